What follows belongs to an exercise in optimizing a design on an open flow for small area; a production flow would make more cautious choices.
Where RTL was checked, it was by simulation tests only, not by an equivalence proof against the original.
Order is by start time. A run may have started before the one above it ended, and the first run may already hold edits.
Some runs may be left out. An edit can pass the tests and still lose a function that they never use.
No functional check of the RTL was part of runs 3 to 8.
The clock cells of runs 21 to 31 come from the design's own scripts or RTL, not from TritonCTS.
The clock input has no modelled driver; a real chip could not lean on it and would need a root buffer or a full tree.
Power and IR drop assume default switching activity.

===== flow/run.sh =====
#!/bin/bash
# synth_recipe.tcl (not shown) runs the flow's synth.tcl, then flattens the netlist and writes it again
# the make line also repeats each setting of config.mk as NAME=value (left out here)
make -C /OpenROAD-flow-scripts/flow DESIGN_CONFIG=/design/flow/config.mk WORK_HOME=/design/flow/orfs CLKGATE_MAP_FILE= SYNTH_SCRIPT=/design/flow/synth_recipe.tcl finish

===== flow/config.mk =====
export PLATFORM = sky130hd
export DESIGN_NAME = top
export DESIGN_NICKNAME = top
export VERILOG_FILES = /design/flow/design.v
export SDC_FILE = /design/flow/constraint.sdc
export NUM_CORES = 4
export LEC_CHECK = 0
export CAP_MARGIN = 20
export CORE_MARGIN = 2
export CORE_UTILIZATION = 40
export SLEW_MARGIN = 20

===== flow/constraint.sdc =====
create_clock -name core_clock -period 10.0 [get_ports {clk}]
set_input_delay 2.0000 -clock core_clock [delete_from_list [all_inputs] [get_ports {clk}]]
set_output_delay 2.0000 -clock core_clock [all_outputs]
set_load 0.01 [all_outputs]

===== flow/design.v =====
module debounc_1 (
	clk,
	n_rst,
	din,
	dout
);
parameter T_20MS = 15'd20_000;  
input clk;
input n_rst;
input din;
output dout;
reg [14:0] cnt;
wire cnt_restart;
reg din_d1;
always @(posedge clk or negedge n_rst)
	if(!n_rst) begin
		din_d1 <= 1'b0;
	end
	else begin
		din_d1 <= din;
	end
assign cnt_restart = (din != din_d1)? 1'b1 : 1'b0;
always @(posedge clk or negedge n_rst)
	if(!n_rst) begin
		cnt <= 15'h0000;
	end
	else begin
		cnt <= (cnt_restart == 1'b1)? T_20MS :
			   (cnt > 15'h0000)? cnt - 15'h0001 : cnt;
	end
reg dout_rdy;
always @(posedge clk or negedge n_rst)
	if(!n_rst) begin
		dout_rdy <= 1'b0;
	end
	else begin
		dout_rdy <= ((cnt == 15'h0000) && (cnt_restart == 1'b0))? din : dout_rdy;
	end	
assign dout = dout_rdy;
endmodule
module debounc_2 (
	clk,
	n_rst,
	din,
	dout
);
parameter T_20MS = 15'd20_000;  
input clk;
input n_rst;
input din;
output dout;
reg [14:0] cnt;
wire cnt_restart;
reg din_d1;
always @(posedge clk or negedge n_rst)
	if(!n_rst) begin
		din_d1 <= 1'b0;
	end
	else begin
		din_d1 <= din;
	end
assign cnt_restart = (din != din_d1)? 1'b1 : 1'b0;
always @(posedge clk or negedge n_rst)
	if(!n_rst) begin
		cnt <= 15'h0000;
	end
	else begin
		 cnt <= ((cnt_restart == 1'b1) && (cnt == 15'h0000))? T_20MS :
            (cnt > 15'h0000)? cnt - 15'h0001 : cnt;
	end
reg dout_rdy;
always @(posedge clk or negedge n_rst)
   if(!n_rst) begin
      dout_rdy <= 1'b0;
   end
   else begin
      dout_rdy <= (cnt == T_20MS)? din_d1 : dout_rdy;
   end   assign dout = dout_rdy;
endmodule
module debounc_3 (
	clk,
	n_rst,
	din,
	dout
);
parameter T_20MS = 15'd20_000;  
input clk;
input n_rst;
input din;
output dout;
reg [14:0] cnt;
wire cnt_restart;
reg din_d1;
always @(posedge clk or negedge n_rst)
	if(!n_rst) begin
		din_d1 <= 1'b0;
	end
	else begin
		din_d1 <= din;
	end
assign cnt_restart = (din != din_d1)? 1'b1 : 1'b0;
always @(posedge clk or negedge n_rst)
	if(!n_rst) begin
		cnt <= 15'h0000;
	end
	else begin
		 cnt <= ((cnt_restart == 1'b1) && (cnt == 15'h0000))? T_20MS :
            (cnt > 15'h0000)? cnt - 15'h0001 : cnt;
	end
reg dout_rdy;
always @(posedge clk or negedge n_rst)
	if(!n_rst) begin
		dout_rdy <= 1'b0;
	end
	else begin
		dout_rdy <= ((cnt == 15'h0000) && (cnt_restart == 1'b0))? din : dout_rdy;
	end	
assign dout = dout_rdy;
endmodule
module edge_det_p(
    clk,
    n_rst,
    b0,
    b0_on
);
input clk;
input n_rst;
input b0;
output b0_on;
reg b0_d1;
reg b0_d2;
wire b0_on;
always @(posedge clk or negedge n_rst)  
if(!n_rst) begin
    b0_d1 <= 1'b0;
    b0_d2 <= 1'b0;
end
else begin
    b0_d1 <= b0;
    b0_d2 <= b0_d1;
end
assign b0_on = (b0_d1 && !b0_d2) ? 1'b1 : 1'b0;  
endmodule
module led(
  clk,
  n_rst,
  din,
  dout
  );
input clk;
input n_rst;
input din;
output reg dout;
parameter T_1S = 20'd1_000_000; 
reg [19:0] counter; 
reg din_prev; 
always @(posedge clk or negedge n_rst) begin
  if (!n_rst) begin
    counter <= 0;
    dout <= 0;
    din_prev <= 0;
  end 
  else begin
    if (din != din_prev) begin
      counter <= 0;  
      dout <= 1;  
    end 
    else if (counter >= T_1S) begin
      dout <= 0;
      counter <= counter;  
    end 
    else begin
      counter <= counter + 1;  
    end
    din_prev <= din;  
  end
end
endmodule
module doorlock_hdl(
  clk,
  n_rst,
  bt,
  btstar,
  led
);
input clk;
input n_rst;
input [9:0] bt;
input btstar;
output led;
parameter S_IDLE = 3'h0;
parameter S_FIRST = 3'h1;
parameter S_SEC = 3'h2;
parameter S_LAST = 3'h3;
parameter S_OPEN = 3'h4;
parameter S_FAKE = 3'h5;
wire bt_any;
reg [2:0] c_state, n_state;
always @(posedge clk or negedge n_rst)
  if(!n_rst) begin
    c_state <= S_IDLE;
  end
  else begin
    c_state <= n_state;
  end
assign bt_any = (bt == 10'h000)? 1'b0 : 1'b1;
always @(c_state or bt or btstar or bt_any)
  case (c_state)
    S_IDLE : begin
      n_state = (bt[1] == 1'b1)? S_FIRST : c_state;
    end
    S_FIRST : begin
      n_state = (bt[2] == 1'b1)? S_SEC : ((btstar == 1'b1) || (bt_any == 1'b1))? S_IDLE : c_state;
    end
    S_SEC : begin
      n_state = (bt[7] == 1'b1)? S_LAST : (btstar == 1'b1) ? S_IDLE : (bt_any == 1'b1) ? S_FAKE : c_state;
    end
    S_LAST : begin
      n_state = (btstar == 1'b1)? S_OPEN : (bt[7] == 1'b1) ? c_state : (bt_any == 1'b1)? S_FAKE : c_state;
    end
    S_OPEN : begin
      n_state = S_IDLE;
    end
    S_FAKE : begin
      n_state = (bt[7] == 1'b1) ? S_LAST : (btstar == 1'b1) ? S_IDLE : c_state;
    end
    default : begin
      n_state = S_IDLE;
    end
  endcase
assign led = (c_state == S_OPEN)? 1'b1 : 1'b0;
endmodule
module bd_if(
  clk,
  n_rst,
  bt_i,
  btstar_i,
  led_i,
  bt_o,
  btstar_o,
  led_o
  );
parameter T_1S = 20'd1_000_000;
parameter T_20MS = 15'd20_000;
input clk;
input n_rst;
input [9:0] bt_i;
input btstar_i;
input led_i;
output [9:0] bt_o;
output btstar_o;
output led_o;
wire [9:0] dwire;
debounc_1 #(.T_20MS(T_20MS)) u_debounc0(
  .clk(clk),
  .n_rst(n_rst),
  .din(bt_i[0]),
  .dout(dwire[0])
);
edge_det_p u_edgedet_p0 (
  .clk(clk),
  .n_rst(n_rst),
  .b0(dwire[0]),
  .b0_on(bt_o[0])
  );
debounc_1 #(.T_20MS(T_20MS)) u_debounc1(
  .clk(clk),
  .n_rst(n_rst),
  .din(bt_i[1]),
  .dout(dwire[1])
);
edge_det_p u_edgedet_p1 (
  .clk(clk),
  .n_rst(n_rst),
  .b0(dwire[1]),
  .b0_on(bt_o[1])
  );
debounc_2 #(.T_20MS(T_20MS)) u_debounc2(
  .clk(clk),
  .n_rst(n_rst),
  .din(bt_i[2]),
  .dout(dwire[2])
);
edge_det_p u_edgedet_p2 (
  .clk(clk),
  .n_rst(n_rst),
  .b0(dwire[2]),
  .b0_on(bt_o[2])
  );
debounc_2 #(.T_20MS(T_20MS)) u_debounc3(
  .clk(clk),
  .n_rst(n_rst),
  .din(bt_i[3]),
  .dout(dwire[3])
);
edge_det_p u_edgedet_p3 (
  .clk(clk),
  .n_rst(n_rst),
  .b0(dwire[3]),
  .b0_on(bt_o[3])
  );
debounc_2 #(.T_20MS(T_20MS)) u_debounc4(
  .clk(clk),
  .n_rst(n_rst),
  .din(bt_i[4]),
  .dout(dwire[4])
);
edge_det_p u_edgedet_p4 (
  .clk(clk),
  .n_rst(n_rst),
  .b0(dwire[4]),
  .b0_on(bt_o[4])
  );
debounc_2 #(.T_20MS(T_20MS)) u_debounc5(
  .clk(clk),
  .n_rst(n_rst),
  .din(bt_i[5]),
  .dout(dwire[5])
);
edge_det_p u_edgedet_p5 (
  .clk(clk),
  .n_rst(n_rst),
  .b0(dwire[5]),
  .b0_on(bt_o[5])
  );
debounc_3 #(.T_20MS(T_20MS)) u_debounc6(
  .clk(clk),
  .n_rst(n_rst),
  .din(bt_i[6]),
  .dout(dwire[6])
);
edge_det_p u_edgedet_p6 (
  .clk(clk),
  .n_rst(n_rst),
  .b0(dwire[6]),
  .b0_on(bt_o[6])
  );
debounc_3 #(.T_20MS(T_20MS)) u_debounc7(
  .clk(clk),
  .n_rst(n_rst),
  .din(bt_i[7]),
  .dout(dwire[7])
);
edge_det_p u_edgedet_p7(
  .clk(clk),
  .n_rst(n_rst),
  .b0(dwire[7]),
  .b0_on(bt_o[7])
  );
debounc_3 #(.T_20MS(T_20MS)) u_debounc8(
  .clk(clk),
  .n_rst(n_rst),
  .din(bt_i[8]),
  .dout(dwire[8])
);
edge_det_p u_edgedet_p8 (
  .clk(clk),
  .n_rst(n_rst),
  .b0(dwire[8]),
  .b0_on(bt_o[8])
  );
debounc_3 #(.T_20MS(T_20MS)) u_debounc9(
  .clk(clk),
  .n_rst(n_rst),
  .din(bt_i[9]),
  .dout(dwire[9])
);
edge_det_p u_edgedet_p9 (
  .clk(clk),
  .n_rst(n_rst),
  .b0(dwire[9]),
  .b0_on(bt_o[9])
  );
edge_det_p u_edgedet_pstar (
  .clk(clk),
  .n_rst(n_rst),
  .b0(~btstar_i),
  .b0_on(btstar_o)
  );
led #(.T_1S(T_1S)) u_led(
  .clk(clk),
  .n_rst(n_rst),
  .din(led_i),
  .dout(led_o)
);
endmodule
module top(
	clk,
	n_rst,
	bt,
	btstar,
	led
);
parameter T_1S = 20'd1_000_000;  
parameter T_20MS = 15'd20_000;  
input clk;
input n_rst;
input [9:0] bt;
input btstar;
output led;
wire [9:0] bt_w;
wire btstar_w;
wire led_w;
bd_if #(
	.T_1S(T_1S),
	.T_20MS(T_20MS)
) u_bd_if(
    .clk(clk),
    .n_rst(n_rst),
    .bt_i(bt),
    .btstar_i(btstar),
    .led_i(led_w),
    .bt_o(bt_w),
    .btstar_o(btstar_w),
    .led_o(led)
);
doorlock_hdl u_doorlock(
    .clk(clk),
    .n_rst(n_rst),
    .bt(bt_w),
    .btstar(btstar_w),
    .led(led_w)
);
endmodule

==> impl_results.md, run 1 <==
- CP max FO: 85
- Clock Skews: 0.00815 ns
- # rows: 59
- # diodes: 0
- Fin cells: 1395
- Synth Flop Type: dfrtp_1
- Area Overhead vs Synth: 12.9%
- Post-synthesis adder-cell area fraction: 2.65%
- TritonCTS sink count: 217
- Crit path required time: 10.52 ns
- Total die area: 27300 um2
- Ys Warns: 6
- Avg Inst Size Synth: 10.2 um2
- Multiplexer share of the synthesized area: 2.00%
- Simple-gate share of the synthesized area: 23.8%
- Synth Instances: 1015
- GP Congestion: 0.809
- Final HPWL DP: 12.7 mm
- PwrDens: 195 nW/um2
- Seq/Total Area, Yosys: 52.2%
- Setup violators final: 0
- Compound-Gate Fraction of Synth Area: 9.08%
- CP delay by family, top: buffers and inverters
- Number of DRC markers in iteration 0: 358
- Vias per inst: 5.30
- Status: finished clean
- DR pass1 iterations: 4
- DR vias: 7397
- CP startpoint kind: primary input
- Final hold viol count: 0
- WP data arrival: 4.10 ns
- Slew Limit Fails: 0
- Post-CTS sizing: 0
- Slew @ Worst Pin: 0.990 ns
- Initial antenna violation count: 0
- Combinational family with the most area after synthesis: simple AND/OR/NAND/NOR gates
- Cell taking the most area after synthesis: dfrtp_1
- Initial Util: 40.4%
- Clock buffer count from CTS: 25
- Final wirelength: 19.1 mm
- I/O Buffers: 13
- Rel. slew slack: 33.5%
- Remaining DRCs: 0
- CP Capture Type: async pin
- Largest net degree at the start of global routing: 86
- CTS max path bufs: 3
- Achievable Freq: 279 MHz
- Slowest stage cell, crit path: buf_4
- First-pass GRT wire length: 34.2 mm
- CTS tree: yes
- Worst-Skew Late Latency: 0.52 ns
- Static Leak: 4.73 nW
- Crit path time final: 3.58 ns
- CP max stage delay: 0.82 ns
- IO Count: 14
- Cell area after synthesis: 10400 um2
- Max capacitance violation total: 0
- Root buf cell: clkbuf_16
- Total GRT Usage: 14.8%
- Post-synth top area share: 52.2%
- Die width: 165 um
- Die Y: 165 um
- Synth async-reset ratio: 100%
- VDD IR max: 121 uV
- Post-layout util: 45.6%
- Synthesized Nets: 1050
- Post-synthesis xor/xnor area fraction: 8.17%
- Place WS: 5.69 ns
- CP dominant cell by count: buf_4
- Grt total ovfl: 0
- Core area: 25800 um2
- H-tree Lvls: 1
- Routed len/inst: 13.7 um
- Routed Antenna Nets: 0
- Placed Instances: 1351
- Synth top area cells: dfrtp_1 52%, xor2_1 4.3%, xnor2_1 3.9%
- CP bufs+invs: 3
- Nets: 1078
- Synth unique cells: 65
- Cell Chain, Critical Path: buf_8 -> buf_4 -> buf_4
- Vias in the first global route: 7183
- Cts-stage hold buffer count: 0
- Fin crit share: 35.8%
- Layout cells sized above 1: 6.89%
- Final TNS setup: 0 ns
- Hold Crit Class: flip-flop to flip-flop
- Worst setup margin: 6.42 ns
- Seq cells post-synth: 217
- Setup Buffers After CTS: 0
- Design Power: 2.28 mW
- Clk slew on worst S/H paths: 0.06 ns
- Number of flops mapped to enable cells by yosys: 0
- WS Path Type: primary input to async pin
- RSZ-0062 raised after global routing: false
[metal layers]
metal | share of wire, % | GRT usage [%] | vias to the layer above | wire, um
li1 | - | - | 3741 | -
met1 | 50 | 21.1 | 3548 | 9550
met2 | 45 | 23.6 | 73 | 8640
met3 | 2.6 | 2.27 | 35 | 505
met4 | 2.2 | 3.95 | 0 | 422
met5 | 0 | 0 | - | 0
[where the power goes]
part | switching, mW | leakage, nW | internal, mW | total (mW)
Sequential | 0.112 | 2.59 | 0.975 | 1.09
Clock | 0.366 | 0.403 | 0.541 | 0.907
Combinational | 0.156 | 1.73 | 0.134 | 0.290
[state kept, by name, indices dropped and copies added (netlist names), 3 cells and up]
register,count
u_bd_if.u_led.counter,20
u_bd_if.u_debounc0.cnt,15
u_bd_if.u_debounc1.cnt,15
u_bd_if.u_debounc2.cnt,15
u_bd_if.u_debounc3.cnt,15
u_bd_if.u_debounc4.cnt,15
u_bd_if.u_debounc5.cnt,15
u_bd_if.u_debounc6.cnt,15
u_bd_if.u_debounc7.cnt,15
u_bd_if.u_debounc8.cnt,15
u_bd_if.u_debounc9.cnt,15
u_doorlock.c_state,3
[layout make-up]
type / count / area [um2]
flip-flops and latches: 217 / 5430
fillers: 2380 / 14000
inverters: 38 / 143
repair buffers: 18 / 173
clock buffers: 31 / 688
multi-input cells: 743 / 4750
well taps: 335 / 419
clock inverters: 13 / 138
[logic make-up (layout without fill, tap and decap cells)]
logic type                 after synthesis  in the layout
and+or+nand+nor                        452            452
DFF                                    217            217
AOI/OAI and AO/OA                      152            152
xor gates and xnor gates                97             97
buffers and inverters                   55            100
adders and majority gates               22             22
muxes                                   20             20
[stage by stage]
stage / instance area (um2) / hold WS (ns)
finish: 11700 / 0.366
global route: 11700 / 0.389
CTS: 11700 / 0.367
detailed placement: 10900 / 0.359
global placement: 10900 / 0.353
floorplan: 10400 / 0.347
[worst paths after layout]
path / start / to / slack (ns) / depth (start not counted)
worst max-delay path: n_rst / u_bd_if.u_debounc5.cnt[6] / 6.42 / 3
max in group core_clock: u_bd_if.u_led.dout / led / 6.61 / 1
worst min-delay path: u_bd_if.u_edgedet_p6.b0_d1 / u_bd_if.u_edgedet_p6.b0_d2 / 0.37 / 0
min in group asynchronous: n_rst / u_bd_if.u_debounc8.cnt[10] / 1.47 / 1
worst min register to register: u_bd_if.u_edgedet_p6.b0_d1 / u_bd_if.u_edgedet_p6.b0_d2 / 0.37 / 0
worst max register to register: u_doorlock.c_state[0] / u_bd_if.u_led.counter[10] / 7.70 / 7
[cell usage after synthesis (all sizes together), types with 9 or more instances]
| master | instances |
|---|---|
| nand2 | 71 |
| a31oi | 10 |
| nand2b | 13 |
| nor3 | 48 |
| or4 | 19 |
| a21oi | 41 |
| inv | 38 |
| nand4 | 19 |
| nor2 | 101 |
| xnor2 | 46 |
| mux2i | 14 |
| a211oi | 14 |
| clkbuf | 11 |
| ha | 22 |
| dfrtp | 217 |
| or3 | 22 |
| xor2 | 51 |
| nand3 | 38 |
| o31ai | 11 |
| nand3b | 9 |
| and3 | 11 |
| nor3b | 10 |
| nor4 | 50 |
| o21ai | 44 |
[layout by cell type, fill, tap and decap left out, drive strengths merged, types with 5 or more instances in the layout]
cell	netlist	final
and3	11	11
xnor2	46	46
nand2b	13	13
nand3	38	38
clkdlybuf4s50	0	12
nor4b	7	7
buf	6	6
clkinv	0	7
and2	7	7
inv	38	39
a21o	5	5
a211oi	14	14
or4	19	19
nor4	50	50
nor3b	10	10
dfrtp	217	217
mux2	6	6
nand2	71	71
nand4b	7	7
nor2	101	101
or3	22	22
a21oi	41	41
nor2b	7	7
nand3b	9	9
o31ai	11	11
a31oi	10	10
ha	22	22
o21ai	44	44
xor2	51	51
clkbuf	11	31
mux2i	14	14
nand4	19	19
nor3	48	48
and4	7	7
==> run 2: changes to the inputs <==
==> flow/design.v (replaced) <==
module debounc_1 (
	clk,
	n_rst,
	din,
	rise
);
input clk;
input n_rst;
input din;
output reg rise;
localparam [14:0] LOAD = 15'h2908;
reg [14:0] cnt;
reg din_d1;
reg dout_rdy;
wire restart = din ^ din_d1;
wire idle = ~|cnt;
wire [14:0] cnt_step = {cnt[13:0], ~(cnt[14] ^ cnt[7]) & ~idle};
wire take = idle & ~restart;
always @(posedge clk or negedge n_rst)
	if(!n_rst) begin
		din_d1 <= 1'b0;
		cnt <= 15'h0;
		dout_rdy <= 1'b0;
		rise <= 1'b0;
	end
	else begin
		din_d1 <= din;
		cnt <= restart ? LOAD : cnt_step;
		if (take) dout_rdy <= din;
		rise <= take & din & ~dout_rdy;
	end
endmodule
module debounc_2 (
	clk,
	n_rst,
	din,
	rise
);
input clk;
input n_rst;
input din;
output reg rise;
localparam [14:0] LOAD = 15'h2908;
reg [14:0] cnt;
reg din_d1;
reg dnext;
reg up;
wire restart = din ^ din_d1;
wire idle = ~|cnt;
wire [14:0] cnt_step = {cnt[13:0], ~(cnt[14] ^ cnt[7]) & ~idle};
wire start = idle & restart;
always @(posedge clk or negedge n_rst)
	if(!n_rst) begin
		din_d1 <= 1'b0;
		cnt <= 15'h0;
		dnext <= 1'b0;
		up <= 1'b0;
		rise <= 1'b0;
	end
	else begin
		din_d1 <= din;
		cnt <= cnt_step | ({15{start}} & LOAD);
		if (start) dnext <= din;
		up <= start & din & ~dnext;
		rise <= up;
	end
endmodule
module debounc_3 (
	clk,
	n_rst,
	din,
	rise
);
input clk;
input n_rst;
input din;
output reg rise;
localparam [14:0] LOAD = 15'h2908;
reg [14:0] cnt;
reg din_d1;
reg dout_rdy;
wire restart = din ^ din_d1;
wire idle = ~|cnt;
wire [14:0] cnt_step = {cnt[13:0], ~(cnt[14] ^ cnt[7]) & ~idle};
wire take = idle & ~restart;
wire start = idle & restart;
always @(posedge clk or negedge n_rst)
	if(!n_rst) begin
		din_d1 <= 1'b0;
		cnt <= 15'h0;
		dout_rdy <= 1'b0;
		rise <= 1'b0;
	end
	else begin
		din_d1 <= din;
		cnt <= cnt_step | ({15{start}} & LOAD);
		if (take) dout_rdy <= din;
		rise <= take & din & ~dout_rdy;
	end
endmodule
module edge_det_p(
    clk,
    n_rst,
    b0,
    b0_on
);
input clk;
input n_rst;
input b0;
output b0_on;
reg b0_d1;
always @(posedge clk or negedge n_rst)
if(!n_rst) begin
    b0_d1 <= 1'b0;
end
else begin
    b0_d1 <= b0;
end
assign b0_on = b0 & ~b0_d1;
endmodule
module led(
  clk,
  n_rst,
  din,
  dout
  );
input clk;
input n_rst;
input din;
output dout;
localparam [19:0] LOAD = 20'haccb;
reg [19:0] counter;
wire idle = ~|counter;
wire [19:0] step = {counter[18:0], ~(counter[19] ^ counter[16]) & ~idle};
always @(posedge clk or negedge n_rst)
  if (!n_rst) counter <= 20'h0;
  else counter <= din ? LOAD : step;
assign dout = ~idle;
endmodule
module doorlock_hdl(
  clk,
  n_rst,
  bt,
  btstar,
  opened
);
input clk;
input n_rst;
input [9:0] bt;
input btstar;
output opened;
parameter S_IDLE = 3'h0;
parameter S_FIRST = 3'h1;
parameter S_SEC = 3'h2;
parameter S_LAST = 3'h3;
parameter S_OPEN = 3'h4;
parameter S_FAKE = 3'h5;
parameter S_IDLE_O = 3'h6;
reg [2:0] c_state, n_state;
wire bt_any = |bt;
always @(posedge clk or negedge n_rst)
  if(!n_rst) c_state <= S_IDLE;
  else c_state <= n_state;
always @(*)
  case (c_state)
    S_IDLE, S_IDLE_O : n_state = bt[1] ? S_FIRST : S_IDLE;
    S_FIRST : n_state = bt[2] ? S_SEC : (btstar | bt_any) ? S_IDLE : S_FIRST;
    S_SEC : n_state = bt[7] ? S_LAST : btstar ? S_IDLE : bt_any ? S_FAKE : S_SEC;
    S_LAST : n_state = btstar ? S_OPEN : bt[7] ? S_LAST : bt_any ? S_FAKE : S_LAST;
    S_OPEN : n_state = S_IDLE_O;
    S_FAKE : n_state = bt[7] ? S_LAST : btstar ? S_IDLE : S_FAKE;
    default : n_state = S_IDLE;
  endcase
assign opened = (c_state == S_IDLE_O);
endmodule
module bd_if(
  clk,
  n_rst,
  bt_i,
  btstar_i,
  led_i,
  bt_o,
  btstar_o,
  led_o
  );
input clk;
input n_rst;
input [9:0] bt_i;
input btstar_i;
input led_i;
output [9:0] bt_o;
output btstar_o;
output led_o;
debounc_1 u_debounc0(.clk(clk), .n_rst(n_rst), .din(bt_i[0]), .rise(bt_o[0]));
debounc_1 u_debounc1(.clk(clk), .n_rst(n_rst), .din(bt_i[1]), .rise(bt_o[1]));
debounc_2 u_debounc2(.clk(clk), .n_rst(n_rst), .din(bt_i[2]), .rise(bt_o[2]));
debounc_2 u_debounc3(.clk(clk), .n_rst(n_rst), .din(bt_i[3]), .rise(bt_o[3]));
debounc_2 u_debounc4(.clk(clk), .n_rst(n_rst), .din(bt_i[4]), .rise(bt_o[4]));
debounc_2 u_debounc5(.clk(clk), .n_rst(n_rst), .din(bt_i[5]), .rise(bt_o[5]));
debounc_3 u_debounc6(.clk(clk), .n_rst(n_rst), .din(bt_i[6]), .rise(bt_o[6]));
debounc_3 u_debounc7(.clk(clk), .n_rst(n_rst), .din(bt_i[7]), .rise(bt_o[7]));
debounc_3 u_debounc8(.clk(clk), .n_rst(n_rst), .din(bt_i[8]), .rise(bt_o[8]));
debounc_3 u_debounc9(.clk(clk), .n_rst(n_rst), .din(bt_i[9]), .rise(bt_o[9]));
edge_det_p u_edgedet_pstar(.clk(clk), .n_rst(n_rst), .b0(~btstar_i), .b0_on(btstar_o));
led u_led(.clk(clk), .n_rst(n_rst), .din(led_i), .dout(led_o));
endmodule
module top(
	clk,
	n_rst,
	bt,
	btstar,
	led
);
input clk;
input n_rst;
input [9:0] bt;
input btstar;
output led;
wire [9:0] bt_w;
wire btstar_w;
wire open_w;
bd_if u_bd_if(
    .clk(clk),
    .n_rst(n_rst),
    .bt_i(bt),
    .btstar_i(btstar),
    .led_i(open_w),
    .bt_o(bt_w),
    .btstar_o(btstar_w),
    .led_o(led)
);
doorlock_hdl u_doorlock(
    .clk(clk),
    .n_rst(n_rst),
    .bt(bt_w),
    .btstar(btstar_w),
    .opened(open_w)
);
endmodule
==> impl_results.md, run 2 <==
- Total die area: 18100 um2 (-34%)
- Synth Flop Type: dfrtp_1
- Nets: 515 (-52%)
- CTS tree: yes
- DR vias: 3544 (-52%)
- CP max stage delay: 0.50 ns (-0.32 ns)
- Slew Limit Fails: 0 (unchanged)
- WS Path Type: flip-flop to output port
- Clock Skews: 0.00938 ns (+0.00123 ns)
- GP Congestion: 0.739 (-8.7%)
- Synth unique cells: 31 (-52%)
- Root buf cell: clkbuf_16
- Setup violators final: 0 (unchanged)
- Largest net degree at the start of global routing: 131 (+52%)
- Hold Crit Class: flip-flop to flip-flop
- Crit path time final: 3.93 ns (+0.350 ns)
- Number of flops mapped to enable cells by yosys: 0 (unchanged)
- TritonCTS sink count: 208 (-4.1%)
- Remaining DRCs: 0 (unchanged)
- Max reg flops: 20 (unchanged)
- Total GRT Usage: 11.9% (-2.9 points)
- Vias in the first global route: 3763 (-48%)
- First-pass GRT wire length: 17.9 mm (-48%)
- Avg Inst Size Synth: 14.6 um2 (+42%)
- Slowest stage cell, crit path: clkdlybuf4s50_1
- Cell Chain, Critical Path: nor4_1 -> and3_1 -> nand3_1 -> clkdlybuf4s50_1
- Synth cell count leaders: 208 x dfrtp_1, 39 x and2_1, 39 x nor4_1
- PwrDens: 275 nW/um2 (+41%)
- Rel. slew slack: 37.6% (+4.1 points)
- RSZ-0062 raised after global routing: false
- H-tree Lvls: 1 (unchanged)
- Vias per inst: 4.82 (-9.2%)
- I/O Buffers: 13 (unchanged)
- Ys Warns: 6 (unchanged)
- Reg2Reg Setup Slack: 8.26 ns (+0.56 ns)
- Synthesized Nets: 481 (-54%)
- Most common cell in the netlist: dfrtp_1
- Most frequent cells in the layout: 208 x dfrtp_1, 39 x and2_1, 39 x nor4_1, 32 x or2_2, 23 x clkbuf_16
- Core area: 16600 um2 (-35%)
- Die Y: 135 um (-19%)
- Crit path required time: 8.00 ns (-2.52 ns)
- VDD IR max: 132 uV (+9.3%)
- Critical R2R Capture: u_doorlock.c_state[0]
- # diodes: 0 (unchanged)
- Seq cells post-synth: 208 (-4.1%)
- Synth top area cells: dfrtp_1 76%, and2_1 3.6%, nor4_1 3.6%
- Post-synth top area share: 76.4% (+24 points)
- Fin crit share: 39.3% (+3.5 points)
- Final TNS setup: 0 ns (unchanged)
- Routed Antenna Nets: 0 (unchanged)
- Grt total ovfl: 0 (unchanged)
- CP max FO: 2 (-98%)
- Achievable Freq: 254 MHz (-8.9%)
- CP delay by family, top: simple AND/OR/NAND/NOR gates
- Cts-stage hold buffer count: 0 (unchanged)
- Commonest non-fill, non-tap cell in the layout: dfrtp_1
- Design Power: 2.18 mW (-4.6%)
- Clock buffer count from CTS: 22 (-12%)
- CP startpoint kind: flip-flop
- Clk slew on worst S/H paths: 0.06 ns (about the same)
- Placed Instances: 697 (-48%)
- Static Leak: 3.45 nW (-27%)
- Fin cells: 736 (-47%)
- CP Capture Type: output port
- IO Count: 14 (unchanged)
- Slew @ Worst Pin: 0.936 ns (-0.0543 ns)
- CP bufs+invs: 1 (-2)
- Cell area after synthesis: 6810 um2 (-35%)
- Design area: 7930 um2 (-32%)
- Status: finished clean
- WP data arrival: 1.93 ns (-2.17 ns)
- Final HPWL DP: 6.20 mm (-51%)
- Routed len/inst: 13.7 um (+0.22%)
- Hold_sp: u_bd_if.u_debounc2.up
- Seq/Total Area, Yosys: 76.4% (+24 points)
- Synth async-reset ratio: 100% (unchanged)
- Area Overhead vs Synth: 16.4%
- DP Area: 7210 um2 (-34%)
- FF-to-FF path depth: 4 (-3)
- Worst hold path depth: 0 (unchanged)
- Max capacitance violation total: 0 (unchanged)
- Initial Util: 40.9% (+0.56 points)
- Cell taking the most area after synthesis: dfrtp_1
- Final hold viol count: 0 (unchanged)
- Post-CTS sizing: 0 (unchanged)
- Synth Instances: 468 (-54%)
- # rows: 47 (-20%)
- Final wirelength: 10.1 mm (-47%)
- Setup Buffers After CTS: 0 (unchanged)
- WHS Endpoint: u_bd_if.u_debounc2.rise
- Number of DRC markers in iteration 0: 169 (-53%)
- Most flop-heavy register: u_bd_if.u_led.counter
- CTS max path bufs: 3 (unchanged)
- Worst r2r src: u_bd_if.u_debounc7.rise
- Die width: 135 um (-19%)
- Worst-Skew Late Latency: 0.49 ns (-0.03 ns)
- Initial antenna violation count: 0 (unchanged)
- DR pass1 iterations: 4 (unchanged)
- Layout cells sized above 1: 13.8% (+6.9 points)
==> run 2: area by class of cell <==
cell class	count	area [um2]
fillers	1430	8710
flip-flops and latches	208	5200
multi-input cells	249	1570
repair buffers	15	169
well taps	220	275
inverters	6	22.5
clock buffers	34	667
clock inverters	4	22.5
==> run 2: through the flow <==
step | worst slack (ns) | utilization, % | hold WS [ns]
2_1_floorplan | 7.13 | - | 0.331
3_5_place_dp | 6.18 | 43.3 | 0.340
5_1_grt | 5.91 | 47.6 | 0.367
4_1_cts | 6.04 | 47.5 | 0.355
3_3_place_gp | 6.23 | 43.3 | 0.334
6_report | 6.07 | 47.6 | 0.353
==> run 2: routing by layer <==
layer  wire length [um]  global-route usage, %  vias to the layer above
met5                  0                      0                        -
met3                353                   2.85                       25
met4                251                   3.98                        0
met1               5120                   17.8                     1810
li1                   -                      -                     1672
met2               4380                   17.3                       37
==> run 2: how the worst max path moves through the flow <==
stage / cells past startpoint / from / end / slack (ns)
2_1_floorplan: 3 / u_bd_if.u_led.counter[2] / led / 7.13
6_report: 4 / u_bd_if.u_led.counter[6] / led / 6.07
5_1_grt: 4 / u_bd_if.u_led.counter[6] / led / 5.91
4_1_cts: 4 / u_bd_if.u_led.counter[6] / led / 6.04
3_5_place_dp: 2 / n_rst / u_bd_if.u_debounc1.cnt[13] / 6.18
3_3_place_gp: 2 / n_rst / u_bd_if.u_debounc1.cnt[13] / 6.23
==> run 2: kinds of logic after synthesis <==
kind of cell	share of synthesized area, %
AND/OR/NAND/NOR	17.0
AO/OA/AOI/OAI	3.14
flip-flops	76.4
buffers and inverters	0.606
multiplexers	0.147
XOR/XNOR	2.70
==> run 2: report_power, final <==
group	internal, mW	leakage [nW]	total [mW]	switching [mW]
clock network	0.456	0.338	0.758	0.301
logic	0.119	0.630	0.204	0.0846
registers	1.08	2.48	1.22	0.140
==> run 3: changes to the inputs <==
--- a/flow/design.v
+++ b/flow/design.v
@@ -41,3 +41,3 @@
 input din;
-output reg rise;
+output rise;
 localparam [14:0] LOAD = 15'h2908;
@@ -48,3 +48,5 @@
 wire restart = din ^ din_d1;
-wire idle = ~|cnt;
+wire low0 = ~|{cnt[13], cnt[11], cnt[10], cnt[8], cnt[7], cnt[6], cnt[5], cnt[3], cnt[2], cnt[1]};
+wire idle = low0 & ~|{cnt[14], cnt[12], cnt[9], cnt[4], cnt[0]};
+assign rise = up & low0 & (&{cnt[14], cnt[12], cnt[9], cnt[4], cnt[0]});
 wire [14:0] cnt_step = {cnt[13:0], ~(cnt[14] ^ cnt[7]) & ~idle};
@@ -57,3 +59,2 @@
 		up <= 1'b0;
-		rise <= 1'b0;
 	end
@@ -62,5 +63,6 @@
 		cnt <= cnt_step | ({15{start}} & LOAD);
-		if (start) dnext <= din;
-		up <= start & din & ~dnext;
-		rise <= up;
+		if (start) begin
+			dnext <= din;
+			up <= din & ~dnext;
+		end
 	end
--- a/flow/config.mk
+++ b/flow/config.mk
@@ -10,2 +10,5 @@
 export CORE_UTILIZATION = 40
+export CTS_BUF_LIST = sky130_fd_sc_hd__clkbuf_16
+export CTS_CLUSTER_DIAMETER = 60
+export CTS_CLUSTER_SIZE = 30
 export SLEW_MARGIN = 20
==> impl_results.md, run 3 <==
- Area Overhead vs Synth: 13.4%
- Root buf cell: clkbuf_16
- Cell Chain, Critical Path: nor4_1 -> nand3_1 -> nand3b_1 -> clkdlybuf4s50_1
- Number of flops mapped to enable cells by yosys: 0 (unchanged)
- Seq cells post-synth: 204 (-1.9%)
- Synth Flop Type: dfrtp_1
- Total GRT Usage: 12.6% (+0.69 points)
- Setup violators final: 0 (unchanged)
- Total die area: 18400 um2 (+1.5%)
- Most flop-heavy register: u_bd_if.u_led.counter
- Hold_sp: u_bd_if.u_debounc4.cnt[6]
- Vias per inst: 4.92 (+2.1%)
- Remaining DRCs: 0 (unchanged)
- # rows: 48 (+2.1%)
- IO Count: 14 (unchanged)
- Worst r2r src: u_bd_if.u_debounc7.rise
- VDD IR max: 137 uV (+4.3%)
- CP startpoint kind: flip-flop
- Int Pwr: 1.51 mW (-8.9%)
- Vias in the first global route: 3918 (+4.1%)
- Rel. slew slack: 39.3% (+1.7 points)
- Fin cells: 766 (+4.1%)
- TritonCTS sink count: 204 (-1.9%)
- Slowest stage cell, crit path: clkdlybuf4s50_1
- Synth cell count leaders: 204 x dfrtp_1, 36 x nor4_1, 35 x and2_1
- Die width: 136 um (+0.75%)
- Synth unique cells: 37 (+19%)
- RSZ-0062 raised after global routing: false
- CTS tree: yes
- CP max FO: 2 (unchanged)
- Cell area after synthesis: 6920 um2 (+1.5%)
- DR vias: 3765 (+6.2%)
- Die Y: 136 um (+0.75%)
- Initial antenna violation count: 0 (unchanged)
- First-pass GRT wire length: 18.9 mm (+5.7%)
- Hold Crit Class: flip-flop to flip-flop
- H-tree Lvls: 1 (unchanged)
- WP data arrival: 2.00 ns (+0.07 ns)
- Most common cell in the netlist: dfrtp_1
- Worst-Skew Late Latency: 0.48 ns (about the same)
- Synth async-reset ratio: 100% (unchanged)
- Crit path required time: 8.00 ns (about the same)
- Post-synth top area share: 73.8% (-2.6 points)
- Achievable Freq: 250 MHz (-1.5%)
- Setup Buffers After CTS: 0 (unchanged)
- Number of DRC markers in iteration 0: 197 (+17%)
- Commonest non-fill, non-tap cell in the layout: dfrtp_1
- Placed Instances: 742 (+6.5%)
- PwrDens: 267 nW/um2 (-2.9%)
- Largest net degree at the start of global routing: 120 (-8.4%)
- Sw Share: 28.0% (+3.9 points)
- WS Path Type: flip-flop to output port
- I/O Buffers: 13 (unchanged)
- Clock buffer count from CTS: 14 (-36%)
- Max reg flops: 20 (unchanged)
- Origin of the worst setup path: u_bd_if.u_led.counter[2]
- Max capacitance violation total: 0 (unchanged)
- Slew Limit Fails: 0 (unchanged)
- Post-CTS sizing: 0 (unchanged)
- CP Capture Type: output port
- Cell taking the most area after synthesis: dfrtp_1
- Static Leak: 3.37 nW (-2.2%)
- Gate power share: 10.0% (+0.7 points)
- Crit path time final: 4.00 ns (+0.0607 ns)
- Synthesized Nets: 521 (+8.3%)
- Layout cells sized above 1: 7.95% (-5.8 points)
- Avg Inst Size Synth: 13.6 um2 (-6.5%)
- Routed len/inst: 14.1 um (+2.4%)
- Fin crit share: 40.0% (+0.61 points)
- Final hold viol count: 0 (unchanged)
- GP Congestion: 0.788 (+6.7%)
- Grt total ovfl: 0 (unchanged)
- Final wirelength: 10.8 mm (+6.5%)
- Clk pwr share: 30.2% (-4.6 points)
- Status: finished clean
- Synth Instances: 508 (+8.5%)
- Synth top area cells: dfrtp_1 74%, nor4_1 3.3%, and2_1 3.2%
- P_sw: 0.587 mW (+12%)
- Clock Skews: 0.0177 ns (+0.00827 ns)
- CTS max path bufs: 3 (unchanged)
- Nets: 546 (+6.0%)
- CP max stage delay: 0.51 ns (about the same)
- Reg2Reg Setup Slack: 7.89 ns (-0.37 ns)
- Core area: 17100 um2 (+2.8%)
- Routed Antenna Nets: 0 (unchanged)
- Initial Util: 40.4% (-0.52 points)
- Cts-stage hold buffer count: 0 (unchanged)
- Final TNS setup: 0 ns (unchanged)
- Most frequent cells in the layout: 204 x dfrtp_1, 36 x nor4_1, 35 x and2_1, 34 x nand2b_1, 25 x nor2_1
- Clk slew on worst S/H paths: 0.10 ns (+0.04 ns)
- Reg power frac: 59.8% (+3.9 points)
- Final HPWL DP: 7.00 mm (+13%)
- Ys Warns: 6 (unchanged)
- Seq/Total Area, Yosys: 73.8% (-2.6 points)
- DR pass1 iterations: 4 (unchanged)
- Slew @ Worst Pin: 0.911 ns (-0.0250 ns)
- # diodes: 0 (unchanged)
[run 3: changes by cell type in the layout (fill, tap and decap cells not counted), moves of 8 or more]
cell,previous run,this run
or2_2,32,16
nand2b_1,18,34
nand2_1,13,23
nor2_1,15,25
xor2_1,0,8
xnor2_1,21,13
clkbuf_16,23,15
[run 3: cells by family after synthesis]
| group | synth area share, % |
|---|---|
| AOI/OAI and AO/OA | 3.69 |
| and+or+nand+nor | 18.9 |
| buffers and inverters | 0.922 |
| DFF | 73.8 |
| xor gates and xnor gates | 2.66 |
[run 3: layout make-up]
cell class | count | area (um2)
fill | 1539 | 9270
sequential | 204 | 5100
multi-input combinational | 287 | 1750
clock buffer | 15 | 375
tap | 225 | 282
timing repair buffer | 14 | 145
clock inverter | 9 | 141
inverter | 12 | 45.0
[run 3: through the flow]
step / power [mW] / util, % / cell area [um2] / setup WS [ns] / hold slack, ns
after global routing: 2.22 / 45.8 / 7840 / 5.87 / 0.393
after CTS: 2.12 / 45.8 / 7840 / 5.99 / 0.378
final: 2.09 / 45.8 / 7840 / 6.00 / 0.381
after global placement: 1.46 / 42.8 / 7320 / 6.23 / 0.359
after detailed placement: 1.48 / 42.8 / 7320 / 6.16 / 0.363
after floorplan: 1.37 / - / 6920 / 7.09 / 0.354
[run 3: final timing paths]
path	to	depth (start not counted)
worst min register to register	u_bd_if.u_debounc4.cnt[7]	0
max in group asynchronous	u_bd_if.u_debounc7.cnt[10]	2
worst min-delay path	u_bd_if.u_debounc4.cnt[7]	0
min in group asynchronous	u_bd_if.u_debounc1.cnt[13]	1
worst max register to register	u_doorlock.c_state[2]	5
worst max-delay path	led	4
[run 3: worst max-delay path: cells and delay by family, from the launching register on]
| family | cells | cell delay (ns) |
|---|---|---|
| DFF | 1 | 0.39 |
| buffers and inverters | 1 | 0.51 |
| and+or+nand+nor | 3 | 0.61 |
[run 3: power groups by stage]
stage	Sequential, mW	Clock (mW)	Combinational (mW)
after floorplan	1.20	0	0.169
after global placement	1.26	0	0.206
after detailed placement	1.27	0	0.212
after CTS	1.25	0.654	0.214
after global routing	1.29	0.692	0.241
final	1.25	0.633	0.209
[run 3: per-layer routing]
metal  global-route usage [%]  vias up  part of all wire [%]
met5                        0        -                     0
met4                     3.53        0                   2.2
met3                     2.69       20                   2.5
met2                     19.0       25                    45
met1                     18.7     1924                    50
li1                         -     1796                     -
==> run 4: changes to the inputs <==
--- a/flow/config.mk
+++ b/flow/config.mk
@@ -10,5 +10,5 @@
 export CORE_UTILIZATION = 40
-export CTS_BUF_LIST = sky130_fd_sc_hd__clkbuf_16
-export CTS_CLUSTER_DIAMETER = 60
-export CTS_CLUSTER_SIZE = 30
+export CTS_BUF_LIST = sky130_fd_sc_hd__clkbuf_8
+export CTS_CLUSTER_DIAMETER = 50
+export CTS_CLUSTER_SIZE = 16
 export SLEW_MARGIN = 20
==> impl_results.md, run 4 <==
- Max capacitance violation total: 0 (unchanged)
- WS Path Type: flip-flop to output port
- Crit. path cell count: 4 (unchanged)
- Final hold viol count: 0 (unchanged)
- Sw Share: 27.6% (-0.41 points)
- Clock buffer count from CTS: 19 (+5)
- Die Y: 136 um (unchanged)
- Simple-gate share of the synthesized area: 18.9% (unchanged)
- Crit path required time: 8.00 ns (about the same)
- Reg power frac: 64.2% (+4.4 points)
- Layout fillers: 1561 (+1.4%)
- CP Capture Type: output port
- Synth cell count leaders: 204 x dfrtp_1, 36 x nor4_1, 35 x and2_1
- Remaining DRCs: 0 (unchanged)
- Nets: 551 (+0.92%)
- DP Area: 7320 um2 (unchanged)
- CP bufs+invs: 1 (unchanged)
- RSZ-0062 raised after global routing: false
- FF-to-FF path depth: 5 (unchanged)
- P_sw: 0.539 mW (-8.3%)
- Number of flops mapped to enable cells by yosys: 0 (unchanged)
- Avg Inst Size Synth: 13.6 um2 (unchanged)
- Seq cells post-synth: 204 (unchanged)
- Synth Flop Type: dfrtp_1
- First-pass GRT wire length: 18.9 mm (about the same)
- Gate power share: 10.8% (+0.8 points)
- Area Overhead vs Synth: 11.3%
- Max reg flops: 20 (unchanged)
- VDD IR max: 122 uV (-11%)
- Setup violators final: 0 (unchanged)
- Clk pwr share: 25.0% (-5.2 points)
- CP max stage delay: 0.51 ns (about the same)
- Largest net degree at the start of global routing: 120 (unchanged)
- Initial antenna violation count: 0 (unchanged)
- Number of DRC markers in iteration 0: 195 (-1.0%)
- Slew Limit Fails: 0 (unchanged)
- Crit path time final: 4.01 ns (+0.0169 ns)
- Hold Crit Class: flip-flop to flip-flop
- Root buf cell: clkbuf_8
- Setup Buffers After CTS: 0 (unchanged)
- Routed len/inst: 14.0 um (-0.48%)
- Routed Antenna Nets: 0 (unchanged)
- I/O Buffers: 13 (unchanged)
- Compound-Gate Fraction of Synth Area: 3.69% (unchanged)
- Post-CTS sizing: 0 (unchanged)
- Synth async-reset ratio: 100% (unchanged)
- Synth top area cells: dfrtp_1 74%, nor4_1 3.3%, and2_1 3.2%
- Combinational family with the most area after synthesis: simple AND/OR/NAND/NOR gates
- Fin crit share: 40.1% (+0.17 points)
- PwrDens: 253 nW/um2 (-5.2%)
- Cts-stage hold buffer count: 0 (unchanged)
- GP Congestion: 0.788 (unchanged)
- Cell Chain, Critical Path: nor4_1 -> nand3_1 -> nand3b_1 -> clkdlybuf4s50_1
- # diodes: 0 (unchanged)
- Multiplexer share of the synthesized area: 0% (unchanged)
- Reg2Reg Setup Slack: 7.90 ns (about the same)
- Core area: 17100 um2 (unchanged)
- Origin of the worst setup path: u_bd_if.u_led.counter[2]
- Post-synthesis adder-cell area fraction: 0% (unchanged)
- Initial Util: 40.4% (unchanged)
- CP Capture Point: led
- Synth Instances: 508 (unchanged)
- Final HPWL DP: 7.00 mm (unchanged)
- IO Count: 14 (unchanged)
- Status: finished clean
- DR vias: 3812 (+1.2%)
- Rel. slew slack: 38.8% (-0.45 points)
- Die width: 136 um (unchanged)
- CP startpoint kind: flip-flop
- Vias in the first global route: 3975 (+1.5%)
- Layout cells sized above 1: 8.96% (+1.0 points)
- CTS tree: yes
- CTS max path bufs: 3 (unchanged)
- Final TNS setup: 0 ns (unchanged)
- Commonest non-fill, non-tap cell in the layout: dfrtp_1
- Ys Warns: 6 (unchanged)
- Static Leak: 3.32 nW (-1.7%)
- Most frequent cells in the layout: 204 x dfrtp_1, 36 x nor4_1, 35 x and2_1, 34 x nand2b_1, 25 x nor2_1
- Clk slew on worst S/H paths: 0.09 ns (about the same)
- Achievable Freq: 249 MHz (-0.42%)
- Most flop-heavy register: u_bd_if.u_led.counter
- # rows: 48 (unchanged)
- DR pass1 iterations: 4 (unchanged)
- Cell taking the most area after synthesis: dfrtp_1
- Post-synth top area share: 73.8% (unchanged)
- Total die area: 18400 um2 (unchanged)
- Slowest stage cell, crit path: clkdlybuf4s50_1
- Seq/Total Area, Yosys: 73.8% (unchanged)
- Slew @ Worst Pin: 0.917 ns (+0.00681 ns)
- Most common cell in the netlist: dfrtp_1
- CP max FO: 2 (unchanged)
- WP data arrival: 2.01 ns (about the same)
- Worst-Skew Late Latency: 0.51 ns (+0.03 ns)
- Vias per inst: 4.94 (+0.46%)
- Int Pwr: 1.41 mW (-6.4%)
- Grt total ovfl: 0 (unchanged)
- H-tree Lvls: 1 (unchanged)
- Multi-input logic area: 1750 um2 (unchanged)
- TritonCTS sink count: 204 (unchanged)
- Synthesized Nets: 521 (unchanged)
- FF/Latch Area: 5100 um2 (unchanged)
- Synth unique cells: 37 (unchanged)
- Post-synthesis xor/xnor area fraction: 2.66% (unchanged)
- CP delay by family, top: simple AND/OR/NAND/NOR gates
- Cell area after synthesis: 6920 um2 (unchanged)
- Worst r2r src: u_bd_if.u_debounc7.rise
- Critical R2R Capture: u_doorlock.c_state[0]
- Clock Skews: 0.0147 ns (-0.00295 ns)
- Total GRT Usage: 12.6% (+0.014 points)
- Final wirelength: 10.8 mm (+0.30%)
- Design area: 7700 um2 (-1.8%)
## run 4: cell types whose count changed in the layout (fill, tap and decap cells not counted)
cell       change
clkbuf_8      +22
inv_12         -4
inv_8          +2
clkbuf_16     -15
clkinv_4       +3
inv_16         -3
clkinv_2       +1
## run 4: kinds of logic after synthesis
| logic type | after synthesis |
|---|---|
| compound gates | 40 |
| xor+xnor | 21 |
| buf+inv | 17 |
| flops | 204 |
| simple gates | 226 |
## run 4: worst min path at each step
stage	from	endpoint	slack, ns	cells past startpoint
floorplan	u_bd_if.u_debounc5.cnt[13]	u_bd_if.u_debounc5.cnt[14]	0.35	0
global placement	u_bd_if.u_debounc9.cnt[13]	u_bd_if.u_debounc9.cnt[14]	0.36	0
detailed placement	u_bd_if.u_debounc8.cnt[5]	u_bd_if.u_debounc8.cnt[6]	0.36	0
CTS	u_bd_if.u_debounc4.cnt[5]	u_bd_if.u_debounc4.cnt[6]	0.37	0
global route	u_bd_if.u_debounc4.cnt[5]	u_bd_if.u_debounc4.cnt[6]	0.37	0
finish	u_bd_if.u_debounc4.cnt[5]	u_bd_if.u_debounc4.cnt[6]	0.37	0
## run 4: routing by layer
metal  track usage (%)  part of all wire [%]
met5                 0                     0
met4              4.57                   2.7
met3              2.62                   3.0
met2              18.9                    45
met1              18.4                    49
## run 4: power groups by stage
stage	Combinational (mW)	Sequential, mW	Clock (mW)
6_report	0.210	1.25	0.488
4_1_cts	0.214	1.25	0.509
5_1_grt	0.240	1.29	0.547
3_5_place_dp	0.212	1.27	0
2_1_floorplan	0.169	1.20	0
3_3_place_gp	0.206	1.26	0
## run 4: worst register-to-register path, delay by kind of cell (launching register included)
| family | cells | cell delay [ns] |
|---|---|---|
| compound gates | 2 | 0.42 |
| flops | 1 | 0.48 |
| simple gates | 3 | 1.08 |
## run 4: final cells by class
cell class                      instances  area share, %
Clock buffer                           22           3.93
Timing Repair Buffer                   14           1.89
Tap cell                              225           3.66
Multi-Input combinational cell        287           22.7
Sequential cell                       204           66.3
Clock inverter                          8          0.910
Inverter                               12          0.585
## run 4: metrics by stage
stage | worst slack, ns | util (%) | hold WS (ns) | instances | power [mW]
finish | 5.99 | 45.0 | 0.370 | 772 | 1.95
floorplan | 7.09 | - | 0.354 | 508 | 1.37
CTS | 5.96 | 45.0 | 0.374 | 772 | 1.98
global route | 5.83 | 45.0 | 0.372 | 772 | 2.07
detailed placement | 6.16 | 42.8 | 0.363 | 742 | 1.48
global placement | 6.23 | 42.8 | 0.359 | 742 | 1.46
==> run 5: changes to the inputs <==
==> flow/flow/run.sh (new file) <==
#!/bin/bash
# The standard layout (standard.sh), with two changes made through the ORFS
# variables it reads: the port buffers are the smallest buffer, and clock tree
# synthesis inserts no dummy loads and uses clkbuf_8 in small clusters.
set -euo pipefail
export BUFFER_PORTS_ARGS="-buffer_cell sky130_fd_sc_hd__buf_1"
export CTS_ARGS="-sink_clustering_enable -repair_clock_nets -dont_use_dummy_load -buf_list sky130_fd_sc_hd__clkbuf_8 -sink_clustering_size 16 -sink_clustering_max_diameter 50"
bash standard.sh > standard.log 2>&1
==> flow/standard.sh (new file) <==
#!/bin/bash
# synth_recipe.tcl (not shown) runs the flow's synth.tcl, then flattens the netlist and writes it again
# the make line also repeats each setting of config.mk as NAME=value (left out here)
make -C /OpenROAD-flow-scripts/flow DESIGN_CONFIG=/design/flow/config.mk WORK_HOME=/design/flow/orfs CLKGATE_MAP_FILE= SYNTH_SCRIPT=/design/flow/synth_recipe.tcl "${@:-finish}"
--- a/flow/config.mk
+++ b/flow/config.mk
@@ -10,5 +10,2 @@
 export CORE_UTILIZATION = 40
-export CTS_BUF_LIST = sky130_fd_sc_hd__clkbuf_8
-export CTS_CLUSTER_DIAMETER = 50
-export CTS_CLUSTER_SIZE = 16
 export SLEW_MARGIN = 20
removed: flow/run.sh
==> impl_results.md, run 5 <==
- Status: finished clean
- Layout cells sized above 1: 7.09% (-1.9 points)
- Crit path required time: 10.49 ns (+2.49 ns)
- Clk slew on worst S/H paths: 0.09 ns (about the same)
- Area Overhead vs Synth: 8.36%
- Synth unique cells: 37 (unchanged)
- CTS max path bufs: 3 (unchanged)
- Most flop-heavy register: u_bd_if.u_led.counter
- Routed Antenna Nets: 0 (unchanged)
- Hold Crit Class: flip-flop to flip-flop
- Initial Util: 40.4% (unchanged)
- Clock buffer count from CTS: 18 (-1)
- CTS tree: yes
- PwrDens: 248 nW/um2 (-2.1%)
- Remaining DRCs: 0 (unchanged)
- # rows: 48 (unchanged)
- WS Path Type: primary input to async pin
- CP max FO: 72 (+70)
- Max reg flops: 20 (unchanged)
- Most frequent cells in the layout: 204 x dfrtp_1, 36 x nor4_1, 35 x and2_1, 34 x nand2b_1, 25 x nor2_1
- Synth top area cells: dfrtp_1 74%, nor4_1 3.3%, and2_1 3.2%
- Vias in the first global route: 4016 (+1.0%)
- CP dominant cell by count: buf_4
- WHS Endpoint: u_bd_if.u_debounc5.cnt[6]
- Slew Limit Fails: 0 (unchanged)
- Setup Buffers After CTS: 0 (unchanged)
- Design area: 7500 um2 (-2.6%)
- FF-to-FF path depth: 5 (unchanged)
- Achievable Freq: 260 MHz (+4.3%)
- VDD IR max: 105 uV (-14%)
- Rel. slew slack: 38.9% (about the same)
- Max capacitance violation total: 0 (unchanged)
- Synth Instances: 508 (unchanged)
- Final HPWL DP: 7.29 mm (+4.2%)
- Synth cell count leaders: 204 x dfrtp_1, 36 x nor4_1, 35 x and2_1
- CP Capture Type: async pin
- Most common cell in the netlist: dfrtp_1
- Hold_sp: u_bd_if.u_debounc5.cnt[5]
- DR vias: 3744 (-1.8%)
- IO Count: 14 (unchanged)
- # diodes: 0 (unchanged)
- Nets: 551 (unchanged)
- Die width: 136 um (unchanged)
- Synth async-reset ratio: 100% (unchanged)
- Fin crit share: 38.5% (-1.7 points)
- Design Power: 1.86 mW (-4.6%)
- Setup violators final: 0 (unchanged)
- CP max stage delay: 0.77 ns (+0.26 ns)
- Post-synth top area share: 73.8% (unchanged)
- Reg2Reg Setup Slack: 7.95 ns (+0.05 ns)
- Synth Flop Type: dfrtp_1
- DR pass1 iterations: 4 (unchanged)
- Grt total ovfl: 0 (unchanged)
- Seq/Total Area, Yosys: 73.8% (unchanged)
- I/O Buffers: 13 (unchanged)
- Die Y: 136 um (unchanged)
- DP Area: 7250 um2 (-1.0%)
- Slowest stage cell, crit path: buf_4
- Cell Chain, Critical Path: clkbuf_4 -> buf_4 -> buf_4
- Static Leak: 3.22 nW (-2.8%)
- Routed len/inst: 14.5 um (+3.5%)
- Cell taking the most area after synthesis: dfrtp_1
- First-pass GRT wire length: 19.7 mm (+4.0%)
- Avg Inst Size Synth: 13.6 um2 (unchanged)
- CP bufs+invs: 3 (+2)
- Commonest non-fill, non-tap cell in the layout: dfrtp_1
- TritonCTS sink count: 204 (unchanged)
- Total GRT Usage: 13.2% (+0.59 points)
- Cell area after synthesis: 6920 um2 (unchanged)
- Clock Skews: 0.0312 ns (+0.0165 ns)
- Critical R2R Capture: u_doorlock.c_state[2]
- Layout fillers: 1563 (+0.13%)
- Largest net degree at the start of global routing: 73 (-39%)
- WP data arrival: 4.34 ns (+2.33 ns)
- Synthesized Nets: 521 (unchanged)
- CP delay by family, top: buffers and inverters
- Initial antenna violation count: 0 (unchanged)
- Final TNS setup: 0 ns (unchanged)
- GP Congestion: 0.757 (-3.9%)
- Worst-Skew Late Latency: 0.49 ns (-0.02 ns)
- H-tree Lvls: 1 (unchanged)
- Total die area: 18400 um2 (unchanged)
- Worst r2r src: u_bd_if.u_debounc7.rise
- Post-CTS sizing: 0 (unchanged)
- Core area: 17100 um2 (unchanged)
- RSZ-0062 raised after global routing: false
- Slew @ Worst Pin: 0.917 ns (-0.000288 ns)
- Number of DRC markers in iteration 0: 148 (-24%)
- Number of flops mapped to enable cells by yosys: 0 (unchanged)
- Worst hold path depth: 0 (unchanged)
- Final hold viol count: 0 (unchanged)
- Seq cells post-synth: 204 (unchanged)
- Final wirelength: 11.0 mm (+2.0%)
- Ys Warns: 6 (unchanged)
- Root buf cell: clkbuf_8
- CP startpoint kind: primary input
- Crit path time final: 3.85 ns (-0.167 ns)
- Vias per inst: 4.92 (-0.36%)
- Cts-stage hold buffer count: 0 (unchanged)
-- run 5: how the worst max path moves through the flow --
stage	end	depth (start not counted)	start	slack [ns]
final	u_bd_if.u_led.counter[8]	3	n_rst	6.15
after global routing	u_bd_if.u_led.counter[6]	3	n_rst	5.66
after CTS	u_bd_if.u_debounc7.cnt[9]	3	n_rst	5.99
after detailed placement	u_bd_if.u_debounc7.dout_rdy	3	n_rst	5.53
after global placement	u_bd_if.u_debounc5.up	3	n_rst	5.61
after floorplan	led	3	u_bd_if.u_led.counter[2]	7.09
-- run 5: cells by family after synthesis --
logic type             share of synthesized area [%]
AO/OA/AOI/OAI                                   3.69
XOR/XNOR                                        2.66
buffers and inverters                          0.922
flip-flops                                      73.8
AND/OR/NAND/NOR                                 18.9
-- run 5: where the power goes --
group          switching, mW  total, mW  internal (mW)
clock                  0.238      0.399          0.162
combinational         0.0939      0.207          0.113
sequential             0.168       1.25           1.08
total                  0.500       1.86           1.36
-- run 5: final cells by class --
class	instances	area, um2	area share, %
clock buffers	18	248	3.30
inverters	12	45.0	0.601
multi-input cells	287	1750	23.3
flip-flops and latches	204	5100	68.1
well taps	225	282	3.76
repair buffers	15	67.6	0.901
-- run 5: routing by layer --
metal | wire length (um) | GRT usage, % | up-vias
met4 | 346 | 4.69 | 0
met1 | 5360 | 18.4 | 1880
met5 | 0 | 0 | -
met3 | 332 | 2.43 | 22
met2 | 4980 | 21.1 | 42
li1 | - | - | 1800
-- run 5: metrics by stage --
stage / worst slack (ns) / util, % / hold slack (ns) / cells
after floorplan: 7.09 / - / 0.354 / 508
after global placement: 5.61 / 42.3 / 0.357 / 743
after detailed placement: 5.53 / 42.3 / 0.361 / 743
after CTS: 5.99 / 43.8 / 0.351 / 761
after global routing: 5.66 / 43.8 / 0.353 / 761
final: 6.15 / 43.8 / 0.359 / 761
==> run 6: changes to the inputs <==
==> flow/run.sh (new file) <==
#!/bin/bash
# synth_recipe.tcl (not shown) runs the flow's synth.tcl, then flattens the netlist and writes it again
# the make line also repeats each setting of config.mk as NAME=value (left out here)
make -C /OpenROAD-flow-scripts/flow DESIGN_CONFIG=/design/flow/config.mk WORK_HOME=/design/flow/orfs CLKGATE_MAP_FILE= SYNTH_SCRIPT=/design/flow/synth_recipe.tcl finish
--- a/flow/config.mk
+++ b/flow/config.mk
@@ -10,2 +10,5 @@
 export CORE_UTILIZATION = 40
+export CTS_BUF_LIST = sky130_fd_sc_hd__clkbuf_8
+export CTS_CLUSTER_DIAMETER = 40
+export CTS_CLUSTER_SIZE = 12
 export SLEW_MARGIN = 20
removed: flow/flow/run.sh
removed: flow/standard.sh
==> impl_results.md, run 6 <==
- Status: finished clean
- Slowest stage cell, crit path: clkdlybuf4s50_1
- Remaining DRCs: 0 (unchanged)
- Clk pwr share: 27.4% (+5.9 points)
- Core area: 17100 um2 (unchanged)
- Crit path time final: 4.06 ns (+0.217 ns)
- Synth top area cells: dfrtp_1 74%, nor4_1 3.3%, and2_1 3.2%
- Final HPWL DP: 7.00 mm (-4.1%)
- DR vias: 3835 (+2.4%)
- CTS tree: yes
- Sw Share: 27.4% (+0.50 points)
- IO Count: 14 (unchanged)
- Most flop-heavy register: u_bd_if.u_led.counter
- Seq cells post-synth: 204 (unchanged)
- CP max stage delay: 0.51 ns (-0.26 ns)
- Post-CTS sizing: 0 (unchanged)
- Die width: 136 um (unchanged)
- Origin of the worst setup path: u_bd_if.u_led.counter[2]
- CP max FO: 2 (-97%)
- CP startpoint kind: flip-flop
- Setup Buffers After CTS: 0 (unchanged)
- Cell Chain, Critical Path: nor4_1 -> nand3_1 -> nand3b_1 -> clkdlybuf4s50_1
- Avg Inst Size Synth: 13.6 um2 (unchanged)
- Int Pwr: 1.46 mW (+7.7%)
- Routed len/inst: 14.0 um (-3.0%)
- Total GRT Usage: 12.8% (-0.43 points)
- RSZ-0062 raised after global routing: false
- Synth async-reset ratio: 100% (unchanged)
- Synth Flop Type: dfrtp_1
- Max capacitance violation total: 0 (unchanged)
- Cell area after synthesis: 6920 um2 (unchanged)
- DR pass1 iterations: 4 (unchanged)
- Reg2Reg Setup Slack: 7.90 ns (-0.05 ns)
- Cell taking the most area after synthesis: dfrtp_1
- Grt total ovfl: 0 (unchanged)
- Total die area: 18400 um2 (unchanged)
- Initial Util: 40.4% (unchanged)
- Crit path required time: 8.00 ns (-2.49 ns)
- WP data arrival: 2.06 ns (-2.28 ns)
- CP delay by family, top: simple AND/OR/NAND/NOR gates
- Final wirelength: 11.0 mm (-0.19%)
- CP bufs+invs: 1 (-2)
- Setup violators final: 0 (unchanged)
- Synthesized Nets: 521 (unchanged)
- Crit. path cell count: 4 (+1)
- Clock Skews: 0.0171 ns (-0.0141 ns)
- Synth Instances: 508 (unchanged)
- Slew Limit Fails: 0 (unchanged)
- Achievable Freq: 246 MHz (-5.3%)
- Cts-stage hold buffer count: 0 (unchanged)
- Layout cells sized above 1: 10.6% (+3.5 points)
- Worst hold slack: 0.372 ns (+0.0126 ns)
- Worst r2r src: u_bd_if.u_debounc7.rise
- Largest net degree at the start of global routing: 120 (+64%)
- CP Capture Type: output port
- Routed Antenna Nets: 0 (unchanged)
- Gate power share: 10.4% (-0.7 points)
- Static Leak: 3.37 nW (+4.7%)
- Synth cell count leaders: 204 x dfrtp_1, 36 x nor4_1, 35 x and2_1
- Max reg flops: 20 (unchanged)
- TritonCTS sink count: 204 (unchanged)
- Slew @ Worst Pin: 0.926 ns (+0.00897 ns)
- Layout fillers: 1555 (-0.51%)
- FF-to-FF path depth: 5 (unchanged)
- Die Y: 136 um (unchanged)
- Design area: 7790 um2 (+3.9%)
- DP Area: 7320 um2 (+1.0%)
- Critical R2R Capture: u_doorlock.c_state[0]
- Vias in the first global route: 4002 (-0.35%)
- Most common cell in the netlist: dfrtp_1
- Clock buffer count from CTS: 25 (+7)
- WS Path Type: flip-flop to output port
- # rows: 48 (unchanged)
- Initial antenna violation count: 0 (unchanged)
- CP Capture Point: led
- Commonest non-fill, non-tap cell in the layout: dfrtp_1
- Ys Warns: 6 (unchanged)
- Seq/Total Area, Yosys: 73.8% (unchanged)
- Final TNS setup: 0 ns (unchanged)
- Vias per inst: 4.90 (-0.45%)
- Area Overhead vs Synth: 12.6%
- PwrDens: 259 nW/um2 (+4.3%)
- H-tree Lvls: 1 (unchanged)
- Reg power frac: 62.2% (-5.2 points)
- Fin crit share: 40.6% (+2.2 points)
- VDD IR max: 117 uV (+11%)
- I/O Buffers: 13 (unchanged)
- # diodes: 0 (unchanged)
- Worst-Skew Late Latency: 0.52 ns (+0.03 ns)
- Nets: 557 (+1.1%)
- First-pass GRT wire length: 19.2 mm (-2.5%)
- Number of flops mapped to enable cells by yosys: 0 (unchanged)
- P_sw: 0.552 mW (+10%)
- Number of DRC markers in iteration 0: 198 (+34%)
- Rel. slew slack: 38.3% (-0.60 points)
- Most frequent cells in the layout: 204 x dfrtp_1, 36 x nor4_1, 35 x and2_1, 34 x nand2b_1, 29 x clkbuf_8
- GP Congestion: 0.788 (+4.1%)
- Root buf cell: clkbuf_8
- Hold Crit Class: flip-flop to flip-flop
- Synth unique cells: 37 (unchanged)
- Clk slew on worst S/H paths: 0.07 ns (-0.02 ns)
- Final hold viol count: 0 (unchanged)
- CTS max path bufs: 3 (unchanged)
- Post-synth top area share: 73.8% (unchanged)
## run 6: kinds of logic (layout without fill, tap and decap cells)
kind of cell	Yosys count	in the layout	synth area share, %
simple gates	226	226	18.9
flops	204	204	73.8
compound gates	40	40	3.69
xor+xnor	21	21	2.66
buf+inv	17	67	0.922
## run 6: layout make-up
cell class / count / area, um2 / area share, %
Sequential cell: 204 / 5100 / 65.5
Multi-Input combinational cell: 287 / 1750 / 22.5
Clock buffer: 28 / 385 / 4.95
Tap cell: 225 / 282 / 3.61
Timing Repair Buffer: 14 / 145 / 1.86
Clock inverter: 13 / 80.1 / 1.03
Inverter: 12 / 45.0 / 0.578
## run 6: metrics by stage
step	power, mW	std cells	setup WS, ns	utilization (%)
2_1_floorplan	1.37	508	7.09	-
3_3_place_gp	1.46	742	6.23	42.8
3_5_place_dp	1.48	742	6.16	42.8
4_1_cts	2.05	783	5.87	45.5
5_1_grt	2.15	783	5.77	45.5
6_report	2.02	783	5.94	45.5
## run 6: worst reg2reg max path, delay by kind of cell, from the launching register on
kind / cells / cell delay, ns
simple gates: 3 / 1.08
flops: 1 / 0.48
compound gates: 2 / 0.42
## run 6: worst min path at each step
stage          cells past startpoint                        from                          to
6_report                           0   u_bd_if.u_debounc8.cnt[8]   u_bd_if.u_debounc8.cnt[9]
5_1_grt                            0   u_bd_if.u_debounc4.cnt[8]   u_bd_if.u_debounc4.cnt[9]
4_1_cts                            0   u_bd_if.u_debounc6.cnt[0]   u_bd_if.u_debounc6.cnt[1]
3_5_place_dp                       0   u_bd_if.u_debounc8.cnt[5]   u_bd_if.u_debounc8.cnt[6]
3_3_place_gp                       0  u_bd_if.u_debounc9.cnt[13]  u_bd_if.u_debounc9.cnt[14]
2_1_floorplan                      0  u_bd_if.u_debounc5.cnt[13]  u_bd_if.u_debounc5.cnt[14]
## run 6: per-layer routing
layer  track usage (%)  wire length, um
met1              18.8             5460
met2              18.8             4880
met3              3.14              370
met4              4.34              282
met5                 0                0
## run 6: power by group through the flow
stage                     logic, mW  registers, mW  clock network [mW]
after floorplan               0.169           1.20                   0
after global placement        0.206           1.26                   0
after detailed placement      0.212           1.27                   0
after CTS                     0.214           1.25               0.579
after global routing          0.240           1.29               0.617
final                         0.210           1.25               0.553
==> run 7: changes to the inputs <==
--- a/flow/design.v
+++ b/flow/design.v
@@ -41,3 +41,3 @@
 input din;
-output rise;
+output reg rise;
 localparam [14:0] LOAD = 15'h2908;
@@ -48,5 +48,3 @@
 wire restart = din ^ din_d1;
-wire low0 = ~|{cnt[13], cnt[11], cnt[10], cnt[8], cnt[7], cnt[6], cnt[5], cnt[3], cnt[2], cnt[1]};
-wire idle = low0 & ~|{cnt[14], cnt[12], cnt[9], cnt[4], cnt[0]};
-assign rise = up & low0 & (&{cnt[14], cnt[12], cnt[9], cnt[4], cnt[0]});
+wire idle = ~|cnt;
 wire [14:0] cnt_step = {cnt[13:0], ~(cnt[14] ^ cnt[7]) & ~idle};
@@ -59,2 +57,3 @@
 		up <= 1'b0;
+		rise <= 1'b0;
 	end
@@ -63,6 +62,5 @@
 		cnt <= cnt_step | ({15{start}} & LOAD);
-		if (start) begin
-			dnext <= din;
-			up <= din & ~dnext;
-		end
+		if (start) dnext <= din;
+		up <= start & din & ~dnext;
+		rise <= up;
 	end
@@ -155,7 +153,7 @@
 parameter S_FIRST = 3'h1;
-parameter S_SEC = 3'h2;
-parameter S_LAST = 3'h3;
+parameter S_SEC = 3'h3;
+parameter S_LAST = 3'h6;
 parameter S_OPEN = 3'h4;
-parameter S_FAKE = 3'h5;
-parameter S_IDLE_O = 3'h6;
+parameter S_FAKE = 3'h2;
+parameter S_IDLE_O = 3'h5;
 reg [2:0] c_state, n_state;
==> flow/flow/run.sh (new file) <==
#!/bin/bash
# The standard layout (standard.sh), with two changes made through the ORFS
# variables it reads: the port buffers are the smallest buffer, and clock tree
# synthesis inserts no dummy loads and uses small clusters.
set -euo pipefail
export BUFFER_PORTS_ARGS="-buffer_cell sky130_fd_sc_hd__buf_1"
export CTS_ARGS="-sink_clustering_enable -repair_clock_nets -dont_use_dummy_load -buf_list {sky130_fd_sc_hd__clkbuf_8} -sink_clustering_size 16 -sink_clustering_max_diameter 50"
bash standard.sh > standard.log 2>&1
==> flow/standard.sh (new file) <==
#!/bin/bash
# synth_recipe.tcl (not shown) runs the flow's synth.tcl, then flattens the netlist and writes it again
# the make line also repeats each setting of config.mk as NAME=value (left out here)
make -C /OpenROAD-flow-scripts/flow DESIGN_CONFIG=/design/flow/config.mk WORK_HOME=/design/flow/orfs CLKGATE_MAP_FILE= SYNTH_SCRIPT=/design/flow/synth_recipe.tcl "${@:-finish}"
--- a/flow/config.mk
+++ b/flow/config.mk
@@ -10,5 +10,2 @@
 export CORE_UTILIZATION = 40
-export CTS_BUF_LIST = sky130_fd_sc_hd__clkbuf_8
-export CTS_CLUSTER_DIAMETER = 40
-export CTS_CLUSTER_SIZE = 12
 export SLEW_MARGIN = 20
removed: flow/run.sh
==> impl_results.md, run 7 <==
- Grt total ovfl: 0 (unchanged)
- Seq cells post-synth: 208 (+2.0%)
- FF-to-FF path depth: 2 (-3)
- Final wirelength: 9.76 mm (-11%)
- CP bufs+invs: 1 (unchanged)
- Fin crit share: 36.4% (-4.2 points)
- # rows: 47 (-2.1%)
- RSZ-0062 raised after global routing: false
- Initial antenna violation count: 0 (unchanged)
- PwrDens: 229 nW/um2 (-11%)
- DP Area: 7060 um2 (-3.6%)
- Cts-stage hold buffer count: 0 (unchanged)
- Setup violators final: 0 (unchanged)
- IO Count: 14 (unchanged)
- H-tree Lvls: 1 (unchanged)
- Seq/Total Area, Yosys: 77.3% (+3.5 points)
- Slew Limit Fails: 0 (unchanged)
- WS Path Type: flip-flop to output port
- Largest net degree at the start of global routing: 74 (-38%)
- VDD IR max: 123 uV (+5.1%)
- Worst r2r src: u_bd_if.u_debounc0.din_d1
- Final TNS setup: 0 ns (unchanged)
- Area Overhead vs Synth: 8.55%
- WP data arrival: 1.64 ns (-0.42 ns)
- DR vias: 3366 (-12%)
- Ys Warns: 6 (unchanged)
- Reg2Reg Setup Slack: 8.51 ns (+0.61 ns)
- Most frequent cells in the layout: 208 x dfrtp_1, 41 x nor4_1, 36 x and2_1, 21 x xnor2_1, 18 x clkbuf_8
- Gate power share: 8.1% (-2.3 points)
- Clk pwr share: 23.7% (-3.7 points)
- Max reg flops: 20 (unchanged)
- Clock buffer count from CTS: 18 (-28%)
- FF/Latch Area: 5200 um2 (+2.0%)
- CP Capture Type: output port
- Initial Util: 40.7% (+0.33 points)
- Setup Buffers After CTS: 0 (unchanged)
- Number of DRC markers in iteration 0: 193 (-2.5%)
- Most flop-heavy register: u_bd_if.u_led.counter
- Reg power frac: 68.2% (+6.0 points)
- Max capacitance violation total: 0 (unchanged)
- Synth Flop Type: dfrtp_1
- Routed len/inst: 13.8 um (-1.8%)
- Cell taking the most area after synthesis: dfrtp_1
- Cell area after synthesis: 6730 um2 (-2.7%)
- Nets: 503 (-9.7%)
- Number of flops mapped to enable cells by yosys: 0 (unchanged)
- First-pass GRT wire length: 17.3 mm (-9.7%)
- Final HPWL DP: 6.30 mm (-10%)
- Layout fillers: 1440 (-7.4%)
- Post-layout util: 44.2% (-1.3 points)
- Die width: 134 um (-1.3%)
- GP Congestion: 0.779 (-1.1%)
- DR pass1 iterations: 4 (unchanged)
- CTS max path bufs: 3 (unchanged)
- CP Capture Point: led
- Achievable Freq: 275 MHz (+12%)
- CP delay by family, top: simple AND/OR/NAND/NOR gates
- Clock Skews: 0.0355 ns (+0.0184 ns)
- Most common cell in the netlist: dfrtp_1
- Core area: 16500 um2 (-3.5%)
- # diodes: 0 (unchanged)
- Synth Instances: 459 (-9.6%)
- Crit path required time: 8.00 ns (about the same)
- Critical R2R Capture: u_bd_if.u_debounc0.cnt[0]
- Post-CTS sizing: 0 (unchanged)
- Worst-Skew Late Latency: 0.48 ns (-0.04 ns)
- CP startpoint kind: flip-flop
- Origin of the worst setup path: u_bd_if.u_led.counter[6]
- Cell Chain, Critical Path: nor4_1 -> and3_1 -> nand3_1 -> buf_1
- Vias in the first global route: 3584 (-10%)
- Crit path time final: 3.64 ns (-0.421 ns)
- Synth async-reset ratio: 100% (unchanged)
- CTS tree: yes
- TritonCTS sink count: 208 (+2.0%)
- Sw Share: 24.3% (-3.1 points)
- I/O Buffers: 13 (unchanged)
- Routed Antenna Nets: 0 (unchanged)
- Avg Inst Size Synth: 14.7 um2 (+7.7%)
- CP max FO: 2 (unchanged)
- Synthesized Nets: 472 (-9.4%)
- Root buf cell: clkbuf_8
- Synth unique cells: 29 (-22%)
- Die Y: 134 um (-1.3%)
- Design area: 7310 um2 (-6.2%)
- Multi-input logic area: 1490 um2 (-15%)
- Status: finished clean
- CP max stage delay: 0.39 ns (-0.12 ns)
- Total GRT Usage: 11.8% (-1.0 points)
- Int Pwr: 1.27 mW (-13%)
- Total die area: 17900 um2 (-2.6%)
- Worst hold path depth: 0 (unchanged)
- Static Leak: 3.26 nW (-3.3%)
- Synth top area cells: dfrtp_1 77%, nor4_1 3.8%, and2_1 3.3%
- Rel. slew slack: 37.6% (-0.69 points)
- Vias per inst: 4.75 (-2.9%)
- Slowest stage cell, crit path: dfrtp_1
- Final hold viol count: 0 (unchanged)
- Hold Crit Class: flip-flop to flip-flop
- Post-synth top area share: 77.3% (+3.5 points)
- Layout cells sized above 1: 8.20% (-2.4 points)
- Clk slew on worst S/H paths: 0.09 ns (+0.02 ns)
- Slew @ Worst Pin: 0.930 ns (+0.00364 ns)
- Commonest non-fill, non-tap cell in the layout: dfrtp_1
- P_sw: 0.408 mW (-26%)
- Remaining DRCs: 0 (unchanged)
- Crit. path cell count: 4 (unchanged)
- Synth cell count leaders: 208 x dfrtp_1, 41 x nor4_1, 36 x and2_1
[run 7: per-layer routing]
layer	global-route usage, %	wire [um]	up-vias
met5	0	0	-
met4	3.43	189	0
met3	2.85	349	15
met2	17.9	4400	40
met1	17.0	4830	1699
li1	-	-	1612
[run 7: worst min-delay path by stage]
stage,endpoint,start,slack (ns)
floorplan,u_bd_if.u_debounc2.rise,u_bd_if.u_debounc2.up,0.33
global placement,u_bd_if.u_debounc5.rise,u_bd_if.u_debounc5.up,0.34
detailed placement,u_bd_if.u_debounc4.rise,u_bd_if.u_debounc4.up,0.33
CTS,u_bd_if.u_debounc4.cnt[10],u_bd_if.u_debounc4.cnt[9],0.34
global route,u_bd_if.u_debounc9.cnt[10],u_bd_if.u_debounc9.cnt[9],0.35
finish,u_bd_if.u_debounc4.cnt[10],u_bd_if.u_debounc4.cnt[9],0.34
[run 7: power by group through the flow]
| stage | Sequential (mW) | Clock, mW | Combinational, mW |
|---|---|---|---|
| 6_report | 1.14 | 0.397 | 0.136 |
| 5_1_grt | 1.17 | 0.457 | 0.155 |
| 4_1_cts | 1.15 | 0.420 | 0.139 |
| 3_5_place_dp | 1.16 | 0 | 0.138 |
| 3_3_place_gp | 1.16 | 0 | 0.133 |
| 2_1_floorplan | 1.12 | 0 | 0.102 |
[run 7: area by class of cell]
| class | instances | area share (%) |
|---|---|---|
| sequential | 208 | 71.2 |
| inverter | 5 | 0.257 |
| timing repair buffer | 15 | 0.924 |
| multi-input combinational | 242 | 20.4 |
| clock buffer | 18 | 3.39 |
| tap | 220 | 3.77 |
[run 7: stage by stage]
| step | power [mW] | hold slack (ns) | std cells | setup slack [ns] |
|---|---|---|---|---|
| after CTS | 1.71 | 0.344 | 708 | 6.31 |
| final | 1.68 | 0.337 | 708 | 6.36 |
| after detailed placement | 1.30 | 0.335 | 690 | 6.30 |
| after global placement | 1.29 | 0.335 | 690 | 6.36 |
| after floorplan | 1.22 | 0.331 | 459 | 7.13 |
| after global routing | 1.79 | 0.350 | 708 | 6.22 |
[run 7: kinds of logic (layout without fill, tap and decap cells)]
kind of cell	after synthesis	after routing	synth area share, %
DFF	208	208	77.3
and+or+nand+nor	193	193	16.6
AOI/OAI and AO/OA	27	27	2.71
xor gates and xnor gates	22	22	2.86
buffers and inverters	9	38	0.502
[run 7: worst register-to-register path: cells and delay by family (launching register included)]
family	cells	cell delay, ns
simple gates	1	0.28
xor+xnor	1	0.75
flops	1	0.41
==> run 8: changes to the inputs <==
--- a/flow/flow/run.sh
+++ b/flow/flow/run.sh
@@ -6,3 +6,3 @@
 export BUFFER_PORTS_ARGS="-buffer_cell sky130_fd_sc_hd__buf_1"
-export CTS_ARGS="-sink_clustering_enable -repair_clock_nets -dont_use_dummy_load -buf_list {sky130_fd_sc_hd__clkbuf_8} -sink_clustering_size 16 -sink_clustering_max_diameter 50"
+export CTS_ARGS="-sink_clustering_enable -repair_clock_nets -dont_use_dummy_load -buf_list {sky130_fd_sc_hd__clkbuf_4} -sink_clustering_size 10 -sink_clustering_max_diameter 40"
 bash standard.sh > standard.log 2>&1
==> impl_results.md, run 8 <==
- WP data arrival: 1.77 ns (+0.13 ns)
- GP Congestion: 0.779 (unchanged)
- Grt total ovfl: 0 (unchanged)
- Final HPWL DP: 6.30 mm (unchanged)
- DP Area: 7060 um2 (unchanged)
- Synth top area cells: dfrtp_1 77%, nor4_1 3.8%, and2_1 3.3%
- Seq cells post-synth: 208 (unchanged)
- Setup Buffers After CTS: 0 (unchanged)
- Slew Limit Fails: 0 (unchanged)
- Final hold viol count: 0 (unchanged)
- Post-CTS sizing: 0 (unchanged)
- Final TNS setup: 0 ns (unchanged)
- Layout fillers: 1448 (+0.56%)
- Setup violators final: 0 (unchanged)
- Total GRT Usage: 12.0% (+0.18 points)
- Clock Skews: 0.0476 ns (+0.0121 ns)
- Worst-Skew Late Latency: 0.62 ns (+0.14 ns)
- Design Power: 1.65 mW (-1.4%)
- Most frequent cells in the layout: 208 x dfrtp_1, 41 x nor4_1, 36 x and2_1, 29 x clkbuf_4, 21 x xnor2_1
- DR vias: 3433 (+2.0%)
- Routed len/inst: 13.8 um (-0.12%)
- CP Capture Type: output port
- Root buf cell: clkbuf_4
- Number of flops mapped to enable cells by yosys: 0 (unchanged)
- Remaining DRCs: 0 (unchanged)
- VDD IR max: 108 uV (-12%)
- Nets: 513 (+2.0%)
- Avg Inst Size Synth: 14.7 um2 (unchanged)
- Place WS: 6.30 ns (unchanged)
- Final wirelength: 9.90 mm (+1.4%)
- CTS max path bufs: 3 (unchanged)
- Reg2Reg Setup Slack: 8.50 ns (about the same)
- Crit path required time: 8.00 ns (about the same)
- Max capacitance violation total: 0 (unchanged)
- PwrDens: 227 nW/um2 (-0.90%)
- Area Overhead vs Synth: 8.03%
- Cell taking the most area after synthesis: dfrtp_1
- Total die area: 17900 um2 (unchanged)
- CP max stage delay: 0.39 ns (about the same)
- Vias per inst: 4.77 (+0.43%)
- Status: finished clean
- Static Leak: 3.26 nW (about the same)
- Synth Instances: 459 (unchanged)
- FF-to-FF path depth: 2 (unchanged)
- CP max FO: 2 (unchanged)
- Synth cell count leaders: 208 x dfrtp_1, 41 x nor4_1, 36 x and2_1
- Die width: 134 um (unchanged)
- Largest net degree at the start of global routing: 74 (unchanged)
- Clock buffer count from CTS: 28 (+10)
- Cell Chain, Critical Path: nor4_1 -> and3_1 -> nand3_1 -> buf_1
- Hold Crit Class: flip-flop to flip-flop
- Ys Warns: 6 (unchanged)
- Slew @ Worst Pin: 0.929 ns (-0.000951 ns)
- Origin of the worst setup path: u_bd_if.u_led.counter[6]
- Layout cells sized above 1: 10.0% (+1.8 points)
- Slowest stage cell, crit path: dfrtp_1
- WS Path Type: flip-flop to output port
- Routed Antenna Nets: 0 (unchanged)
- Seq/Total Area, Yosys: 77.3% (unchanged)
- Synth Flop Type: dfrtp_1
- Rel. slew slack: 37.6% (+0.064 points)
- Initial Util: 40.7% (unchanged)
- I/O Buffers: 13 (unchanged)
- Number of DRC markers in iteration 0: 178 (-7.8%)
- Initial antenna violation count: 1 (+1)
- Worst setup margin: 6.23 ns (-0.127 ns)
- H-tree Lvls: 1 (unchanged)
- Max reg flops: 20 (unchanged)
- # rows: 47 (unchanged)
- First-pass GRT wire length: 17.6 mm (+1.4%)
- CP Capture Point: led
- Critical R2R Capture: u_bd_if.u_debounc0.cnt[0]
- Crit path time final: 3.77 ns (+0.127 ns)
- Post-synth top area share: 77.3% (unchanged)
- Core area: 16500 um2 (unchanged)
- Worst r2r src: u_bd_if.u_debounc0.din_d1
- Cell area after synthesis: 6730 um2 (unchanged)
- Fin crit share: 37.7% (+1.3 points)
- Design area: 7270 um2 (-0.48%)
- TritonCTS sink count: 208 (unchanged)
- Clk slew on worst S/H paths: 0.10 ns (about the same)
- Synth unique cells: 29 (unchanged)
- Commonest non-fill, non-tap cell in the layout: dfrtp_1
- Most common cell in the netlist: dfrtp_1
- CP startpoint kind: flip-flop
- Synth async-reset ratio: 100% (unchanged)
- CTS tree: yes
- Cts-stage hold buffer count: 0 (unchanged)
- Achievable Freq: 265 MHz (-3.4%)
- RSZ-0062 raised after global routing: false
- DR pass1 iterations: 4 (unchanged)
- Vias in the first global route: 3668 (+2.3%)
- IO Count: 14 (unchanged)
- Most flop-heavy register: u_bd_if.u_led.counter
- Synthesized Nets: 472 (unchanged)
- Die Y: 134 um (unchanged)
-- run 8: changes by cell type in the layout (fill, tap and decap cells not counted), sizes merged --
cell	delta
diode	+1
clkbuf	+10
-- run 8: final cells by class --
class	count	area [um2]	share of cell area [%]
sequential	208	5200	71.6
multi-input combinational	242	1490	20.5
tap	220	275	3.78
clock buffer	28	210	2.89
timing repair buffer	15	67.6	0.929
inverter	5	18.8	0.258
antenna	1	2.50	0.0344
-- run 8: cell families (layout without fill, tap and decap cells) --
family          Yosys count  in the layout  share of synthesized area, %
buf+inv                   9             48                         0.502
xor+xnor                 22             22                          2.86
other cells               0              1                             0
compound gates           27             27                          2.71
flops                   208            208                          77.3
simple gates            193            193                          16.6
-- run 8: metal layers --
| metal | wire length (um) | global-route usage [%] | vias to the layer above | share of wire, % |
|---|---|---|---|---|
| li1 | - | - | 1635 | - |
| met1 | 4810 | 16.9 | 1722 | 49 |
| met2 | 4460 | 18.1 | 52 | 45 |
| met3 | 379 | 3.20 | 24 | 3.8 |
| met4 | 251 | 4.20 | 0 | 2.5 |
| met5 | 0 | 0 | - | 0 |
-- run 8: where the power goes --
group / internal [mW] / switching (mW)
clock network: 0.128 / 0.246
logic: 0.0761 / 0.0598
registers: 1.03 / 0.113
total: 1.24 / 0.418
-- run 8: worst min path at each step --
stage | startpoint | to | slack (ns) | cells after the start
after floorplan | u_bd_if.u_debounc2.up | u_bd_if.u_debounc2.rise | 0.33 | 0
after CTS | u_bd_if.u_debounc3.cnt[13] | u_bd_if.u_debounc3.cnt[14] | 0.35 | 0
final | u_bd_if.u_debounc3.cnt[13] | u_bd_if.u_debounc3.cnt[14] | 0.35 | 0
after detailed placement | u_bd_if.u_debounc4.up | u_bd_if.u_debounc4.rise | 0.33 | 0
after global placement | u_bd_if.u_debounc5.up | u_bd_if.u_debounc5.rise | 0.34 | 0
after global routing | u_bd_if.u_debounc3.cnt[13] | u_bd_if.u_debounc3.cnt[14] | 0.34 | 0
-- run 8: stage by stage --
step	util, %	cells	hold WS [ns]
after detailed placement	42.7	690	0.335
final	44.0	719	0.346
after CTS	44.0	718	0.347
after global placement	42.7	690	0.335
after floorplan	-	459	0.331
after global routing	44.0	719	0.345
-- run 8: worst max-delay path: cells and delay by family, from the launching register on --
| family | cells | cell delay, ns |
|---|---|---|
| and+or+nand+nor | 3 | 0.62 |
| DFF | 1 | 0.39 |
| buffers and inverters | 1 | 0.15 |
==> run 9: changes to the inputs <==
--- a/flow/design.v
+++ b/flow/design.v
@@ -9,11 +9,12 @@
 input din;
-output reg rise;
-localparam [14:0] LOAD = 15'h2908;
+output rise;
+localparam [14:0] LOAD = 15'h1484;
 reg [14:0] cnt;
 reg din_d1;
-reg dout_rdy;
+reg dout_d1;
 wire restart = din ^ din_d1;
-wire idle = ~|cnt;
+wire idle = ~|cnt[13:0];
+wire zero = idle & ~cnt[14];
 wire [14:0] cnt_step = {cnt[13:0], ~(cnt[14] ^ cnt[7]) & ~idle};
-wire take = idle & ~restart;
+assign rise = zero & din_d1 & ~dout_d1;
 always @(posedge clk or negedge n_rst)
@@ -22,4 +23,3 @@
 		cnt <= 15'h0;
-		dout_rdy <= 1'b0;
-		rise <= 1'b0;
+		dout_d1 <= 1'b0;
 	end
@@ -28,4 +28,3 @@
 		cnt <= restart ? LOAD : cnt_step;
-		if (take) dout_rdy <= din;
-		rise <= take & din & ~dout_rdy;
+		if (zero) dout_d1 <= din_d1;
 	end
@@ -76,12 +75,12 @@
 input din;
-output reg rise;
-localparam [14:0] LOAD = 15'h2908;
+output rise;
+localparam [14:0] LOAD = 15'h1484;
 reg [14:0] cnt;
 reg din_d1;
-reg dout_rdy;
+reg dout_d1;
 wire restart = din ^ din_d1;
-wire idle = ~|cnt;
+wire idle = ~|cnt[13:0];
+wire zero = idle & ~cnt[14];
 wire [14:0] cnt_step = {cnt[13:0], ~(cnt[14] ^ cnt[7]) & ~idle};
-wire take = idle & ~restart;
-wire start = idle & restart;
+assign rise = zero & din_d1 & ~dout_d1;
 always @(posedge clk or negedge n_rst)
@@ -90,4 +89,3 @@
 		cnt <= 15'h0;
-		dout_rdy <= 1'b0;
-		rise <= 1'b0;
+		dout_d1 <= 1'b0;
 	end
@@ -95,5 +93,4 @@
 		din_d1 <= din;
-		cnt <= cnt_step | ({15{start}} & LOAD);
-		if (take) dout_rdy <= din;
-		rise <= take & din & ~dout_rdy;
+		cnt <= cnt_step | ({15{idle & restart}} & LOAD);
+		if (zero) dout_d1 <= din_d1;
 	end
==> impl_results.md, run 9 <==
- # rows: 47 (unchanged)
- Number of DRC markers in iteration 0: 168 (-5.6%)
- Initial antenna violation count: 1 (unchanged)
- VDD IR max: 73.5 uV (-32%)
- Worst hold path depth: 0 (unchanged)
- Post-CTS sizing: 0 (unchanged)
- Clock Skews: 0.0454 ns (-0.00221 ns)
- Cts-stage hold buffer count: 0 (unchanged)
- Ys Warns: 6 (unchanged)
- Achievable Freq: 266 MHz (+0.38%)
- Setup violators final: 0 (unchanged)
- PwrDens: 232 nW/um2 (+1.9%)
- DR vias: 3374 (-1.7%)
- WS Path Type: flip-flop to output port
- Final hold viol count: 0 (unchanged)
- CP max FO: 2 (unchanged)
- Seq/Total Area, Yosys: 76.4% (-0.87 points)
- Final TNS setup: 0 ns (unchanged)
- CP Capture Type: output port
- Commonest non-fill, non-tap cell in the layout: dfrtp_1
- Rel. slew slack: 40.4% (+2.8 points)
- Die Y: 133 um (-0.87%)
- Worst-Skew Late Latency: 0.60 ns (-0.02 ns)
- Synth top area cells: dfrtp_1 76%, and2_1 3.2%, nor4_1 3.1%
- Crit path time final: 3.75 ns (-0.0141 ns)
- CTS max path bufs: 3 (unchanged)
- CTS tree: yes
- Synth async-reset ratio: 100% (unchanged)
- TritonCTS sink count: 202 (-2.9%)
- Slew Limit Fails: 0 (unchanged)
- Nets: 498 (-2.9%)
- IO Count: 14 (unchanged)
- Most common cell in the netlist: dfrtp_1
- Core area: 16300 um2 (-1.1%)
- Seq cells post-synth: 202 (-2.9%)
- Hold Crit Class: flip-flop to flip-flop
- Routed len/inst: 13.8 um (about the same)
- FF-to-FF path depth: 6 (+4)
- Fin crit share: 37.5% (-0.14 points)
- Vias in the first global route: 3676 (+0.22%)
- Max capacitance violation total: 0 (unchanged)
- Cell area after synthesis: 6610 um2 (-1.8%)
- Worst r2r src: u_bd_if.u_debounc7.cnt[2]
- Vias per inst: 4.79 (+0.38%)
- Root buf cell: clkbuf_4
- Final wirelength: 9.70 mm (-2.1%)
- Clk slew on worst S/H paths: 0.10 ns (about the same)
- DR pass1 iterations: 4 (unchanged)
- Initial Util: 40.4% (-0.30 points)
- Critical R2R Capture: u_doorlock.c_state[0]
- Post-synth top area share: 76.4% (-0.87 points)
- Grt total ovfl: 0 (unchanged)
- Die width: 133 um (-0.87%)
- Reg2Reg Setup Slack: 8.15 ns (-0.35 ns)
- Synthesized Nets: 459 (-2.8%)
- Synth Instances: 446 (-2.8%)
- Crit path required time: 8.00 ns (about the same)
- Layout cells sized above 1: 15.7% (+5.7 points)
- GP Congestion: 0.708 (-9.1%)
- Clock buffer count from CTS: 27 (-3.6%)
- Synth Flop Type: dfrtp_1
- CP startpoint kind: flip-flop
- Synth unique cells: 33 (+14%)
- RSZ-0062 raised after global routing: false
- Status: finished clean
- Remaining DRCs: 0 (unchanged)
- Max reg flops: 20 (unchanged)
- Most flop-heavy register: u_bd_if.u_led.counter
- WHS Endpoint: u_bd_if.u_debounc4.rise
- Slew @ Worst Pin: 0.894 ns (-0.0351 ns)
- I/O Buffers: 13 (unchanged)
- Hold_sp: u_bd_if.u_debounc4.up
- First-pass GRT wire length: 17.2 mm (-2.4%)
- Most frequent cells in the layout: 202 x dfrtp_1, 34 x and2_1, 33 x nor4_1, 32 x or2_2, 28 x clkbuf_4
- Setup Buffers After CTS: 0 (unchanged)
- Largest net degree at the start of global routing: 93 (+26%)
- WP data arrival: 1.75 ns (-0.02 ns)
- Static Leak: 3.15 nW (-3.4%)
- Design Power: 1.66 mW (+0.11%)
- Avg Inst Size Synth: 14.8 um2 (+1.1%)
- Synth cell count leaders: 202 x dfrtp_1, 34 x and2_1, 33 x nor4_1
- Total die area: 17600 um2 (-1.7%)
- Routed Antenna Nets: 0 (unchanged)
- Number of flops mapped to enable cells by yosys: 0 (unchanged)
- Cell taking the most area after synthesis: dfrtp_1
- Final HPWL DP: 6.35 mm (+0.72%)
- Total GRT Usage: 11.7% (-0.25 points)
- H-tree Lvls: 1 (unchanged)
- Area Overhead vs Synth: 8.06% (about the same)
- Layout fillers: 1517 (+4.8%)
run 9: cell count changes after synthesis, sizes merged, moves of 5 or more:
cell    before  now
o211ai       6    0
nor2        16   26
mux2         0    6
dfrtp      208  202
nor4b        0    6
nand2       13    6
nor4        41   36
nor3        17   10
run 9: layout make-up:
cell class / instances / area [um2] / share of cell area [%]
Sequential cell: 202 / 5050 / 70.7
Multi-Input combinational cell: 233 / 1520 / 21.2
Tap cell: 220 / 275 / 3.85
Clock buffer: 27 / 203 / 2.84
Timing Repair Buffer: 15 / 71.3 / 0.998
Inverter: 6 / 22.5 / 0.315
Antenna cell: 1 / 2.50 / 0.0350
run 9: kinds of logic after synthesis:
kind of cell / after synthesis / synth area share, %
DFF: 202 / 76.4
AOI/OAI and AO/OA: 18 / 1.74
xor gates and xnor gates: 22 / 2.91
buffers and inverters: 11 / 0.624
muxes: 6 / 1.02
and+or+nand+nor: 187 / 17.3
run 9: power by group:
group	switching, mW	internal (mW)	total, mW
logic	0.0605	0.0800	0.140
clock network	0.232	0.124	0.356
registers	0.131	1.03	1.16
run 9: worst max path at each step:
stage                             startpoint                         end  cells past startpoint
floorplan           u_bd_if.u_led.counter[2]                         led                      3
global placement                       n_rst  u_bd_if.u_debounc5.cnt[11]                      2
detailed placement                     n_rst    u_bd_if.u_led.counter[0]                      2
CTS                 u_bd_if.u_led.counter[6]                         led                      4
global route        u_bd_if.u_led.counter[6]                         led                      4
finish              u_bd_if.u_led.counter[6]                         led                      4
run 9: worst max-delay path: stages (launching register included):
cell	delay, ns
dfrtp_1	0.39
nor4_1	0.34
nand3_1	0.11
nand3b_1	0.18
buf_1	0.15
run 9: stage by stage:
step	setup WS (ns)	hold slack (ns)	std cells	util, %	cell area, um2
floorplan	7.09	0.331	446	-	6610
global placement	6.49	0.335	676	42.4	6940
detailed placement	6.41	0.340	676	42.4	6940
CTS	6.18	0.354	703	43.7	7140
global route	6.08	0.357	704	43.7	7150
finish	6.25	0.355	704	43.7	7150
run 9: layer usage:
metal  global-route usage (%)  share of wire (%)
met1                     15.9                 46
met2                     19.0                 48
met3                     2.68                3.8
met4                     3.58                1.4
met5                        0                  0
==> run 10: changes to the inputs <==
--- a/flow/flow/run.sh
+++ b/flow/flow/run.sh
@@ -6,3 +6,3 @@
 export BUFFER_PORTS_ARGS="-buffer_cell sky130_fd_sc_hd__buf_1"
-export CTS_ARGS="-sink_clustering_enable -repair_clock_nets -dont_use_dummy_load -buf_list {sky130_fd_sc_hd__clkbuf_4} -sink_clustering_size 10 -sink_clustering_max_diameter 40"
+export CTS_ARGS="-sink_clustering_enable -repair_clock_nets -dont_use_dummy_load -buf_list {sky130_fd_sc_hd__clkbuf_2} -sink_clustering_size 5 -sink_clustering_max_diameter 25"
 bash standard.sh > standard.log 2>&1
--- a/flow/config.mk
+++ b/flow/config.mk
@@ -9,3 +9,3 @@
 export CORE_MARGIN = 2
-export CORE_UTILIZATION = 40
+export CORE_UTILIZATION = 70
 export SLEW_MARGIN = 20
==> impl_results.md, run 10 <==
- # rows: 35 (-26%)
- VDD IR max: 151 uV (+110%)
- Seq cells post-synth: 202 (unchanged)
- Final HPWL DP: 6.46 mm (+1.9%)
- Seq/Total Area, Yosys: 76.4% (unchanged)
- Static Leak: 3.23 nW (+2.5%)
- Max reg flops: 20 (unchanged)
- Hold_sp: u_bd_if.u_debounc6.cnt[4]
- Post-CTS sizing: 0 (unchanged)
- Synth top area cells: dfrtp_1 76%, and2_1 3.2%, nor4_1 3.1%
- Critical R2R Capture: u_doorlock.c_state[0]
- IO Count: 14 (unchanged)
- Die width: 101 um (-24%)
- CP bufs+invs: 1 (unchanged)
- Root buf cell: clkbuf_2
- Clk slew on worst S/H paths: 0.09 ns (about the same)
- Grt total ovfl: 0 (unchanged)
- Routed len/inst: 16.4 um (+19%)
- WP data arrival: 1.76 ns (about the same)
- CTS max path bufs: 3 (unchanged)
- Most flop-heavy register: u_bd_if.u_led.counter
- Routed Antenna Nets: 0 (unchanged)
- Number of flops mapped to enable cells by yosys: 0 (unchanged)
- Reg power frac: 68.8% (-1.2 points)
- Synthesized Nets: 459 (unchanged)
- Slew Limit Fails: 0 (unchanged)
- Largest net degree at the start of global routing: 76 (-18%)
- I/O Buffers: 13 (unchanged)
- Cell area after synthesis: 6610 um2 (unchanged)
- Setup violators final: 0 (unchanged)
- WHS Endpoint: u_bd_if.u_debounc6.cnt[5]
- Final TNS setup: 0 ns (unchanged)
- Core area: 9200 um2 (-44%)
- Worst r2r src: u_bd_if.u_debounc1.cnt[7]
- Vias per inst: 5.57 (+16%)
- Die Y: 101 um (-24%)
- CP max FO: 2 (unchanged)
- WS Path Type: flip-flop to output port
- Sw Share: 27.1% (+1.5 points)
- Clock Skews: 0.0519 ns (+0.00646 ns)
- Vias in the first global route: 3752 (+2.1%)
- Ys Warns: 6 (unchanged)
- Nets: 520 (+4.4%)
- DR vias: 3431 (+1.7%)
- Status: finished clean
- Post-synth top area share: 76.4% (unchanged)
- CP delay by family, top: simple AND/OR/NAND/NOR gates
- Final hold viol count: 0 (unchanged)
- # diodes: 0 (-1)
- Crit. path cell count: 4 (unchanged)
- Synth Flop Type: dfrtp_1
- Remaining DRCs: 0 (unchanged)
- Slew @ Worst Pin: 0.893 ns (-0.000413 ns)
- Worst hold path depth: 0 (unchanged)
- Initial antenna violation count: 0 (-1)
- Most common cell in the netlist: dfrtp_1
- Synth Instances: 446 (unchanged)
- Synth unique cells: 33 (unchanged)
- Initial Util: 71.9% (+31 points)
- H-tree Lvls: 2 (+1)
- RSZ-0062 raised after global routing: false
- Avg Inst Size Synth: 14.8 um2 (unchanged)
- Worst-Skew Late Latency: 0.65 ns (+0.05 ns)
- Layout fillers: 574 (-62%)
- Slowest stage cell, crit path: dfrtp_1
- CTS tree: yes
- Achievable Freq: 266 MHz (-0.21%)
- Clk pwr share: 22.8% (+1.3 points)
- Design area: 7050 um2 (-1.4%)
- TritonCTS sink count: 202 (unchanged)
- Crit path required time: 8.00 ns (about the same)
- Number of DRC markers in iteration 0: 135 (-20%)
- Hold Crit Class: flip-flop to flip-flop
- Area Overhead vs Synth: 6.55%
- Int Pwr: 1.24 mW (+0.30%)
- Fin crit share: 37.6% (+0.078 points)
- PwrDens: 241 nW/um2 (+3.9%)
- Gate power share: 8.5% (about the same)
- Layout cells sized above 1: 19.4% (+3.7 points)
- CP Capture Type: output port
- DP Area: 6800 um2 (-2.0%)
- First-pass GRT wire length: 17.5 mm (+1.7%)
- Clock buffer count from CTS: 49 (+81%)
- FF-to-FF path depth: 6 (unchanged)
- Rel. slew slack: 40.0% (-0.40 points)
- Max capacitance violation total: 0 (unchanged)
- Reg2Reg Setup Slack: 8.01 ns (-0.14 ns)
- GP Congestion: 0.745 (+5.2%)
- P_sw: 0.460 mW (+8.5%)
- Cts-stage hold buffer count: 0 (unchanged)
- Synth async-reset ratio: 100% (unchanged)
- CP max stage delay: 0.39 ns (about the same)
- Crit path time final: 3.76 ns (+0.00781 ns)
- DR pass1 iterations: 4 (unchanged)
- Cell taking the most area after synthesis: dfrtp_1
- Cell Chain, Critical Path: nor4_1 -> nand3_1 -> nand3b_1 -> buf_1
- Total GRT Usage: 21.9% (+10 points)
- Synth cell count leaders: 202 x dfrtp_1, 34 x and2_1, 33 x nor4_1
- Commonest non-fill, non-tap cell in the layout: dfrtp_1
- Setup Buffers After CTS: 0 (unchanged)
- Total die area: 10200 um2 (-42%)
- Most frequent cells in the layout: 202 x dfrtp_1, 49 x clkbuf_2, 34 x and2_1, 33 x nor4_1, 32 x or2_2
- CP startpoint kind: flip-flop
- Final wirelength: 10.1 mm (+4.0%)
-- run 10: cell counts after synthesis --
No cell type changed its count.
-- run 10: final cells by class --
| cell class | instances | area [um2] | share of cell area [%] |
|---|---|---|---|
| sequential | 202 | 5050 | 71.7 |
| multi-input combinational | 233 | 1520 | 21.5 |
| clock buffer | 49 | 245 | 3.48 |
| tap | 111 | 139 | 1.97 |
| timing repair buffer | 15 | 67.6 | 0.959 |
| inverter | 6 | 22.5 | 0.320 |
-- run 10: cells by family after synthesis --
kind of cell	after synthesis	synth area share (%)
buffers and inverters	11	0.624
DFF	202	76.4
muxes	6	1.02
AOI/OAI and AO/OA	18	1.74
and+or+nand+nor	187	17.3
xor gates and xnor gates	22	2.91
-- run 10: stage by stage --
| stage | instances | hold WS, ns | utilization [%] | power, mW | worst slack [ns] |
|---|---|---|---|---|---|
| 6_report | 616 | 0.354 | 76.6 | 1.70 | 6.24 |
| 3_3_place_gp | 567 | 0.332 | 73.9 | 1.31 | 6.47 |
| 4_1_cts | 616 | 0.357 | 76.6 | 1.72 | 6.17 |
| 3_5_place_dp | 567 | 0.338 | 73.9 | 1.32 | 6.44 |
| 2_1_floorplan | 446 | 0.331 | - | 1.24 | 7.09 |
| 5_1_grt | 616 | 0.349 | 76.6 | 1.80 | 6.03 |
-- run 10: worst max path at each step --
stage	end	startpoint	slack (ns)
finish	led	u_bd_if.u_led.counter[2]	6.24
global route	led	u_bd_if.u_led.counter[6]	6.03
CTS	led	u_bd_if.u_led.counter[2]	6.17
detailed placement	u_bd_if.u_debounc2.cnt[8]	n_rst	6.44
global placement	u_bd_if.u_debounc2.cnt[12]	n_rst	6.47
floorplan	led	u_bd_if.u_led.counter[2]	7.09
-- run 10: worst reg2reg max path, cell delays in order, from the launching register on --
cell and delay [ns]:
dfrtp_1 0.41, nor4_1 0.28, nand4_1 0.18, nor4b_1 0.61
nor4_1 0.12, nand2_1 0.16, o32ai_1 0.12
-- run 10: routing by layer --
| metal | vias up | wire, um | GRT usage, % |
|---|---|---|---|
| li1 | 1634 | - | - |
| met1 | 1722 | 4890 | 31.8 |
| met2 | 58 | 4640 | 32.6 |
| met3 | 17 | 375 | 5.66 |
| met4 | 0 | 173 | 8.63 |
| met5 | - | 0 | 0 |
-- run 10: power by group through the flow --
stage | combinational, mW | sequential (mW) | clock [mW]
final | 0.143 | 1.17 | 0.386
after global routing | 0.161 | 1.19 | 0.445
after CTS | 0.145 | 1.17 | 0.405
after detailed placement | 0.144 | 1.18 | 0
after global placement | 0.137 | 1.17 | 0
after floorplan | 0.107 | 1.13 | 0
==> run 11: changes to the inputs <==
--- a/flow/flow/run.sh
+++ b/flow/flow/run.sh
@@ -6,3 +6,3 @@
 export BUFFER_PORTS_ARGS="-buffer_cell sky130_fd_sc_hd__buf_1"
-export CTS_ARGS="-sink_clustering_enable -repair_clock_nets -dont_use_dummy_load -buf_list {sky130_fd_sc_hd__clkbuf_2} -sink_clustering_size 5 -sink_clustering_max_diameter 25"
+export CTS_ARGS="-sink_clustering_enable -repair_clock_nets -dont_use_dummy_load -buf_list {sky130_fd_sc_hd__clkbuf_4} -sink_clustering_size 10 -sink_clustering_max_diameter 40"
 bash standard.sh > standard.log 2>&1
==> impl_results.md, run 11 <==
- Status: finished clean
- CTS tree: yes
- GP Congestion: 0.745 (unchanged)
- Reg power frac: 70.5% (+1.7 points)
- Initial Util: 71.9% (unchanged)
- Worst setup margin: 6.29 ns (+0.0492 ns)
- H-tree Lvls: 1 (-1)
- CP Capture Type: output port
- Largest net degree at the start of global routing: 76 (unchanged)
- Hold Crit Class: flip-flop to flip-flop
- DP Area: 6800 um2 (unchanged)
- Worst-Skew Late Latency: 0.58 ns (-0.07 ns)
- Post-CTS sizing: 0 (unchanged)
- IO Count: 14 (unchanged)
- DR vias: 3350 (-2.4%)
- Slew Limit Fails: 0 (unchanged)
- Synth async-reset ratio: 100% (unchanged)
- Commonest non-fill, non-tap cell in the layout: dfrtp_1
- Sw Share: 26.0% (-1.1 points)
- Gate power share: 8.6% (about the same)
- VDD IR max: 153 uV (+1.6%)
- Seq/Total Area, Yosys: 76.4% (unchanged)
- CP max FO: 2 (unchanged)
- Fin crit share: 37.1% (-0.49 points)
- Most frequent cells in the layout: 202 x dfrtp_1, 34 x and2_1, 33 x nor4_1, 32 x or2_2
- Final wirelength: 9.85 mm (-2.3%)
- Layout cells sized above 1: 15.4% (-4.0 points)
- Max reg flops: 20 (unchanged)
- Synth unique cells: 33 (unchanged)
- I/O Buffers: 13 (unchanged)
- Avg Inst Size Synth: 14.8 um2 (unchanged)
- Total GRT Usage: 21.2% (-0.68 points)
- Setup Buffers After CTS: 0 (unchanged)
- Most flop-heavy register: u_bd_if.u_led.counter
- # diodes: 0 (unchanged)
- P_sw: 0.431 mW (-6.3%)
- CTS max path bufs: 3 (unchanged)
- Setup violators final: 0 (unchanged)
- Clk slew on worst S/H paths: 0.10 ns (about the same)
- # rows: 35 (unchanged)
- Place WS: 6.44 ns (unchanged)
- Vias in the first global route: 3589 (-4.3%)
- Remaining DRCs: 0 (unchanged)
- Root buf cell: clkbuf_4
- Nets: 496 (-4.6%)
- Clk pwr share: 20.9% (-1.9 points)
- Grt total ovfl: 0 (unchanged)
- Clock buffer count from CTS: 25 (-49%)
- Cell taking the most area after synthesis: dfrtp_1
- Post-synth top area share: 76.4% (unchanged)
- Seq cells post-synth: 202 (unchanged)
- Vias per inst: 5.66 (+1.6%)
- CP startpoint kind: flip-flop
- Routed len/inst: 16.6 um (+1.6%)
- Die Y: 101 um (unchanged)
- Max capacitance violation total: 0 (unchanged)
- RSZ-0062 raised after global routing: false
- Final TNS setup: 0 ns (unchanged)
- Final HPWL DP: 6.46 mm (unchanged)
- Final hold viol count: 0 (unchanged)
- Rel. slew slack: 40.1% (+0.059 points)
- WS Path Type: flip-flop to output port
- Number of flops mapped to enable cells by yosys: 0 (unchanged)
- Core area: 9200 um2 (unchanged)
- Die width: 101 um (unchanged)
- Most common cell in the netlist: dfrtp_1
- Synthesized Nets: 459 (unchanged)
- First-pass GRT wire length: 17.1 mm (-2.0%)
- Synth top area cells: dfrtp_1 76%, and2_1 3.2%, nor4_1 3.1%
- WP data arrival: 1.71 ns (-0.05 ns)
- Total die area: 10200 um2 (unchanged)
- Static Leak: 3.14 nW (-2.7%)
- Crit path required time: 8.00 ns (about the same)
- Synth cell count leaders: 202 x dfrtp_1, 34 x and2_1, 33 x nor4_1
- Worst hold slack: 0.331 ns (-0.0234 ns)
- TritonCTS sink count: 202 (unchanged)
- Initial antenna violation count: 0 (unchanged)
- Int Pwr: 1.22 mW (-1.0%)
- Area Overhead vs Synth: 5.68%
- Routed Antenna Nets: 0 (unchanged)
- Slew @ Worst Pin: 0.892 ns (-0.000882 ns)
- Synth Flop Type: dfrtp_1
- Design Power: 1.65 mW (-2.5%)
- PwrDens: 237 nW/um2 (-1.7%)
- DR pass1 iterations: 4 (unchanged)
- Clock Skews: 0.0485 ns (-0.00333 ns)
- Ys Warns: 6 (unchanged)
- Cell area after synthesis: 6610 um2 (unchanged)
- Achievable Freq: 269 MHz (+1.3%)
- Design area: 6990 um2 (-0.82%)
- Synth Instances: 446 (unchanged)
- Number of DRC markers in iteration 0: 180 (+33%)
- Crit path time final: 3.71 ns (-0.0492 ns)
- Cts-stage hold buffer count: 0 (unchanged)
[run 11: cell counts after synthesis]
Identical to the previous run, type by type.
[run 11: kinds of logic (layout without fill, tap and decap cells)]
kind of cell / after synthesis / count (layout) / share of synthesized area, %
multiplexers: 6 / 6 / 1.02
AO/OA/AOI/OAI: 18 / 18 / 1.74
buffers and inverters: 11 / 46 / 0.624
AND/OR/NAND/NOR: 187 / 187 / 17.3
XOR/XNOR: 22 / 22 / 2.91
flip-flops: 202 / 202 / 76.4
[run 11: layer usage]
layer	GRT usage, %	part of all wire (%)	routed length (um)	up-vias
met5	0	0	0	-
met4	6.44	1.8	182	0
met3	4.14	3.4	338	16
met2	32.0	46	4540	41
met1	32.3	49	4790	1700
li1	-	-	-	1593
[run 11: path summary, 6_finish.rpt]
kind,startpoint,endpoint,slack (ns),depth (start not counted)
max,u_bd_if.u_led.counter[2],led,6.29,4
min,u_bd_if.u_debounc3.cnt[8],u_bd_if.u_debounc3.cnt[9],0.33,0
max reg2reg,u_bd_if.u_debounc1.cnt[9],u_doorlock.c_state[0],8.01,6
min reg2reg,u_bd_if.u_debounc3.cnt[8],u_bd_if.u_debounc3.cnt[9],0.33,0
max in group asynchronous,n_rst,u_bd_if.u_debounc3.cnt[7],7.11,2
min in group asynchronous,n_rst,u_bd_if.u_debounc0.cnt[11],1.49,1
[run 11: final cells by class]
type                            count  area (um2)
Inverter                            6        22.5
Multi-Input combinational cell    233        1520
Sequential cell                   202        5050
Timing Repair Buffer               15        67.6
Fill cell                         574        2210
Tap cell                          111         139
Clock buffer                       25         188
[run 11: power groups by stage]
stage          clock network [mW]  registers (mW)  logic [mW]
5_1_grt                     0.396            1.19       0.161
3_3_place_gp                    0            1.17       0.137
4_1_cts                     0.358            1.17       0.145
3_5_place_dp                    0            1.18       0.144
2_1_floorplan                   0            1.13       0.107
6_report                    0.345            1.17       0.143
[run 11: stage by stage]
step,util (%),std cells
floorplan,-,446
global placement,73.9,567
detailed placement,73.9,567
CTS,76.0,592
global route,76.0,592
finish,76.0,592
[run 11: critical path, stage by stage, from the launching register on]
cell	delay, ns
dfrtp_1	0.39
nor4_1	0.29
nand3_1	0.10
nand3b_1	0.19
buf_1	0.15
==> run 12: changes to the inputs <==
--- a/flow/design.v
+++ b/flow/design.v
@@ -41,3 +41,3 @@
 output reg rise;
-localparam [14:0] LOAD = 15'h2908;
+localparam [14:0] LOAD = 15'h1484;
 reg [14:0] cnt;
@@ -47,3 +47,3 @@
 wire restart = din ^ din_d1;
-wire idle = ~|cnt;
+wire idle = ~|cnt[13:0];    
 wire [14:0] cnt_step = {cnt[13:0], ~(cnt[14] ^ cnt[7]) & ~idle};
@@ -127,5 +127,5 @@
 output dout;
-localparam [19:0] LOAD = 20'haccb;
+localparam [19:0] LOAD = 20'h5665;
 reg [19:0] counter;
-wire idle = ~|counter;
+wire idle = ~|counter[18:0];    
 wire [19:0] step = {counter[18:0], ~(counter[19] ^ counter[16]) & ~idle};
==> flow/flow/run.sh (replaced) <==
#!/bin/bash
# The standard layout (standard.sh) with three changes:
# - after the standard synthesis, its combinational logic is re-mapped by
#   flow/reopt.ys (registers untouched), and the layout continues from that;
# - the port buffers are the smallest buffer (BUFFER_PORTS_ARGS);
# - clock tree synthesis inserts no dummy loads and uses small clusters
#   of small buffers (CTS_ARGS).
# Each tool's output goes to a log file in this folder.
set -euo pipefail
export BUFFER_PORTS_ARGS="-buffer_cell sky130_fd_sc_hd__buf_1"
export CTS_ARGS="-sink_clustering_enable -repair_clock_nets -dont_use_dummy_load -buf_list {sky130_fd_sc_hd__clkbuf_8} -sink_clustering_size 20 -sink_clustering_max_diameter 50"
R=$PWD/orfs/results/$FLOW_PLATFORM/top/base
LIB=$FLOW_HOME/platforms/$FLOW_PLATFORM/lib/sky130_fd_sc_hd__tt_025C_1v80.lib
YOSYS=$(command -v yosys || echo $FLOW_HOME/../tools/install/yosys/bin/yosys)
bash standard.sh $R/1_2_yosys.v > synth.log 2>&1
cp $R/1_2_yosys.v standard_1_2_yosys.v
sed -e "s#LIBFILE#$LIB#g; s#IN_NETLIST#$PWD/standard_1_2_yosys.v#; s#OUT_NETLIST#$PWD/reopt_1_2_yosys.v#" flow/reopt.ys > reopt_run.ys
"$YOSYS" -s reopt_run.ys > reopt.log 2>&1
cp reopt_1_2_yosys.v $R/1_2_yosys.v
bash standard.sh > standard.log 2>&1
==> flow/flow/reopt.ys (new file) <==
# Re-map the combinational logic of the standard synthesis netlist with a
# stronger area-oriented ABC script. Flip-flops (and tie cells) are kept as
# black boxes, so every register keeps its name and cell type.
read_liberty -ignore_miss_func LIBFILE
read_verilog IN_NETLIST
hierarchy -top top
setattr -mod -set blackbox 1 sky130_fd_sc_hd__df* sky130_fd_sc_hd__sdf* sky130_fd_sc_hd__edf* sky130_fd_sc_hd__sedf* sky130_fd_sc_hd__dl* sky130_fd_sc_hd__conb_1
flatten -noscopeinfo
opt_clean
abc -liberty LIBFILE -dont_use sky130_fd_sc_hd__probe_p_8 -dont_use sky130_fd_sc_hd__probec_p_8 -dont_use sky130_fd_sc_hd__lpflow_* -script +strash;&get,-n;&dch,-f;&nf,-a,-R,1000;&put
opt_clean -purge
hierarchy -top top
rename -enumerate
hilomap -singleton -hicell sky130_fd_sc_hd__conb_1 HI -locell sky130_fd_sc_hd__conb_1 LO
insbuf -buf sky130_fd_sc_hd__buf_4 A X
opt_clean -purge
tee -o reopt_stat.txt stat -liberty LIBFILE
write_verilog -noattr -noexpr -nohex -nodec OUT_NETLIST
==> impl_results.md, run 12 <==
- Nets: 492 (-0.81%)
- DR vias: 3299 (-1.5%)
- Cts-stage hold buffer count: 0 (unchanged)
- WP data arrival: 1.73 ns (+0.02 ns)
- Layout cells sized above 1: 3.77% (-12 points)
- Worst setup margin: 6.27 ns (-0.0202 ns)
- Initial Util: 71.3% (-0.65 points)
- Area Overhead vs Synth: 6.39%
- Largest net degree at the start of global routing: 90 (+18%)
- Number of DRC markers in iteration 0: 169 (-6.1%)
- CP dominant cell by count: nor4_1
- RSZ-0062 raised after global routing: false
- CP max stage delay: 0.39 ns (about the same)
- Static Leak: 2.92 nW (-6.9%)
- Cell area after synthesis: 6520 um2 (-1.4%)
- CP delay by family, top: simple AND/OR/NAND/NOR gates
- CTS tree: yes
- DR pass1 iterations: 4 (unchanged)
- Slowest stage cell, crit path: dfrtp_1
- Vias in the first global route: 3467 (-3.4%)
- TritonCTS sink count: 202 (unchanged)
- Root buf cell: clkbuf_8
- Core area: 9150 um2 (-0.48%)
- CP startpoint kind: flip-flop
- Status: finished clean
- GP Congestion: 0.886 (+19%)
- Cell Chain, Critical Path: nor4_1 -> nand2_1 -> nor4_1 -> nand3_1 -> buf_1
- Fin crit share: 37.3% (+0.20 points)
- Initial antenna violation count: 0 (unchanged)
- Final wirelength: 9.30 mm (-5.5%)
- Avg Inst Size Synth: 14.6 um2 (-1.6%)
- First-pass GRT wire length: 16.2 mm (-5.4%)
- Total GRT Usage: 20.3% (-0.91 points)
- Rel. slew slack: 36.3% (-3.8 points)
- WS Path Type: flip-flop to output port
- H-tree Lvls: 1 (unchanged)
- Die Y: 101 um (-0.67%)
- Max reg flops: 20 (unchanged)
- CP max FO: 2 (unchanged)
- CP bufs+invs: 1 (unchanged)
- Most frequent cells in the layout: 202 x dfrtp_1, 36 x and2_0, 32 x or2_0, 31 x nor4_1, 24 x nor2_1
- Slew Limit Fails: 0 (unchanged)
- Final hold viol count: 0 (unchanged)
- Remaining DRCs: 0 (unchanged)
- I/O Buffers: 13 (unchanged)
- Final HPWL DP: 6.11 mm (-5.5%)
- Routed Antenna Nets: 0 (unchanged)
- Synthesized Nets: 460 (+0.22%)
- Clock buffer count from CTS: 15 (-40%)
- Final TNS setup: 0 ns (unchanged)
- Setup Buffers After CTS: 0 (unchanged)
- # rows: 35 (unchanged)
- Vias per inst: 5.61 (-0.85%)
- Routed len/inst: 15.8 um (-4.9%)
- Place WS: 6.28 ns (-0.156 ns)
- VDD IR max: 184 uV (+20%)
- Hold Crit Class: flip-flop to flip-flop
- Post-CTS sizing: 0 (unchanged)
- CTS max path bufs: 3 (unchanged)
- Slew @ Worst Pin: 0.948 ns (+0.0561 ns)
- IO Count: 14 (unchanged)
- Clock Skews: 0.0343 ns (-0.0142 ns)
- DP Area: 6730 um2 (-1.1%)
- PwrDens: 247 nW/um2 (+4.4%)
- Total die area: 10100 um2 (-1.3%)
- Clk slew on worst S/H paths: 0.11 ns (about the same)
- Crit path time final: 3.73 ns (+0.0202 ns)
- Ys Warns: 6 (unchanged)
- Synth Instances: 447 (+0.22%)
- Commonest non-fill, non-tap cell in the layout: dfrtp_1
- Max capacitance violation total: 0 (unchanged)
- Achievable Freq: 268 MHz (-0.54%)
- Die width: 101 um (-0.67%)
- Crit path required time: 8.00 ns (about the same)
- Layout fillers: 583 (+1.6%)
- Worst-Skew Late Latency: 0.49 ns (-0.09 ns)
- # diodes: 0 (unchanged)
- Grt total ovfl: 0 (unchanged)
- CP Capture Type: output port
- Most flop-heavy register: u_bd_if.u_led.counter
- Setup violators final: 0 (unchanged)
- Design area: 6940 um2 (-0.72%)
==> run 12: power by group <==
group	total, mW	switching, mW	internal [mW]
clock	0.361	0.225	0.136
sequential	1.21	0.141	1.07
combinational	0.147	0.0695	0.0773
==> run 12: final cells by class <==
cell class	instances	area (um2)	share of cell area, %
Sequential cell	202	5050	72.9
Multi-Input combinational cell	241	1450	20.9
Clock buffer	15	206	2.98
Tap cell	111	139	2.00
Timing Repair Buffer	15	71.3	1.03
Inverter	4	15.0	0.216
==> run 12: final timing paths <==
path / startpoint / endpoint / slack [ns] / cells past startpoint
max in group asynchronous: n_rst / u_bd_if.u_debounc3.cnt[12] / 7.20 / 2
max reg2reg: u_bd_if.u_debounc1.cnt[7] / u_doorlock.c_state[2] / 7.57 / 8
min reg2reg: u_bd_if.u_debounc3.up / u_bd_if.u_debounc3.rise / 0.34 / 0
max: u_bd_if.u_led.counter[12] / led / 6.27 / 5
min: u_bd_if.u_debounc3.up / u_bd_if.u_debounc3.rise / 0.34 / 0
min in group asynchronous: n_rst / u_bd_if.u_debounc7.cnt[10] / 1.59 / 1
==> run 12: routing by layer <==
metal  track usage (%)  up-vias  wire length (um)
li1                  -     1570                 -
met1              31.5     1674              4610
met2              30.8       39              4260
met3              3.12       16               232
met4              6.11        0               203
met5                 0        -                 0
==> run 12: per-stage QoR <==
stage	total power, mW	hold WS, ns	cells	util [%]
3_3_place_gp	1.36	0.335	573	73.5
4_1_cts	1.74	0.338	588	75.8
2_1_floorplan	1.28	0.331	447	-
3_5_place_dp	1.37	0.341	573	73.5
6_report	1.71	0.344	588	75.8
5_1_grt	1.81	0.353	588	75.8
==> run 13: changes to the inputs <==
--- a/flow/flow/run.sh
+++ b/flow/flow/run.sh
@@ -10,3 +10,3 @@
 export BUFFER_PORTS_ARGS="-buffer_cell sky130_fd_sc_hd__buf_1"
-export CTS_ARGS="-sink_clustering_enable -repair_clock_nets -dont_use_dummy_load -buf_list {sky130_fd_sc_hd__clkbuf_8} -sink_clustering_size 20 -sink_clustering_max_diameter 50"
+export CTS_ARGS="-sink_clustering_enable -repair_clock_nets -dont_use_dummy_load -buf_list {sky130_fd_sc_hd__clkbuf_4} -sink_clustering_size 10 -sink_clustering_max_diameter 40"
 R=$PWD/orfs/results/$FLOW_PLATFORM/top/base
==> impl_results.md, run 13 <==
- Grt total ovfl: 0 (unchanged)
- DR vias: 3361 (+1.9%)
- Core area: 9150 um2 (unchanged)
- Commonest non-fill, non-tap cell in the layout: dfrtp_1
- Met3 usage: 3.88% (+0.76 points)
- Routed Antenna Nets: 0 (unchanged)
- Max capacitance violation total: 0 (unchanged)
- Post-CTS sizing: 0 (unchanged)
- Layout fillers: 575 (-1.4%)
- Synth Instances: 447 (unchanged)
- IO Count: 14 (unchanged)
- FF/Latch Area: 5050 um2 (unchanged)
- Total die area: 10100 um2 (unchanged)
- CTS tree: yes
- Number of DRC markers in iteration 0: 129 (-24%)
- # rows: 35 (unchanged)
- Vias per inst: 5.63 (+0.34%)
- Multi-input logic area: 1450 um2 (unchanged)
- PwrDens: 245 nW/um2 (-0.73%)
- Nets: 501 (+1.8%)
- Worst setup margin: 6.17 ns (-0.0940 ns)
- Clk pwr share: 20.2% (-0.8 points)
- Hold Crit Class: flip-flop to flip-flop
- Gate power share: 8.6% (about the same)
- Layout cells sized above 1: 5.56% (+1.8 points)
- Reg2Reg Setup Slack: 7.59 ns (+0.02 ns)
- DP Area: 6730 um2 (unchanged)
- Routed len/inst: 15.7 um (-0.64%)
- Clock buffer count from CTS: 24 (+9)
- Worst-Skew Late Latency: 0.58 ns (+0.09 ns)
- CP max FO: 2 (unchanged)
- Hold_sp: u_bd_if.u_debounc5.cnt[10]
- Final TNS setup: 0 ns (unchanged)
- Crit path time final: 3.83 ns (+0.0940 ns)
- Global Route met2 Usage: 30.4% (-0.41 points)
- Most used routing layer: met1
- Remaining DRCs: 0 (unchanged)
- Cts-stage hold buffer count: 0 (unchanged)
- RSZ-0062 raised after global routing: false
- Total GRT Usage: 20.5% (+0.26 points)
- Root buf cell: clkbuf_4
- Cell area after synthesis: 6520 um2 (unchanged)
- Setup Buffers After CTS: 0 (unchanged)
- Area Overhead vs Synth: 5.99%
- Place WS: 6.28 ns (unchanged)
- CTS max path bufs: 3 (unchanged)
- # diodes: 0 (unchanged)
- Most flop-heavy register: u_bd_if.u_led.counter
- Largest net degree at the start of global routing: 90 (unchanged)
- Status: finished clean
- Achievable Freq: 261 MHz (-2.5%)
- WP data arrival: 1.83 ns (+0.10 ns)
- Final HPWL DP: 6.11 mm (unchanged)
- Initial antenna violation count: 0 (unchanged)
- Static Leak: 2.92 nW (about the same)
- Initial Util: 71.3% (unchanged)
- WHS Endpoint: u_bd_if.u_debounc5.cnt[11]
- Worst r2r src: u_bd_if.u_debounc1.cnt[7]
- Rel. slew slack: 37.4% (+1.1 points)
- Setup violators final: 0 (unchanged)
- Final hold viol count: 0 (unchanged)
- Clk slew on worst S/H paths: 0.10 ns (about the same)
- Reg power frac: 71.2% (+0.8 points)
- Design area: 6910 um2 (-0.38%)
- Most frequent cells in the layout: 202 x dfrtp_1, 36 x and2_0, 32 x or2_0, 31 x nor4_1, 25 x clkbuf_4
- Crit path required time: 8.00 ns (about the same)
- Vias in the first global route: 3524 (+1.6%)
- Met1 Use GR: 32.4% (+0.83 points)
- First-pass GRT wire length: 16.3 mm (+1.1%)
- Die Y: 101 um (unchanged)
- Fin crit share: 38.3% (+0.94 points)
- Critical R2R Capture: u_doorlock.c_state[2]
- I/O Buffers: 13 (unchanged)
- TritonCTS sink count: 202 (unchanged)
- Int Pwr: 1.25 mW (-2.0%)
- Final wirelength: 9.38 mm (+0.88%)
- Die width: 101 um (unchanged)
- FF-to-FF path depth: 8 (unchanged)
- Ys Warns: 6 (unchanged)
- Slew Limit Fails: 0 (unchanged)
- DR pass1 iterations: 4 (unchanged)
- CP startpoint kind: flip-flop
- WS Path Type: flip-flop to output port
- Worst hold path depth: 0 (unchanged)
- Synthesized Nets: 460 (unchanged)
- CP Capture Type: output port
- Slew @ Worst Pin: 0.932 ns (-0.0165 ns)
- Clock Skews: 0.0298 ns (-0.00451 ns)
- VDD IR max: 145 uV (-21%)
- Sw Share: 26.0% (+0.65 points)
- Max reg flops: 20 (unchanged)
- H-tree Lvls: 1 (unchanged)
- P_sw: 0.441 mW (+1.4%)
- GP Congestion: 0.886 (unchanged)
- Avg Inst Size Synth: 14.6 um2 (unchanged)
==> run 13: layout make-up <==
class / count / share of cell area (%)
clock buffer: 24 / 2.61
inverter: 4 / 0.217
multi-input combinational: 241 / 21.0
sequential: 202 / 73.1
tap: 111 / 2.01
timing repair buffer: 15 / 1.03
==> run 13: power by group through the flow <==
| stage | clock [mW] | sequential [mW] | combinational (mW) |
|---|---|---|---|
| 2_1_floorplan | 0 | 1.17 | 0.109 |
| 3_3_place_gp | 0 | 1.22 | 0.142 |
| 3_5_place_dp | 0 | 1.22 | 0.148 |
| 4_1_cts | 0.354 | 1.21 | 0.149 |
| 5_1_grt | 0.391 | 1.24 | 0.168 |
| 6_report | 0.343 | 1.21 | 0.146 |
==> run 13: worst max path at each step <==
stage | slack, ns | depth (start not counted) | to | startpoint
final | 6.17 | 5 | led | u_bd_if.u_led.counter[12]
after global routing | 6.00 | 5 | led | u_bd_if.u_led.counter[12]
after CTS | 6.13 | 5 | led | u_bd_if.u_led.counter[12]
after detailed placement | 6.28 | 2 | u_bd_if.u_debounc3.cnt[11] | n_rst
after global placement | 6.33 | 2 | u_bd_if.u_debounc3.cnt[12] | n_rst
after floorplan | 7.00 | 4 | led | u_bd_if.u_led.counter[12]
==> run 13: critical path: stages (launching register included) <==
cell and delay, ns:
dfrtp_1 0.39, nor4_1 0.29, nand2_1 0.08, nor4_1 0.20
nand3_1 0.14, buf_1 0.15
==> run 13: stage by stage <==
| stage | hold slack [ns] | std cells | utilization, % | power (mW) |
|---|---|---|---|---|
| 3_5_place_dp | 0.341 | 573 | 73.5 | 1.37 |
| 3_3_place_gp | 0.335 | 573 | 73.5 | 1.36 |
| 2_1_floorplan | 0.331 | 447 | - | 1.28 |
| 4_1_cts | 0.365 | 597 | 75.5 | 1.71 |
| 5_1_grt | 0.368 | 597 | 75.5 | 1.80 |
| 6_report | 0.359 | 597 | 75.5 | 1.70 |
==> run 13: routing by layer <==
| metal | share of wire [%] | wire length (um) | vias up |
|---|---|---|---|
| met5 | 0 | 0 | - |
| met4 | 2.4 | 229 | 0 |
| met3 | 2.8 | 260 | 24 |
| met2 | 45 | 4230 | 45 |
| met1 | 50 | 4660 | 1688 |
| li1 | - | - | 1604 |
==> run 14: changes to the inputs <==
--- a/flow/flow/run.sh
+++ b/flow/flow/run.sh
@@ -10,3 +10,3 @@
 export BUFFER_PORTS_ARGS="-buffer_cell sky130_fd_sc_hd__buf_1"
-export CTS_ARGS="-sink_clustering_enable -repair_clock_nets -dont_use_dummy_load -buf_list {sky130_fd_sc_hd__clkbuf_4} -sink_clustering_size 10 -sink_clustering_max_diameter 40"
+export CTS_ARGS="-sink_clustering_enable -repair_clock_nets -dont_use_dummy_load -buf_list {sky130_fd_sc_hd__clkbuf_16} -sink_clustering_size 40 -sink_clustering_max_diameter 60"
 R=$PWD/orfs/results/$FLOW_PLATFORM/top/base
==> impl_results.md, run 14 <==
- Status: finished clean
- Final TNS setup: 0 ns (unchanged)
- CP Capture Point: led
- Synth Instances: 447 (unchanged)
- Fin crit share: 37.1% (-1.2 points)
- Vias in the first global route: 3455 (-2.0%)
- CTS tree: yes
- Largest net degree at the start of global routing: 90 (unchanged)
- Slew Limit Fails: 0 (unchanged)
- Final wirelength: 9.35 mm (-0.37%)
- Area Overhead vs Synth: 7.44%
- Initial Util: 71.3% (unchanged)
- Hold Crit Class: flip-flop to flip-flop
- Root buf cell: clkbuf_16
- Post-CTS sizing: 0 (unchanged)
- CP dominant cell by count: nor4_1
- Cell area after synthesis: 6520 um2 (unchanged)
- CP max FO: 2 (unchanged)
- Crit path time final: 3.71 ns (-0.119 ns)
- Final hold viol count: 0 (unchanged)
- Rel. slew slack: 37.7% (+0.28 points)
- Routed Antenna Nets: 0 (unchanged)
- Fin cells: 584 (-2.2%)
- Max reg flops: 20 (unchanged)
- RSZ-0062 raised after global routing: false
- Layout cells sized above 1: 2.96% (-2.6 points)
- Critical R2R Capture: u_doorlock.c_state[2]
- Avg Inst Size Synth: 14.6 um2 (unchanged)
- # diodes: 0 (unchanged)
- Origin of the worst setup path: u_bd_if.u_led.counter[12]
- WS Path Type: flip-flop to output port
- IO Count: 14 (unchanged)
- Clock buffer count from CTS: 11 (-54%)
- Placed Instances: 573 (unchanged)
- Slowest stage cell, crit path: dfrtp_1
- Clock Skews: 0.0303 ns (+0.000462 ns)
- Number of DRC markers in iteration 0: 135 (+4.7%)
- CP startpoint kind: flip-flop
- Grt total ovfl: 0 (unchanged)
- Achievable Freq: 270 MHz (+3.2%)
- Die width: 101 um (unchanged)
- Reg2Reg Setup Slack: 7.53 ns (-0.06 ns)
- Setup violators final: 0 (unchanged)
- Most frequent cells in the layout: 202 x dfrtp_1, 36 x and2_0, 32 x or2_0, 31 x nor4_1, 24 x nor2_1
- GP Congestion: 0.886 (unchanged)
- CTS max path bufs: 3 (unchanged)
- Static Leak: 2.95 nW (+0.86%)
- Final HPWL DP: 6.11 mm (unchanged)
- Synthesized Nets: 460 (unchanged)
- Cell Chain, Critical Path: nor4_1 -> nand2_1 -> nor4_1 -> nand3_1 -> buf_1
- Layout fillers: 560 (-2.6%)
- Routed len/inst: 16.0 um (+1.8%)
- PwrDens: 254 nW/um2 (+3.7%)
- Ys Warns: 6 (unchanged)
- Total die area: 10100 um2 (unchanged)
- Max capacitance violation total: 0 (unchanged)
- Crit path required time: 8.00 ns (about the same)
- Worst r2r src: u_bd_if.u_debounc1.cnt[7]
- Worst-Skew Late Latency: 0.45 ns (-0.13 ns)
- # rows: 35 (unchanged)
- Vias per inst: 5.61 (-0.42%)
- Cts-stage hold buffer count: 0 (unchanged)
- Nets: 488 (-2.6%)
- CP Capture Type: output port
- Clk slew on worst S/H paths: 0.11 ns (about the same)
- Remaining DRCs: 0 (unchanged)
- First-pass GRT wire length: 16.3 mm (-0.46%)
- VDD IR max: 192 uV (+33%)
- DR pass1 iterations: 4 (unchanged)
- Core area: 9150 um2 (unchanged)
- Setup Buffers After CTS: 0 (unchanged)
- I/O Buffers: 13 (unchanged)
- Die Y: 101 um (unchanged)
- FF-to-FF path depth: 8 (unchanged)
- DR vias: 3274 (-2.6%)
- TritonCTS sink count: 202 (unchanged)
- Slew @ Worst Pin: 0.928 ns (-0.00424 ns)
- Most flop-heavy register: u_bd_if.u_led.counter
- Commonest non-fill, non-tap cell in the layout: dfrtp_1
- Initial antenna violation count: 0 (unchanged)
- WP data arrival: 1.71 ns (-0.12 ns)
- Design area: 7010 um2 (+1.4%)
- Total GRT Usage: 20.4% (-0.16 points)
- CP max stage delay: 0.39 ns (about the same)
- DP Area: 6730 um2 (unchanged)
- H-tree Lvls: 1 (unchanged)
run 14: worst min path at each step:
stage / start / to / slack [ns] / cells after the start
after detailed placement: u_bd_if.u_debounc5.up / u_bd_if.u_debounc5.rise / 0.34 / 0
after global routing: u_bd_if.u_debounc5.up / u_bd_if.u_debounc5.rise / 0.38 / 0
after CTS: u_bd_if.u_debounc5.up / u_bd_if.u_debounc5.rise / 0.37 / 0
after global placement: u_bd_if.u_debounc5.up / u_bd_if.u_debounc5.rise / 0.34 / 0
final: u_bd_if.u_debounc5.up / u_bd_if.u_debounc5.rise / 0.36 / 0
after floorplan: u_bd_if.u_debounc2.up / u_bd_if.u_debounc2.rise / 0.33 / 0
run 14: layout make-up:
type / instances / area, um2 / share of cell area (%)
flip-flops and latches: 202 / 5050 / 72.1
multi-input cells: 241 / 1450 / 20.7
clock buffers: 11 / 275 / 3.93
well taps: 111 / 139 / 1.98
repair buffers: 15 / 71.3 / 1.02
inverters: 4 / 15.0 / 0.214
run 14: per-stage QoR:
stage	setup slack, ns	total power, mW	utilization (%)	hold slack (ns)
after floorplan	7.00	1.28	-	0.331
after global placement	6.33	1.36	73.5	0.335
after detailed placement	6.28	1.37	73.5	0.341
after CTS	6.26	1.80	76.5	0.367
after global routing	6.14	1.88	76.6	0.381
final	6.29	1.78	76.6	0.363
run 14: critical path: cells and delay by family, from the launching register on:
| kind | cells | cell delay [ns] |
|---|---|---|
| flops | 1 | 0.39 |
| buf+inv | 1 | 0.15 |
| simple gates | 4 | 0.71 |
run 14: per-layer routing:
metal / wire (um) / track usage [%]
met1: 4590 / 31.8
met2: 4380 / 31.7
met3: 217 / 2.91
met4: 161 / 4.74
met5: 0 / 0
run 14: where the power goes:
part	total (mW)	leakage [nW]	switching, mW	internal, mW
registers	1.21	2.37	0.144	1.07
clock network	0.425	0.136	0.227	0.198
logic	0.148	0.444	0.0702	0.0773
total	1.78	2.95	0.441	1.34
==> run 15: changes to the inputs <==
--- a/flow/flow/run.sh
+++ b/flow/flow/run.sh
@@ -10,3 +10,3 @@
 export BUFFER_PORTS_ARGS="-buffer_cell sky130_fd_sc_hd__buf_1"
-export CTS_ARGS="-sink_clustering_enable -repair_clock_nets -dont_use_dummy_load -buf_list {sky130_fd_sc_hd__clkbuf_16} -sink_clustering_size 40 -sink_clustering_max_diameter 60"
+export CTS_ARGS="-sink_clustering_enable -repair_clock_nets -dont_use_dummy_load -buf_list {sky130_fd_sc_hd__clkbuf_4} -sink_clustering_size 12 -sink_clustering_max_diameter 35"
 R=$PWD/orfs/results/$FLOW_PLATFORM/top/base
==> impl_results.md, run 15 <==
- # diodes: 0 (unchanged)
- I/O Buffers: 13 (unchanged)
- CP dominant cell by count: nor4_1
- Cell Chain, Critical Path: nor4_1 -> nand2_1 -> nor4_1 -> nand3_1 -> buf_1
- Core area: 9150 um2 (unchanged)
- Crit path required time: 8.00 ns (about the same)
- CP delay by family, top: simple AND/OR/NAND/NOR gates
- FF-to-FF path depth: 8 (unchanged)
- Final TNS setup: 0 ns (unchanged)
- WHS Endpoint: u_bd_if.u_debounc3.cnt[1]
- Initial antenna violation count: 0 (unchanged)
- Initial Util: 71.3% (unchanged)
- Area Overhead vs Synth: 6.33%
- WP data arrival: 1.83 ns (+0.12 ns)
- CP startpoint kind: flip-flop
- Remaining DRCs: 0 (unchanged)
- Setup violators final: 0 (unchanged)
- Static Leak: 2.94 nW (-0.38%)
- Root buf cell: clkbuf_4
- Hold_sp: u_bd_if.u_debounc3.cnt[0]
- DR pass1 iterations: 4 (unchanged)
- Routed len/inst: 15.8 um (-1.5%)
- CP Capture Type: output port
- Synth Instances: 447 (unchanged)
- Slew Limit Fails: 0 (unchanged)
- Max capacitance violation total: 0 (unchanged)
- Design area: 6930 um2 (-1.0%)
- Die width: 101 um (unchanged)
- Slew @ Worst Pin: 0.921 ns (-0.00660 ns)
- CP bufs+invs: 1 (unchanged)
- Worst r2r src: u_bd_if.u_debounc1.cnt[7]
- WS Path Type: flip-flop to output port
- Synthesized Nets: 460 (unchanged)
- Grt total ovfl: 0 (unchanged)
- Final HPWL DP: 6.11 mm (unchanged)
- Most flop-heavy register: u_bd_if.u_led.counter
- Die Y: 101 um (unchanged)
- Status: finished clean
- TritonCTS sink count: 202 (unchanged)
- Vias per inst: 5.61 (about the same)
- Max reg flops: 20 (unchanged)
- DR vias: 3365 (+2.8%)
- Setup Buffers After CTS: 0 (unchanged)
- Clk slew on worst S/H paths: 0.12 ns (about the same)
- Crit path time final: 3.83 ns (+0.118 ns)
- DP Area: 6730 um2 (unchanged)
- Vias in the first global route: 3588 (+3.8%)
- Commonest non-fill, non-tap cell in the layout: dfrtp_1
- Most frequent cells in the layout: 202 x dfrtp_1, 36 x and2_0, 32 x or2_0, 31 x nor4_1, 28 x clkbuf_4
- Final wirelength: 9.46 mm (+1.2%)
- IO Count: 14 (unchanged)
- Layout fillers: 577 (+3.0%)
- Ys Warns: 6 (unchanged)
- Reg2Reg Setup Slack: 7.58 ns (+0.05 ns)
- Routed Antenna Nets: 0 (unchanged)
- Cell area after synthesis: 6520 um2 (unchanged)
- Avg Inst Size Synth: 14.6 um2 (unchanged)
- # rows: 35 (unchanged)
- Fin crit share: 38.3% (+1.2 points)
- CTS max path bufs: 3 (unchanged)
- PwrDens: 247 nW/um2 (-2.8%)
- Cts-stage hold buffer count: 0 (unchanged)
- Post-layout util: 75.8% (-0.79 points)
- Post-CTS sizing: 0 (unchanged)
- Nets: 504 (+3.3%)
- CP max FO: 2 (unchanged)
- Total die area: 10100 um2 (unchanged)
- VDD IR max: 139 uV (-28%)
- H-tree Lvls: 1 (unchanged)
- Clock Skews: 0.0429 ns (+0.0126 ns)
- Clock buffer count from CTS: 27 (+16)
- Achievable Freq: 261 MHz (-3.1%)
- Final hold viol count: 0 (unchanged)
- Layout cells sized above 1: 6.13% (+3.2 points)
- Hold Crit Class: flip-flop to flip-flop
- RSZ-0062 raised after global routing: false
- Worst-Skew Late Latency: 0.59 ns (+0.14 ns)
- Slowest stage cell, crit path: dfrtp_1
- Number of DRC markers in iteration 0: 150 (+11%)
- CTS tree: yes
- Critical R2R Capture: u_doorlock.c_state[2]
- CP max stage delay: 0.39 ns (about the same)
- Largest net degree at the start of global routing: 90 (unchanged)
- GP Congestion: 0.886 (unchanged)
- First-pass GRT wire length: 16.6 mm (+2.3%)
- Total GRT Usage: 20.8% (+0.45 points)
- Worst hold path depth: 0 (unchanged)
- Rel. slew slack: 38.2% (+0.44 points)
## run 15: worst max path at each step
| stage | slack (ns) | depth (start not counted) | startpoint | to |
|---|---|---|---|---|
| 2_1_floorplan | 7.00 | 4 | u_bd_if.u_led.counter[12] | led |
| 3_3_place_gp | 6.33 | 2 | n_rst | u_bd_if.u_debounc3.cnt[12] |
| 3_5_place_dp | 6.28 | 2 | n_rst | u_bd_if.u_debounc3.cnt[11] |
| 4_1_cts | 6.14 | 5 | u_bd_if.u_led.counter[12] | led |
| 5_1_grt | 5.99 | 5 | u_bd_if.u_led.counter[0] | led |
| 6_report | 6.17 | 5 | u_bd_if.u_led.counter[0] | led |
## run 15: final cells by class
class | count | area, um2 | share of cell area, %
timing repair buffer | 15 | 71.3 | 1.03
multi-input combinational | 241 | 1450 | 20.9
sequential | 202 | 5050 | 72.9
clock buffer | 27 | 203 | 2.92
tap | 111 | 139 | 2.00
inverter | 4 | 15.0 | 0.217
## run 15: stage by stage
step           worst slack, ns  hold slack [ns]  total power, mW  std cells
3_5_place_dp              6.28            0.341             1.37        573
4_1_cts                   6.14            0.346             1.73        600
5_1_grt                   5.99            0.351             1.82        600
6_report                  6.17            0.344             1.71        600
2_1_floorplan             7.00            0.331             1.28        447
3_3_place_gp              6.33            0.335             1.36        573
## run 15: where the power goes
part           switching [mW]  internal, mW  total [mW]
registers               0.141          1.07        1.21
logic                  0.0693        0.0773       0.147
clock network           0.237         0.124       0.361
## run 15: metal layers
layer  share of wire, %  wire length (um)  GRT usage (%)
met1                 49              4650           32.7
met2                 46              4310           30.7
met3                3.4               326           4.23
met4                1.8               170           6.11
met5                  0                 0              0
==> run 16: changes to the inputs <==
--- a/flow/flow/run.sh
+++ b/flow/flow/run.sh
@@ -10,3 +10,3 @@
 export BUFFER_PORTS_ARGS="-buffer_cell sky130_fd_sc_hd__buf_1"
-export CTS_ARGS="-sink_clustering_enable -repair_clock_nets -dont_use_dummy_load -buf_list {sky130_fd_sc_hd__clkbuf_4} -sink_clustering_size 12 -sink_clustering_max_diameter 35"
+export CTS_ARGS="-sink_clustering_enable -repair_clock_nets -dont_use_dummy_load -buf_list {sky130_fd_sc_hd__clkbuf_4} -sink_clustering_size 8 -sink_clustering_max_diameter 30"
 R=$PWD/orfs/results/$FLOW_PLATFORM/top/base
==> impl_results.md, run 16 <==
- Remaining DRCs: 0 (unchanged)
- WP data arrival: 1.78 ns (-0.05 ns)
- Total GRT Usage: 21.1% (+0.27 points)
- H-tree Lvls: 2 (+1)
- Max reg flops: 20 (unchanged)
- Core area: 9150 um2 (unchanged)
- Root buf cell: clkbuf_4
- Nets: 513 (+1.8%)
- CTS tree: yes
- Status: finished clean
- Number of DRC markers in iteration 0: 108 (-28%)
- Rel. slew slack: 38.0% (-0.18 points)
- Cell area after synthesis: 6520 um2 (unchanged)
- GP Congestion: 0.886 (unchanged)
- Layout cells sized above 1: 7.83% (+1.7 points)
- PwrDens: 252 nW/um2 (+2.1%)
- Grt total ovfl: 0 (unchanged)
- Final TNS setup: 0 ns (unchanged)
- # rows: 35 (unchanged)
- Cts-stage hold buffer count: 0 (unchanged)
- Crit path time final: 3.78 ns (-0.0423 ns)
- Avg Inst Size Synth: 14.6 um2 (unchanged)
- VDD IR max: 151 uV (+8.8%)
- Routed Antenna Nets: 0 (unchanged)
- Ys Warns: 6 (unchanged)
- Largest net degree at the start of global routing: 90 (unchanged)
- CTS max path bufs: 3 (unchanged)
- CP startpoint kind: flip-flop
- Vias in the first global route: 3688 (+2.8%)
- Initial Util: 71.3% (unchanged)
- DR pass1 iterations: 4 (unchanged)
- Clock Skews: 0.0344 ns (-0.00847 ns)
- Clock buffer count from CTS: 36 (+33%)
- Max capacitance violation total: 0 (unchanged)
- Routed len/inst: 15.8 um (about the same)
- RSZ-0062 raised after global routing: false
- FF-to-FF path depth: 8 (unchanged)
- Final hold viol count: 0 (unchanged)
- Vias per inst: 5.60 (-0.19%)
- Die width: 101 um (unchanged)
- Synthesized Nets: 460 (unchanged)
- Final HPWL DP: 6.11 mm (unchanged)
- Area Overhead vs Synth: 7.37%
- Hold Crit Class: flip-flop to flip-flop
- WS Path Type: flip-flop to output port
- Static Leak: 2.98 nW (+1.4%)
- Achievable Freq: 264 MHz (+1.1%)
- Most frequent cells in the layout: 202 x dfrtp_1, 37 x clkbuf_4, 36 x and2_0, 32 x or2_0, 31 x nor4_1
- CP max FO: 2 (unchanged)
- DR vias: 3409 (+1.3%)
- Worst hold path depth: 0 (unchanged)
- # diodes: 0 (unchanged)
- I/O Buffers: 13 (unchanged)
- Die Y: 101 um (unchanged)
- Post-CTS sizing: 0 (unchanged)
- Total die area: 10100 um2 (unchanged)
- Synth Instances: 447 (unchanged)
- Fin crit share: 37.8% (-0.42 points)
- Commonest non-fill, non-tap cell in the layout: dfrtp_1
- Final wirelength: 9.61 mm (+1.6%)
- Most flop-heavy register: u_bd_if.u_led.counter
- Worst hold slack: 0.354 ns (+0.00984 ns)
- Slew @ Worst Pin: 0.924 ns (+0.00270 ns)
- IO Count: 14 (unchanged)
- Slew Limit Fails: 0 (unchanged)
- Initial antenna violation count: 0 (unchanged)
- Clk slew on worst S/H paths: 0.08 ns (-0.04 ns)
- Worst-Skew Late Latency: 0.55 ns (-0.04 ns)
- Crit path required time: 8.00 ns (about the same)
- Setup violators final: 0 (unchanged)
- TritonCTS sink count: 202 (unchanged)
- First-pass GRT wire length: 16.7 mm (+0.33%)
- Setup Buffers After CTS: 0 (unchanged)
- CP Capture Type: output port
-- run 16: area by class of cell --
type / count / area (um2)
fill: 585 / 2150
timing repair buffer: 15 / 71.3
inverter: 4 / 15.0
clock buffer: 36 / 270
tap: 111 / 139
sequential: 202 / 5050
multi-input combinational: 241 / 1450
-- run 16: metal layers --
metal,track usage [%],wire (um)
met2,31.4,4520
met3,5.20,329
met1,31.6,4630
met5,0,0
met4,7.17,122
-- run 16: metrics by stage --
step	power (mW)	worst slack [ns]	cells	area, um2	util (%)
5_1_grt	1.88	6.05	609	7000	76.5
3_3_place_gp	1.36	6.33	573	6730	73.5
2_1_floorplan	1.28	7.00	447	6520	-
4_1_cts	1.79	6.16	609	7000	76.5
3_5_place_dp	1.37	6.28	573	6730	73.5
6_report	1.77	6.22	609	7000	76.5
-- run 16: report_power, final --
group	internal, mW	switching (mW)
logic	0.0773	0.0697
registers	1.07	0.142
clock network	0.166	0.245
-- run 16: worst paths after layout --
| path | from | end | slack (ns) |
|---|---|---|---|
| max in group asynchronous | n_rst | u_bd_if.u_debounc2.cnt[5] | 7.25 |
| setup / recovery | u_bd_if.u_led.counter[12] | led | 6.22 |
| setup reg to reg | u_bd_if.u_debounc1.cnt[7] | u_doorlock.c_state[2] | 7.59 |
| hold reg to reg | u_bd_if.u_debounc5.up | u_bd_if.u_debounc5.rise | 0.35 |
| hold / removal | u_bd_if.u_debounc5.up | u_bd_if.u_debounc5.rise | 0.35 |
| min in group asynchronous | n_rst | u_bd_if.u_debounc7.cnt[4] | 1.54 |
-- run 16: critical path: stages, from the launching register on --
cell     delay [ns]
dfrtp_1        0.38
nor4_1         0.29
nand2_1        0.09
nor4_1         0.20
nand3_1        0.14
buf_1          0.15
==> run 17: changes to the inputs <==
--- a/flow/flow/run.sh
+++ b/flow/flow/run.sh
@@ -10,3 +10,3 @@
 export BUFFER_PORTS_ARGS="-buffer_cell sky130_fd_sc_hd__buf_1"
-export CTS_ARGS="-sink_clustering_enable -repair_clock_nets -dont_use_dummy_load -buf_list {sky130_fd_sc_hd__clkbuf_4} -sink_clustering_size 8 -sink_clustering_max_diameter 30"
+export CTS_ARGS="-sink_clustering_enable -repair_clock_nets -dont_use_dummy_load -buf_list {sky130_fd_sc_hd__clkbuf_4} -sink_clustering_size 10 -sink_clustering_max_diameter 40"
 R=$PWD/orfs/results/$FLOW_PLATFORM/top/base
--- a/flow/config.mk
+++ b/flow/config.mk
@@ -9,3 +9,3 @@
 export CORE_MARGIN = 2
-export CORE_UTILIZATION = 70
+export CORE_UTILIZATION = 85
 export SLEW_MARGIN = 20
==> impl_results.md, run 17 <==
- I/O Buffers: 13 (unchanged)
- Last stage the flow got to: detailed placement (3_5_place_dp)
- # rows: 31 (-11%)
- Die Y: 91.6 um (-8.9%)
- Error: [ERROR DPL-0033] detailed placement checks failed during check placement.
- Avg Inst Size Synth: 14.6 um2 (unchanged)
- Synth Instances: 447 (unchanged)
- Initial Util: 89.0% (+18 points)
- Final HPWL DP: 9.81 mm (+61%)
- GP Congestion: 0.811 (-8.5%)
- Ys Warns: 6 (unchanged)
- Status: aborted with a tool error
- Synthesized Nets: 460 (unchanged)
- IO Count: 14 (unchanged)
- Cell area after synthesis: 6520 um2 (unchanged)
- Die width: 91.6 um (-8.9%)
[run 17: worst max-delay path by stage]
stage	start	endpoint	cells after the start
global placement	n_rst	u_bd_if.u_debounc3.cnt[0]	3
floorplan	u_bd_if.u_led.counter[12]	led	4
[run 17: power groups by stage]
stage / sequential (mW) / clock [mW] / combinational [mW]
3_3_place_gp: 1.21 / 0 / 0.142
2_1_floorplan: 1.17 / 0 / 0.109
[run 17: per-stage QoR]
stage / hold slack, ns / cells / power [mW]
after floorplan: 0.331 / 447 / 1.28
after global placement: 0.337 / 561 / 1.36
==> run 18: changes to the inputs <==
--- a/flow/flow/reopt.ys
+++ b/flow/flow/reopt.ys
@@ -9,3 +9,3 @@
 opt_clean
-abc -liberty LIBFILE -dont_use sky130_fd_sc_hd__probe_p_8 -dont_use sky130_fd_sc_hd__probec_p_8 -dont_use sky130_fd_sc_hd__lpflow_* -script +strash;&get,-n;&dch,-f;&nf,-a,-R,1000;&put
+abc -liberty LIBFILE -dont_use sky130_fd_sc_hd__probe_p_8 -dont_use sky130_fd_sc_hd__probec_p_8 -dont_use sky130_fd_sc_hd__lpflow_* -script +strash;dc2;dc2;&get,-n;&dch,-f;&nf,-a,-R,1000;&dch,-f;&nf,-a,-R,1000;&put;mfs3,-a
 opt_clean -purge
--- a/flow/config.mk
+++ b/flow/config.mk
@@ -9,3 +9,3 @@
 export CORE_MARGIN = 2
-export CORE_UTILIZATION = 85
+export CORE_UTILIZATION = 70
 export SLEW_MARGIN = 20
==> impl_results.md, run 18 <==
- Int Pwr: 1.24 mW
- CP dominant cell by count: nor4_1
- Design Power: 1.68 mW
- CTS tree: yes
- Number of DRC markers in iteration 0: 103
- Area Overhead vs Synth: 6.09%
- Fin crit share: 38.1%
- Root buf cell: clkbuf_4
- Initial Util: 71.1% (-18 points)
- Most frequent cells in the layout: 202 x dfrtp_1, 36 x nor4_1, 34 x nor2_1, 28 x and2_0, 25 x clkbuf_4
- Gate power share: 9.0%
- CP max stage delay: 0.39 ns
- Achievable Freq: 263 MHz
- Final hold viol count: 0
- PwrDens: 245 nW/um2
- Design area: 6870 um2
- Status: finished clean
- Origin of the worst setup path: u_bd_if.u_led.counter[0]
- H-tree Lvls: 1
- CP bufs+invs: 1
- Hold_sp: u_bd_if.u_debounc5.cnt[0]
- Synthesized Nets: 455 (-1.1%)
- Routed len/inst: 15.7 um
- First-pass GRT wire length: 16.3 mm
- Commonest non-fill, non-tap cell in the layout: dfrtp_1
- Clock Skews: 0.0787 ns
- Core area: 9110 um2
- Rel. slew slack: 34.4%
- Die Y: 100 um (+9.4%)
- DR vias: 3273
- # rows: 35 (+13%)
- CP delay by family, top: simple AND/OR/NAND/NOR gates
- Final wirelength: 9.32 mm
- Clk pwr share: 20.6%
- GP Congestion: 0.771 (-4.9%)
- Static Leak: 3.11 nW
- Final HPWL DP: 5.92 mm (-40%)
- Crit path time final: 3.81 ns
- # diodes: 0
- Crit path required time: 8.00 ns
- Reg power frac: 70.4%
- Most flop-heavy register: u_bd_if.u_led.counter
- Clock buffer count from CTS: 25
- Largest net degree at the start of global routing: 78
- Clk slew on worst S/H paths: 0.10 ns
- Hold Crit Class: flip-flop to flip-flop
- Layout cells sized above 1: 5.81%
- Sw Share: 26.0%
- Post-CTS sizing: 0
- Vias per inst: 5.52
- Avg Inst Size Synth: 14.6 um2 (+0.41%)
- VDD IR max: 165 uV
- Total die area: 10000 um2
- Cts-stage hold buffer count: 0
- CP startpoint kind: flip-flop
- I/O Buffers: 13 (unchanged)
- Worst hold slack: 0.353 ns
- Post-layout util: 75.4%
- DR pass1 iterations: 4
- CTS max path bufs: 3
- Die width: 100 um (+9.4%)
- WP data arrival: 1.81 ns
- Max capacitance violation total: 0
- Cell Chain, Critical Path: nor4_1 -> nand2_1 -> nor4_1 -> nand3_1 -> buf_1
- Final TNS setup: 0 ns
- Worst-Skew Late Latency: 0.60 ns
- IO Count: 14 (unchanged)
- Remaining DRCs: 0
- Synth Instances: 442 (-1.1%)
- P_sw: 0.437 mW
- Total GRT Usage: 20.4%
- Slew Limit Fails: 0
- Nets: 497
- Slowest stage cell, crit path: dfrtp_1
- WS Path Type: flip-flop to output port
- Routed Antenna Nets: 0
- TritonCTS sink count: 202
- Worst r2r src: u_bd_if.u_debounc7.cnt[13]
- Initial antenna violation count: 0
- Grt total ovfl: 0
- RSZ-0062 raised after global routing: false
- CP max FO: 2
- DP Area: 6680 um2
- Max reg flops: 20
- Slew @ Worst Pin: 0.976 ns
- Setup Buffers After CTS: 0
- Vias in the first global route: 3441
- Setup violators final: 0
- CP Capture Type: output port
- Ys Warns: 6 (unchanged)
- Cell area after synthesis: 6470 um2 (-0.71%)
run 18: path summary, 6_finish.rpt:
| kind | endpoint | slack [ns] | cells after the start |
|---|---|---|---|
| worst max-delay path | led | 6.19 | 5 |
| worst min-delay path | u_bd_if.u_debounc5.cnt[1] | 0.35 | 0 |
| worst max register to register | u_doorlock.c_state[2] | 7.92 | 10 |
| worst min register to register | u_bd_if.u_debounc5.cnt[1] | 0.35 | 0 |
| max in group asynchronous | u_bd_if.u_debounc1.cnt[14] | 7.11 | 2 |
| min in group asynchronous | u_doorlock.c_state[1] | 1.55 | 1 |
run 18: stage by stage:
step	setup slack, ns	instances
after global routing	5.98	593
final	6.19	593
after detailed placement	6.37	568
after global placement	6.43	568
after CTS	6.16	593
after floorplan	7.00	442
run 18: layout make-up:
| class | count | area, um2 |
|---|---|---|
| well taps | 111 | 139 |
| multi-input cells | 237 | 1410 |
| inverters | 3 | 11.3 |
| fillers | 601 | 2240 |
| repair buffers | 15 | 67.6 |
| flip-flops and latches | 202 | 5050 |
| clock buffers | 25 | 188 |
run 18: worst reg2reg max path, cell delays in order (launching register included):
cell and delay [ns]:
dfrtp_1 0.39, nor4_1 0.30, nand4_1 0.22, nor2_1 0.13
nand2_1 0.07, nor2_1 0.24, nor3_1 0.11, nand2_1 0.10
nand2_1 0.06, nor3_1 0.21, o22ai_1 0.09
run 18: power groups by stage:
stage,registers [mW],logic [mW],clock network [mW]
3_3_place_gp,1.19,0.148,0
3_5_place_dp,1.20,0.152,0
4_1_cts,1.19,0.155,0.361
5_1_grt,1.22,0.174,0.393
6_report,1.18,0.152,0.346
2_1_floorplan,1.15,0.110,0
run 18: per-layer routing:
| layer | wire, um | up-vias | track usage, % | share of wire [%] |
|---|---|---|---|---|
| li1 | - | 1578 | - | - |
| met1 | 4640 | 1637 | 32.8 | 50 |
| met2 | 4160 | 42 | 29.5 | 45 |
| met3 | 325 | 16 | 4.18 | 3.5 |
| met4 | 193 | 0 | 5.48 | 2.1 |
| met5 | 0 | - | 0 | 0 |
==> run 19: changes to the inputs <==
--- a/flow/design.v
+++ b/flow/design.v
@@ -40,4 +40,5 @@
 input din;
-output reg rise;
+output rise;
 localparam [14:0] LOAD = 15'h1484;
+localparam [14:0] LOAD_NEXT = 15'h2908;
 reg [14:0] cnt;
@@ -50,2 +51,3 @@
 wire start = idle & restart;
+assign rise = up & (cnt == LOAD_NEXT);
 always @(posedge clk or negedge n_rst)
@@ -56,3 +58,2 @@
 		up <= 1'b0;
-		rise <= 1'b0;
 	end
@@ -61,5 +62,6 @@
 		cnt <= cnt_step | ({15{start}} & LOAD);
-		if (start) dnext <= din;
-		up <= start & din & ~dnext;
-		rise <= up;
+		if (start) begin
+			dnext <= din;
+			up <= din & ~dnext;
+		end
 	end
--- a/flow/flow/run.sh
+++ b/flow/flow/run.sh
@@ -10,3 +10,3 @@
 export BUFFER_PORTS_ARGS="-buffer_cell sky130_fd_sc_hd__buf_1"
-export CTS_ARGS="-sink_clustering_enable -repair_clock_nets -dont_use_dummy_load -buf_list {sky130_fd_sc_hd__clkbuf_4} -sink_clustering_size 10 -sink_clustering_max_diameter 40"
+export CTS_ARGS="-sink_clustering_enable -repair_clock_nets -dont_use_dummy_load -buf_list {sky130_fd_sc_hd__clkbuf_8} -sink_clustering_size 20 -sink_clustering_max_diameter 50"
 R=$PWD/orfs/results/$FLOW_PLATFORM/top/base
==> impl_results.md, run 19 <==
- Die Y: 100 um (-0.15%)
- Total die area: 10000 um2 (-0.31%)
- Routed Antenna Nets: 0 (unchanged)
- # diodes: 0 (unchanged)
- PwrDens: 243 nW/um2 (-0.72%)
- Nets: 509 (+2.4%)
- WHS Endpoint: u_bd_if.u_debounc9.cnt[9]
- Crit. path cell count: 4 (-1)
- Synthesized Nets: 475 (+4.4%)
- CP max stage delay: 0.51 ns (+0.12 ns)
- Largest net degree at the start of global routing: 78 (unchanged)
- Cts-stage hold buffer count: 0 (unchanged)
- DR pass1 iterations: 4 (unchanged)
- FF-to-FF path depth: 8 (-2)
- Final HPWL DP: 6.55 mm (+11%)
- TritonCTS sink count: 198 (-2.0%)
- Routed len/inst: 16.0 um (+1.5%)
- # rows: 35 (unchanged)
- GP Congestion: 0.779 (+1.0%)
- Rel. slew slack: 39.7% (+5.3 points)
- Hold Crit Class: flip-flop to flip-flop
- Setup Buffers After CTS: 0 (unchanged)
- Crit path required time: 8.00 ns (about the same)
- Slowest stage cell, crit path: or4_1
- Setup violators final: 0 (unchanged)
- Slew Limit Fails: 0 (unchanged)
- Worst hold path depth: 0 (unchanged)
- Cell Chain, Critical Path: or4_1 -> nor4_1 -> nand4_1 -> buf_1
- Slew @ Worst Pin: 0.898 ns (-0.0787 ns)
- Max capacitance violation total: 0 (unchanged)
- Clk slew on worst S/H paths: 0.09 ns (about the same)
- Static Leak: 3.08 nW (-0.89%)
- Max reg flops: 20 (unchanged)
- Worst hold slack: 0.357 ns (+0.00397 ns)
- Final hold viol count: 0 (unchanged)
- H-tree Lvls: 4 (+3)
- DP Area: 6660 um2 (-0.32%)
- Origin of the worst setup path: u_bd_if.u_led.counter[0]
- RSZ-0062 raised after global routing: false
- WS Path Type: flip-flop to output port
- Design area: 6890 um2 (+0.36%)
- Status: finished clean
- First-pass GRT wire length: 17.1 mm (+5.0%)
- Clock buffer count from CTS: 17 (-32%)
- CP Capture Type: output port
- Root buf cell: clkbuf_8
- Avg Inst Size Synth: 14.0 um2 (-4.6%)
- Clock Skews: 0.0287 ns (-0.0499 ns)
- Area Overhead vs Synth: 6.82%
- Hold_sp: u_bd_if.u_debounc9.cnt[8]
- IO Count: 14 (unchanged)
- Final wirelength: 9.66 mm (+3.6%)
- Worst-Skew Late Latency: 0.44 ns (-0.16 ns)
- Core area: 9110 um2 (unchanged)
- Crit path time final: 3.83 ns (+0.0276 ns)
- Vias in the first global route: 3527 (+2.5%)
- CP max FO: 2 (unchanged)
- Die width: 100 um (-0.15%)
- Cell area after synthesis: 6450 um2 (-0.33%)
- Initial antenna violation count: 0 (unchanged)
- DR vias: 3454 (+5.5%)
- CTS max path bufs: 2 (-1)
- CP delay by family, top: simple AND/OR/NAND/NOR gates
- Post-CTS sizing: 0 (unchanged)
- Most flop-heavy register: u_bd_if.u_led.counter
- Remaining DRCs: 0 (unchanged)
- Fin crit share: 38.3% (+0.28 points)
- Grt total ovfl: 0 (unchanged)
- Achievable Freq: 261 MHz (-0.72%)
- Reg2Reg Setup Slack: 7.64 ns (-0.28 ns)
- WP data arrival: 1.83 ns (+0.02 ns)
- Layout cells sized above 1: 4.05% (-1.8 points)
- CP startpoint kind: flip-flop
- Layout fillers: 593 (-1.3%)
- CP bufs+invs: 1 (unchanged)
- Final TNS setup: 0 ns (unchanged)
- Initial Util: 70.9% (-0.23 points)
- CTS tree: yes
- Ys Warns: 6 (unchanged)
- Number of DRC markers in iteration 0: 137 (+33%)
- VDD IR max: 151 uV (-8.4%)
- Critical R2R Capture: u_doorlock.c_state[2]
- I/O Buffers: 13 (unchanged)
- Worst r2r src: u_bd_if.u_debounc2.cnt[5]
- Commonest non-fill, non-tap cell in the layout: dfrtp_1
- Synth Instances: 462 (+4.5%)
- Vias per inst: 5.71 (+3.4%)
- Total GRT Usage: 22.7% (+2.3 points)
- Most frequent cells in the layout: 198 x dfrtp_1, 52 x nor2_1, 36 x and2_0, 31 x nor4_1, 26 x nand2_1
## run 19: cell count changes in the layout (fill, tap and decap cells not counted), moves of 5 or more
cell / change
clkbuf_4: -24
nor2_1: +18
nor2b_1: -18
clkbuf_8: +17
nand2_1: +10
nor3b_1: -9
and2_0: +8
nand2b_1: +8
or2_0: -7
nor4_1: -5
or4_1: +5
## run 19: power breakdown
part	internal (mW)	leakage, nW	switching (mW)	total [mW]
Sequential	1.03	2.42	0.141	1.17
Combinational	0.0669	0.538	0.0616	0.129
Clock	0.151	0.122	0.224	0.375
## run 19: area by class of cell
type / count / area, um2 / area share (%)
flip-flops and latches: 198 / 4950 / 71.9
repair buffers: 15 / 67.6 / 0.980
well taps: 111 / 139 / 2.01
inverters: 3 / 11.3 / 0.163
clock buffers: 17 / 234 / 3.39
multi-input cells: 261 / 1490 / 21.6
## run 19: worst max path at each step
stage	slack [ns]	end
5_1_grt	5.94	led
4_1_cts	6.16	led
2_1_floorplan	6.80	led
6_report	6.17	led
3_3_place_gp	6.31	u_bd_if.u_debounc2.dnext
3_5_place_dp	6.26	u_bd_if.u_debounc2.cnt[1]
## run 19: routing by layer
layer | GRT usage [%] | share of wire [%] | up-vias
met4 | 7.69 | 1.4 | 0
met3 | 5.50 | 2.6 | 15
met5 | 0 | 0 | -
met1 | 35.2 | 51 | 1761
met2 | 32.6 | 45 | 40
li1 | - | - | 1638
## run 19: stage by stage
step	power [mW]	util (%)	setup WS (ns)	std cells
after detailed placement	1.32	73.1	6.26	588
after CTS	1.69	75.7	6.16	605
after floorplan	1.23	-	6.80	462
after global routing	1.76	75.7	5.94	605
final	1.67	75.7	6.17	605
after global placement	1.30	73.1	6.31	588
==> run 20: changes to the inputs <==
--- a/flow/flow/run.sh
+++ b/flow/flow/run.sh
@@ -10,3 +10,3 @@
 export BUFFER_PORTS_ARGS="-buffer_cell sky130_fd_sc_hd__buf_1"
-export CTS_ARGS="-sink_clustering_enable -repair_clock_nets -dont_use_dummy_load -buf_list {sky130_fd_sc_hd__clkbuf_8} -sink_clustering_size 20 -sink_clustering_max_diameter 50"
+export CTS_ARGS="-sink_clustering_enable -repair_clock_nets -dont_use_dummy_load -buf_list {sky130_fd_sc_hd__clkbuf_4 sky130_fd_sc_hd__clkbuf_8} -sink_clustering_size 10 -sink_clustering_max_diameter 40"
 R=$PWD/orfs/results/$FLOW_PLATFORM/top/base
==> impl_results.md, run 20 <==
- PwrDens: 243 nW/um2 (unchanged)
- FF/Latch Area: 4950 um2 (unchanged)
- CP startpoint kind: flip-flop
- Max reg flops: 20 (unchanged)
- Multi-input logic area: 1490 um2 (unchanged)
- CTS max path bufs: 2 (unchanged)
- DR pass1 iterations: 4 (unchanged)
- Die width: 100 um (unchanged)
- Root buf cell: clkbuf_8
- IO Count: 14 (unchanged)
- Vias per inst: 5.71 (unchanged)
- Total GRT Usage: 22.7% (unchanged)
- Crit path required time: 8.00 ns (about the same)
- Achievable Freq: 261 MHz (unchanged)
- H-tree Lvls: 4 (unchanged)
- Number of DRC markers in iteration 0: 137 (unchanged)
- DR vias: 3454 (unchanged)
- Die Y: 100 um (unchanged)
- Initial antenna violation count: 0 (unchanged)
- Final hold viol count: 0 (unchanged)
- CTS tree: yes
- Slowest stage cell, crit path: or4_1
- CP max FO: 2 (unchanged)
- Initial Util: 70.9% (unchanged)
- Vias in the first global route: 3527 (unchanged)
- Area Overhead vs Synth: 6.82% (unchanged)
- GP Congestion: 0.779 (unchanged)
- # rows: 35 (unchanged)
- CP max stage delay: 0.51 ns (about the same)
- Synth Instances: 462 (unchanged)
- Final HPWL DP: 6.55 mm (unchanged)
- Setup violators final: 0 (unchanged)
- RSZ-0062 raised after global routing: false
- Rel. slew slack: 39.7% (unchanged)
- Status: finished clean
- WP data arrival: 1.83 ns (about the same)
- CP Capture Type: output port
- Slew @ Worst Pin: 0.898 ns (unchanged)
- Core area: 9110 um2 (unchanged)
- I/O Buffers: 13 (unchanged)
- Remaining DRCs: 0 (unchanged)
- Static Leak: 3.08 nW (unchanged)
- Total die area: 10000 um2 (unchanged)
- Hold Crit Class: flip-flop to flip-flop
- Routed len/inst: 16.0 um (unchanged)
- Final wirelength: 9.66 mm (unchanged)
- VDD IR max: 151 uV (unchanged)
- Nets: 509 (unchanged)
- Clock buffer count from CTS: 17 (unchanged)
- Design Power: 1.67 mW (unchanged)
- Ys Warns: 6 (unchanged)
- Post-CTS sizing: 0 (unchanged)
- First-pass GRT wire length: 17.1 mm (unchanged)
- Clk slew on worst S/H paths: 0.09 ns (about the same)
- Cell Chain, Critical Path: or4_1 -> nor4_1 -> nand4_1 -> buf_1
- Synthesized Nets: 475 (unchanged)
- Commonest non-fill, non-tap cell in the layout: dfrtp_1
- TritonCTS sink count: 198 (unchanged)
- Cts-stage hold buffer count: 0 (unchanged)
- Layout fillers: 593 (unchanged)
- Fin crit share: 38.3% (unchanged)
- WS Path Type: flip-flop to output port
- Routed Antenna Nets: 0 (unchanged)
- Slew Limit Fails: 0 (unchanged)
- Crit path time final: 3.83 ns (unchanged)
- Largest net degree at the start of global routing: 78 (unchanged)
- CP delay by family, top: simple AND/OR/NAND/NOR gates
- Clock Skews: 0.0287 ns (unchanged)
- Avg Inst Size Synth: 14.0 um2 (unchanged)
- Grt total ovfl: 0 (unchanged)
- Layout cells sized above 1: 4.05% (unchanged)
- CP bufs+invs: 1 (unchanged)
- Final TNS setup: 0 ns (unchanged)
- # diodes: 0 (unchanged)
- Worst-Skew Late Latency: 0.44 ns (about the same)
- Most flop-heavy register: u_bd_if.u_led.counter
- Most frequent cells in the layout: 198 x dfrtp_1, 52 x nor2_1, 36 x and2_0, 31 x nor4_1, 26 x nand2_1
- Max capacitance violation total: 0 (unchanged)
- Setup Buffers After CTS: 0 (unchanged)
- Cell area after synthesis: 6450 um2 (unchanged)
run 20: path summary, 6_finish.rpt:
path	slack [ns]	startpoint	endpoint	depth (start not counted)
max in group asynchronous	6.81	n_rst	u_bd_if.u_debounc4.cnt[1]	2
worst min-delay path	0.36	u_bd_if.u_debounc9.cnt[8]	u_bd_if.u_debounc9.cnt[9]	0
worst max-delay path	6.17	u_bd_if.u_led.counter[0]	led	4
worst min register to register	0.36	u_bd_if.u_debounc9.cnt[8]	u_bd_if.u_debounc9.cnt[9]	0
worst max register to register	7.64	u_bd_if.u_debounc2.cnt[5]	u_doorlock.c_state[2]	8
min in group asynchronous	1.71	n_rst	u_bd_if.u_debounc0.cnt[10]	1
run 20: routing by layer:
metal / wire length, um / share of wire (%) / GRT usage, %
met1: 4940 / 51 / 35.2
met2: 4330 / 45 / 32.6
met3: 253 / 2.6 / 5.50
met4: 140 / 1.4 / 7.69
met5: 0 / 0 / 0
run 20: worst reg2reg max path, delay by kind of cell (launching register included):
| kind | cells | cell delay (ns) |
|---|---|---|
| compound gates | 3 | 0.36 |
| flops | 1 | 0.39 |
| simple gates | 5 | 1.47 |
run 20: cell type report:
cell class	instances	share of cell area, %
multi-input combinational	261	21.6
inverter	3	0.163
clock buffer	17	3.39
sequential	198	71.9
tap	111	2.01
timing repair buffer	15	0.980
run 20: where the power goes:
part           switching, mW  internal [mW]
Combinational         0.0616         0.0669
Clock                  0.224          0.151
Sequential             0.141           1.03
Total                  0.427           1.25
run 20: metrics by stage:
step           utilization (%)  instances  hold WS [ns]  area, um2  setup slack [ns]
2_1_floorplan                -        462         0.354       6450              6.80
3_3_place_gp              73.1        588         0.359       6660              6.31
3_5_place_dp              73.1        588         0.360       6660              6.26
4_1_cts                   75.7        605         0.358       6890              6.16
5_1_grt                   75.7        605         0.361       6890              5.94
6_report                  75.7        605         0.357       6890              6.17
==> run 21: changes to the inputs <==
--- a/flow/flow/run.sh
+++ b/flow/flow/run.sh
@@ -5,4 +5,4 @@
 # - the port buffers are the smallest buffer (BUFFER_PORTS_ARGS);
-# - clock tree synthesis inserts no dummy loads and uses small clusters
-#   of small buffers (CTS_ARGS).
+# - the clock tree is built by flow/cts_hook.tcl (a root buffer and one leaf
+#   buffer per cluster of flip-flops) in place of TritonCTS.
 # Each tool's output goes to a log file in this folder.
@@ -10,3 +10,7 @@
 export BUFFER_PORTS_ARGS="-buffer_cell sky130_fd_sc_hd__buf_1"
-export CTS_ARGS="-sink_clustering_enable -repair_clock_nets -dont_use_dummy_load -buf_list {sky130_fd_sc_hd__clkbuf_4 sky130_fd_sc_hd__clkbuf_8} -sink_clustering_size 10 -sink_clustering_max_diameter 40"
+export PRE_CTS_TCL=$PWD/flow/cts_hook.tcl
+export CTS_CLOCK_PORT=clk
+export CTS_LEAF_BUF=sky130_fd_sc_hd__clkbuf_4
+export CTS_LEAF_SIZE=12
+export CTS_ROOT_BUF=sky130_fd_sc_hd__clkbuf_8
 R=$PWD/orfs/results/$FLOW_PLATFORM/top/base
==> flow/flow/cts_hook.tcl (new file) <==
# Sourced by ORFS's cts.tcl (PRE_CTS_TCL) just before it calls
# clock_tree_synthesis. Replaces that command with a plain two-level clock
# tree: the clock port drives one root buffer, which drives one leaf buffer
# per cluster of at most CTS_LEAF_SIZE flip-flops. Clusters come from
# recursive bisection of the flip-flop positions, so every flip-flop sees
# the same two buffers between it and the clock port.

proc cts_split {sinks n} {
  set len [llength $sinks]
  if {$len <= $n} { return [list $sinks] }
  set xs {}; set ys {}
  foreach s $sinks { lappend xs [lindex $s 0]; lappend ys [lindex $s 1] }
  set xs [lsort -integer $xs]; set ys [lsort -integer $ys]
  set dx [expr {[lindex $xs end] - [lindex $xs 0]}]
  set dy [expr {[lindex $ys end] - [lindex $ys 0]}]
  set key [expr {$dx >= $dy ? 0 : 1}]
  set sorted [lsort -integer -index $key $sinks]
  set k [expr {($len + $n - 1) / $n}]
  set left [expr {int(round(double($len) * ($k / 2) / $k))}]
  if {$left < 1} { set left 1 }
  return [concat [cts_split [lrange $sorted 0 [expr {$left - 1}]] $n] \
                 [cts_split [lrange $sorted $left end] $n]]
}

proc cts_center {sinks} {
  set sx 0; set sy 0
  foreach s $sinks { incr sx [lindex $s 0]; incr sy [lindex $s 1] }
  set l [llength $sinks]
  return [list [expr {$sx / $l}] [expr {$sy / $l}]]
}

rename clock_tree_synthesis tritoncts_clock_tree_synthesis
proc clock_tree_synthesis {args} {
  set n $::env(CTS_LEAF_SIZE)
  set db [ord::get_db]
  set block [ord::get_db_block]
  set clk_net [[$block findBTerm $::env(CTS_CLOCK_PORT)] getNet]
  set leaf_master [$db findMaster $::env(CTS_LEAF_BUF)]
  set root_master [$db findMaster $::env(CTS_ROOT_BUF)]
  set sinks {}
  foreach it [$clk_net getITerms] {
    set bb [[$it getInst] getBBox]
    lappend sinks [list [expr {([$bb xMin] + [$bb xMax]) / 2}] \
                        [expr {([$bb yMin] + [$bb yMax]) / 2}] $it]
  }
  set clusters [cts_split $sinks $n]
  puts "own clock tree: [llength $sinks] sinks in [llength $clusters] leaf clusters"

  set root [odb::dbInst_create $block $root_master clkbuf_root]
  lassign [cts_center $sinks] x y
  $root setLocation $x $y
  $root setPlacementStatus PLACED
  set root_net [odb::dbNet_create $block clknet_root]
  $root_net setSigType CLOCK
  [$root findITerm A] connect $clk_net
  [$root findITerm X] connect $root_net

  set i 0
  foreach c $clusters {
    set b [odb::dbInst_create $block $leaf_master clkbuf_leaf_$i]
    lassign [cts_center $c] x y
    $b setLocation $x $y
    $b setPlacementStatus PLACED
    set net [odb::dbNet_create $block clknet_leaf_$i]
    $net setSigType CLOCK
    [$b findITerm A] connect $root_net
    [$b findITerm X] connect $net
    foreach s $c {
      set it [lindex $s 2]
      $it disconnect
      $it connect $net
    }
    puts "  leaf $i: [llength $c] sinks"
    incr i
  }
  set_propagated_clock [all_clocks]
}
==> impl_results.md, run 21 <==
- Status: finished clean
- Die width: 100 um (unchanged)
- CP Capture Type: output port
- Ys Warns: 6 (unchanged)
- Vias in the first global route: 3540 (+0.37%)
- Core area: 9110 um2 (unchanged)
- Area Overhead vs Synth: 5.39%
- Post-CTS sizing: 0 (unchanged)
- Synth Instances: 462 (unchanged)
- Crit path required time: 8.00 ns (about the same)
- CP max FO: 2 (unchanged)
- Nets: 510 (+0.20%)
- Routed Antenna Nets: 0 (unchanged)
- RSZ-0062 raised after global routing: false
- IO Count: 14 (unchanged)
- # diodes: 0 (unchanged)
- Routed len/inst: 15.9 um (-0.31%)
- Initial Util: 70.9% (unchanged)
- Max reg flops: 20 (unchanged)
- Number of DRC markers in iteration 0: 136 (-0.73%)
- Layout cells sized above 1: 4.24% (+0.19 points)
- Most flop-heavy register: u_bd_if.u_led.counter
- DR vias: 3469 (+0.43%)
- VDD IR max: 154 uV (+1.7%)
- Total die area: 10000 um2 (unchanged)
- Worst hold slack: 0.381 ns (+0.0242 ns)
- Grt total ovfl: 0 (unchanged)
- Rel. slew slack: 38.8% (-0.90 points)
- CP startpoint kind: flip-flop
- Synthesized Nets: 475 (unchanged)
- GP Congestion: 0.779 (unchanged)
- Cts-stage hold buffer count: 0 (unchanged)
- Commonest non-fill, non-tap cell in the layout: dfrtp_1
- Fin crit share: 38.5% (+0.15 points)
- Slew @ Worst Pin: 0.918 ns (+0.0200 ns)
- Crit path time final: 3.85 ns (+0.0151 ns)
- Worst setup margin: 6.15 ns (-0.0151 ns)
- I/O Buffers: 13 (unchanged)
- Final TNS setup: 0 ns (unchanged)
- Remaining DRCs: 0 (unchanged)
- Final hold viol count: 0 (unchanged)
- DR pass1 iterations: 4 (unchanged)
- WP data arrival: 1.85 ns (+0.02 ns)
- Slew Limit Fails: 0 (unchanged)
- Final wirelength: 9.64 mm (-0.14%)
- Achievable Freq: 260 MHz (-0.39%)
- Clock Skews: 0.0204 ns (-0.00836 ns)
- First-pass GRT wire length: 16.9 mm (-1.1%)
- Max capacitance violation total: 0 (unchanged)
- Vias per inst: 5.72 (+0.27%)
- PwrDens: 235 nW/um2 (-3.1%)
- Setup violators final: 0 (unchanged)
- WS Path Type: flip-flop to output port
- Largest net degree at the start of global routing: 78 (unchanged)
- Place WS: 6.26 ns (unchanged)
- Initial antenna violation count: 0 (unchanged)
- Avg Inst Size Synth: 14.0 um2 (unchanged)
- Cell area after synthesis: 6450 um2 (unchanged)
- Setup Buffers After CTS: 0 (unchanged)
- Design area: 6800 um2 (-1.3%)
- Static Leak: 3.04 nW (-1.2%)
- Total GRT Usage: 20.9% (-1.7 points)
- Clk slew on worst S/H paths: 0.11 ns (+0.02 ns)
- Worst-Skew Late Latency: 0.45 ns (about the same)
- Die Y: 100 um (unchanged)
- Hold Crit Class: flip-flop to flip-flop
- # rows: 35 (unchanged)
- Most frequent cells in the layout: 198 x dfrtp_1, 52 x nor2_1, 36 x and2_0, 31 x nor4_1, 26 x nand2_1
- Final HPWL DP: 6.55 mm (unchanged)
- DP Area: 6660 um2 (unchanged)
[run 21: cell type report]
| cell class | instances | area [um2] |
|---|---|---|
| Timing Repair Buffer | 15 | 67.6 |
| Tap cell | 111 | 139 |
| Buffer | 18 | 141 |
| Sequential cell | 198 | 4950 |
| Fill cell | 596 | 2310 |
| Inverter | 3 | 11.3 |
| Multi-Input combinational cell | 261 | 1490 |
[run 21: metrics by stage]
step                      instances  utilization [%]  power, mW
after floorplan                 462                -       1.23
after global placement          588             73.1       1.30
after detailed placement        588             73.1       1.32
after CTS                       606             74.7       1.62
after global routing            606             74.7       1.69
final                           606             74.7       1.60
[run 21: worst max-delay path: stages, from the launching register on]
cell     delay, ns
dfrtp_1       0.39
or4_1         0.51
nor4_1        0.17
nand4_1       0.16
buf_1         0.16
[run 21: where the power goes]
part / internal [mW] / switching (mW)
Clock: 0.0881 / 0.215
Combinational: 0.0669 / 0.0615
Sequential: 1.03 / 0.141
Total: 1.18 / 0.418
[run 21: worst paths after layout]
path | slack [ns] | cells after the start | startpoint | end
min in group asynchronous | 1.70 | 1 | n_rst | u_bd_if.u_debounc0.din_d1
worst min-delay path | 0.38 | 0 | u_bd_if.u_debounc9.cnt[2] | u_bd_if.u_debounc9.cnt[3]
worst max-delay path | 6.15 | 4 | u_bd_if.u_led.counter[0] | led
worst max register to register | 7.73 | 8 | u_bd_if.u_debounc2.cnt[5] | u_doorlock.c_state[2]
max in group asynchronous | 6.84 | 2 | n_rst | u_bd_if.u_debounc4.cnt[1]
worst min register to register | 0.38 | 0 | u_bd_if.u_debounc9.cnt[2] | u_bd_if.u_debounc9.cnt[3]
[run 21: metal layers]
metal / share of wire, % / vias up / global-route usage, %
met5: 0 / - / 0
met3: 3.5 / 17 / 2.58
met4: 1.7 / 0 / 3.69
li1: - / 1652 / -
met1: 50 / 1746 / 34.4
met2: 45 / 54 / 31.8
==> run 22: changes to the inputs <==
--- a/flow/flow/run.sh
+++ b/flow/flow/run.sh
@@ -13,3 +13,3 @@
 export CTS_LEAF_BUF=sky130_fd_sc_hd__clkbuf_4
-export CTS_LEAF_SIZE=12
+export CTS_LEAF_SIZE=10
 export CTS_ROOT_BUF=sky130_fd_sc_hd__clkbuf_8
==> impl_results.md, run 22 <==
- Reg power frac: 72.4% (-0.7 points)
- Vias per inst: 5.68 (-0.81%)
- Max capacitance violation total: 0 (unchanged)
- Cts-stage hold buffer count: 0 (unchanged)
- Slowest stage cell, crit path: or4_1
- Core area: 9110 um2 (unchanged)
- # rows: 35 (unchanged)
- Cell area after synthesis: 6450 um2 (unchanged)
- Final HPWL DP: 6.55 mm (unchanged)
- Setup Buffers After CTS: 0 (unchanged)
- WS Path Type: flip-flop to output port
- Largest net degree at the start of global routing: 78 (unchanged)
- Total die area: 10000 um2 (unchanged)
- Sw Share: 26.0% (-0.082 points)
- Final TNS setup: 0 ns (unchanged)
- Static Leak: 3.06 nW (+0.45%)
- CP Capture Type: output port
- Place WS: 6.26 ns (unchanged)
- Crit path required time: 8.00 ns (about the same)
- Post-CTS sizing: 0 (unchanged)
- Grt total ovfl: 0 (unchanged)
- CP startpoint kind: flip-flop
- Remaining DRCs: 0 (unchanged)
- CP delay by family, top: simple AND/OR/NAND/NOR gates
- Fin crit share: 38.6% (+0.12 points)
- IO Count: 14 (unchanged)
- Synth Instances: 462 (unchanged)
- Hold Crit Class: flip-flop to flip-flop
- Status: finished clean
- Final wirelength: 9.62 mm (-0.26%)
- Layout fillers: 603 (+1.2%)
- Fin cells: 609 (+0.50%)
- Setup violators final: 0 (unchanged)
- Layout cells sized above 1: 4.82% (+0.58 points)
- Die width: 100 um (unchanged)
- Clk slew on worst S/H paths: 0.10 ns (about the same)
- Design Power: 1.62 mW (+1.0%)
- Placed Instances: 588 (unchanged)
- Total GRT Usage: 21.1% (+0.19 points)
- Clock Skews: 0.0157 ns (-0.00467 ns)
- Most flop-heavy register: u_bd_if.u_led.counter
- Post-layout util: 74.9% (+0.25 points)
- Final hold viol count: 0 (unchanged)
- WP data arrival: 1.86 ns (about the same)
- Vias in the first global route: 3544 (+0.11%)
- Die Y: 100 um (unchanged)
- Synthesized Nets: 475 (unchanged)
- Gate power share: 7.9% (about the same)
- Achievable Freq: 259 MHz (-0.31%)
- Initial Util: 70.9% (unchanged)
- CP max stage delay: 0.51 ns (about the same)
- Worst-Skew Late Latency: 0.46 ns (about the same)
- CP bufs+invs: 1 (unchanged)
- Initial antenna violation count: 0 (unchanged)
- CP max FO: 2 (unchanged)
- RSZ-0062 raised after global routing: false
- Number of DRC markers in iteration 0: 131 (-3.7%)
- Crit path time final: 3.86 ns (+0.0119 ns)
- PwrDens: 237 nW/um2 (+0.71%)
- Clk pwr share: 19.7% (+0.8 points)
- P_sw: 0.421 mW (+0.73%)
- Max reg flops: 20 (unchanged)
- Routed Antenna Nets: 0 (unchanged)
- Most frequent cells in the layout: 198 x dfrtp_1, 52 x nor2_1, 36 x and2_0, 31 x nor4_1, 26 x nand2_1
- Slew @ Worst Pin: 0.907 ns (-0.0104 ns)
- Commonest non-fill, non-tap cell in the layout: dfrtp_1
- Rel. slew slack: 39.5% (+0.69 points)
- Nets: 513 (+0.59%)
- Ys Warns: 6 (unchanged)
- # diodes: 0 (unchanged)
- Worst setup margin: 6.14 ns (-0.0119 ns)
- First-pass GRT wire length: 17.1 mm (+0.98%)
- Slew Limit Fails: 0 (unchanged)
- Routed len/inst: 15.8 um (-0.75%)
- Int Pwr: 1.20 mW (+1.2%)
- Cell Chain, Critical Path: or4_1 -> nor4_1 -> nand4_1 -> buf_1
- Area Overhead vs Synth: 5.74%
- I/O Buffers: 13 (unchanged)
- DR pass1 iterations: 4 (unchanged)
- Avg Inst Size Synth: 14.0 um2 (unchanged)
- DR vias: 3458 (-0.32%)
- GP Congestion: 0.779 (unchanged)
- VDD IR max: 145 uV (-6.0%)
## run 22: power by group through the flow
stage          Clock, mW  Combinational (mW)  Sequential, mW
2_1_floorplan          0              0.0933            1.13
3_3_place_gp           0               0.126            1.17
3_5_place_dp           0               0.129            1.19
4_1_cts            0.330               0.131            1.17
5_1_grt            0.360               0.148            1.20
6_report           0.318               0.128            1.17
## run 22: worst register-to-register path: stages (launching register included)
cell and delay, ns:
dfrtp_1 0.39, nor4_1 0.32, nand3_1 0.13, or4b_1 0.62
o41ai_1 0.12, nor4_1 0.12, o2111ai_1 0.15, nor3b_1 0.22
o22ai_1 0.09
## run 22: worst paths after layout
kind	startpoint	end	slack (ns)	cells after the start
worst max-delay path	u_bd_if.u_led.counter[0]	led	6.14	4
worst max register to register	u_bd_if.u_debounc2.cnt[5]	u_doorlock.c_state[2]	7.72	8
min in group asynchronous	n_rst	u_bd_if.u_debounc0.cnt[10]	1.70	1
worst min register to register	u_bd_if.u_debounc9.cnt[2]	u_bd_if.u_debounc9.cnt[3]	0.38	0
max in group asynchronous	n_rst	u_bd_if.u_debounc2.cnt[0]	6.86	2
worst min-delay path	u_bd_if.u_debounc9.cnt[2]	u_bd_if.u_debounc9.cnt[3]	0.38	0
## run 22: final cells by class
cell class	instances	area [um2]	share of cell area [%]
multi-input cells	261	1490	21.8
well taps	111	139	2.04
flip-flops and latches	198	4950	72.6
plain buffers	21	164	2.40
repair buffers	15	67.6	0.990
inverters	3	11.3	0.165
## run 22: stage by stage
stage,hold slack (ns),instance area (um2)
finish,0.379,6820
CTS,0.382,6820
global route,0.391,6820
global placement,0.359,6660
detailed placement,0.360,6660
floorplan,0.354,6450
## run 22: layer usage
metal	track usage [%]	vias up	part of all wire (%)
li1	-	1651	-
met1	34.7	1747	50
met2	31.9	44	45
met3	3.06	16	3.3
met4	3.16	0	1.5
met5	0	-	0
==> run 23: changes to the inputs <==
--- a/flow/flow/run.sh
+++ b/flow/flow/run.sh
@@ -12,5 +12,5 @@
 export CTS_CLOCK_PORT=clk
-export CTS_LEAF_BUF=sky130_fd_sc_hd__clkbuf_4
-export CTS_LEAF_SIZE=10
-export CTS_ROOT_BUF=sky130_fd_sc_hd__clkbuf_8
+export CTS_LEAF_BUF=sky130_fd_sc_hd__clkbuf_8
+export CTS_LEAF_SIZE=22
+export CTS_ROOT_BUF=sky130_fd_sc_hd__clkbuf_4
 R=$PWD/orfs/results/$FLOW_PLATFORM/top/base
==> impl_results.md, run 23 <==
- Status: finished clean
- Final TNS setup: 0 ns (unchanged)
- Achievable Freq: 255 MHz (-1.5%)
- Routed Antenna Nets: 0 (unchanged)
- Static Leak: 3.03 nW (-0.98%)
- GP Congestion: 0.779 (unchanged)
- CP bufs+invs: 1 (unchanged)
- Final HPWL DP: 6.55 mm (unchanged)
- Commonest non-fill, non-tap cell in the layout: dfrtp_1
- Final hold viol count: 0 (unchanged)
- Post-CTS sizing: 0 (unchanged)
- Most flop-heavy register: u_bd_if.u_led.counter
- Max capacitance violation total: 0 (unchanged)
- Largest net degree at the start of global routing: 78 (unchanged)
- Cell Chain, Critical Path: or4_1 -> nor4_1 -> nand4_1 -> buf_1
- Vias per inst: 5.70 (+0.31%)
- Area Overhead vs Synth: 5.23%
- DR pass1 iterations: 4 (unchanged)
- RSZ-0062 raised after global routing: false
- Worst-Skew Late Latency: 0.50 ns (+0.04 ns)
- Synth Instances: 462 (unchanged)
- Fin crit share: 39.2% (+0.58 points)
- Clk slew on worst S/H paths: 0.12 ns (+0.02 ns)
- Crit path time final: 3.92 ns (+0.0585 ns)
- Total die area: 10000 um2 (unchanged)
- Most frequent cells in the layout: 198 x dfrtp_1, 52 x nor2_1, 36 x and2_0, 31 x nor4_1, 26 x nand2_1
- Rel. slew slack: 40.0% (+0.53 points)
- Slew Limit Fails: 0 (unchanged)
- Cts-stage hold buffer count: 0 (unchanged)
- Nets: 502 (-2.1%)
- Post-layout util: 74.6% (-0.36 points)
- Worst hold slack: 0.383 ns (+0.00396 ns)
- Die width: 100 um (unchanged)
- WP data arrival: 1.92 ns (+0.06 ns)
- CP max FO: 2 (unchanged)
- CP startpoint kind: flip-flop
- First-pass GRT wire length: 16.8 mm (-1.9%)
- Layout cells sized above 1: 2.67% (-2.1 points)
- Cell area after synthesis: 6450 um2 (unchanged)
- Total GRT Usage: 20.7% (-0.39 points)
- VDD IR max: 147 uV (+1.7%)
- I/O Buffers: 13 (unchanged)
- Number of DRC markers in iteration 0: 128 (-2.3%)
- DR vias: 3406 (-1.5%)
- IO Count: 14 (unchanged)
- PwrDens: 234 nW/um2 (-1.5%)
- DP Area: 6660 um2 (unchanged)
- Initial antenna violation count: 0 (unchanged)
- Worst r2r src: u_bd_if.u_debounc2.cnt[5]
- Setup Buffers After CTS: 0 (unchanged)
- Crit path required time: 8.00 ns (about the same)
- Final wirelength: 9.43 mm (-2.0%)
- Slew @ Worst Pin: 0.893 ns (-0.0144 ns)
- CP max stage delay: 0.51 ns (about the same)
- Synthesized Nets: 475 (unchanged)
- FF-to-FF path depth: 8 (unchanged)
- Grt total ovfl: 0 (unchanged)
- Core area: 9110 um2 (unchanged)
- Routed len/inst: 15.8 um (-0.19%)
- CP Capture Type: output port
- Clock Skews: 0.0108 ns (-0.00496 ns)
- Design Power: 1.59 mW (-2.0%)
- CP Capture Point: led
- Hold Crit Class: flip-flop to flip-flop
- Design area: 6790 um2 (-0.48%)
- Crit. path cell count: 4 (unchanged)
- Setup violators final: 0 (unchanged)
- Avg Inst Size Synth: 14.0 um2 (unchanged)
- Die Y: 100 um (unchanged)
- Reg2Reg Setup Slack: 7.71 ns (about the same)
- CP delay by family, top: simple AND/OR/NAND/NOR gates
- WS Path Type: flip-flop to output port
- # diodes: 0 (unchanged)
- Slowest stage cell, crit path: or4_1
- Critical R2R Capture: u_doorlock.c_state[2]
- Origin of the worst setup path: u_bd_if.u_led.counter[0]
- Ys Warns: 6 (unchanged)
- Initial Util: 70.9% (unchanged)
- Vias in the first global route: 3457 (-2.5%)
- Max reg flops: 20 (unchanged)
- # rows: 35 (unchanged)
- Remaining DRCs: 0 (unchanged)
## run 23: cell count changes in the layout (fill, tap and decap cells not counted)
cell / previous run / this run
clkbuf_4: 21 / 2
clkbuf_8: 1 / 9
## run 23: cell type report
cell class | count | area [um2]
Buffer | 10 | 131
Fill cell | 604 | 2320
Inverter | 3 | 11.3
Multi-Input combinational cell | 261 | 1490
Sequential cell | 198 | 4950
Tap cell | 111 | 139
Timing Repair Buffer | 15 | 67.6
## run 23: per-layer routing
layer  share of wire, %  global-route usage [%]  routed length (um)
met5                  0                       0                   0
met4                1.6                    2.63                 148
met3                2.7                    2.09                 258
met2                 46                    32.0                4330
met1                 50                    34.3                4690
## run 23: power breakdown
| part | internal, mW | switching (mW) | leakage [nW] | total [mW] |
|---|---|---|---|---|
| registers | 1.03 | 0.140 | 2.42 | 1.17 |
| logic | 0.0669 | 0.0611 | 0.538 | 0.128 |
| clock network | 0.0857 | 0.204 | 0.0693 | 0.290 |
| total | 1.18 | 0.406 | 3.03 | 1.59 |
## run 23: worst min-delay path by stage
stage	cells after the start	endpoint	startpoint
detailed placement	0	u_bd_if.u_debounc9.cnt[3]	u_bd_if.u_debounc9.cnt[2]
global route	0	u_bd_if.u_debounc4.cnt[6]	u_bd_if.u_debounc4.cnt[5]
global placement	0	u_bd_if.u_debounc9.cnt[6]	u_bd_if.u_debounc9.cnt[5]
CTS	0	u_bd_if.u_debounc4.cnt[3]	u_bd_if.u_debounc4.cnt[2]
finish	0	u_bd_if.u_debounc4.cnt[3]	u_bd_if.u_debounc4.cnt[2]
floorplan	0	u_bd_if.u_debounc2.cnt[6]	u_bd_if.u_debounc2.cnt[5]
## run 23: metrics by stage
| step | worst slack (ns) | cells |
|---|---|---|
| floorplan | 6.80 | 462 |
| global placement | 6.31 | 588 |
| detailed placement | 6.26 | 588 |
| CTS | 6.05 | 598 |
| global route | 5.84 | 598 |
| finish | 6.08 | 598 |
==> run 24: changes to the inputs <==
--- a/flow/flow/run.sh
+++ b/flow/flow/run.sh
@@ -12,5 +12,5 @@
 export CTS_CLOCK_PORT=clk
-export CTS_LEAF_BUF=sky130_fd_sc_hd__clkbuf_8
-export CTS_LEAF_SIZE=22
-export CTS_ROOT_BUF=sky130_fd_sc_hd__clkbuf_4
+export CTS_LEAF_BUF=sky130_fd_sc_hd__clkbuf_4
+export CTS_LEAF_SIZE=11
+export CTS_ROOT_BUF=sky130_fd_sc_hd__clkbuf_8
 R=$PWD/orfs/results/$FLOW_PLATFORM/top/base
==> impl_results.md, run 24 <==
- WP data arrival: 1.84 ns (-0.08 ns)
- Die Y: 100 um (unchanged)
- Cell area after synthesis: 6450 um2 (unchanged)
- DP Area: 6660 um2 (unchanged)
- Static Leak: 3.05 nW (+0.68%)
- Critical R2R Capture: u_doorlock.c_state[2]
- Achievable Freq: 260 MHz (+1.9%)
- CP startpoint kind: flip-flop
- Slew Limit Fails: 0 (unchanged)
- Nets: 511 (+1.8%)
- Post-CTS sizing: 0 (unchanged)
- FF/Latch Area: 4950 um2 (unchanged)
- Avg Inst Size Synth: 14.0 um2 (unchanged)
- DR vias: 3417 (+0.32%)
- Vias in the first global route: 3475 (+0.52%)
- P_sw: 0.416 mW (+2.7%)
- Hold Crit Class: flip-flop to flip-flop
- Area Overhead vs Synth: 5.51%
- Layout cells sized above 1: 4.44% (+1.8 points)
- # rows: 35 (unchanged)
- Clk slew on worst S/H paths: 0.11 ns (about the same)
- Setup violators final: 0 (unchanged)
- Most frequent cells in the layout: 198 x dfrtp_1, 52 x nor2_1, 36 x and2_0, 31 x nor4_1, 26 x nand2_1
- Vias per inst: 5.63 (-1.2%)
- Total GRT Usage: 21.1% (+0.33 points)
- Crit path time final: 3.84 ns (-0.0749 ns)
- CP max FO: 2 (unchanged)
- WHS Endpoint: u_bd_if.u_debounc8.cnt[9]
- Status: finished clean
- Reg2Reg Setup Slack: 7.71 ns (about the same)
- Synth Instances: 462 (unchanged)
- Slew @ Worst Pin: 0.897 ns (+0.00407 ns)
- First-pass GRT wire length: 17.0 mm (+1.2%)
- CP Capture Type: output port
- Ys Warns: 6 (unchanged)
- DR pass1 iterations: 4 (unchanged)
- Max capacitance violation total: 0 (unchanged)
- Remaining DRCs: 0 (unchanged)
- Final HPWL DP: 6.55 mm (unchanged)
- Worst r2r src: u_bd_if.u_debounc2.cnt[5]
- # diodes: 0 (unchanged)
- PwrDens: 236 nW/um2 (+0.88%)
- Most flop-heavy register: u_bd_if.u_led.counter
- RSZ-0062 raised after global routing: false
- Clock Skews: 0.00795 ns (-0.00281 ns)
- Initial antenna violation count: 0 (unchanged)
- Final wirelength: 9.52 mm (+0.93%)
- Routed len/inst: 15.7 um (-0.56%)
- Worst-Skew Late Latency: 0.45 ns (-0.05 ns)
- Routed Antenna Nets: 0 (unchanged)
- I/O Buffers: 13 (unchanged)
- Largest net degree at the start of global routing: 78 (unchanged)
- Rel. slew slack: 39.8% (-0.27 points)
- Synthesized Nets: 475 (unchanged)
- GP Congestion: 0.779 (unchanged)
- Worst hold path depth: 0 (unchanged)
- IO Count: 14 (unchanged)
- Final TNS setup: 0 ns (unchanged)
- Commonest non-fill, non-tap cell in the layout: dfrtp_1
- Cts-stage hold buffer count: 0 (unchanged)
- Layout fillers: 602 (-0.33%)
- Reg power frac: 72.9% (-0.8 points)
- Post-layout util: 74.8% (+0.19 points)
- Die width: 100 um (unchanged)
- Core area: 9110 um2 (unchanged)
- Gate power share: 8.0% (about the same)
- Fin crit share: 38.4% (-0.75 points)
- WS Path Type: flip-flop to output port
- Final hold viol count: 0 (unchanged)
- Crit path required time: 8.00 ns (about the same)
- Clk pwr share: 19.1% (+0.8 points)
- Worst hold slack: 0.381 ns (-0.00250 ns)
- Grt total ovfl: 0 (unchanged)
- Total die area: 10000 um2 (unchanged)
- Setup Buffers After CTS: 0 (unchanged)
- Design Power: 1.60 mW (+1.1%)
- Int Pwr: 1.19 mW (+0.62%)
- Hold_sp: u_bd_if.u_debounc8.cnt[8]
- VDD IR max: 152 uV (+3.5%)
- Design area: 6810 um2 (+0.26%)
- Initial Util: 70.9% (unchanged)
- Multi-input logic area: 1490 um2 (unchanged)
- Sw Share: 26.0% (+0.39 points)
- Max reg flops: 20 (unchanged)
- Number of DRC markers in iteration 0: 203 (+59%)
- FF-to-FF path depth: 8 (unchanged)
[run 24: through the flow]
stage          setup slack (ns)  std cells
3_5_place_dp               6.26        588
4_1_cts                    6.12        607
6_report                   6.16        607
3_3_place_gp               6.31        588
5_1_grt                    5.90        607
2_1_floorplan              6.80        462
[run 24: final cells by class]
class | count | share of cell area (%)
timing repair buffer | 15 | 0.992
sequential | 198 | 72.8
inverter | 3 | 0.165
tap | 111 | 2.04
buffer | 19 | 2.19
multi-input combinational | 261 | 21.8
[run 24: how the worst max path moves through the flow]
stage                                            to  slack (ns)                      from  cells past startpoint
final                                           led        6.16  u_bd_if.u_led.counter[0]                      4
after global routing                            led        5.90  u_bd_if.u_led.counter[0]                      4
after CTS                                       led        6.12  u_bd_if.u_led.counter[0]                      4
after detailed placement  u_bd_if.u_debounc2.cnt[1]        6.26                     n_rst                      2
after global placement     u_bd_if.u_debounc2.dnext        6.31                     n_rst                      2
after floorplan                                 led        6.80  u_bd_if.u_led.counter[0]                      3
[run 24: metal layers]
| layer | GRT usage [%] | wire [um] | up-vias |
|---|---|---|---|
| met3 | 2.51 | 316 | 13 |
| met2 | 31.0 | 4260 | 43 |
| met4 | 3.69 | 151 | 0 |
| met5 | 0 | 0 | - |
| met1 | 35.6 | 4790 | 1709 |
| li1 | - | - | 1652 |
[run 24: worst max-delay path, stage by stage, from the launching register on]
cell     delay (ns)
dfrtp_1        0.39
or4_1          0.51
nor4_1         0.18
nand4_1        0.15
buf_1          0.16
[run 24: power by group through the flow]
stage	combinational (mW)	sequential (mW)	clock (mW)
3_5_place_dp	0.129	1.19	0
4_1_cts	0.131	1.17	0.317
6_report	0.128	1.17	0.307
5_1_grt	0.148	1.20	0.351
3_3_place_gp	0.126	1.17	0
2_1_floorplan	0.0933	1.13	0
==> run 25: changes to the inputs <==
--- a/flow/flow/run.sh
+++ b/flow/flow/run.sh
@@ -12,5 +12,5 @@
 export CTS_CLOCK_PORT=clk
-export CTS_LEAF_BUF=sky130_fd_sc_hd__clkbuf_4
-export CTS_LEAF_SIZE=11
-export CTS_ROOT_BUF=sky130_fd_sc_hd__clkbuf_8
+export CTS_LEAF_BUF=sky130_fd_sc_hd__clkbuf_16
+export CTS_LEAF_SIZE=36
+export CTS_ROOT_BUF=sky130_fd_sc_hd__clkbuf_4
 R=$PWD/orfs/results/$FLOW_PLATFORM/top/base
==> impl_results.md, run 25 <==
- Worst r2r src: u_bd_if.u_debounc2.cnt[5]
- Layout cells sized above 1: 2.07% (-2.4 points)
- Setup violators final: 0 (unchanged)
- Crit path required time: 8.00 ns (about the same)
- Most frequent cells in the layout: 198 x dfrtp_1, 52 x nor2_1, 36 x and2_0, 31 x nor4_1, 26 x nand2_1
- Final TNS setup: 0 ns (unchanged)
- Static Leak: 3.04 nW (-0.38%)
- CP startpoint kind: flip-flop
- Largest net degree at the start of global routing: 78 (unchanged)
- Die width: 100 um (unchanged)
- Routed Antenna Nets: 0 (unchanged)
- Design area: 6820 um2 (+0.13%)
- # rows: 35 (unchanged)
- Hold Crit Class: flip-flop to flip-flop
- WP data arrival: 1.92 ns (+0.08 ns)
- DR vias: 3381 (-1.1%)
- Status: finished clean
- Cell area after synthesis: 6450 um2 (unchanged)
- Max reg flops: 20 (unchanged)
- CP max FO: 2 (unchanged)
- WS Path Type: flip-flop to output port
- Number of DRC markers in iteration 0: 246 (+21%)
- Vias in the first global route: 3443 (-0.92%)
- Max capacitance violation total: 0 (unchanged)
- Setup Buffers After CTS: 0 (unchanged)
- Synth Instances: 462 (unchanged)
- Avg Inst Size Synth: 14.0 um2 (unchanged)
- Initial Util: 70.9% (unchanged)
- Worst hold path depth: 0 (unchanged)
- Routed len/inst: 16.3 um (+3.9%)
- Vias per inst: 5.68 (+0.94%)
- DP Area: 6660 um2 (unchanged)
- Hold_sp: u_bd_if.u_debounc9.cnt[2]
- Total die area: 10000 um2 (unchanged)
- Remaining DRCs: 0 (unchanged)
- Slew Limit Fails: 0 (unchanged)
- WHS Endpoint: u_bd_if.u_debounc9.cnt[3]
- CP Capture Type: output port
- Total GRT Usage: 21.1% (unchanged)
- First-pass GRT wire length: 17.0 mm (+0.37%)
- Clk slew on worst S/H paths: 0.11 ns (about the same)
- Slew @ Worst Pin: 0.898 ns (+0.00130 ns)
- Synthesized Nets: 475 (unchanged)
- Most flop-heavy register: u_bd_if.u_led.counter
- Layout fillers: 589 (-2.2%)
- Core area: 9110 um2 (unchanged)
- Area Overhead vs Synth: 5.64%
- Post-CTS sizing: 0 (unchanged)
- PwrDens: 238 nW/um2 (+0.87%)
- Fin crit share: 39.2% (+0.79 points)
- GP Congestion: 0.779 (unchanged)
- Final hold viol count: 0 (unchanged)
- Nets: 499 (-2.3%)
- Cts-stage hold buffer count: 0 (unchanged)
- Most used routing layer: met1
- RSZ-0062 raised after global routing: false
- Reg2Reg Setup Slack: 7.70 ns (about the same)
- Origin of the worst setup path: u_bd_if.u_led.counter[0]
- Met1 Use GR: 35.2% (-0.36 points)
- FF-to-FF path depth: 8 (unchanged)
- IO Count: 14 (unchanged)
- Final HPWL DP: 6.55 mm (unchanged)
- VDD IR max: 191 uV (+26%)
- Global Route met2 Usage: 33.0% (+2.0 points)
- Final wirelength: 9.69 mm (+1.8%)
- Ys Warns: 6 (unchanged)
- Commonest non-fill, non-tap cell in the layout: dfrtp_1
- I/O Buffers: 13 (unchanged)
- # diodes: 0 (unchanged)
- Die Y: 100 um (unchanged)
- Critical R2R Capture: u_doorlock.c_state[2]
- Rel. slew slack: 39.7% (-0.087 points)
- Clock Skews: 0.00980 ns (+0.00186 ns)
- Initial antenna violation count: 0 (unchanged)
- Crit path time final: 3.92 ns (+0.0794 ns)
- DR pass1 iterations: 4 (unchanged)
- Achievable Freq: 255 MHz (-2.0%)
- Grt total ovfl: 0 (unchanged)
- Met3 usage: 1.74% (-0.77 points)
- Worst-Skew Late Latency: 0.50 ns (+0.05 ns)
-- run 25: critical path: stages, from the launching register on --
cell	delay, ns
dfrtp_1	0.39
or4_1	0.51
nor4_1	0.18
nand4_1	0.18
buf_1	0.17
-- run 25: through the flow --
stage	util, %	hold slack [ns]	power, mW	setup slack (ns)	instances
after floorplan	-	0.354	1.23	6.80	462
after global placement	73.1	0.359	1.30	6.31	588
after detailed placement	73.1	0.360	1.32	6.26	588
after CTS	74.8	0.387	1.64	6.06	595
after global routing	74.8	0.394	1.71	5.85	595
final	74.8	0.384	1.62	6.08	595
-- run 25: worst max-delay path by stage --
stage / slack, ns / endpoint
after CTS: 6.06 / led
after global routing: 5.85 / led
final: 6.08 / led
after floorplan: 6.80 / led
after detailed placement: 6.26 / u_bd_if.u_debounc2.cnt[1]
after global placement: 6.31 / u_bd_if.u_debounc2.dnext
-- run 25: area by class of cell --
class	instances	area, um2	area share [%]
well taps	111	139	2.04
repair buffers	15	67.6	0.991
flip-flops and latches	198	4950	72.7
plain buffers	7	158	2.31
inverters	3	11.3	0.165
multi-input cells	261	1490	21.8
-- run 25: per-layer routing --
metal | share of wire [%] | wire [um]
met4 | 0.90 | 87
met5 | 0 | 0
met3 | 2.6 | 255
met1 | 50 | 4880
met2 | 46 | 4470
-- run 25: where the power goes --
part,switching [mW],leakage [nW],internal [mW]
logic,0.0627,0.538,0.0669
registers,0.143,2.42,1.03
clock network,0.206,0.0785,0.113
total,0.412,3.04,1.21
==> run 26: changes to the inputs <==
--- a/flow/flow/run.sh
+++ b/flow/flow/run.sh
@@ -12,4 +12,4 @@
 export CTS_CLOCK_PORT=clk
-export CTS_LEAF_BUF=sky130_fd_sc_hd__clkbuf_16
-export CTS_LEAF_SIZE=36
+export CTS_LEAF_BUF=sky130_fd_sc_hd__clkbuf_8
+export CTS_LEAF_SIZE=18
 export CTS_ROOT_BUF=sky130_fd_sc_hd__clkbuf_4
==> impl_results.md, run 26 <==
- Status: finished clean
- CP bufs+invs: 1 (unchanged)
- Static Leak: 3.04 nW (+0.17%)
- WS Path Type: flip-flop to output port
- Die width: 100 um (unchanged)
- Final TNS setup: 0 ns (unchanged)
- GP Congestion: 0.779 (unchanged)
- CP Capture Point: led
- Layout fillers: 603 (+2.4%)
- Number of DRC markers in iteration 0: 128 (-48%)
- Commonest non-fill, non-tap cell in the layout: dfrtp_1
- RSZ-0062 raised after global routing: false
- Achievable Freq: 255 MHz (+0.16%)
- Cell area after synthesis: 6450 um2 (unchanged)
- CP delay by family, top: simple AND/OR/NAND/NOR gates
- Nets: 504 (+1.0%)
- Clock Skews: 0.00888 ns (-0.000923 ns)
- Placed Instances: 588 (unchanged)
- Routed len/inst: 15.7 um (-3.4%)
- Max capacitance violation total: 0 (unchanged)
- Hold Crit Class: flip-flop to flip-flop
- Crit path required time: 8.00 ns (about the same)
- Critical R2R Capture: u_doorlock.c_state[2]
- Synthesized Nets: 475 (unchanged)
- Slowest stage cell, crit path: or4_1
- Post-CTS sizing: 0 (unchanged)
- Origin of the worst setup path: u_bd_if.u_led.counter[0]
- Die Y: 100 um (unchanged)
- DR vias: 3387 (+0.18%)
- Fin cells: 600 (+0.84%)
- Routed Antenna Nets: 0 (unchanged)
- CP startpoint kind: flip-flop
- Core area: 9110 um2 (unchanged)
- IO Count: 14 (unchanged)
- Vias per inst: 5.65 (-0.66%)
- Final HPWL DP: 6.55 mm (unchanged)
- Slew @ Worst Pin: 0.909 ns (+0.0111 ns)
- Total die area: 10000 um2 (unchanged)
- Reg2Reg Setup Slack: 7.72 ns (+0.02 ns)
- DR pass1 iterations: 4 (unchanged)
- PwrDens: 236 nW/um2 (-0.73%)
- WP data arrival: 1.92 ns (about the same)
- Worst setup margin: 6.08 ns (+0.00634 ns)
- CP Capture Type: output port
- Most flop-heavy register: u_bd_if.u_led.counter
- Synth Instances: 462 (unchanged)
- Remaining DRCs: 0 (unchanged)
- Area Overhead vs Synth: 5.66% (about the same)
- Cell Chain, Critical Path: or4_1 -> nor4_1 -> nand4_1 -> buf_1
- Initial Util: 70.9% (unchanged)
- P_sw: 0.411 mW (-0.43%)
- Setup violators final: 0 (unchanged)
- Max reg flops: 20 (unchanged)
- Clk slew on worst S/H paths: 0.10 ns (about the same)
- Total GRT Usage: 20.7% (-0.35 points)
- Final hold viol count: 0 (unchanged)
- # diodes: 0 (unchanged)
- Design Power: 1.61 mW (-0.71%)
- Most frequent cells in the layout: 198 x dfrtp_1, 52 x nor2_1, 36 x and2_0, 31 x nor4_1, 26 x nand2_1
- Final wirelength: 9.44 mm (-2.5%)
- Crit path time final: 3.92 ns (-0.00634 ns)
- Reg power frac: 72.7% (+0.4 points)
- FF-to-FF path depth: 8 (unchanged)
- Crit. path cell count: 4 (unchanged)
- Setup Buffers After CTS: 0 (unchanged)
- I/O Buffers: 13 (unchanged)
- Initial antenna violation count: 0 (unchanged)
- Grt total ovfl: 0 (unchanged)
- Rel. slew slack: 39.4% (-0.31 points)
- CP max FO: 2 (unchanged)
- Clk pwr share: 19.3% (-0.4 points)
- Cts-stage hold buffer count: 0 (unchanged)
- CP max stage delay: 0.51 ns (about the same)
- Vias in the first global route: 3425 (-0.52%)
- Worst hold slack: 0.378 ns (-0.00645 ns)
- Largest net degree at the start of global routing: 78 (unchanged)
- Gate power share: 8.0% (about the same)
- Fin crit share: 39.2% (-0.063 points)
- Avg Inst Size Synth: 14.0 um2 (unchanged)
- Worst r2r src: u_bd_if.u_debounc2.cnt[5]
- Layout cells sized above 1: 3.07% (+1.0 points)
- Sw Share: 25.5% (+0.072 points)
- Ys Warns: 6 (unchanged)
- # rows: 35 (unchanged)
- Worst-Skew Late Latency: 0.51 ns (about the same)
- Place WS: 6.26 ns (unchanged)
- Slew Limit Fails: 0 (unchanged)
- Int Pwr: 1.20 mW (-0.81%)
- First-pass GRT wire length: 16.7 mm (-1.8%)
- VDD IR max: 138 uV (-28%)
run 26: worst reg2reg max path: cells and delay by family (launching register included):
kind,cells,cell delay (ns)
and+or+nand+nor,5,1.42
AOI/OAI and AO/OA,3,0.37
DFF,1,0.39
run 26: area by class of cell:
class | count | area [um2] | area share [%]
timing repair buffer | 15 | 67.6 | 0.991
sequential | 198 | 4950 | 72.7
buffer | 12 | 159 | 2.33
tap | 111 | 139 | 2.04
multi-input combinational | 261 | 1490 | 21.8
inverter | 3 | 11.3 | 0.165
run 26: how the worst min path moves through the flow:
stage | from | end | slack (ns) | depth (start not counted)
after floorplan | u_bd_if.u_debounc2.cnt[5] | u_bd_if.u_debounc2.cnt[6] | 0.35 | 0
after global placement | u_bd_if.u_debounc9.cnt[5] | u_bd_if.u_debounc9.cnt[6] | 0.36 | 0
after detailed placement | u_bd_if.u_debounc9.cnt[2] | u_bd_if.u_debounc9.cnt[3] | 0.36 | 0
after CTS | u_bd_if.u_debounc8.cnt[8] | u_bd_if.u_debounc8.cnt[9] | 0.38 | 0
after global routing | u_bd_if.u_debounc8.cnt[8] | u_bd_if.u_debounc8.cnt[9] | 0.38 | 0
final | u_bd_if.u_debounc8.cnt[5] | u_bd_if.u_debounc8.cnt[6] | 0.38 | 0
run 26: stage by stage:
| step | cell area [um2] | utilization (%) |
|---|---|---|
| after CTS | 6820 | 74.9 |
| after floorplan | 6450 | - |
| after global placement | 6660 | 73.1 |
| final | 6820 | 74.9 |
| after detailed placement | 6660 | 73.1 |
| after global routing | 6820 | 74.9 |
run 26: power groups by stage:
stage | combinational [mW] | clock, mW | sequential, mW
after floorplan | 0.0933 | 0 | 1.13
after global placement | 0.126 | 0 | 1.17
after detailed placement | 0.129 | 0 | 1.19
after CTS | 0.131 | 0.319 | 1.17
after global routing | 0.148 | 0.349 | 1.20
final | 0.128 | 0.311 | 1.17
run 26: routing by layer:
metal	track usage, %	part of all wire, %
met5	0	0
met1	35.3	51
met4	2.32	1.1
met3	2.16	3.1
met2	31.1	44
==> run 27: changes to the inputs <==
--- a/flow/flow/run.sh
+++ b/flow/flow/run.sh
@@ -12,4 +12,4 @@
 export CTS_CLOCK_PORT=clk
-export CTS_LEAF_BUF=sky130_fd_sc_hd__clkbuf_8
-export CTS_LEAF_SIZE=18
+export CTS_LEAF_BUF=sky130_fd_sc_hd__clkbuf_4
+export CTS_LEAF_SIZE=11
 export CTS_ROOT_BUF=sky130_fd_sc_hd__clkbuf_4
--- a/flow/config.mk
+++ b/flow/config.mk
@@ -9,3 +9,3 @@
 export CORE_MARGIN = 2
-export CORE_UTILIZATION = 70
+export CORE_UTILIZATION = 60
 export SLEW_MARGIN = 20
==> impl_results.md, run 27 <==
- Status: finished clean
- Grt total ovfl: 0 (unchanged)
- Most frequent cells in the layout: 198 x dfrtp_1, 52 x nor2_1, 36 x and2_0, 31 x nor4_1, 26 x nand2_1
- Cts-stage hold buffer count: 0 (unchanged)
- Clock Skews: 0.0154 ns (+0.00653 ns)
- Origin of the worst setup path: u_bd_if.u_led.counter[0]
- WS Path Type: flip-flop to output port
- Cell area after synthesis: 6450 um2 (unchanged)
- CP Capture Type: output port
- Area Overhead vs Synth: 6.44%
- Worst-Skew Late Latency: 0.59 ns (+0.08 ns)
- Number of DRC markers in iteration 0: 192 (+50%)
- Fin crit share: 39.9% (+0.72 points)
- Core area: 10400 um2 (+14%)
- Synth Instances: 462 (unchanged)
- Max reg flops: 20 (unchanged)
- IO Count: 14 (unchanged)
- Remaining DRCs: 0 (unchanged)
- Cell Chain, Critical Path: or4_1 -> nor4_1 -> nand4_1 -> buf_1
- Layout fillers: 804 (+33%)
- Max capacitance violation total: 0 (unchanged)
- Hold Crit Class: flip-flop to flip-flop
- Post-CTS sizing: 0 (unchanged)
- Rel. slew slack: 36.2% (-3.2 points)
- Final TNS setup: 0 ns (unchanged)
- Slew Limit Fails: 0 (unchanged)
- Synthesized Nets: 475 (unchanged)
- Total GRT Usage: 17.9% (-2.8 points)
- Largest net degree at the start of global routing: 199 (+160%)
- Commonest non-fill, non-tap cell in the layout: dfrtp_1
- I/O Buffers: 13 (unchanged)
- Vias per inst: 5.41 (-4.1%)
- PwrDens: 233 nW/um2 (-1.3%)
- Total die area: 11600 um2 (+16%)
- Nets: 511 (+1.4%)
- CP max stage delay: 0.51 ns (about the same)
- Achievable Freq: 251 MHz (-1.8%)
- Place WS: 6.64 ns (+0.383 ns)
- Hold_sp: u_bd_if.u_debounc6.cnt[8]
- Final HPWL DP: 6.20 mm (-5.2%)
- Final hold viol count: 0 (unchanged)
- Setup violators final: 0 (unchanged)
- GP Congestion: 0.793 (+1.7%)
- First-pass GRT wire length: 17.0 mm (+1.4%)
- Slowest stage cell, crit path: or4_1
- Reg2Reg Setup Slack: 7.71 ns (about the same)
- Ys Warns: 6 (unchanged)
- WP data arrival: 1.99 ns (+0.07 ns)
- Die width: 108 um (+7.7%)
- Layout cells sized above 1: 4.44% (+1.4 points)
- Worst r2r src: u_bd_if.u_debounc2.cnt[6]
- Initial Util: 62.2% (-8.6 points)
- Final wirelength: 9.62 mm (+1.9%)
- Die Y: 108 um (+7.7%)
- Crit path time final: 3.99 ns (+0.0719 ns)
- Worst hold slack: 0.374 ns (-0.00413 ns)
- Slew @ Worst Pin: 0.950 ns (+0.0408 ns)
- DR vias: 3426 (+1.2%)
- RSZ-0062 raised after global routing: false
- Worst setup margin: 6.01 ns (-0.0719 ns)
- Crit path required time: 8.00 ns (about the same)
- Static Leak: 3.06 nW (+0.53%)
- CP startpoint kind: flip-flop
- DR pass1 iterations: 6 (+2)
- Vias in the first global route: 3545 (+3.5%)
- Most flop-heavy register: u_bd_if.u_led.counter
- Fin cells: 633 (+5.5%)
- Routed len/inst: 15.2 um (-3.4%)
- Routed Antenna Nets: 0 (unchanged)
- Avg Inst Size Synth: 14.0 um2 (unchanged)
- Setup Buffers After CTS: 0 (unchanged)
- # rows: 37 (+5.7%)
- CP max FO: 2 (unchanged)
- VDD IR max: 135 uV (-2.0%)
- Initial antenna violation count: 0 (unchanged)
- Placed Instances: 612 (+4.1%)
- Design Power: 1.60 mW (-0.58%)
- Clk slew on worst S/H paths: 0.11 ns (about the same)
run 27: final cells by class:
cell class	count	area, um2	area share [%]
antenna	1	2.50	0.0364
inverter	3	11.3	0.164
multi-input combinational	261	1490	21.7
timing repair buffer	15	100	1.46
sequential	198	4950	72.1
tap	136	170	2.48
buffer	19	143	2.08
run 27: worst paths after layout:
| check | to | depth (start not counted) |
|---|---|---|
| max | led | 4 |
| min | u_bd_if.u_debounc6.cnt[9] | 0 |
| max reg2reg | u_doorlock.c_state[2] | 8 |
| min reg2reg | u_bd_if.u_debounc6.cnt[9] | 0 |
| max in group asynchronous | u_bd_if.u_debounc2.cnt[9] | 3 |
| min in group asynchronous | u_bd_if.u_debounc0.cnt[9] | 2 |
run 27: per-layer routing:
| layer | vias to the layer above | global-route usage, % | part of all wire [%] |
|---|---|---|---|
| li1 | 1641 | - | - |
| met1 | 1733 | 29.8 | 51 |
| met2 | 35 | 25.8 | 44 |
| met3 | 17 | 2.54 | 3.2 |
| met4 | 0 | 2.93 | 1.8 |
| met5 | - | 0 | 0 |
run 27: stage by stage:
stage / utilization (%) / area, um2
after global routing: 66.2 / 6870
after global placement: 64.6 / 6700
after CTS: 66.0 / 6840
after floorplan: - / 6450
after detailed placement: 64.6 / 6700
final: 66.2 / 6870
run 27: worst max-delay path, delay by kind of cell (launching register included):
kind          cells  cell delay (ns)
buf+inv           1             0.16
flops             1             0.39
simple gates      3             0.86
run 27: where the power goes:
group	internal, mW	leakage, nW	switching [mW]	total (mW)
registers	1.03	2.42	0.138	1.17
logic	0.0684	0.551	0.0621	0.130
clock network	0.0867	0.0874	0.216	0.302
total	1.18	3.06	0.416	1.60
==> run 28: changes to the inputs <==
--- a/flow/config.mk
+++ b/flow/config.mk
@@ -9,3 +9,3 @@
 export CORE_MARGIN = 2
-export CORE_UTILIZATION = 60
+export CORE_UTILIZATION = 80
 export SLEW_MARGIN = 20
==> impl_results.md, run 28 <==
- Status: finished clean
- Routed Antenna Nets: 0 (unchanged)
- Crit path time final: 4.10 ns (+0.106 ns)
- DR vias: 3706 (+8.2%)
- Setup violators final: 0 (unchanged)
- CP bufs+invs: 1 (unchanged)
- CP max FO: 2 (unchanged)
- Total GRT Usage: 30.3% (+12 points)
- Initial antenna violation count: 0 (unchanged)
- Vias in the first global route: 3983 (+12%)
- Setup Buffers After CTS: 0 (unchanged)
- Achievable Freq: 244 MHz (-2.6%)
- Slew @ Worst Pin: 1.05 ns (+0.0963 ns)
- Synthesized Nets: 475 (unchanged)
- Layout cells sized above 1: 4.44% (unchanged)
- Area Overhead vs Synth: 5.29%
- Cell Chain, Critical Path: or4_1 -> nor4_1 -> nand4_1 -> buf_1
- Clk pwr share: 18.9% (about the same)
- WS Path Type: flip-flop to output port
- CP max stage delay: 0.53 ns (+0.02 ns)
- Cell area after synthesis: 6450 um2 (unchanged)
- # diodes: 0 (-1)
- Final hold viol count: 0 (unchanged)
- Worst-Skew Late Latency: 0.57 ns (-0.02 ns)
- Most flop-heavy register: u_bd_if.u_led.counter
- Commonest non-fill, non-tap cell in the layout: dfrtp_1
- Layout fillers: 332 (-59%)
- Routed len/inst: 20.4 um (+34%)
- VDD IR max: 177 uV (+31%)
- Nets: 511 (unchanged)
- Largest net degree at the start of global routing: 86 (-57%)
- Post-layout util: 87.5% (+21 points)
- Die width: 93.8 um (-13%)
- FF-to-FF path depth: 8 (unchanged)
- Grt total ovfl: 0 (unchanged)
- Remaining DRCs: 0 (unchanged)
- GP Congestion: 0.840 (+6.0%)
- Hold Crit Class: flip-flop to flip-flop
- Crit. path cell count: 4 (unchanged)
- RSZ-0062 raised after global routing: false
- Max reg flops: 20 (unchanged)
- Crit path required time: 8.00 ns (about the same)
- I/O Buffers: 13 (unchanged)
- Gate power share: 8.7% (+0.5 points)
- Post-CTS sizing: 0 (unchanged)
- PwrDens: 241 nW/um2 (+3.5%)
- Clk slew on worst S/H paths: 0.12 ns (about the same)
- Most frequent cells in the layout: 198 x dfrtp_1, 52 x nor2_1, 36 x and2_0, 31 x nor4_1, 26 x nand2_1
- Int Pwr: 1.18 mW (about the same)
- Final wirelength: 12.2 mm (+27%)
- Avg Inst Size Synth: 14.0 um2 (unchanged)
- Number of DRC markers in iteration 0: 322 (+68%)
- First-pass GRT wire length: 20.3 mm (+20%)
- Total die area: 8800 um2 (-24%)
- Fin crit share: 41.0% (+1.1 points)
- Ys Warns: 6 (unchanged)
- P_sw: 0.454 mW (+9.2%)
- CP delay by family, top: simple AND/OR/NAND/NOR gates
- DR pass1 iterations: 4 (-2)
- Slowest stage cell, crit path: or4_1
- Final HPWL DP: 7.74 mm (+25%)
- Clock Skews: 0.0175 ns (+0.00206 ns)
- Core area: 7770 um2 (-25%)
- Reg power frac: 72.5% (-0.5 points)
- CP startpoint kind: flip-flop
- Sw Share: 27.7% (+1.7 points)
- WP data arrival: 2.10 ns (+0.11 ns)
- Worst hold path depth: 0 (unchanged)
- Static Leak: 3.05 nW (-0.37%)
- Initial Util: 83.1% (+21 points)
- Slew Limit Fails: 0 (unchanged)
- CP Capture Type: output port
- # rows: 32 (-14%)
- IO Count: 14 (unchanged)
- Rel. slew slack: 29.7% (-6.5 points)
- Reg2Reg Setup Slack: 7.59 ns (-0.12 ns)
- Die Y: 93.8 um (-13%)
- Max capacitance violation total: 0 (unchanged)
- Synth Instances: 462 (unchanged)
- Final TNS setup: 0 ns (unchanged)
- Cts-stage hold buffer count: 0 (unchanged)
- Vias per inst: 6.20 (+15%)
run 28: per-layer routing:
layer  up-vias  track usage (%)  wire (um)  part of all wire (%)
met3        35             3.69        579                   4.7
met2       118             49.6       6210                    51
met4         0             8.82        394                   3.2
li1       1636                -          -                     -
met5         -                0          0                     0
met1      1917             44.6       5030                    41
run 28: power by group through the flow:
stage | registers [mW] | logic [mW] | clock network (mW)
global placement | 1.17 | 0.126 | 0
floorplan | 1.13 | 0.0933 | 0
detailed placement | 1.19 | 0.137 | 0
global route | 1.21 | 0.159 | 0.343
CTS | 1.18 | 0.144 | 0.312
finish | 1.19 | 0.142 | 0.309
run 28: metrics by stage:
| step | setup WS, ns | cell area, um2 | std cells | hold slack [ns] | power [mW] |
|---|---|---|---|---|---|
| finish | 5.90 | 6800 | 598 | 0.373 | 1.64 |
| floorplan | 6.80 | 6450 | 462 | 0.354 | 1.23 |
| CTS | 5.85 | 6790 | 598 | 0.383 | 1.64 |
| detailed placement | 5.60 | 6650 | 579 | 0.364 | 1.33 |
| global placement | 5.70 | 6650 | 579 | 0.356 | 1.30 |
| global route | 5.78 | 6800 | 598 | 0.402 | 1.71 |
run 28: final timing paths:
| kind | startpoint | end |
|---|---|---|
| max | u_bd_if.u_led.counter[0] | led |
| min | u_bd_if.u_debounc7.cnt[13] | u_bd_if.u_debounc7.cnt[14] |
| max reg2reg | u_bd_if.u_debounc2.cnt[5] | u_doorlock.c_state[2] |
| min reg2reg | u_bd_if.u_debounc7.cnt[13] | u_bd_if.u_debounc7.cnt[14] |
| max in group asynchronous | n_rst | u_bd_if.u_debounc9.cnt[14] |
| min in group asynchronous | n_rst | u_bd_if.u_debounc0.cnt[11] |
run 28: area by class of cell:
class / count / area (um2) / share of cell area [%]
Buffer: 19 / 143 / 2.10
Inverter: 3 / 11.3 / 0.166
Multi-Input combinational cell: 261 / 1490 / 21.9
Sequential cell: 198 / 4950 / 72.9
Tap cell: 102 / 128 / 1.88
Timing Repair Buffer: 15 / 71.3 / 1.05
==> run 29: changes to the inputs <==
--- a/flow/config.mk
+++ b/flow/config.mk
@@ -9,3 +9,3 @@
 export CORE_MARGIN = 2
-export CORE_UTILIZATION = 80
+export CORE_UTILIZATION = 70
 export SLEW_MARGIN = 20
==> impl_results.md, run 29 <==
- VDD IR max: 152 uV (-14%)
- RSZ-0062 raised after global routing: false
- Avg Inst Size Synth: 14.0 um2 (unchanged)
- Cell Chain, Critical Path: or4_1 -> nor4_1 -> nand4_1 -> buf_1
- Grt total ovfl: 0 (unchanged)
- Cts-stage hold buffer count: 0 (unchanged)
- CP bufs+invs: 1 (unchanged)
- Layout fillers: 605 (+82%)
- Most flop-heavy register: u_bd_if.u_led.counter
- Final wirelength: 9.52 mm (-22%)
- Final TNS setup: 0 ns (unchanged)
- Max capacitance violation total: 0 (unchanged)
- Post-CTS sizing: 0 (unchanged)
- CP max FO: 2 (unchanged)
- Die Y: 100 um (+6.6%)
- Core area: 9110 um2 (+17%)
- Hold Crit Class: flip-flop to flip-flop
- IO Count: 14 (unchanged)
- Clk slew on worst S/H paths: 0.11 ns (about the same)
- Vias in the first global route: 3475 (-13%)
- Nets: 511 (unchanged)
- # diodes: 0 (unchanged)
- Setup Buffers After CTS: 0 (unchanged)
- Achievable Freq: 251 MHz (+3.0%)
- Worst-Skew Late Latency: 0.58 ns (about the same)
- GP Congestion: 0.779 (-7.2%)
- Slowest stage cell, crit path: or4_1
- Final hold viol count: 0 (unchanged)
- Post-layout util: 74.7% (-13 points)
- Layout cells sized above 1: 4.44% (unchanged)
- Total GRT Usage: 21.1% (-9.2 points)
- DR pass1 iterations: 4 (unchanged)
- Cell area after synthesis: 6450 um2 (unchanged)
- Crit path required time: 8.00 ns (about the same)
- Multi-input logic area: 1490 um2 (unchanged)
- FF/Latch Area: 4950 um2 (unchanged)
- Ys Warns: 6 (unchanged)
- Commonest non-fill, non-tap cell in the layout: dfrtp_1
- CP startpoint kind: flip-flop
- Remaining DRCs: 0 (unchanged)
- Synth Instances: 462 (unchanged)
- Rel. slew slack: 39.8% (+10 points)
- Initial antenna violation count: 0 (unchanged)
- CP Capture Type: output port
- Fin cells: 607 (+1.5%)
- Slew Limit Fails: 0 (unchanged)
- Initial Util: 70.9% (-12 points)
- DR vias: 3419 (-7.7%)
- Largest net degree at the start of global routing: 78 (-9.3%)
- Synthesized Nets: 475 (unchanged)
- Vias per inst: 5.63 (-9.1%)
- DP Area: 6660 um2 (+0.17%)
- Die width: 100 um (+6.6%)
- Design area: 6800 um2 (+0.11%)
- CP max stage delay: 0.51 ns (-0.02 ns)
- Placed Instances: 588 (+1.6%)
- WS Path Type: flip-flop to output port
- Setup violators final: 0 (unchanged)
- CP delay by family, top: simple AND/OR/NAND/NOR gates
- PwrDens: 235 nW/um2 (-2.5%)
- Status: finished clean
- I/O Buffers: 13 (unchanged)
- First-pass GRT wire length: 17.0 mm (-17%)
- Max reg flops: 20 (unchanged)
- # rows: 35 (+9.4%)
- Fin crit share: 39.8% (-1.2 points)
- Clock Skews: 0.00800 ns (-0.00947 ns)
- Area Overhead vs Synth: 5.41%
- Final HPWL DP: 6.55 mm (-15%)
- Static Leak: 3.05 nW (about the same)
- Routed len/inst: 15.7 um (-23%)
- Number of DRC markers in iteration 0: 203 (-37%)
- Total die area: 10000 um2 (+14%)
- Design Power: 1.60 mW (-2.4%)
- Slew @ Worst Pin: 0.897 ns (-0.149 ns)
- Routed Antenna Nets: 0 (unchanged)
- Most frequent cells in the layout: 198 x dfrtp_1, 52 x nor2_1, 36 x and2_0, 31 x nor4_1, 26 x nand2_1
- WP data arrival: 1.98 ns (-0.12 ns)
- Crit path time final: 3.98 ns (-0.118 ns)
run 29: worst paths after layout:
kind / cells past startpoint / endpoint / slack, ns / startpoint
min in group asynchronous: 1 / u_bd_if.u_debounc0.cnt[10] / 1.57 / n_rst
min: 0 / u_bd_if.u_debounc8.cnt[9] / 0.38 / u_bd_if.u_debounc8.cnt[8]
max in group asynchronous: 2 / u_bd_if.u_debounc4.cnt[1] / 6.99 / n_rst
min reg2reg: 0 / u_bd_if.u_debounc8.cnt[9] / 0.38 / u_bd_if.u_debounc8.cnt[8]
max reg2reg: 8 / u_doorlock.c_state[2] / 7.71 / u_bd_if.u_debounc2.cnt[5]
max: 4 / led / 6.02 / u_bd_if.u_led.counter[0]
run 29: stage by stage:
stage / worst slack [ns] / hold WS, ns
5_1_grt: 5.75 / 0.387
4_1_cts: 5.97 / 0.380
2_1_floorplan: 6.80 / 0.354
3_3_place_gp: 6.31 / 0.359
3_5_place_dp: 6.26 / 0.360
6_report: 6.02 / 0.381
run 29: report_power, final:
part	switching [mW]	internal, mW
registers	0.140	1.03
logic	0.0612	0.0669
clock network	0.215	0.0866
total	0.417	1.18
run 29: layout make-up:
type                            count  area share (%)
Sequential cell                   198            72.8
Multi-Input combinational cell    261            21.9
Buffer                             19            2.10
Tap cell                          111            2.04
Timing Repair Buffer               15           0.993
Inverter                            3           0.166
run 29: layer usage:
metal	global-route usage, %	share of wire, %
met1	35.6	50
met2	31.0	45
met3	2.51	3.3
met4	3.69	1.6
met5	0	0
==> run 30: changes to the inputs <==
--- a/flow/config.mk
+++ b/flow/config.mk
@@ -7,5 +7,5 @@
 export LEC_CHECK = 0
-export CAP_MARGIN = 20
+export CAP_MARGIN = 0
 export CORE_MARGIN = 2
 export CORE_UTILIZATION = 70
-export SLEW_MARGIN = 20
+export SLEW_MARGIN = 0
==> impl_results.md, run 30 <==
- Vias per inst: 5.63 (unchanged)
- Top Layer Used: met4
- WL met2: 4.26 mm (unchanged)
- First-pass GRT wire length: 17.0 mm (unchanged)
- Grt total ovfl: 0 (unchanged)
- WHS Endpoint: u_bd_if.u_debounc8.cnt[9]
- Largest net degree at the start of global routing: 78 (unchanged)
- Static Leak: 3.05 nW (unchanged)
- Max reg flops: 20 (unchanged)
- PwrDens: 235 nW/um2 (unchanged)
- CP startpoint kind: flip-flop
- # rows: 35 (unchanged)
- Synth Instances: 462 (unchanged)
- Place WS: 6.26 ns (unchanged)
- WP data arrival: 1.98 ns (about the same)
- Worst setup margin: 6.02 ns (unchanged)
- DR vias: 3419 (unchanged)
- Commonest non-fill, non-tap cell in the layout: dfrtp_1
- Ys Warns: 6 (unchanged)
- Hold Crit Class: flip-flop to flip-flop
- Core area: 9110 um2 (unchanged)
- CP max FO: 2 (unchanged)
- RSZ-0062 raised after global routing: false
- WS Path Type: flip-flop to output port
- Vias in the first global route: 3475 (unchanged)
- Most frequent cells in the layout: 198 x dfrtp_1, 52 x nor2_1, 36 x and2_0, 31 x nor4_1, 26 x nand2_1
- Slew Limit Fails: 0 (unchanged)
- Routed Antenna Nets: 0 (unchanged)
- Final HPWL DP: 6.55 mm (unchanged)
- Post-CTS sizing: 0 (unchanged)
- Number of DRC markers in iteration 0: 203 (unchanged)
- Worst r2r src: u_bd_if.u_debounc2.cnt[5]
- Nets: 511 (unchanged)
- VDD IR max: 152 uV (unchanged)
- Initial antenna violation count: 0 (unchanged)
- Achievable Freq: 251 MHz (unchanged)
- Layout cells sized above 1: 4.44% (unchanged)
- Placed Instances: 588 (unchanged)
- Remaining DRCs: 0 (unchanged)
- Final hold viol count: 0 (unchanged)
- # diodes: 0 (unchanged)
- GP Congestion: 0.779 (unchanged)
- DR WL met3: 315 um (unchanged)
- Max capacitance violation total: 0 (unchanged)
- CP Capture Type: output port
- Total GRT Usage: 21.1% (unchanged)
- Final wirelength: 9.52 mm (unchanged)
- Clk slew on worst S/H paths: 0.11 ns (about the same)
- Cell area after synthesis: 6450 um2 (unchanged)
- Most flop-heavy register: u_bd_if.u_led.counter
- Routed length on met1: 4.79 mm (unchanged)
- Critical R2R Capture: u_doorlock.c_state[2]
- Total die area: 10000 um2 (unchanged)
- Area Overhead vs Synth: 5.41% (unchanged)
- Fin crit share: 39.8% (unchanged)
- FF-to-FF path depth: 8 (unchanged)
- Die width: 100 um (unchanged)
- Layout fillers: 605 (unchanged)
- IO Count: 14 (unchanged)
- Final TNS setup: 0 ns (unchanged)
- Clock Skews: 0.00800 ns (unchanged)
- Worst hold path depth: 0 (unchanged)
- Setup Buffers After CTS: 0 (unchanged)
- I/O Buffers: 13 (unchanged)
- Status: finished clean
- Crit path required time: 8.00 ns (about the same)
- Worst-Skew Late Latency: 0.58 ns (about the same)
- DR pass1 iterations: 4 (unchanged)
- Reg2Reg Setup Slack: 7.71 ns (about the same)
- Crit path time final: 3.98 ns (unchanged)
- Rel. slew slack: 39.8% (unchanged)
- Synthesized Nets: 475 (unchanged)
- Slew @ Worst Pin: 0.897 ns (unchanged)
- Initial Util: 70.9% (unchanged)
- Die Y: 100 um (unchanged)
- Fin cells: 607 (unchanged)
- Hold_sp: u_bd_if.u_debounc8.cnt[8]
- Avg Inst Size Synth: 14.0 um2 (unchanged)
- Routed len/inst: 15.7 um (unchanged)
- Setup violators final: 0 (unchanged)
- Cts-stage hold buffer count: 0 (unchanged)
run 30: routing by layer:
layer	global-route usage, %	vias to the layer above
met1	35.6	1710
met4	3.69	0
met5	0	-
met3	2.51	13
li1	-	1653
met2	31.0	43
run 30: layout make-up:
class	count	area (um2)	share of cell area [%]
Multi-Input combinational cell	261	1490	21.9
Tap cell	111	139	2.04
Inverter	3	11.3	0.166
Sequential cell	198	4950	72.8
Buffer	19	143	2.10
Timing Repair Buffer	15	67.6	0.993
run 30: worst max path at each step:
stage          slack [ns]  cells past startpoint                startpoint                   endpoint
6_report             6.02                      4  u_bd_if.u_led.counter[0]                        led
5_1_grt              5.75                      4  u_bd_if.u_led.counter[0]                        led
4_1_cts              5.97                      4  u_bd_if.u_led.counter[0]                        led
3_5_place_dp         6.26                      2                     n_rst  u_bd_if.u_debounc2.cnt[1]
3_3_place_gp         6.31                      2                     n_rst   u_bd_if.u_debounc2.dnext
2_1_floorplan        6.80                      3  u_bd_if.u_led.counter[0]                        led
run 30: report_power, final:
part           internal, mW  switching, mW  leakage [nW]
clock network        0.0866          0.215        0.0874
registers              1.03          0.140          2.42
logic                0.0669         0.0612         0.538
run 30: through the flow:
| step | instance area, um2 | hold WS (ns) | power (mW) | utilization [%] |
|---|---|---|---|---|
| after global placement | 6660 | 0.359 | 1.30 | 73.1 |
| after global routing | 6800 | 0.387 | 1.69 | 74.7 |
| final | 6800 | 0.381 | 1.60 | 74.7 |
| after CTS | 6800 | 0.380 | 1.62 | 74.7 |
| after floorplan | 6450 | 0.354 | 1.23 | - |
| after detailed placement | 6660 | 0.360 | 1.32 | 73.1 |
run 30: critical path, cell delays in order, from the launching register on:
cell and delay [ns]:
dfrtp_1 0.39, or4_1 0.51, nor4_1 0.18, nand4_1 0.15
buf_1 0.16
==> run 31: changes to the inputs <==
--- a/flow/flow/run.sh
+++ b/flow/flow/run.sh
@@ -14,3 +14,3 @@
 export CTS_LEAF_SIZE=11
-export CTS_ROOT_BUF=sky130_fd_sc_hd__clkbuf_4
+export CTS_ROOT_BUF=sky130_fd_sc_hd__clkbuf_2
 R=$PWD/orfs/results/$FLOW_PLATFORM/top/base
--- a/flow/config.mk
+++ b/flow/config.mk
@@ -7,5 +7,5 @@
 export LEC_CHECK = 0
-export CAP_MARGIN = 0
+export CAP_MARGIN = 20
 export CORE_MARGIN = 2
 export CORE_UTILIZATION = 70
-export SLEW_MARGIN = 0
+export SLEW_MARGIN = 20
==> impl_results.md, run 31 <==
- Static Leak: 3.05 nW (about the same)
- Achievable Freq: 240 MHz (-4.6%)
- CP max FO: 2 (unchanged)
- Clock Skews: 0.00817 ns (+0.000168 ns)
- Total GRT Usage: 21.1% (unchanged)
- Routed len/inst: 15.7 um (about the same)
- Max reg flops: 20 (unchanged)
- Status: finished clean
- Initial antenna violation count: 0 (unchanged)
- Rel. slew slack: 39.8% (about the same)
- Setup Buffers After CTS: 0 (unchanged)
- Nets: 511 (unchanged)
- P_sw: 0.417 mW (about the same)
- Ys Warns: 6 (unchanged)
- Place WS: 6.26 ns (unchanged)
- Final wirelength: 9.52 mm (about the same)
- Cts-stage hold buffer count: 0 (unchanged)
- Vias in the first global route: 3475 (unchanged)
- Post-CTS sizing: 0 (unchanged)
- Clk slew on worst S/H paths: 0.12 ns (about the same)
- CP max stage delay: 0.51 ns (about the same)
- Die Y: 100 um (unchanged)
- DR WL met3: 317 um (+0.63%)
- Remaining DRCs: 0 (unchanged)
- Area Overhead vs Synth: 5.37% (about the same)
- Worst setup margin: 5.83 ns (-0.192 ns)
- Hold Crit Class: flip-flop to flip-flop
- Slowest stage cell, crit path: or4_1
- Commonest non-fill, non-tap cell in the layout: dfrtp_1
- Most flop-heavy register: u_bd_if.u_led.counter
- # rows: 35 (unchanged)
- Synthesized Nets: 475 (unchanged)
- RSZ-0062 raised after global routing: false
- Avg Inst Size Synth: 14.0 um2 (unchanged)
- # diodes: 0 (unchanged)
- Int Pwr: 1.18 mW (-0.20%)
- Die width: 100 um (unchanged)
- Vias per inst: 5.63 (about the same)
- Grt total ovfl: 0 (unchanged)
- DR vias: 3418 (-0.029%)
- Max capacitance violation total: 0 (unchanged)
- Layout cells sized above 1: 4.44% (unchanged)
- Worst-Skew Late Latency: 0.78 ns (+0.20 ns)
- Synth Instances: 462 (unchanged)
- Clk pwr share: 18.8% (about the same)
- CP Capture Type: output port
- GP Congestion: 0.779 (unchanged)
- Setup violators final: 0 (unchanged)
- Gate power share: 8.0% (about the same)
- VDD IR max: 152 uV (about the same)
- WP data arrival: 2.17 ns (+0.19 ns)
- Crit path required time: 8.00 ns (about the same)
- Multi-input logic area: 1490 um2 (unchanged)
- Slew Limit Fails: 0 (unchanged)
- WS Path Type: flip-flop to output port
- First-pass GRT wire length: 17.0 mm (unchanged)
- Routed length on met1: 4.78 mm (-0.13%)
- Crit path time final: 4.17 ns (+0.192 ns)
- IO Count: 14 (unchanged)
- Cell Chain, Critical Path: or4_1 -> nor4_1 -> nand4_1 -> buf_1
- Most frequent cells in the layout: 198 x dfrtp_1, 52 x nor2_1, 36 x and2_0, 31 x nor4_1, 26 x nand2_1
- Core area: 9110 um2 (unchanged)
- Number of DRC markers in iteration 0: 203 (unchanged)
- Final HPWL DP: 6.55 mm (unchanged)
- Final hold viol count: 0 (unchanged)
- PwrDens: 235 nW/um2 (-0.10%)
- Total die area: 10000 um2 (unchanged)
- FF/Latch Area: 4950 um2 (unchanged)
- Cell area after synthesis: 6450 um2 (unchanged)
- Final TNS setup: 0 ns (unchanged)
- Fin crit share: 41.7% (+1.9 points)
- I/O Buffers: 13 (unchanged)
- WL met2: 4.27 mm (+0.12%)
- DR pass1 iterations: 4 (unchanged)
- Initial Util: 70.9% (unchanged)
- Largest net degree at the start of global routing: 78 (unchanged)
- Top Layer Used: met4
- CP startpoint kind: flip-flop
- Sw Share: 26.1% (+0.042 points)
- Layout fillers: 605 (unchanged)
- Routed Antenna Nets: 0 (unchanged)
- Slew @ Worst Pin: 0.897 ns (-0.000000119 ns)
- Reg power frac: 73.2% (about the same)
-- run 31: final timing paths --
check / start / to / slack (ns) / cells past startpoint
max: u_bd_if.u_led.counter[0] / led / 5.83 / 4
min: u_bd_if.u_debounc8.cnt[8] / u_bd_if.u_debounc8.cnt[9] / 0.38 / 0
max reg2reg: u_bd_if.u_debounc2.cnt[5] / u_doorlock.c_state[2] / 7.71 / 8
min reg2reg: u_bd_if.u_debounc8.cnt[8] / u_bd_if.u_debounc8.cnt[9] / 0.38 / 0
max in group asynchronous: n_rst / u_bd_if.u_debounc4.cnt[1] / 7.19 / 2
min in group asynchronous: n_rst / u_bd_if.u_debounc0.cnt[10] / 1.38 / 1
-- run 31: per-stage QoR --
stage          cells  total power, mW  hold slack (ns)  cell area (um2)  util, %
5_1_grt          607             1.69            0.388             6800     74.7
3_5_place_dp     588             1.32            0.360             6660     73.1
6_report         607             1.60            0.382             6800     74.7
4_1_cts          607             1.61            0.381             6800     74.7
2_1_floorplan    462             1.23            0.354             6450        -
3_3_place_gp     588             1.30            0.359             6660     73.1
-- run 31: worst max-delay path, delay by kind of cell (launching register included) --
family,cells,cell delay (ns)
buf+inv,1,0.16
flops,1,0.39
simple gates,3,0.84
-- run 31: cell type report --
type	instances	area share, %
flip-flops and latches	198	72.9
plain buffers	19	2.06
well taps	111	2.04
inverters	3	0.166
repair buffers	15	0.994
multi-input cells	261	21.9
-- run 31: per-layer routing --
metal | up-vias | track usage (%)
li1 | 1652 | -
met1 | 1710 | 35.6
met2 | 43 | 31.0
met3 | 13 | 2.51
met4 | 0 | 3.69
met5 | - | 0
-- run 31: power groups by stage --
stage	sequential [mW]	combinational [mW]	clock, mW
5_1_grt	1.20	0.148	0.343
6_report	1.17	0.128	0.299
4_1_cts	1.17	0.131	0.310
3_5_place_dp	1.19	0.129	0
2_1_floorplan	1.13	0.0933	0
3_3_place_gp	1.17	0.126	0

==> what the ideal ports hide <==
No port has a modelled driver above. Below, the same layouts with a new extraction and two added sets of constraints.
Step 1 sets driving cells, clkbuf_16 on the clock port and buf_2 on the other inputs (assumed; they add their load-dependent delay and slew).
Step 2 also shifts input and output timing later by t, the mid clock arrival at the registers, as if the neighbouring blocks saw the same clock.
Three values: ideal ports, drivers, drivers and shift; two values: the first two.
run	t, ns	setup slack, ns	worst hold slack (ns)
run 1	0.557	6.416 / 6.410 / 5.852	0.366 / 0.366 / 0.366
run 2	0.522	6.065 / 6.026 / 6.384	0.353 / 0.353 / 0.353
run 3	0.514	6.005 / 5.964 / 6.472	0.381 / 0.381 / 0.381
run 4	0.537	5.988 / 5.952 / 6.461	0.370 / 0.370 / 0.370
run 5	0.514	6.155 / 6.169 / 5.655	0.359 / 0.359 / 0.359
run 6	0.545	5.938 / 5.902 / 6.447	0.372 / 0.372 / 0.372
run 7	0.501	6.359 / 6.325 / 6.377	0.337 / 0.337 / 0.337
run 8	0.633	6.232 / 6.198 / 6.372	0.346 / 0.346 / 0.346
run 9	0.611	6.246 / 6.213 / 6.710	0.355 / 0.355 / 0.355
run 10	0.660	6.238 / 6.206 / 6.514	0.354 / 0.354 / 0.354
run 11	0.591	6.287 / 6.254 / 6.528	0.331 / 0.331 / 0.331
run 12	0.496	6.267 / 6.236 / 6.705	0.344 / 0.344 / 0.344
run 13	0.599	6.173 / 6.143 / 6.724	0.359 / 0.359 / 0.359
run 14	0.473	6.292 / 6.253 / 6.715	0.363 / 0.363 / 0.363
run 15	0.609	6.174 / 6.142 / 6.708	0.344 / 0.344 / 0.344
run 16	0.556	6.216 / 6.184 / 6.706	0.354 / 0.354 / 0.354
run 18	0.589	6.194 / 6.163 / 6.524	0.353 / 0.353 / 0.353
run 19	0.458	6.166 / 6.132 / 6.363	0.357 / 0.357 / 0.357
run 20	0.458	6.166 / 6.132 / 6.363	0.357 / 0.357 / 0.357
run 21	0.475	6.151 / 6.119 / 6.378	0.381 / 0.381 / 0.381
run 22	0.486	6.139 / 6.109 / 6.377	0.379 / 0.379 / 0.379
run 23	0.528	6.081 / 6.051 / 6.396	0.383 / 0.383 / 0.383
run 24	0.478	6.156 / 6.126 / 6.388	0.381 / 0.381 / 0.381
run 25	0.524	6.076 / 6.047 / 6.396	0.384 / 0.384 / 0.384
run 26	0.538	6.082 / 6.053 / 6.373	0.378 / 0.378 / 0.378
run 27	0.609	6.011 / 5.979 / 6.588	0.374 / 0.374 / 0.374
run 28	0.597	5.904 / 5.874 / 6.015	0.373 / 0.373 / 0.373
run 29	0.611	6.022 / 5.993 / 6.389	0.381 / 0.381 / 0.381
run 30	0.611	6.022 / 5.993 / 6.389	0.381 / 0.381 / 0.381
run 31	0.800	5.830 / 5.803 / 6.390	0.382 / 0.382 / 0.382
After both steps setup and hold are still met in every run listed. For run 1, which loses most, drivers alone change the setup slack by -0.006 ns; drivers and shift together by -0.564 ns. The worst setup slack also covers recovery checks on asynchronous resets.
